Source: an optimization exercise on an open RTL-to-GDS flow (aim: small area). Production flows keep margins and buffers that such runs may drop. In this exercise RTL edits were held to simulation tests only and were not proved equivalent to the original. Runs are listed by start time; runs that overlapped did not see each other's results, and the first one shown may already differ from the original design. Some runs may be left out. An edit can pass the tests and still lose a function that they never use. The clock port is modelled as an ideal driver; clocking choices that lean on that would not hold on a real chip.

<file path="design/flow/config.mk">
export PLATFORM = sky130hd
export DESIGN_NAME = sort_pipe
export DESIGN_NICKNAME = sort_pipe
export VERILOG_FILES = /design/flow/design.v
export SDC_FILE = /design/flow/constraint.sdc
export NUM_CORES = 4
export LEC_CHECK = 0
export CAP_MARGIN = 20
export CORE_MARGIN = 2
export CORE_UTILIZATION = 60
export CTS_BUF_LIST = sky130_fd_sc_hd__clkbuf_4 sky130_fd_sc_hd__clkbuf_8
export CTS_CLUSTER_SIZE = 20
export SLEW_MARGIN = 20
export SYNTH_HIERARCHICAL = 1
</file>
<file path="design/flow/constraint.sdc">
create_clock -name core_clock -period 6.0 [get_ports {clk}]
set_input_delay 1.2000 -clock core_clock [delete_from_list [all_inputs] [get_ports {clk}]]
set_output_delay 1.2000 -clock core_clock [all_outputs]
set_load 0.01 [all_outputs]
</file>
<file path="design/flow/design.v">
module sort_pipe(
     input clk,
     input  [7:0] x_0, x_1, x_2, x_3, x_4, x_5, x_6, x_7, x_8, x_9, x_10, x_11, x_12, x_13, x_14, x_15, x_16, x_17, x_18, x_19, x_20, x_21, x_22, x_23, x_24, x_25, x_26, x_27, x_28, x_29, x_30, x_31, x_32, x_33, x_34, x_35, x_36, x_37, x_38, x_39, x_40, x_41, x_42, x_43, x_44, x_45, x_46, x_47, x_48,
     output [7:0] median
);
wire [2:0] s0_e0;
wire [2:0] s0_e1;
wire [2:0] s0_e2;
wire [2:0] s0_e3;
wire [2:0] s0_e4;
wire [2:0] s0_e5;
wire [2:0] s0_e6;
wire [2:0] s0_e7;
wire [2:0] s0_e8;
wire [2:0] s0_e9;
wire [2:0] s0_e10;
wire [2:0] s0_e11;
wire [2:0] s0_e12;
wire [2:0] s0_e13;
wire [2:0] s0_e14;
wire [2:0] s0_e15;
wire [2:0] s0_e16;
wire [2:0] s0_e17;
wire [2:0] s0_e18;
wire [2:0] s0_e19;
wire [2:0] s0_e20;
wire [2:0] s0_e21;
wire [2:0] s0_e22;
wire [2:0] s0_e23;
wire [2:0] s0_e24;
wire [2:0] s0_e25;
wire [2:0] s0_e26;
wire [2:0] s0_e27;
wire [2:0] s0_e28;
wire [2:0] s0_e29;
wire [2:0] s0_e30;
wire [2:0] s0_e31;
wire [2:0] s0_e32;
wire [2:0] s0_e33;
wire [2:0] s0_e34;
wire [2:0] s0_e35;
wire [2:0] s0_e36;
wire [2:0] s0_e37;
wire [2:0] s0_e38;
wire [2:0] s0_e39;
wire [2:0] s0_e40;
wire [2:0] s0_e41;
wire [2:0] s0_e42;
wire [2:0] s0_e43;
wire [2:0] s0_e44;
wire [2:0] s0_e45;
wire [2:0] s0_e46;
wire [2:0] s0_e47;
wire [2:0] s0_e48;
wire [1:0] s0_f0;
wire [1:0] s0_f1;
wire [1:0] s0_f2;
wire [1:0] s0_f3;
wire [1:0] s0_f4;
wire [1:0] s0_f5;
wire [1:0] s0_f6;
wire [1:0] s0_f7;
wire [1:0] s0_f8;
wire [1:0] s0_f9;
wire [1:0] s0_f10;
wire [1:0] s0_f11;
wire [1:0] s0_f12;
wire [1:0] s0_f13;
wire [1:0] s0_f14;
wire [1:0] s0_f15;
wire [1:0] s0_f16;
wire [1:0] s0_f17;
wire [1:0] s0_f18;
wire [1:0] s0_f19;
wire [1:0] s0_f20;
wire [1:0] s0_f21;
wire [1:0] s0_f22;
wire [1:0] s0_f23;
wire [1:0] s0_f24;
wire [1:0] s0_f25;
wire [1:0] s0_f26;
wire [1:0] s0_f27;
wire [1:0] s0_f28;
wire [1:0] s0_f29;
wire [1:0] s0_f30;
wire [1:0] s0_f31;
wire [1:0] s0_f32;
wire [1:0] s0_f33;
wire [1:0] s0_f34;
wire [1:0] s0_f35;
wire [1:0] s0_f36;
wire [1:0] s0_f37;
wire [1:0] s0_f38;
wire [1:0] s0_f39;
wire [1:0] s0_f40;
wire [1:0] s0_f41;
wire [1:0] s0_f42;
wire [1:0] s0_f43;
wire [1:0] s0_f44;
wire [1:0] s0_f45;
wire [1:0] s0_f46;
wire [1:0] s0_f47;
wire [1:0] s0_f48;
wire [3:1] s0_t;
wire [1:0] s0_d;
wire [3:0] s0_h;
wire [0:0] s0_dl;
wire [5:0] s0_c0;
wire [5:0] s0_c1;
wire [5:0] s0_c2;
wire [5:0] s0_c3;
wire [5:0] s0_c4;
wire [5:0] s0_c5;
wire [5:0] s0_c6;
wire [5:0] s0_c7;
wire [5:0] s0_c8;
wire [5:0] s0_c9;
wire [5:0] s0_c10;
wire [5:0] s0_c11;
wire [5:0] s0_c12;
wire [5:0] s0_c13;
wire [5:0] s0_c14;
wire [5:0] s0_c15;
wire [5:0] s0_c16;
wire [5:0] s0_c17;
wire [5:0] s0_c18;
wire [5:0] s0_c19;
wire [5:0] s0_c20;
wire [5:0] s0_c21;
wire [5:0] s0_c22;
wire [5:0] s0_c23;
wire [5:0] s0_c24;
wire [5:0] s0_c25;
wire [5:0] s0_c26;
wire [5:0] s0_c27;
wire [5:0] s0_c28;
wire [5:0] s0_c29;
wire [5:0] s0_c30;
wire [5:0] s0_c31;
wire [5:0] s0_c32;
wire [5:0] s0_c33;
wire [5:0] s0_c34;
wire [5:0] s0_c35;
wire [5:0] s0_c36;
wire [5:0] s0_c37;
wire [5:0] s0_c38;
wire [5:0] s0_c39;
wire [5:0] s0_c40;
wire [5:0] s0_c41;
wire [5:0] s0_c42;
wire [5:0] s0_c43;
wire [5:0] s0_c44;
wire [5:0] s0_c45;
wire [5:0] s0_c46;
wire [5:0] s0_c47;
wire [5:0] s0_c48;
reg [5:0] s0_v0;
reg [5:0] s0_v1;
reg [5:0] s0_v2;
reg [5:0] s0_v3;
reg [5:0] s0_v4;
reg [5:0] s0_v5;
reg [5:0] s0_v6;
reg [5:0] s0_v7;
reg [5:0] s0_v8;
reg [5:0] s0_v9;
reg [5:0] s0_v10;
reg [5:0] s0_v11;
reg [5:0] s0_v12;
reg [5:0] s0_v13;
reg [5:0] s0_v14;
reg [5:0] s0_v15;
reg [5:0] s0_v16;
reg [5:0] s0_v17;
reg [5:0] s0_v18;
reg [5:0] s0_v19;
reg [5:0] s0_v20;
reg [5:0] s0_v21;
reg [5:0] s0_v22;
reg [5:0] s0_v23;
reg [5:0] s0_v24;
reg [5:0] s0_v25;
reg [5:0] s0_v26;
reg [5:0] s0_v27;
reg [5:0] s0_v28;
reg [5:0] s0_v29;
reg [5:0] s0_v30;
reg [5:0] s0_v31;
reg [5:0] s0_v32;
reg [5:0] s0_v33;
reg [5:0] s0_v34;
reg [5:0] s0_v35;
reg [5:0] s0_v36;
reg [5:0] s0_v37;
reg [5:0] s0_v38;
reg [5:0] s0_v39;
reg [5:0] s0_v40;
reg [5:0] s0_v41;
reg [5:0] s0_v42;
reg [5:0] s0_v43;
reg [5:0] s0_v44;
reg [5:0] s0_v45;
reg [5:0] s0_v46;
reg [5:0] s0_v47;
reg [5:0] s0_v48;
reg [1:0] s0_m;
wire [2:0] s1_e0;
wire [2:0] s1_e1;
wire [2:0] s1_e2;
wire [2:0] s1_e3;
wire [2:0] s1_e4;
wire [2:0] s1_e5;
wire [2:0] s1_e6;
wire [2:0] s1_e7;
wire [2:0] s1_e8;
wire [2:0] s1_e9;
wire [2:0] s1_e10;
wire [2:0] s1_e11;
wire [2:0] s1_e12;
wire [2:0] s1_e13;
wire [2:0] s1_e14;
wire [2:0] s1_e15;
wire [2:0] s1_e16;
wire [2:0] s1_e17;
wire [2:0] s1_e18;
wire [2:0] s1_e19;
wire [2:0] s1_e20;
wire [2:0] s1_e21;
wire [2:0] s1_e22;
wire [2:0] s1_e23;
wire [2:0] s1_e24;
wire [2:0] s1_e25;
wire [2:0] s1_e26;
wire [2:0] s1_e27;
wire [2:0] s1_e28;
wire [2:0] s1_e29;
wire [2:0] s1_e30;
wire [2:0] s1_e31;
wire [2:0] s1_e32;
wire [2:0] s1_e33;
wire [2:0] s1_e34;
wire [2:0] s1_e35;
wire [2:0] s1_e36;
wire [2:0] s1_e37;
wire [2:0] s1_e38;
wire [2:0] s1_e39;
wire [2:0] s1_e40;
wire [2:0] s1_e41;
wire [2:0] s1_e42;
wire [2:0] s1_e43;
wire [2:0] s1_e44;
wire [2:0] s1_e45;
wire [2:0] s1_e46;
wire [2:0] s1_e47;
wire [2:0] s1_e48;
wire [1:0] s1_f0;
wire [1:0] s1_f1;
wire [1:0] s1_f2;
wire [1:0] s1_f3;
wire [1:0] s1_f4;
wire [1:0] s1_f5;
wire [1:0] s1_f6;
wire [1:0] s1_f7;
wire [1:0] s1_f8;
wire [1:0] s1_f9;
wire [1:0] s1_f10;
wire [1:0] s1_f11;
wire [1:0] s1_f12;
wire [1:0] s1_f13;
wire [1:0] s1_f14;
wire [1:0] s1_f15;
wire [1:0] s1_f16;
wire [1:0] s1_f17;
wire [1:0] s1_f18;
wire [1:0] s1_f19;
wire [1:0] s1_f20;
wire [1:0] s1_f21;
wire [1:0] s1_f22;
wire [1:0] s1_f23;
wire [1:0] s1_f24;
wire [1:0] s1_f25;
wire [1:0] s1_f26;
wire [1:0] s1_f27;
wire [1:0] s1_f28;
wire [1:0] s1_f29;
wire [1:0] s1_f30;
wire [1:0] s1_f31;
wire [1:0] s1_f32;
wire [1:0] s1_f33;
wire [1:0] s1_f34;
wire [1:0] s1_f35;
wire [1:0] s1_f36;
wire [1:0] s1_f37;
wire [1:0] s1_f38;
wire [1:0] s1_f39;
wire [1:0] s1_f40;
wire [1:0] s1_f41;
wire [1:0] s1_f42;
wire [1:0] s1_f43;
wire [1:0] s1_f44;
wire [1:0] s1_f45;
wire [1:0] s1_f46;
wire [1:0] s1_f47;
wire [1:0] s1_f48;
wire [3:1] s1_t;
wire [1:0] s1_d;
wire [3:0] s1_h;
wire [0:0] s1_dl;
wire [3:0] s1_c0;
wire [3:0] s1_c1;
wire [3:0] s1_c2;
wire [3:0] s1_c3;
wire [3:0] s1_c4;
wire [3:0] s1_c5;
wire [3:0] s1_c6;
wire [3:0] s1_c7;
wire [3:0] s1_c8;
wire [3:0] s1_c9;
wire [3:0] s1_c10;
wire [3:0] s1_c11;
wire [3:0] s1_c12;
wire [3:0] s1_c13;
wire [3:0] s1_c14;
wire [3:0] s1_c15;
wire [3:0] s1_c16;
wire [3:0] s1_c17;
wire [3:0] s1_c18;
wire [3:0] s1_c19;
wire [3:0] s1_c20;
wire [3:0] s1_c21;
wire [3:0] s1_c22;
wire [3:0] s1_c23;
wire [3:0] s1_c24;
wire [3:0] s1_c25;
wire [3:0] s1_c26;
wire [3:0] s1_c27;
wire [3:0] s1_c28;
wire [3:0] s1_c29;
wire [3:0] s1_c30;
wire [3:0] s1_c31;
wire [3:0] s1_c32;
wire [3:0] s1_c33;
wire [3:0] s1_c34;
wire [3:0] s1_c35;
wire [3:0] s1_c36;
wire [3:0] s1_c37;
wire [3:0] s1_c38;
wire [3:0] s1_c39;
wire [3:0] s1_c40;
wire [3:0] s1_c41;
wire [3:0] s1_c42;
wire [3:0] s1_c43;
wire [3:0] s1_c44;
wire [3:0] s1_c45;
wire [3:0] s1_c46;
wire [3:0] s1_c47;
wire [3:0] s1_c48;
reg [3:0] s1_v0;
reg [3:0] s1_v1;
reg [3:0] s1_v2;
reg [3:0] s1_v3;
reg [3:0] s1_v4;
reg [3:0] s1_v5;
reg [3:0] s1_v6;
reg [3:0] s1_v7;
reg [3:0] s1_v8;
reg [3:0] s1_v9;
reg [3:0] s1_v10;
reg [3:0] s1_v11;
reg [3:0] s1_v12;
reg [3:0] s1_v13;
reg [3:0] s1_v14;
reg [3:0] s1_v15;
reg [3:0] s1_v16;
reg [3:0] s1_v17;
reg [3:0] s1_v18;
reg [3:0] s1_v19;
reg [3:0] s1_v20;
reg [3:0] s1_v21;
reg [3:0] s1_v22;
reg [3:0] s1_v23;
reg [3:0] s1_v24;
reg [3:0] s1_v25;
reg [3:0] s1_v26;
reg [3:0] s1_v27;
reg [3:0] s1_v28;
reg [3:0] s1_v29;
reg [3:0] s1_v30;
reg [3:0] s1_v31;
reg [3:0] s1_v32;
reg [3:0] s1_v33;
reg [3:0] s1_v34;
reg [3:0] s1_v35;
reg [3:0] s1_v36;
reg [3:0] s1_v37;
reg [3:0] s1_v38;
reg [3:0] s1_v39;
reg [3:0] s1_v40;
reg [3:0] s1_v41;
reg [3:0] s1_v42;
reg [3:0] s1_v43;
reg [3:0] s1_v44;
reg [3:0] s1_v45;
reg [3:0] s1_v46;
reg [3:0] s1_v47;
reg [3:0] s1_v48;
reg [3:0] s1_m;
wire [2:0] s2_e0;
wire [2:0] s2_e1;
wire [2:0] s2_e2;
wire [2:0] s2_e3;
wire [2:0] s2_e4;
wire [2:0] s2_e5;
wire [2:0] s2_e6;
wire [2:0] s2_e7;
wire [2:0] s2_e8;
wire [2:0] s2_e9;
wire [2:0] s2_e10;
wire [2:0] s2_e11;
wire [2:0] s2_e12;
wire [2:0] s2_e13;
wire [2:0] s2_e14;
wire [2:0] s2_e15;
wire [2:0] s2_e16;
wire [2:0] s2_e17;
wire [2:0] s2_e18;
wire [2:0] s2_e19;
wire [2:0] s2_e20;
wire [2:0] s2_e21;
wire [2:0] s2_e22;
wire [2:0] s2_e23;
wire [2:0] s2_e24;
wire [2:0] s2_e25;
wire [2:0] s2_e26;
wire [2:0] s2_e27;
wire [2:0] s2_e28;
wire [2:0] s2_e29;
wire [2:0] s2_e30;
wire [2:0] s2_e31;
wire [2:0] s2_e32;
wire [2:0] s2_e33;
wire [2:0] s2_e34;
wire [2:0] s2_e35;
wire [2:0] s2_e36;
wire [2:0] s2_e37;
wire [2:0] s2_e38;
wire [2:0] s2_e39;
wire [2:0] s2_e40;
wire [2:0] s2_e41;
wire [2:0] s2_e42;
wire [2:0] s2_e43;
wire [2:0] s2_e44;
wire [2:0] s2_e45;
wire [2:0] s2_e46;
wire [2:0] s2_e47;
wire [2:0] s2_e48;
wire [1:0] s2_f0;
wire [1:0] s2_f1;
wire [1:0] s2_f2;
wire [1:0] s2_f3;
wire [1:0] s2_f4;
wire [1:0] s2_f5;
wire [1:0] s2_f6;
wire [1:0] s2_f7;
wire [1:0] s2_f8;
wire [1:0] s2_f9;
wire [1:0] s2_f10;
wire [1:0] s2_f11;
wire [1:0] s2_f12;
wire [1:0] s2_f13;
wire [1:0] s2_f14;
wire [1:0] s2_f15;
wire [1:0] s2_f16;
wire [1:0] s2_f17;
wire [1:0] s2_f18;
wire [1:0] s2_f19;
wire [1:0] s2_f20;
wire [1:0] s2_f21;
wire [1:0] s2_f22;
wire [1:0] s2_f23;
wire [1:0] s2_f24;
wire [1:0] s2_f25;
wire [1:0] s2_f26;
wire [1:0] s2_f27;
wire [1:0] s2_f28;
wire [1:0] s2_f29;
wire [1:0] s2_f30;
wire [1:0] s2_f31;
wire [1:0] s2_f32;
wire [1:0] s2_f33;
wire [1:0] s2_f34;
wire [1:0] s2_f35;
wire [1:0] s2_f36;
wire [1:0] s2_f37;
wire [1:0] s2_f38;
wire [1:0] s2_f39;
wire [1:0] s2_f40;
wire [1:0] s2_f41;
wire [1:0] s2_f42;
wire [1:0] s2_f43;
wire [1:0] s2_f44;
wire [1:0] s2_f45;
wire [1:0] s2_f46;
wire [1:0] s2_f47;
wire [1:0] s2_f48;
wire [3:1] s2_t;
wire [1:0] s2_d;
wire [3:0] s2_h;
wire [0:0] s2_dl;
wire [1:0] s2_c0;
wire [1:0] s2_c1;
wire [1:0] s2_c2;
wire [1:0] s2_c3;
wire [1:0] s2_c4;
wire [1:0] s2_c5;
wire [1:0] s2_c6;
wire [1:0] s2_c7;
wire [1:0] s2_c8;
wire [1:0] s2_c9;
wire [1:0] s2_c10;
wire [1:0] s2_c11;
wire [1:0] s2_c12;
wire [1:0] s2_c13;
wire [1:0] s2_c14;
wire [1:0] s2_c15;
wire [1:0] s2_c16;
wire [1:0] s2_c17;
wire [1:0] s2_c18;
wire [1:0] s2_c19;
wire [1:0] s2_c20;
wire [1:0] s2_c21;
wire [1:0] s2_c22;
wire [1:0] s2_c23;
wire [1:0] s2_c24;
wire [1:0] s2_c25;
wire [1:0] s2_c26;
wire [1:0] s2_c27;
wire [1:0] s2_c28;
wire [1:0] s2_c29;
wire [1:0] s2_c30;
wire [1:0] s2_c31;
wire [1:0] s2_c32;
wire [1:0] s2_c33;
wire [1:0] s2_c34;
wire [1:0] s2_c35;
wire [1:0] s2_c36;
wire [1:0] s2_c37;
wire [1:0] s2_c38;
wire [1:0] s2_c39;
wire [1:0] s2_c40;
wire [1:0] s2_c41;
wire [1:0] s2_c42;
wire [1:0] s2_c43;
wire [1:0] s2_c44;
wire [1:0] s2_c45;
wire [1:0] s2_c46;
wire [1:0] s2_c47;
wire [1:0] s2_c48;
reg [1:0] s2_v0;
reg [1:0] s2_v1;
reg [1:0] s2_v2;
reg [1:0] s2_v3;
reg [1:0] s2_v4;
reg [1:0] s2_v5;
reg [1:0] s2_v6;
reg [1:0] s2_v7;
reg [1:0] s2_v8;
reg [1:0] s2_v9;
reg [1:0] s2_v10;
reg [1:0] s2_v11;
reg [1:0] s2_v12;
reg [1:0] s2_v13;
reg [1:0] s2_v14;
reg [1:0] s2_v15;
reg [1:0] s2_v16;
reg [1:0] s2_v17;
reg [1:0] s2_v18;
reg [1:0] s2_v19;
reg [1:0] s2_v20;
reg [1:0] s2_v21;
reg [1:0] s2_v22;
reg [1:0] s2_v23;
reg [1:0] s2_v24;
reg [1:0] s2_v25;
reg [1:0] s2_v26;
reg [1:0] s2_v27;
reg [1:0] s2_v28;
reg [1:0] s2_v29;
reg [1:0] s2_v30;
reg [1:0] s2_v31;
reg [1:0] s2_v32;
reg [1:0] s2_v33;
reg [1:0] s2_v34;
reg [1:0] s2_v35;
reg [1:0] s2_v36;
reg [1:0] s2_v37;
reg [1:0] s2_v38;
reg [1:0] s2_v39;
reg [1:0] s2_v40;
reg [1:0] s2_v41;
reg [1:0] s2_v42;
reg [1:0] s2_v43;
reg [1:0] s2_v44;
reg [1:0] s2_v45;
reg [1:0] s2_v46;
reg [1:0] s2_v47;
reg [1:0] s2_v48;
reg [5:0] s2_m;
wire [2:0] s3_e0;
wire [2:0] s3_e1;
wire [2:0] s3_e2;
wire [2:0] s3_e3;
wire [2:0] s3_e4;
wire [2:0] s3_e5;
wire [2:0] s3_e6;
wire [2:0] s3_e7;
wire [2:0] s3_e8;
wire [2:0] s3_e9;
wire [2:0] s3_e10;
wire [2:0] s3_e11;
wire [2:0] s3_e12;
wire [2:0] s3_e13;
wire [2:0] s3_e14;
wire [2:0] s3_e15;
wire [2:0] s3_e16;
wire [2:0] s3_e17;
wire [2:0] s3_e18;
wire [2:0] s3_e19;
wire [2:0] s3_e20;
wire [2:0] s3_e21;
wire [2:0] s3_e22;
wire [2:0] s3_e23;
wire [2:0] s3_e24;
wire [2:0] s3_e25;
wire [2:0] s3_e26;
wire [2:0] s3_e27;
wire [2:0] s3_e28;
wire [2:0] s3_e29;
wire [2:0] s3_e30;
wire [2:0] s3_e31;
wire [2:0] s3_e32;
wire [2:0] s3_e33;
wire [2:0] s3_e34;
wire [2:0] s3_e35;
wire [2:0] s3_e36;
wire [2:0] s3_e37;
wire [2:0] s3_e38;
wire [2:0] s3_e39;
wire [2:0] s3_e40;
wire [2:0] s3_e41;
wire [2:0] s3_e42;
wire [2:0] s3_e43;
wire [2:0] s3_e44;
wire [2:0] s3_e45;
wire [2:0] s3_e46;
wire [2:0] s3_e47;
wire [2:0] s3_e48;
wire [1:0] s3_f0;
wire [1:0] s3_f1;
wire [1:0] s3_f2;
wire [1:0] s3_f3;
wire [1:0] s3_f4;
wire [1:0] s3_f5;
wire [1:0] s3_f6;
wire [1:0] s3_f7;
wire [1:0] s3_f8;
wire [1:0] s3_f9;
wire [1:0] s3_f10;
wire [1:0] s3_f11;
wire [1:0] s3_f12;
wire [1:0] s3_f13;
wire [1:0] s3_f14;
wire [1:0] s3_f15;
wire [1:0] s3_f16;
wire [1:0] s3_f17;
wire [1:0] s3_f18;
wire [1:0] s3_f19;
wire [1:0] s3_f20;
wire [1:0] s3_f21;
wire [1:0] s3_f22;
wire [1:0] s3_f23;
wire [1:0] s3_f24;
wire [1:0] s3_f25;
wire [1:0] s3_f26;
wire [1:0] s3_f27;
wire [1:0] s3_f28;
wire [1:0] s3_f29;
wire [1:0] s3_f30;
wire [1:0] s3_f31;
wire [1:0] s3_f32;
wire [1:0] s3_f33;
wire [1:0] s3_f34;
wire [1:0] s3_f35;
wire [1:0] s3_f36;
wire [1:0] s3_f37;
wire [1:0] s3_f38;
wire [1:0] s3_f39;
wire [1:0] s3_f40;
wire [1:0] s3_f41;
wire [1:0] s3_f42;
wire [1:0] s3_f43;
wire [1:0] s3_f44;
wire [1:0] s3_f45;
wire [1:0] s3_f46;
wire [1:0] s3_f47;
wire [1:0] s3_f48;
wire [3:1] s3_t;
wire [1:0] s3_d;
wire [3:0] s3_h;
wire [0:0] s3_dl;
reg [7:0] s3_m;
reg [7:0] dly1;
reg [7:0] dly2;
reg [7:0] dly3;
reg [7:0] dly4;
reg [7:0] dly5;
reg [7:0] dly6;
reg [7:0] dly7;
reg [7:0] dly8;
reg [7:0] dly9;
reg [7:0] dly10;
reg [7:0] dly11;
reg [7:0] dly12;
reg [7:0] dly13;
reg [7:0] dly14;
reg [7:0] dly15;
reg [7:0] dly16;
reg [7:0] dly17;
reg [7:0] dly18;
reg [7:0] dly19;
reg [7:0] dly20;
reg [7:0] dly21;
reg [7:0] dly22;
reg [7:0] dly23;
reg [7:0] dly24;
reg [7:0] dly25;
reg [7:0] dly26;
reg [7:0] dly27;
reg [7:0] dly28;
reg [7:0] dly29;
reg [7:0] dly30;
reg [7:0] dly31;
reg [7:0] dly32;
reg [7:0] dly33;
reg [7:0] dly34;
reg [7:0] dly35;
reg [7:0] dly36;
reg [7:0] dly37;
hyp_2 s0_hy0 (.a(x_0[7:6]), .f(s0_f0));
assign s0_e0 = {s0_f0[1:1], x_0[7], s0_f0[0:0]};
hyp_2 s0_hy1 (.a(x_1[7:6]), .f(s0_f1));
assign s0_e1 = {s0_f1[1:1], x_1[7], s0_f1[0:0]};
hyp_2 s0_hy2 (.a(x_2[7:6]), .f(s0_f2));
assign s0_e2 = {s0_f2[1:1], x_2[7], s0_f2[0:0]};
hyp_2 s0_hy3 (.a(x_3[7:6]), .f(s0_f3));
assign s0_e3 = {s0_f3[1:1], x_3[7], s0_f3[0:0]};
hyp_2 s0_hy4 (.a(x_4[7:6]), .f(s0_f4));
assign s0_e4 = {s0_f4[1:1], x_4[7], s0_f4[0:0]};
hyp_2 s0_hy5 (.a(x_5[7:6]), .f(s0_f5));
assign s0_e5 = {s0_f5[1:1], x_5[7], s0_f5[0:0]};
hyp_2 s0_hy6 (.a(x_6[7:6]), .f(s0_f6));
assign s0_e6 = {s0_f6[1:1], x_6[7], s0_f6[0:0]};
hyp_2 s0_hy7 (.a(x_7[7:6]), .f(s0_f7));
assign s0_e7 = {s0_f7[1:1], x_7[7], s0_f7[0:0]};
hyp_2 s0_hy8 (.a(x_8[7:6]), .f(s0_f8));
assign s0_e8 = {s0_f8[1:1], x_8[7], s0_f8[0:0]};
hyp_2 s0_hy9 (.a(x_9[7:6]), .f(s0_f9));
assign s0_e9 = {s0_f9[1:1], x_9[7], s0_f9[0:0]};
hyp_2 s0_hy10 (.a(x_10[7:6]), .f(s0_f10));
assign s0_e10 = {s0_f10[1:1], x_10[7], s0_f10[0:0]};
hyp_2 s0_hy11 (.a(x_11[7:6]), .f(s0_f11));
assign s0_e11 = {s0_f11[1:1], x_11[7], s0_f11[0:0]};
hyp_2 s0_hy12 (.a(x_12[7:6]), .f(s0_f12));
assign s0_e12 = {s0_f12[1:1], x_12[7], s0_f12[0:0]};
hyp_2 s0_hy13 (.a(x_13[7:6]), .f(s0_f13));
assign s0_e13 = {s0_f13[1:1], x_13[7], s0_f13[0:0]};
hyp_2 s0_hy14 (.a(x_14[7:6]), .f(s0_f14));
assign s0_e14 = {s0_f14[1:1], x_14[7], s0_f14[0:0]};
hyp_2 s0_hy15 (.a(x_15[7:6]), .f(s0_f15));
assign s0_e15 = {s0_f15[1:1], x_15[7], s0_f15[0:0]};
hyp_2 s0_hy16 (.a(x_16[7:6]), .f(s0_f16));
assign s0_e16 = {s0_f16[1:1], x_16[7], s0_f16[0:0]};
hyp_2 s0_hy17 (.a(x_17[7:6]), .f(s0_f17));
assign s0_e17 = {s0_f17[1:1], x_17[7], s0_f17[0:0]};
hyp_2 s0_hy18 (.a(x_18[7:6]), .f(s0_f18));
assign s0_e18 = {s0_f18[1:1], x_18[7], s0_f18[0:0]};
hyp_2 s0_hy19 (.a(x_19[7:6]), .f(s0_f19));
assign s0_e19 = {s0_f19[1:1], x_19[7], s0_f19[0:0]};
hyp_2 s0_hy20 (.a(x_20[7:6]), .f(s0_f20));
assign s0_e20 = {s0_f20[1:1], x_20[7], s0_f20[0:0]};
hyp_2 s0_hy21 (.a(x_21[7:6]), .f(s0_f21));
assign s0_e21 = {s0_f21[1:1], x_21[7], s0_f21[0:0]};
hyp_2 s0_hy22 (.a(x_22[7:6]), .f(s0_f22));
assign s0_e22 = {s0_f22[1:1], x_22[7], s0_f22[0:0]};
hyp_2 s0_hy23 (.a(x_23[7:6]), .f(s0_f23));
assign s0_e23 = {s0_f23[1:1], x_23[7], s0_f23[0:0]};
hyp_2 s0_hy24 (.a(x_24[7:6]), .f(s0_f24));
assign s0_e24 = {s0_f24[1:1], x_24[7], s0_f24[0:0]};
hyp_2 s0_hy25 (.a(x_25[7:6]), .f(s0_f25));
assign s0_e25 = {s0_f25[1:1], x_25[7], s0_f25[0:0]};
hyp_2 s0_hy26 (.a(x_26[7:6]), .f(s0_f26));
assign s0_e26 = {s0_f26[1:1], x_26[7], s0_f26[0:0]};
hyp_2 s0_hy27 (.a(x_27[7:6]), .f(s0_f27));
assign s0_e27 = {s0_f27[1:1], x_27[7], s0_f27[0:0]};
hyp_2 s0_hy28 (.a(x_28[7:6]), .f(s0_f28));
assign s0_e28 = {s0_f28[1:1], x_28[7], s0_f28[0:0]};
hyp_2 s0_hy29 (.a(x_29[7:6]), .f(s0_f29));
assign s0_e29 = {s0_f29[1:1], x_29[7], s0_f29[0:0]};
hyp_2 s0_hy30 (.a(x_30[7:6]), .f(s0_f30));
assign s0_e30 = {s0_f30[1:1], x_30[7], s0_f30[0:0]};
hyp_2 s0_hy31 (.a(x_31[7:6]), .f(s0_f31));
assign s0_e31 = {s0_f31[1:1], x_31[7], s0_f31[0:0]};
hyp_2 s0_hy32 (.a(x_32[7:6]), .f(s0_f32));
assign s0_e32 = {s0_f32[1:1], x_32[7], s0_f32[0:0]};
hyp_2 s0_hy33 (.a(x_33[7:6]), .f(s0_f33));
assign s0_e33 = {s0_f33[1:1], x_33[7], s0_f33[0:0]};
hyp_2 s0_hy34 (.a(x_34[7:6]), .f(s0_f34));
assign s0_e34 = {s0_f34[1:1], x_34[7], s0_f34[0:0]};
hyp_2 s0_hy35 (.a(x_35[7:6]), .f(s0_f35));
assign s0_e35 = {s0_f35[1:1], x_35[7], s0_f35[0:0]};
hyp_2 s0_hy36 (.a(x_36[7:6]), .f(s0_f36));
assign s0_e36 = {s0_f36[1:1], x_36[7], s0_f36[0:0]};
hyp_2 s0_hy37 (.a(x_37[7:6]), .f(s0_f37));
assign s0_e37 = {s0_f37[1:1], x_37[7], s0_f37[0:0]};
hyp_2 s0_hy38 (.a(x_38[7:6]), .f(s0_f38));
assign s0_e38 = {s0_f38[1:1], x_38[7], s0_f38[0:0]};
hyp_2 s0_hy39 (.a(x_39[7:6]), .f(s0_f39));
assign s0_e39 = {s0_f39[1:1], x_39[7], s0_f39[0:0]};
hyp_2 s0_hy40 (.a(x_40[7:6]), .f(s0_f40));
assign s0_e40 = {s0_f40[1:1], x_40[7], s0_f40[0:0]};
hyp_2 s0_hy41 (.a(x_41[7:6]), .f(s0_f41));
assign s0_e41 = {s0_f41[1:1], x_41[7], s0_f41[0:0]};
hyp_2 s0_hy42 (.a(x_42[7:6]), .f(s0_f42));
assign s0_e42 = {s0_f42[1:1], x_42[7], s0_f42[0:0]};
hyp_2 s0_hy43 (.a(x_43[7:6]), .f(s0_f43));
assign s0_e43 = {s0_f43[1:1], x_43[7], s0_f43[0:0]};
hyp_2 s0_hy44 (.a(x_44[7:6]), .f(s0_f44));
assign s0_e44 = {s0_f44[1:1], x_44[7], s0_f44[0:0]};
hyp_2 s0_hy45 (.a(x_45[7:6]), .f(s0_f45));
assign s0_e45 = {s0_f45[1:1], x_45[7], s0_f45[0:0]};
hyp_2 s0_hy46 (.a(x_46[7:6]), .f(s0_f46));
assign s0_e46 = {s0_f46[1:1], x_46[7], s0_f46[0:0]};
hyp_2 s0_hy47 (.a(x_47[7:6]), .f(s0_f47));
assign s0_e47 = {s0_f47[1:1], x_47[7], s0_f47[0:0]};
hyp_2 s0_hy48 (.a(x_48[7:6]), .f(s0_f48));
assign s0_e48 = {s0_f48[1:1], x_48[7], s0_f48[0:0]};
maj49 s0_mj1 (.in({s0_e48[0], s0_e47[0], s0_e46[0], s0_e45[0], s0_e44[0], s0_e43[0], s0_e42[0], s0_e41[0], s0_e40[0], s0_e39[0], s0_e38[0], s0_e37[0], s0_e36[0], s0_e35[0], s0_e34[0], s0_e33[0], s0_e32[0], s0_e31[0], s0_e30[0], s0_e29[0], s0_e28[0], s0_e27[0], s0_e26[0], s0_e25[0], s0_e24[0], s0_e23[0], s0_e22[0], s0_e21[0], s0_e20[0], s0_e19[0], s0_e18[0], s0_e17[0], s0_e16[0], s0_e15[0], s0_e14[0], s0_e13[0], s0_e12[0], s0_e11[0], s0_e10[0], s0_e9[0], s0_e8[0], s0_e7[0], s0_e6[0], s0_e5[0], s0_e4[0], s0_e3[0], s0_e2[0], s0_e1[0], s0_e0[0]}), .out(s0_t[1]));
maj49 s0_mj2 (.in({s0_e48[1], s0_e47[1], s0_e46[1], s0_e45[1], s0_e44[1], s0_e43[1], s0_e42[1], s0_e41[1], s0_e40[1], s0_e39[1], s0_e38[1], s0_e37[1], s0_e36[1], s0_e35[1], s0_e34[1], s0_e33[1], s0_e32[1], s0_e31[1], s0_e30[1], s0_e29[1], s0_e28[1], s0_e27[1], s0_e26[1], s0_e25[1], s0_e24[1], s0_e23[1], s0_e22[1], s0_e21[1], s0_e20[1], s0_e19[1], s0_e18[1], s0_e17[1], s0_e16[1], s0_e15[1], s0_e14[1], s0_e13[1], s0_e12[1], s0_e11[1], s0_e10[1], s0_e9[1], s0_e8[1], s0_e7[1], s0_e6[1], s0_e5[1], s0_e4[1], s0_e3[1], s0_e2[1], s0_e1[1], s0_e0[1]}), .out(s0_t[2]));
maj49 s0_mj3 (.in({s0_e48[2], s0_e47[2], s0_e46[2], s0_e45[2], s0_e44[2], s0_e43[2], s0_e42[2], s0_e41[2], s0_e40[2], s0_e39[2], s0_e38[2], s0_e37[2], s0_e36[2], s0_e35[2], s0_e34[2], s0_e33[2], s0_e32[2], s0_e31[2], s0_e30[2], s0_e29[2], s0_e28[2], s0_e27[2], s0_e26[2], s0_e25[2], s0_e24[2], s0_e23[2], s0_e22[2], s0_e21[2], s0_e20[2], s0_e19[2], s0_e18[2], s0_e17[2], s0_e16[2], s0_e15[2], s0_e14[2], s0_e13[2], s0_e12[2], s0_e11[2], s0_e10[2], s0_e9[2], s0_e8[2], s0_e7[2], s0_e6[2], s0_e5[2], s0_e4[2], s0_e3[2], s0_e2[2], s0_e1[2], s0_e0[2]}), .out(s0_t[3]));
dec_2 s0_dc (.t(s0_t), .dl(s0_dl), .h(s0_h));
assign s0_d = {s0_t[2], s0_dl};
clamp_8_2 s0_cl0 (.v(x_0[5:0]), .e(s0_e0), .h(s0_h), .o(s0_c0));
clamp_8_2 s0_cl1 (.v(x_1[5:0]), .e(s0_e1), .h(s0_h), .o(s0_c1));
clamp_8_2 s0_cl2 (.v(x_2[5:0]), .e(s0_e2), .h(s0_h), .o(s0_c2));
clamp_8_2 s0_cl3 (.v(x_3[5:0]), .e(s0_e3), .h(s0_h), .o(s0_c3));
clamp_8_2 s0_cl4 (.v(x_4[5:0]), .e(s0_e4), .h(s0_h), .o(s0_c4));
clamp_8_2 s0_cl5 (.v(x_5[5:0]), .e(s0_e5), .h(s0_h), .o(s0_c5));
clamp_8_2 s0_cl6 (.v(x_6[5:0]), .e(s0_e6), .h(s0_h), .o(s0_c6));
clamp_8_2 s0_cl7 (.v(x_7[5:0]), .e(s0_e7), .h(s0_h), .o(s0_c7));
clamp_8_2 s0_cl8 (.v(x_8[5:0]), .e(s0_e8), .h(s0_h), .o(s0_c8));
clamp_8_2 s0_cl9 (.v(x_9[5:0]), .e(s0_e9), .h(s0_h), .o(s0_c9));
clamp_8_2 s0_cl10 (.v(x_10[5:0]), .e(s0_e10), .h(s0_h), .o(s0_c10));
clamp_8_2 s0_cl11 (.v(x_11[5:0]), .e(s0_e11), .h(s0_h), .o(s0_c11));
clamp_8_2 s0_cl12 (.v(x_12[5:0]), .e(s0_e12), .h(s0_h), .o(s0_c12));
clamp_8_2 s0_cl13 (.v(x_13[5:0]), .e(s0_e13), .h(s0_h), .o(s0_c13));
clamp_8_2 s0_cl14 (.v(x_14[5:0]), .e(s0_e14), .h(s0_h), .o(s0_c14));
clamp_8_2 s0_cl15 (.v(x_15[5:0]), .e(s0_e15), .h(s0_h), .o(s0_c15));
clamp_8_2 s0_cl16 (.v(x_16[5:0]), .e(s0_e16), .h(s0_h), .o(s0_c16));
clamp_8_2 s0_cl17 (.v(x_17[5:0]), .e(s0_e17), .h(s0_h), .o(s0_c17));
clamp_8_2 s0_cl18 (.v(x_18[5:0]), .e(s0_e18), .h(s0_h), .o(s0_c18));
clamp_8_2 s0_cl19 (.v(x_19[5:0]), .e(s0_e19), .h(s0_h), .o(s0_c19));
clamp_8_2 s0_cl20 (.v(x_20[5:0]), .e(s0_e20), .h(s0_h), .o(s0_c20));
clamp_8_2 s0_cl21 (.v(x_21[5:0]), .e(s0_e21), .h(s0_h), .o(s0_c21));
clamp_8_2 s0_cl22 (.v(x_22[5:0]), .e(s0_e22), .h(s0_h), .o(s0_c22));
clamp_8_2 s0_cl23 (.v(x_23[5:0]), .e(s0_e23), .h(s0_h), .o(s0_c23));
clamp_8_2 s0_cl24 (.v(x_24[5:0]), .e(s0_e24), .h(s0_h), .o(s0_c24));
clamp_8_2 s0_cl25 (.v(x_25[5:0]), .e(s0_e25), .h(s0_h), .o(s0_c25));
clamp_8_2 s0_cl26 (.v(x_26[5:0]), .e(s0_e26), .h(s0_h), .o(s0_c26));
clamp_8_2 s0_cl27 (.v(x_27[5:0]), .e(s0_e27), .h(s0_h), .o(s0_c27));
clamp_8_2 s0_cl28 (.v(x_28[5:0]), .e(s0_e28), .h(s0_h), .o(s0_c28));
clamp_8_2 s0_cl29 (.v(x_29[5:0]), .e(s0_e29), .h(s0_h), .o(s0_c29));
clamp_8_2 s0_cl30 (.v(x_30[5:0]), .e(s0_e30), .h(s0_h), .o(s0_c30));
clamp_8_2 s0_cl31 (.v(x_31[5:0]), .e(s0_e31), .h(s0_h), .o(s0_c31));
clamp_8_2 s0_cl32 (.v(x_32[5:0]), .e(s0_e32), .h(s0_h), .o(s0_c32));
clamp_8_2 s0_cl33 (.v(x_33[5:0]), .e(s0_e33), .h(s0_h), .o(s0_c33));
clamp_8_2 s0_cl34 (.v(x_34[5:0]), .e(s0_e34), .h(s0_h), .o(s0_c34));
clamp_8_2 s0_cl35 (.v(x_35[5:0]), .e(s0_e35), .h(s0_h), .o(s0_c35));
clamp_8_2 s0_cl36 (.v(x_36[5:0]), .e(s0_e36), .h(s0_h), .o(s0_c36));
clamp_8_2 s0_cl37 (.v(x_37[5:0]), .e(s0_e37), .h(s0_h), .o(s0_c37));
clamp_8_2 s0_cl38 (.v(x_38[5:0]), .e(s0_e38), .h(s0_h), .o(s0_c38));
clamp_8_2 s0_cl39 (.v(x_39[5:0]), .e(s0_e39), .h(s0_h), .o(s0_c39));
clamp_8_2 s0_cl40 (.v(x_40[5:0]), .e(s0_e40), .h(s0_h), .o(s0_c40));
clamp_8_2 s0_cl41 (.v(x_41[5:0]), .e(s0_e41), .h(s0_h), .o(s0_c41));
clamp_8_2 s0_cl42 (.v(x_42[5:0]), .e(s0_e42), .h(s0_h), .o(s0_c42));
clamp_8_2 s0_cl43 (.v(x_43[5:0]), .e(s0_e43), .h(s0_h), .o(s0_c43));
clamp_8_2 s0_cl44 (.v(x_44[5:0]), .e(s0_e44), .h(s0_h), .o(s0_c44));
clamp_8_2 s0_cl45 (.v(x_45[5:0]), .e(s0_e45), .h(s0_h), .o(s0_c45));
clamp_8_2 s0_cl46 (.v(x_46[5:0]), .e(s0_e46), .h(s0_h), .o(s0_c46));
clamp_8_2 s0_cl47 (.v(x_47[5:0]), .e(s0_e47), .h(s0_h), .o(s0_c47));
clamp_8_2 s0_cl48 (.v(x_48[5:0]), .e(s0_e48), .h(s0_h), .o(s0_c48));
always @(posedge clk) begin
  s0_v0 <= s0_c0;
  s0_v1 <= s0_c1;
  s0_v2 <= s0_c2;
  s0_v3 <= s0_c3;
  s0_v4 <= s0_c4;
  s0_v5 <= s0_c5;
  s0_v6 <= s0_c6;
  s0_v7 <= s0_c7;
  s0_v8 <= s0_c8;
  s0_v9 <= s0_c9;
  s0_v10 <= s0_c10;
  s0_v11 <= s0_c11;
  s0_v12 <= s0_c12;
  s0_v13 <= s0_c13;
  s0_v14 <= s0_c14;
  s0_v15 <= s0_c15;
  s0_v16 <= s0_c16;
  s0_v17 <= s0_c17;
  s0_v18 <= s0_c18;
  s0_v19 <= s0_c19;
  s0_v20 <= s0_c20;
  s0_v21 <= s0_c21;
  s0_v22 <= s0_c22;
  s0_v23 <= s0_c23;
  s0_v24 <= s0_c24;
  s0_v25 <= s0_c25;
  s0_v26 <= s0_c26;
  s0_v27 <= s0_c27;
  s0_v28 <= s0_c28;
  s0_v29 <= s0_c29;
  s0_v30 <= s0_c30;
  s0_v31 <= s0_c31;
  s0_v32 <= s0_c32;
  s0_v33 <= s0_c33;
  s0_v34 <= s0_c34;
  s0_v35 <= s0_c35;
  s0_v36 <= s0_c36;
  s0_v37 <= s0_c37;
  s0_v38 <= s0_c38;
  s0_v39 <= s0_c39;
  s0_v40 <= s0_c40;
  s0_v41 <= s0_c41;
  s0_v42 <= s0_c42;
  s0_v43 <= s0_c43;
  s0_v44 <= s0_c44;
  s0_v45 <= s0_c45;
  s0_v46 <= s0_c46;
  s0_v47 <= s0_c47;
  s0_v48 <= s0_c48;
  s0_m <= s0_d;
end
hyp_2 s1_hy0 (.a(s0_v0[5:4]), .f(s1_f0));
assign s1_e0 = {s1_f0[1:1], s0_v0[5], s1_f0[0:0]};
hyp_2 s1_hy1 (.a(s0_v1[5:4]), .f(s1_f1));
assign s1_e1 = {s1_f1[1:1], s0_v1[5], s1_f1[0:0]};
hyp_2 s1_hy2 (.a(s0_v2[5:4]), .f(s1_f2));
assign s1_e2 = {s1_f2[1:1], s0_v2[5], s1_f2[0:0]};
hyp_2 s1_hy3 (.a(s0_v3[5:4]), .f(s1_f3));
assign s1_e3 = {s1_f3[1:1], s0_v3[5], s1_f3[0:0]};
hyp_2 s1_hy4 (.a(s0_v4[5:4]), .f(s1_f4));
assign s1_e4 = {s1_f4[1:1], s0_v4[5], s1_f4[0:0]};
hyp_2 s1_hy5 (.a(s0_v5[5:4]), .f(s1_f5));
assign s1_e5 = {s1_f5[1:1], s0_v5[5], s1_f5[0:0]};
hyp_2 s1_hy6 (.a(s0_v6[5:4]), .f(s1_f6));
assign s1_e6 = {s1_f6[1:1], s0_v6[5], s1_f6[0:0]};
hyp_2 s1_hy7 (.a(s0_v7[5:4]), .f(s1_f7));
assign s1_e7 = {s1_f7[1:1], s0_v7[5], s1_f7[0:0]};
hyp_2 s1_hy8 (.a(s0_v8[5:4]), .f(s1_f8));
assign s1_e8 = {s1_f8[1:1], s0_v8[5], s1_f8[0:0]};
hyp_2 s1_hy9 (.a(s0_v9[5:4]), .f(s1_f9));
assign s1_e9 = {s1_f9[1:1], s0_v9[5], s1_f9[0:0]};
hyp_2 s1_hy10 (.a(s0_v10[5:4]), .f(s1_f10));
assign s1_e10 = {s1_f10[1:1], s0_v10[5], s1_f10[0:0]};
hyp_2 s1_hy11 (.a(s0_v11[5:4]), .f(s1_f11));
assign s1_e11 = {s1_f11[1:1], s0_v11[5], s1_f11[0:0]};
hyp_2 s1_hy12 (.a(s0_v12[5:4]), .f(s1_f12));
assign s1_e12 = {s1_f12[1:1], s0_v12[5], s1_f12[0:0]};
hyp_2 s1_hy13 (.a(s0_v13[5:4]), .f(s1_f13));
assign s1_e13 = {s1_f13[1:1], s0_v13[5], s1_f13[0:0]};
hyp_2 s1_hy14 (.a(s0_v14[5:4]), .f(s1_f14));
assign s1_e14 = {s1_f14[1:1], s0_v14[5], s1_f14[0:0]};
hyp_2 s1_hy15 (.a(s0_v15[5:4]), .f(s1_f15));
assign s1_e15 = {s1_f15[1:1], s0_v15[5], s1_f15[0:0]};
hyp_2 s1_hy16 (.a(s0_v16[5:4]), .f(s1_f16));
assign s1_e16 = {s1_f16[1:1], s0_v16[5], s1_f16[0:0]};
hyp_2 s1_hy17 (.a(s0_v17[5:4]), .f(s1_f17));
assign s1_e17 = {s1_f17[1:1], s0_v17[5], s1_f17[0:0]};
hyp_2 s1_hy18 (.a(s0_v18[5:4]), .f(s1_f18));
assign s1_e18 = {s1_f18[1:1], s0_v18[5], s1_f18[0:0]};
hyp_2 s1_hy19 (.a(s0_v19[5:4]), .f(s1_f19));
assign s1_e19 = {s1_f19[1:1], s0_v19[5], s1_f19[0:0]};
hyp_2 s1_hy20 (.a(s0_v20[5:4]), .f(s1_f20));
assign s1_e20 = {s1_f20[1:1], s0_v20[5], s1_f20[0:0]};
hyp_2 s1_hy21 (.a(s0_v21[5:4]), .f(s1_f21));
assign s1_e21 = {s1_f21[1:1], s0_v21[5], s1_f21[0:0]};
hyp_2 s1_hy22 (.a(s0_v22[5:4]), .f(s1_f22));
assign s1_e22 = {s1_f22[1:1], s0_v22[5], s1_f22[0:0]};
hyp_2 s1_hy23 (.a(s0_v23[5:4]), .f(s1_f23));
assign s1_e23 = {s1_f23[1:1], s0_v23[5], s1_f23[0:0]};
hyp_2 s1_hy24 (.a(s0_v24[5:4]), .f(s1_f24));
assign s1_e24 = {s1_f24[1:1], s0_v24[5], s1_f24[0:0]};
hyp_2 s1_hy25 (.a(s0_v25[5:4]), .f(s1_f25));
assign s1_e25 = {s1_f25[1:1], s0_v25[5], s1_f25[0:0]};
hyp_2 s1_hy26 (.a(s0_v26[5:4]), .f(s1_f26));
assign s1_e26 = {s1_f26[1:1], s0_v26[5], s1_f26[0:0]};
hyp_2 s1_hy27 (.a(s0_v27[5:4]), .f(s1_f27));
assign s1_e27 = {s1_f27[1:1], s0_v27[5], s1_f27[0:0]};
hyp_2 s1_hy28 (.a(s0_v28[5:4]), .f(s1_f28));
assign s1_e28 = {s1_f28[1:1], s0_v28[5], s1_f28[0:0]};
hyp_2 s1_hy29 (.a(s0_v29[5:4]), .f(s1_f29));
assign s1_e29 = {s1_f29[1:1], s0_v29[5], s1_f29[0:0]};
hyp_2 s1_hy30 (.a(s0_v30[5:4]), .f(s1_f30));
assign s1_e30 = {s1_f30[1:1], s0_v30[5], s1_f30[0:0]};
hyp_2 s1_hy31 (.a(s0_v31[5:4]), .f(s1_f31));
assign s1_e31 = {s1_f31[1:1], s0_v31[5], s1_f31[0:0]};
hyp_2 s1_hy32 (.a(s0_v32[5:4]), .f(s1_f32));
assign s1_e32 = {s1_f32[1:1], s0_v32[5], s1_f32[0:0]};
hyp_2 s1_hy33 (.a(s0_v33[5:4]), .f(s1_f33));
assign s1_e33 = {s1_f33[1:1], s0_v33[5], s1_f33[0:0]};
hyp_2 s1_hy34 (.a(s0_v34[5:4]), .f(s1_f34));
assign s1_e34 = {s1_f34[1:1], s0_v34[5], s1_f34[0:0]};
hyp_2 s1_hy35 (.a(s0_v35[5:4]), .f(s1_f35));
assign s1_e35 = {s1_f35[1:1], s0_v35[5], s1_f35[0:0]};
hyp_2 s1_hy36 (.a(s0_v36[5:4]), .f(s1_f36));
assign s1_e36 = {s1_f36[1:1], s0_v36[5], s1_f36[0:0]};
hyp_2 s1_hy37 (.a(s0_v37[5:4]), .f(s1_f37));
assign s1_e37 = {s1_f37[1:1], s0_v37[5], s1_f37[0:0]};
hyp_2 s1_hy38 (.a(s0_v38[5:4]), .f(s1_f38));
assign s1_e38 = {s1_f38[1:1], s0_v38[5], s1_f38[0:0]};
hyp_2 s1_hy39 (.a(s0_v39[5:4]), .f(s1_f39));
assign s1_e39 = {s1_f39[1:1], s0_v39[5], s1_f39[0:0]};
hyp_2 s1_hy40 (.a(s0_v40[5:4]), .f(s1_f40));
assign s1_e40 = {s1_f40[1:1], s0_v40[5], s1_f40[0:0]};
hyp_2 s1_hy41 (.a(s0_v41[5:4]), .f(s1_f41));
assign s1_e41 = {s1_f41[1:1], s0_v41[5], s1_f41[0:0]};
hyp_2 s1_hy42 (.a(s0_v42[5:4]), .f(s1_f42));
assign s1_e42 = {s1_f42[1:1], s0_v42[5], s1_f42[0:0]};
hyp_2 s1_hy43 (.a(s0_v43[5:4]), .f(s1_f43));
assign s1_e43 = {s1_f43[1:1], s0_v43[5], s1_f43[0:0]};
hyp_2 s1_hy44 (.a(s0_v44[5:4]), .f(s1_f44));
assign s1_e44 = {s1_f44[1:1], s0_v44[5], s1_f44[0:0]};
hyp_2 s1_hy45 (.a(s0_v45[5:4]), .f(s1_f45));
assign s1_e45 = {s1_f45[1:1], s0_v45[5], s1_f45[0:0]};
hyp_2 s1_hy46 (.a(s0_v46[5:4]), .f(s1_f46));
assign s1_e46 = {s1_f46[1:1], s0_v46[5], s1_f46[0:0]};
hyp_2 s1_hy47 (.a(s0_v47[5:4]), .f(s1_f47));
assign s1_e47 = {s1_f47[1:1], s0_v47[5], s1_f47[0:0]};
hyp_2 s1_hy48 (.a(s0_v48[5:4]), .f(s1_f48));
assign s1_e48 = {s1_f48[1:1], s0_v48[5], s1_f48[0:0]};
maj49 s1_mj1 (.in({s1_e48[0], s1_e47[0], s1_e46[0], s1_e45[0], s1_e44[0], s1_e43[0], s1_e42[0], s1_e41[0], s1_e40[0], s1_e39[0], s1_e38[0], s1_e37[0], s1_e36[0], s1_e35[0], s1_e34[0], s1_e33[0], s1_e32[0], s1_e31[0], s1_e30[0], s1_e29[0], s1_e28[0], s1_e27[0], s1_e26[0], s1_e25[0], s1_e24[0], s1_e23[0], s1_e22[0], s1_e21[0], s1_e20[0], s1_e19[0], s1_e18[0], s1_e17[0], s1_e16[0], s1_e15[0], s1_e14[0], s1_e13[0], s1_e12[0], s1_e11[0], s1_e10[0], s1_e9[0], s1_e8[0], s1_e7[0], s1_e6[0], s1_e5[0], s1_e4[0], s1_e3[0], s1_e2[0], s1_e1[0], s1_e0[0]}), .out(s1_t[1]));
maj49 s1_mj2 (.in({s1_e48[1], s1_e47[1], s1_e46[1], s1_e45[1], s1_e44[1], s1_e43[1], s1_e42[1], s1_e41[1], s1_e40[1], s1_e39[1], s1_e38[1], s1_e37[1], s1_e36[1], s1_e35[1], s1_e34[1], s1_e33[1], s1_e32[1], s1_e31[1], s1_e30[1], s1_e29[1], s1_e28[1], s1_e27[1], s1_e26[1], s1_e25[1], s1_e24[1], s1_e23[1], s1_e22[1], s1_e21[1], s1_e20[1], s1_e19[1], s1_e18[1], s1_e17[1], s1_e16[1], s1_e15[1], s1_e14[1], s1_e13[1], s1_e12[1], s1_e11[1], s1_e10[1], s1_e9[1], s1_e8[1], s1_e7[1], s1_e6[1], s1_e5[1], s1_e4[1], s1_e3[1], s1_e2[1], s1_e1[1], s1_e0[1]}), .out(s1_t[2]));
maj49 s1_mj3 (.in({s1_e48[2], s1_e47[2], s1_e46[2], s1_e45[2], s1_e44[2], s1_e43[2], s1_e42[2], s1_e41[2], s1_e40[2], s1_e39[2], s1_e38[2], s1_e37[2], s1_e36[2], s1_e35[2], s1_e34[2], s1_e33[2], s1_e32[2], s1_e31[2], s1_e30[2], s1_e29[2], s1_e28[2], s1_e27[2], s1_e26[2], s1_e25[2], s1_e24[2], s1_e23[2], s1_e22[2], s1_e21[2], s1_e20[2], s1_e19[2], s1_e18[2], s1_e17[2], s1_e16[2], s1_e15[2], s1_e14[2], s1_e13[2], s1_e12[2], s1_e11[2], s1_e10[2], s1_e9[2], s1_e8[2], s1_e7[2], s1_e6[2], s1_e5[2], s1_e4[2], s1_e3[2], s1_e2[2], s1_e1[2], s1_e0[2]}), .out(s1_t[3]));
dec_2 s1_dc (.t(s1_t), .dl(s1_dl), .h(s1_h));
assign s1_d = {s1_t[2], s1_dl};
clamp_6_2 s1_cl0 (.v(s0_v0[3:0]), .e(s1_e0), .h(s1_h), .o(s1_c0));
clamp_6_2 s1_cl1 (.v(s0_v1[3:0]), .e(s1_e1), .h(s1_h), .o(s1_c1));
clamp_6_2 s1_cl2 (.v(s0_v2[3:0]), .e(s1_e2), .h(s1_h), .o(s1_c2));
clamp_6_2 s1_cl3 (.v(s0_v3[3:0]), .e(s1_e3), .h(s1_h), .o(s1_c3));
clamp_6_2 s1_cl4 (.v(s0_v4[3:0]), .e(s1_e4), .h(s1_h), .o(s1_c4));
clamp_6_2 s1_cl5 (.v(s0_v5[3:0]), .e(s1_e5), .h(s1_h), .o(s1_c5));
clamp_6_2 s1_cl6 (.v(s0_v6[3:0]), .e(s1_e6), .h(s1_h), .o(s1_c6));
clamp_6_2 s1_cl7 (.v(s0_v7[3:0]), .e(s1_e7), .h(s1_h), .o(s1_c7));
clamp_6_2 s1_cl8 (.v(s0_v8[3:0]), .e(s1_e8), .h(s1_h), .o(s1_c8));
clamp_6_2 s1_cl9 (.v(s0_v9[3:0]), .e(s1_e9), .h(s1_h), .o(s1_c9));
clamp_6_2 s1_cl10 (.v(s0_v10[3:0]), .e(s1_e10), .h(s1_h), .o(s1_c10));
clamp_6_2 s1_cl11 (.v(s0_v11[3:0]), .e(s1_e11), .h(s1_h), .o(s1_c11));
clamp_6_2 s1_cl12 (.v(s0_v12[3:0]), .e(s1_e12), .h(s1_h), .o(s1_c12));
clamp_6_2 s1_cl13 (.v(s0_v13[3:0]), .e(s1_e13), .h(s1_h), .o(s1_c13));
clamp_6_2 s1_cl14 (.v(s0_v14[3:0]), .e(s1_e14), .h(s1_h), .o(s1_c14));
clamp_6_2 s1_cl15 (.v(s0_v15[3:0]), .e(s1_e15), .h(s1_h), .o(s1_c15));
clamp_6_2 s1_cl16 (.v(s0_v16[3:0]), .e(s1_e16), .h(s1_h), .o(s1_c16));
clamp_6_2 s1_cl17 (.v(s0_v17[3:0]), .e(s1_e17), .h(s1_h), .o(s1_c17));
clamp_6_2 s1_cl18 (.v(s0_v18[3:0]), .e(s1_e18), .h(s1_h), .o(s1_c18));
clamp_6_2 s1_cl19 (.v(s0_v19[3:0]), .e(s1_e19), .h(s1_h), .o(s1_c19));
clamp_6_2 s1_cl20 (.v(s0_v20[3:0]), .e(s1_e20), .h(s1_h), .o(s1_c20));
clamp_6_2 s1_cl21 (.v(s0_v21[3:0]), .e(s1_e21), .h(s1_h), .o(s1_c21));
clamp_6_2 s1_cl22 (.v(s0_v22[3:0]), .e(s1_e22), .h(s1_h), .o(s1_c22));
clamp_6_2 s1_cl23 (.v(s0_v23[3:0]), .e(s1_e23), .h(s1_h), .o(s1_c23));
clamp_6_2 s1_cl24 (.v(s0_v24[3:0]), .e(s1_e24), .h(s1_h), .o(s1_c24));
clamp_6_2 s1_cl25 (.v(s0_v25[3:0]), .e(s1_e25), .h(s1_h), .o(s1_c25));
clamp_6_2 s1_cl26 (.v(s0_v26[3:0]), .e(s1_e26), .h(s1_h), .o(s1_c26));
clamp_6_2 s1_cl27 (.v(s0_v27[3:0]), .e(s1_e27), .h(s1_h), .o(s1_c27));
clamp_6_2 s1_cl28 (.v(s0_v28[3:0]), .e(s1_e28), .h(s1_h), .o(s1_c28));
clamp_6_2 s1_cl29 (.v(s0_v29[3:0]), .e(s1_e29), .h(s1_h), .o(s1_c29));
clamp_6_2 s1_cl30 (.v(s0_v30[3:0]), .e(s1_e30), .h(s1_h), .o(s1_c30));
clamp_6_2 s1_cl31 (.v(s0_v31[3:0]), .e(s1_e31), .h(s1_h), .o(s1_c31));
clamp_6_2 s1_cl32 (.v(s0_v32[3:0]), .e(s1_e32), .h(s1_h), .o(s1_c32));
clamp_6_2 s1_cl33 (.v(s0_v33[3:0]), .e(s1_e33), .h(s1_h), .o(s1_c33));
clamp_6_2 s1_cl34 (.v(s0_v34[3:0]), .e(s1_e34), .h(s1_h), .o(s1_c34));
clamp_6_2 s1_cl35 (.v(s0_v35[3:0]), .e(s1_e35), .h(s1_h), .o(s1_c35));
clamp_6_2 s1_cl36 (.v(s0_v36[3:0]), .e(s1_e36), .h(s1_h), .o(s1_c36));
clamp_6_2 s1_cl37 (.v(s0_v37[3:0]), .e(s1_e37), .h(s1_h), .o(s1_c37));
clamp_6_2 s1_cl38 (.v(s0_v38[3:0]), .e(s1_e38), .h(s1_h), .o(s1_c38));
clamp_6_2 s1_cl39 (.v(s0_v39[3:0]), .e(s1_e39), .h(s1_h), .o(s1_c39));
clamp_6_2 s1_cl40 (.v(s0_v40[3:0]), .e(s1_e40), .h(s1_h), .o(s1_c40));
clamp_6_2 s1_cl41 (.v(s0_v41[3:0]), .e(s1_e41), .h(s1_h), .o(s1_c41));
clamp_6_2 s1_cl42 (.v(s0_v42[3:0]), .e(s1_e42), .h(s1_h), .o(s1_c42));
clamp_6_2 s1_cl43 (.v(s0_v43[3:0]), .e(s1_e43), .h(s1_h), .o(s1_c43));
clamp_6_2 s1_cl44 (.v(s0_v44[3:0]), .e(s1_e44), .h(s1_h), .o(s1_c44));
clamp_6_2 s1_cl45 (.v(s0_v45[3:0]), .e(s1_e45), .h(s1_h), .o(s1_c45));
clamp_6_2 s1_cl46 (.v(s0_v46[3:0]), .e(s1_e46), .h(s1_h), .o(s1_c46));
clamp_6_2 s1_cl47 (.v(s0_v47[3:0]), .e(s1_e47), .h(s1_h), .o(s1_c47));
clamp_6_2 s1_cl48 (.v(s0_v48[3:0]), .e(s1_e48), .h(s1_h), .o(s1_c48));
always @(posedge clk) begin
  s1_v0 <= s1_c0;
  s1_v1 <= s1_c1;
  s1_v2 <= s1_c2;
  s1_v3 <= s1_c3;
  s1_v4 <= s1_c4;
  s1_v5 <= s1_c5;
  s1_v6 <= s1_c6;
  s1_v7 <= s1_c7;
  s1_v8 <= s1_c8;
  s1_v9 <= s1_c9;
  s1_v10 <= s1_c10;
  s1_v11 <= s1_c11;
  s1_v12 <= s1_c12;
  s1_v13 <= s1_c13;
  s1_v14 <= s1_c14;
  s1_v15 <= s1_c15;
  s1_v16 <= s1_c16;
  s1_v17 <= s1_c17;
  s1_v18 <= s1_c18;
  s1_v19 <= s1_c19;
  s1_v20 <= s1_c20;
  s1_v21 <= s1_c21;
  s1_v22 <= s1_c22;
  s1_v23 <= s1_c23;
  s1_v24 <= s1_c24;
  s1_v25 <= s1_c25;
  s1_v26 <= s1_c26;
  s1_v27 <= s1_c27;
  s1_v28 <= s1_c28;
  s1_v29 <= s1_c29;
  s1_v30 <= s1_c30;
  s1_v31 <= s1_c31;
  s1_v32 <= s1_c32;
  s1_v33 <= s1_c33;
  s1_v34 <= s1_c34;
  s1_v35 <= s1_c35;
  s1_v36 <= s1_c36;
  s1_v37 <= s1_c37;
  s1_v38 <= s1_c38;
  s1_v39 <= s1_c39;
  s1_v40 <= s1_c40;
  s1_v41 <= s1_c41;
  s1_v42 <= s1_c42;
  s1_v43 <= s1_c43;
  s1_v44 <= s1_c44;
  s1_v45 <= s1_c45;
  s1_v46 <= s1_c46;
  s1_v47 <= s1_c47;
  s1_v48 <= s1_c48;
  s1_m <= {s0_m, s1_d};
end
hyp_2 s2_hy0 (.a(s1_v0[3:2]), .f(s2_f0));
assign s2_e0 = {s2_f0[1:1], s1_v0[3], s2_f0[0:0]};
hyp_2 s2_hy1 (.a(s1_v1[3:2]), .f(s2_f1));
assign s2_e1 = {s2_f1[1:1], s1_v1[3], s2_f1[0:0]};
hyp_2 s2_hy2 (.a(s1_v2[3:2]), .f(s2_f2));
assign s2_e2 = {s2_f2[1:1], s1_v2[3], s2_f2[0:0]};
hyp_2 s2_hy3 (.a(s1_v3[3:2]), .f(s2_f3));
assign s2_e3 = {s2_f3[1:1], s1_v3[3], s2_f3[0:0]};
hyp_2 s2_hy4 (.a(s1_v4[3:2]), .f(s2_f4));
assign s2_e4 = {s2_f4[1:1], s1_v4[3], s2_f4[0:0]};
hyp_2 s2_hy5 (.a(s1_v5[3:2]), .f(s2_f5));
assign s2_e5 = {s2_f5[1:1], s1_v5[3], s2_f5[0:0]};
hyp_2 s2_hy6 (.a(s1_v6[3:2]), .f(s2_f6));
assign s2_e6 = {s2_f6[1:1], s1_v6[3], s2_f6[0:0]};
hyp_2 s2_hy7 (.a(s1_v7[3:2]), .f(s2_f7));
assign s2_e7 = {s2_f7[1:1], s1_v7[3], s2_f7[0:0]};
hyp_2 s2_hy8 (.a(s1_v8[3:2]), .f(s2_f8));
assign s2_e8 = {s2_f8[1:1], s1_v8[3], s2_f8[0:0]};
hyp_2 s2_hy9 (.a(s1_v9[3:2]), .f(s2_f9));
assign s2_e9 = {s2_f9[1:1], s1_v9[3], s2_f9[0:0]};
hyp_2 s2_hy10 (.a(s1_v10[3:2]), .f(s2_f10));
assign s2_e10 = {s2_f10[1:1], s1_v10[3], s2_f10[0:0]};
hyp_2 s2_hy11 (.a(s1_v11[3:2]), .f(s2_f11));
assign s2_e11 = {s2_f11[1:1], s1_v11[3], s2_f11[0:0]};
hyp_2 s2_hy12 (.a(s1_v12[3:2]), .f(s2_f12));
assign s2_e12 = {s2_f12[1:1], s1_v12[3], s2_f12[0:0]};
hyp_2 s2_hy13 (.a(s1_v13[3:2]), .f(s2_f13));
assign s2_e13 = {s2_f13[1:1], s1_v13[3], s2_f13[0:0]};
hyp_2 s2_hy14 (.a(s1_v14[3:2]), .f(s2_f14));
assign s2_e14 = {s2_f14[1:1], s1_v14[3], s2_f14[0:0]};
hyp_2 s2_hy15 (.a(s1_v15[3:2]), .f(s2_f15));
assign s2_e15 = {s2_f15[1:1], s1_v15[3], s2_f15[0:0]};
hyp_2 s2_hy16 (.a(s1_v16[3:2]), .f(s2_f16));
assign s2_e16 = {s2_f16[1:1], s1_v16[3], s2_f16[0:0]};
hyp_2 s2_hy17 (.a(s1_v17[3:2]), .f(s2_f17));
assign s2_e17 = {s2_f17[1:1], s1_v17[3], s2_f17[0:0]};
hyp_2 s2_hy18 (.a(s1_v18[3:2]), .f(s2_f18));
assign s2_e18 = {s2_f18[1:1], s1_v18[3], s2_f18[0:0]};
hyp_2 s2_hy19 (.a(s1_v19[3:2]), .f(s2_f19));
assign s2_e19 = {s2_f19[1:1], s1_v19[3], s2_f19[0:0]};
hyp_2 s2_hy20 (.a(s1_v20[3:2]), .f(s2_f20));
assign s2_e20 = {s2_f20[1:1], s1_v20[3], s2_f20[0:0]};
hyp_2 s2_hy21 (.a(s1_v21[3:2]), .f(s2_f21));
assign s2_e21 = {s2_f21[1:1], s1_v21[3], s2_f21[0:0]};
hyp_2 s2_hy22 (.a(s1_v22[3:2]), .f(s2_f22));
assign s2_e22 = {s2_f22[1:1], s1_v22[3], s2_f22[0:0]};
hyp_2 s2_hy23 (.a(s1_v23[3:2]), .f(s2_f23));
assign s2_e23 = {s2_f23[1:1], s1_v23[3], s2_f23[0:0]};
hyp_2 s2_hy24 (.a(s1_v24[3:2]), .f(s2_f24));
assign s2_e24 = {s2_f24[1:1], s1_v24[3], s2_f24[0:0]};
hyp_2 s2_hy25 (.a(s1_v25[3:2]), .f(s2_f25));
assign s2_e25 = {s2_f25[1:1], s1_v25[3], s2_f25[0:0]};
hyp_2 s2_hy26 (.a(s1_v26[3:2]), .f(s2_f26));
assign s2_e26 = {s2_f26[1:1], s1_v26[3], s2_f26[0:0]};
hyp_2 s2_hy27 (.a(s1_v27[3:2]), .f(s2_f27));
assign s2_e27 = {s2_f27[1:1], s1_v27[3], s2_f27[0:0]};
hyp_2 s2_hy28 (.a(s1_v28[3:2]), .f(s2_f28));
assign s2_e28 = {s2_f28[1:1], s1_v28[3], s2_f28[0:0]};
hyp_2 s2_hy29 (.a(s1_v29[3:2]), .f(s2_f29));
assign s2_e29 = {s2_f29[1:1], s1_v29[3], s2_f29[0:0]};
hyp_2 s2_hy30 (.a(s1_v30[3:2]), .f(s2_f30));
assign s2_e30 = {s2_f30[1:1], s1_v30[3], s2_f30[0:0]};
hyp_2 s2_hy31 (.a(s1_v31[3:2]), .f(s2_f31));
assign s2_e31 = {s2_f31[1:1], s1_v31[3], s2_f31[0:0]};
hyp_2 s2_hy32 (.a(s1_v32[3:2]), .f(s2_f32));
assign s2_e32 = {s2_f32[1:1], s1_v32[3], s2_f32[0:0]};
hyp_2 s2_hy33 (.a(s1_v33[3:2]), .f(s2_f33));
assign s2_e33 = {s2_f33[1:1], s1_v33[3], s2_f33[0:0]};
hyp_2 s2_hy34 (.a(s1_v34[3:2]), .f(s2_f34));
assign s2_e34 = {s2_f34[1:1], s1_v34[3], s2_f34[0:0]};
hyp_2 s2_hy35 (.a(s1_v35[3:2]), .f(s2_f35));
assign s2_e35 = {s2_f35[1:1], s1_v35[3], s2_f35[0:0]};
hyp_2 s2_hy36 (.a(s1_v36[3:2]), .f(s2_f36));
assign s2_e36 = {s2_f36[1:1], s1_v36[3], s2_f36[0:0]};
hyp_2 s2_hy37 (.a(s1_v37[3:2]), .f(s2_f37));
assign s2_e37 = {s2_f37[1:1], s1_v37[3], s2_f37[0:0]};
hyp_2 s2_hy38 (.a(s1_v38[3:2]), .f(s2_f38));
assign s2_e38 = {s2_f38[1:1], s1_v38[3], s2_f38[0:0]};
hyp_2 s2_hy39 (.a(s1_v39[3:2]), .f(s2_f39));
assign s2_e39 = {s2_f39[1:1], s1_v39[3], s2_f39[0:0]};
hyp_2 s2_hy40 (.a(s1_v40[3:2]), .f(s2_f40));
assign s2_e40 = {s2_f40[1:1], s1_v40[3], s2_f40[0:0]};
hyp_2 s2_hy41 (.a(s1_v41[3:2]), .f(s2_f41));
assign s2_e41 = {s2_f41[1:1], s1_v41[3], s2_f41[0:0]};
hyp_2 s2_hy42 (.a(s1_v42[3:2]), .f(s2_f42));
assign s2_e42 = {s2_f42[1:1], s1_v42[3], s2_f42[0:0]};
hyp_2 s2_hy43 (.a(s1_v43[3:2]), .f(s2_f43));
assign s2_e43 = {s2_f43[1:1], s1_v43[3], s2_f43[0:0]};
hyp_2 s2_hy44 (.a(s1_v44[3:2]), .f(s2_f44));
assign s2_e44 = {s2_f44[1:1], s1_v44[3], s2_f44[0:0]};
hyp_2 s2_hy45 (.a(s1_v45[3:2]), .f(s2_f45));
assign s2_e45 = {s2_f45[1:1], s1_v45[3], s2_f45[0:0]};
hyp_2 s2_hy46 (.a(s1_v46[3:2]), .f(s2_f46));
assign s2_e46 = {s2_f46[1:1], s1_v46[3], s2_f46[0:0]};
hyp_2 s2_hy47 (.a(s1_v47[3:2]), .f(s2_f47));
assign s2_e47 = {s2_f47[1:1], s1_v47[3], s2_f47[0:0]};
hyp_2 s2_hy48 (.a(s1_v48[3:2]), .f(s2_f48));
assign s2_e48 = {s2_f48[1:1], s1_v48[3], s2_f48[0:0]};
maj49 s2_mj1 (.in({s2_e48[0], s2_e47[0], s2_e46[0], s2_e45[0], s2_e44[0], s2_e43[0], s2_e42[0], s2_e41[0], s2_e40[0], s2_e39[0], s2_e38[0], s2_e37[0], s2_e36[0], s2_e35[0], s2_e34[0], s2_e33[0], s2_e32[0], s2_e31[0], s2_e30[0], s2_e29[0], s2_e28[0], s2_e27[0], s2_e26[0], s2_e25[0], s2_e24[0], s2_e23[0], s2_e22[0], s2_e21[0], s2_e20[0], s2_e19[0], s2_e18[0], s2_e17[0], s2_e16[0], s2_e15[0], s2_e14[0], s2_e13[0], s2_e12[0], s2_e11[0], s2_e10[0], s2_e9[0], s2_e8[0], s2_e7[0], s2_e6[0], s2_e5[0], s2_e4[0], s2_e3[0], s2_e2[0], s2_e1[0], s2_e0[0]}), .out(s2_t[1]));
maj49 s2_mj2 (.in({s2_e48[1], s2_e47[1], s2_e46[1], s2_e45[1], s2_e44[1], s2_e43[1], s2_e42[1], s2_e41[1], s2_e40[1], s2_e39[1], s2_e38[1], s2_e37[1], s2_e36[1], s2_e35[1], s2_e34[1], s2_e33[1], s2_e32[1], s2_e31[1], s2_e30[1], s2_e29[1], s2_e28[1], s2_e27[1], s2_e26[1], s2_e25[1], s2_e24[1], s2_e23[1], s2_e22[1], s2_e21[1], s2_e20[1], s2_e19[1], s2_e18[1], s2_e17[1], s2_e16[1], s2_e15[1], s2_e14[1], s2_e13[1], s2_e12[1], s2_e11[1], s2_e10[1], s2_e9[1], s2_e8[1], s2_e7[1], s2_e6[1], s2_e5[1], s2_e4[1], s2_e3[1], s2_e2[1], s2_e1[1], s2_e0[1]}), .out(s2_t[2]));
maj49 s2_mj3 (.in({s2_e48[2], s2_e47[2], s2_e46[2], s2_e45[2], s2_e44[2], s2_e43[2], s2_e42[2], s2_e41[2], s2_e40[2], s2_e39[2], s2_e38[2], s2_e37[2], s2_e36[2], s2_e35[2], s2_e34[2], s2_e33[2], s2_e32[2], s2_e31[2], s2_e30[2], s2_e29[2], s2_e28[2], s2_e27[2], s2_e26[2], s2_e25[2], s2_e24[2], s2_e23[2], s2_e22[2], s2_e21[2], s2_e20[2], s2_e19[2], s2_e18[2], s2_e17[2], s2_e16[2], s2_e15[2], s2_e14[2], s2_e13[2], s2_e12[2], s2_e11[2], s2_e10[2], s2_e9[2], s2_e8[2], s2_e7[2], s2_e6[2], s2_e5[2], s2_e4[2], s2_e3[2], s2_e2[2], s2_e1[2], s2_e0[2]}), .out(s2_t[3]));
dec_2 s2_dc (.t(s2_t), .dl(s2_dl), .h(s2_h));
assign s2_d = {s2_t[2], s2_dl};
clamp_4_2 s2_cl0 (.v(s1_v0[1:0]), .e(s2_e0), .h(s2_h), .o(s2_c0));
clamp_4_2 s2_cl1 (.v(s1_v1[1:0]), .e(s2_e1), .h(s2_h), .o(s2_c1));
clamp_4_2 s2_cl2 (.v(s1_v2[1:0]), .e(s2_e2), .h(s2_h), .o(s2_c2));
clamp_4_2 s2_cl3 (.v(s1_v3[1:0]), .e(s2_e3), .h(s2_h), .o(s2_c3));
clamp_4_2 s2_cl4 (.v(s1_v4[1:0]), .e(s2_e4), .h(s2_h), .o(s2_c4));
clamp_4_2 s2_cl5 (.v(s1_v5[1:0]), .e(s2_e5), .h(s2_h), .o(s2_c5));
clamp_4_2 s2_cl6 (.v(s1_v6[1:0]), .e(s2_e6), .h(s2_h), .o(s2_c6));
clamp_4_2 s2_cl7 (.v(s1_v7[1:0]), .e(s2_e7), .h(s2_h), .o(s2_c7));
clamp_4_2 s2_cl8 (.v(s1_v8[1:0]), .e(s2_e8), .h(s2_h), .o(s2_c8));
clamp_4_2 s2_cl9 (.v(s1_v9[1:0]), .e(s2_e9), .h(s2_h), .o(s2_c9));
clamp_4_2 s2_cl10 (.v(s1_v10[1:0]), .e(s2_e10), .h(s2_h), .o(s2_c10));
clamp_4_2 s2_cl11 (.v(s1_v11[1:0]), .e(s2_e11), .h(s2_h), .o(s2_c11));
clamp_4_2 s2_cl12 (.v(s1_v12[1:0]), .e(s2_e12), .h(s2_h), .o(s2_c12));
clamp_4_2 s2_cl13 (.v(s1_v13[1:0]), .e(s2_e13), .h(s2_h), .o(s2_c13));
clamp_4_2 s2_cl14 (.v(s1_v14[1:0]), .e(s2_e14), .h(s2_h), .o(s2_c14));
clamp_4_2 s2_cl15 (.v(s1_v15[1:0]), .e(s2_e15), .h(s2_h), .o(s2_c15));
clamp_4_2 s2_cl16 (.v(s1_v16[1:0]), .e(s2_e16), .h(s2_h), .o(s2_c16));
clamp_4_2 s2_cl17 (.v(s1_v17[1:0]), .e(s2_e17), .h(s2_h), .o(s2_c17));
clamp_4_2 s2_cl18 (.v(s1_v18[1:0]), .e(s2_e18), .h(s2_h), .o(s2_c18));
clamp_4_2 s2_cl19 (.v(s1_v19[1:0]), .e(s2_e19), .h(s2_h), .o(s2_c19));
clamp_4_2 s2_cl20 (.v(s1_v20[1:0]), .e(s2_e20), .h(s2_h), .o(s2_c20));
clamp_4_2 s2_cl21 (.v(s1_v21[1:0]), .e(s2_e21), .h(s2_h), .o(s2_c21));
clamp_4_2 s2_cl22 (.v(s1_v22[1:0]), .e(s2_e22), .h(s2_h), .o(s2_c22));
clamp_4_2 s2_cl23 (.v(s1_v23[1:0]), .e(s2_e23), .h(s2_h), .o(s2_c23));
clamp_4_2 s2_cl24 (.v(s1_v24[1:0]), .e(s2_e24), .h(s2_h), .o(s2_c24));
clamp_4_2 s2_cl25 (.v(s1_v25[1:0]), .e(s2_e25), .h(s2_h), .o(s2_c25));
clamp_4_2 s2_cl26 (.v(s1_v26[1:0]), .e(s2_e26), .h(s2_h), .o(s2_c26));
clamp_4_2 s2_cl27 (.v(s1_v27[1:0]), .e(s2_e27), .h(s2_h), .o(s2_c27));
clamp_4_2 s2_cl28 (.v(s1_v28[1:0]), .e(s2_e28), .h(s2_h), .o(s2_c28));
clamp_4_2 s2_cl29 (.v(s1_v29[1:0]), .e(s2_e29), .h(s2_h), .o(s2_c29));
clamp_4_2 s2_cl30 (.v(s1_v30[1:0]), .e(s2_e30), .h(s2_h), .o(s2_c30));
clamp_4_2 s2_cl31 (.v(s1_v31[1:0]), .e(s2_e31), .h(s2_h), .o(s2_c31));
clamp_4_2 s2_cl32 (.v(s1_v32[1:0]), .e(s2_e32), .h(s2_h), .o(s2_c32));
clamp_4_2 s2_cl33 (.v(s1_v33[1:0]), .e(s2_e33), .h(s2_h), .o(s2_c33));
clamp_4_2 s2_cl34 (.v(s1_v34[1:0]), .e(s2_e34), .h(s2_h), .o(s2_c34));
clamp_4_2 s2_cl35 (.v(s1_v35[1:0]), .e(s2_e35), .h(s2_h), .o(s2_c35));
clamp_4_2 s2_cl36 (.v(s1_v36[1:0]), .e(s2_e36), .h(s2_h), .o(s2_c36));
clamp_4_2 s2_cl37 (.v(s1_v37[1:0]), .e(s2_e37), .h(s2_h), .o(s2_c37));
clamp_4_2 s2_cl38 (.v(s1_v38[1:0]), .e(s2_e38), .h(s2_h), .o(s2_c38));
clamp_4_2 s2_cl39 (.v(s1_v39[1:0]), .e(s2_e39), .h(s2_h), .o(s2_c39));
clamp_4_2 s2_cl40 (.v(s1_v40[1:0]), .e(s2_e40), .h(s2_h), .o(s2_c40));
clamp_4_2 s2_cl41 (.v(s1_v41[1:0]), .e(s2_e41), .h(s2_h), .o(s2_c41));
clamp_4_2 s2_cl42 (.v(s1_v42[1:0]), .e(s2_e42), .h(s2_h), .o(s2_c42));
clamp_4_2 s2_cl43 (.v(s1_v43[1:0]), .e(s2_e43), .h(s2_h), .o(s2_c43));
clamp_4_2 s2_cl44 (.v(s1_v44[1:0]), .e(s2_e44), .h(s2_h), .o(s2_c44));
clamp_4_2 s2_cl45 (.v(s1_v45[1:0]), .e(s2_e45), .h(s2_h), .o(s2_c45));
clamp_4_2 s2_cl46 (.v(s1_v46[1:0]), .e(s2_e46), .h(s2_h), .o(s2_c46));
clamp_4_2 s2_cl47 (.v(s1_v47[1:0]), .e(s2_e47), .h(s2_h), .o(s2_c47));
clamp_4_2 s2_cl48 (.v(s1_v48[1:0]), .e(s2_e48), .h(s2_h), .o(s2_c48));
always @(posedge clk) begin
  s2_v0 <= s2_c0;
  s2_v1 <= s2_c1;
  s2_v2 <= s2_c2;
  s2_v3 <= s2_c3;
  s2_v4 <= s2_c4;
  s2_v5 <= s2_c5;
  s2_v6 <= s2_c6;
  s2_v7 <= s2_c7;
  s2_v8 <= s2_c8;
  s2_v9 <= s2_c9;
  s2_v10 <= s2_c10;
  s2_v11 <= s2_c11;
  s2_v12 <= s2_c12;
  s2_v13 <= s2_c13;
  s2_v14 <= s2_c14;
  s2_v15 <= s2_c15;
  s2_v16 <= s2_c16;
  s2_v17 <= s2_c17;
  s2_v18 <= s2_c18;
  s2_v19 <= s2_c19;
  s2_v20 <= s2_c20;
  s2_v21 <= s2_c21;
  s2_v22 <= s2_c22;
  s2_v23 <= s2_c23;
  s2_v24 <= s2_c24;
  s2_v25 <= s2_c25;
  s2_v26 <= s2_c26;
  s2_v27 <= s2_c27;
  s2_v28 <= s2_c28;
  s2_v29 <= s2_c29;
  s2_v30 <= s2_c30;
  s2_v31 <= s2_c31;
  s2_v32 <= s2_c32;
  s2_v33 <= s2_c33;
  s2_v34 <= s2_c34;
  s2_v35 <= s2_c35;
  s2_v36 <= s2_c36;
  s2_v37 <= s2_c37;
  s2_v38 <= s2_c38;
  s2_v39 <= s2_c39;
  s2_v40 <= s2_c40;
  s2_v41 <= s2_c41;
  s2_v42 <= s2_c42;
  s2_v43 <= s2_c43;
  s2_v44 <= s2_c44;
  s2_v45 <= s2_c45;
  s2_v46 <= s2_c46;
  s2_v47 <= s2_c47;
  s2_v48 <= s2_c48;
  s2_m <= {s1_m, s2_d};
end
hyp_2 s3_hy0 (.a(s2_v0[1:0]), .f(s3_f0));
assign s3_e0 = {s3_f0[1:1], s2_v0[1], s3_f0[0:0]};
hyp_2 s3_hy1 (.a(s2_v1[1:0]), .f(s3_f1));
assign s3_e1 = {s3_f1[1:1], s2_v1[1], s3_f1[0:0]};
hyp_2 s3_hy2 (.a(s2_v2[1:0]), .f(s3_f2));
assign s3_e2 = {s3_f2[1:1], s2_v2[1], s3_f2[0:0]};
hyp_2 s3_hy3 (.a(s2_v3[1:0]), .f(s3_f3));
assign s3_e3 = {s3_f3[1:1], s2_v3[1], s3_f3[0:0]};
hyp_2 s3_hy4 (.a(s2_v4[1:0]), .f(s3_f4));
assign s3_e4 = {s3_f4[1:1], s2_v4[1], s3_f4[0:0]};
hyp_2 s3_hy5 (.a(s2_v5[1:0]), .f(s3_f5));
assign s3_e5 = {s3_f5[1:1], s2_v5[1], s3_f5[0:0]};
hyp_2 s3_hy6 (.a(s2_v6[1:0]), .f(s3_f6));
assign s3_e6 = {s3_f6[1:1], s2_v6[1], s3_f6[0:0]};
hyp_2 s3_hy7 (.a(s2_v7[1:0]), .f(s3_f7));
assign s3_e7 = {s3_f7[1:1], s2_v7[1], s3_f7[0:0]};
hyp_2 s3_hy8 (.a(s2_v8[1:0]), .f(s3_f8));
assign s3_e8 = {s3_f8[1:1], s2_v8[1], s3_f8[0:0]};
hyp_2 s3_hy9 (.a(s2_v9[1:0]), .f(s3_f9));
assign s3_e9 = {s3_f9[1:1], s2_v9[1], s3_f9[0:0]};
hyp_2 s3_hy10 (.a(s2_v10[1:0]), .f(s3_f10));
assign s3_e10 = {s3_f10[1:1], s2_v10[1], s3_f10[0:0]};
hyp_2 s3_hy11 (.a(s2_v11[1:0]), .f(s3_f11));
assign s3_e11 = {s3_f11[1:1], s2_v11[1], s3_f11[0:0]};
hyp_2 s3_hy12 (.a(s2_v12[1:0]), .f(s3_f12));
assign s3_e12 = {s3_f12[1:1], s2_v12[1], s3_f12[0:0]};
hyp_2 s3_hy13 (.a(s2_v13[1:0]), .f(s3_f13));
assign s3_e13 = {s3_f13[1:1], s2_v13[1], s3_f13[0:0]};
hyp_2 s3_hy14 (.a(s2_v14[1:0]), .f(s3_f14));
assign s3_e14 = {s3_f14[1:1], s2_v14[1], s3_f14[0:0]};
hyp_2 s3_hy15 (.a(s2_v15[1:0]), .f(s3_f15));
assign s3_e15 = {s3_f15[1:1], s2_v15[1], s3_f15[0:0]};
hyp_2 s3_hy16 (.a(s2_v16[1:0]), .f(s3_f16));
assign s3_e16 = {s3_f16[1:1], s2_v16[1], s3_f16[0:0]};
hyp_2 s3_hy17 (.a(s2_v17[1:0]), .f(s3_f17));
assign s3_e17 = {s3_f17[1:1], s2_v17[1], s3_f17[0:0]};
hyp_2 s3_hy18 (.a(s2_v18[1:0]), .f(s3_f18));
assign s3_e18 = {s3_f18[1:1], s2_v18[1], s3_f18[0:0]};
hyp_2 s3_hy19 (.a(s2_v19[1:0]), .f(s3_f19));
assign s3_e19 = {s3_f19[1:1], s2_v19[1], s3_f19[0:0]};
hyp_2 s3_hy20 (.a(s2_v20[1:0]), .f(s3_f20));
assign s3_e20 = {s3_f20[1:1], s2_v20[1], s3_f20[0:0]};
hyp_2 s3_hy21 (.a(s2_v21[1:0]), .f(s3_f21));
assign s3_e21 = {s3_f21[1:1], s2_v21[1], s3_f21[0:0]};
hyp_2 s3_hy22 (.a(s2_v22[1:0]), .f(s3_f22));
assign s3_e22 = {s3_f22[1:1], s2_v22[1], s3_f22[0:0]};
hyp_2 s3_hy23 (.a(s2_v23[1:0]), .f(s3_f23));
assign s3_e23 = {s3_f23[1:1], s2_v23[1], s3_f23[0:0]};
hyp_2 s3_hy24 (.a(s2_v24[1:0]), .f(s3_f24));
assign s3_e24 = {s3_f24[1:1], s2_v24[1], s3_f24[0:0]};
hyp_2 s3_hy25 (.a(s2_v25[1:0]), .f(s3_f25));
assign s3_e25 = {s3_f25[1:1], s2_v25[1], s3_f25[0:0]};
hyp_2 s3_hy26 (.a(s2_v26[1:0]), .f(s3_f26));
assign s3_e26 = {s3_f26[1:1], s2_v26[1], s3_f26[0:0]};
hyp_2 s3_hy27 (.a(s2_v27[1:0]), .f(s3_f27));
assign s3_e27 = {s3_f27[1:1], s2_v27[1], s3_f27[0:0]};
hyp_2 s3_hy28 (.a(s2_v28[1:0]), .f(s3_f28));
assign s3_e28 = {s3_f28[1:1], s2_v28[1], s3_f28[0:0]};
hyp_2 s3_hy29 (.a(s2_v29[1:0]), .f(s3_f29));
assign s3_e29 = {s3_f29[1:1], s2_v29[1], s3_f29[0:0]};
hyp_2 s3_hy30 (.a(s2_v30[1:0]), .f(s3_f30));
assign s3_e30 = {s3_f30[1:1], s2_v30[1], s3_f30[0:0]};
hyp_2 s3_hy31 (.a(s2_v31[1:0]), .f(s3_f31));
assign s3_e31 = {s3_f31[1:1], s2_v31[1], s3_f31[0:0]};
hyp_2 s3_hy32 (.a(s2_v32[1:0]), .f(s3_f32));
assign s3_e32 = {s3_f32[1:1], s2_v32[1], s3_f32[0:0]};
hyp_2 s3_hy33 (.a(s2_v33[1:0]), .f(s3_f33));
assign s3_e33 = {s3_f33[1:1], s2_v33[1], s3_f33[0:0]};
hyp_2 s3_hy34 (.a(s2_v34[1:0]), .f(s3_f34));
assign s3_e34 = {s3_f34[1:1], s2_v34[1], s3_f34[0:0]};
hyp_2 s3_hy35 (.a(s2_v35[1:0]), .f(s3_f35));
assign s3_e35 = {s3_f35[1:1], s2_v35[1], s3_f35[0:0]};
hyp_2 s3_hy36 (.a(s2_v36[1:0]), .f(s3_f36));
assign s3_e36 = {s3_f36[1:1], s2_v36[1], s3_f36[0:0]};
hyp_2 s3_hy37 (.a(s2_v37[1:0]), .f(s3_f37));
assign s3_e37 = {s3_f37[1:1], s2_v37[1], s3_f37[0:0]};
hyp_2 s3_hy38 (.a(s2_v38[1:0]), .f(s3_f38));
assign s3_e38 = {s3_f38[1:1], s2_v38[1], s3_f38[0:0]};
hyp_2 s3_hy39 (.a(s2_v39[1:0]), .f(s3_f39));
assign s3_e39 = {s3_f39[1:1], s2_v39[1], s3_f39[0:0]};
hyp_2 s3_hy40 (.a(s2_v40[1:0]), .f(s3_f40));
assign s3_e40 = {s3_f40[1:1], s2_v40[1], s3_f40[0:0]};
hyp_2 s3_hy41 (.a(s2_v41[1:0]), .f(s3_f41));
assign s3_e41 = {s3_f41[1:1], s2_v41[1], s3_f41[0:0]};
hyp_2 s3_hy42 (.a(s2_v42[1:0]), .f(s3_f42));
assign s3_e42 = {s3_f42[1:1], s2_v42[1], s3_f42[0:0]};
hyp_2 s3_hy43 (.a(s2_v43[1:0]), .f(s3_f43));
assign s3_e43 = {s3_f43[1:1], s2_v43[1], s3_f43[0:0]};
hyp_2 s3_hy44 (.a(s2_v44[1:0]), .f(s3_f44));
assign s3_e44 = {s3_f44[1:1], s2_v44[1], s3_f44[0:0]};
hyp_2 s3_hy45 (.a(s2_v45[1:0]), .f(s3_f45));
assign s3_e45 = {s3_f45[1:1], s2_v45[1], s3_f45[0:0]};
hyp_2 s3_hy46 (.a(s2_v46[1:0]), .f(s3_f46));
assign s3_e46 = {s3_f46[1:1], s2_v46[1], s3_f46[0:0]};
hyp_2 s3_hy47 (.a(s2_v47[1:0]), .f(s3_f47));
assign s3_e47 = {s3_f47[1:1], s2_v47[1], s3_f47[0:0]};
hyp_2 s3_hy48 (.a(s2_v48[1:0]), .f(s3_f48));
assign s3_e48 = {s3_f48[1:1], s2_v48[1], s3_f48[0:0]};
maj49 s3_mj1 (.in({s3_e48[0], s3_e47[0], s3_e46[0], s3_e45[0], s3_e44[0], s3_e43[0], s3_e42[0], s3_e41[0], s3_e40[0], s3_e39[0], s3_e38[0], s3_e37[0], s3_e36[0], s3_e35[0], s3_e34[0], s3_e33[0], s3_e32[0], s3_e31[0], s3_e30[0], s3_e29[0], s3_e28[0], s3_e27[0], s3_e26[0], s3_e25[0], s3_e24[0], s3_e23[0], s3_e22[0], s3_e21[0], s3_e20[0], s3_e19[0], s3_e18[0], s3_e17[0], s3_e16[0], s3_e15[0], s3_e14[0], s3_e13[0], s3_e12[0], s3_e11[0], s3_e10[0], s3_e9[0], s3_e8[0], s3_e7[0], s3_e6[0], s3_e5[0], s3_e4[0], s3_e3[0], s3_e2[0], s3_e1[0], s3_e0[0]}), .out(s3_t[1]));
maj49 s3_mj2 (.in({s3_e48[1], s3_e47[1], s3_e46[1], s3_e45[1], s3_e44[1], s3_e43[1], s3_e42[1], s3_e41[1], s3_e40[1], s3_e39[1], s3_e38[1], s3_e37[1], s3_e36[1], s3_e35[1], s3_e34[1], s3_e33[1], s3_e32[1], s3_e31[1], s3_e30[1], s3_e29[1], s3_e28[1], s3_e27[1], s3_e26[1], s3_e25[1], s3_e24[1], s3_e23[1], s3_e22[1], s3_e21[1], s3_e20[1], s3_e19[1], s3_e18[1], s3_e17[1], s3_e16[1], s3_e15[1], s3_e14[1], s3_e13[1], s3_e12[1], s3_e11[1], s3_e10[1], s3_e9[1], s3_e8[1], s3_e7[1], s3_e6[1], s3_e5[1], s3_e4[1], s3_e3[1], s3_e2[1], s3_e1[1], s3_e0[1]}), .out(s3_t[2]));
maj49 s3_mj3 (.in({s3_e48[2], s3_e47[2], s3_e46[2], s3_e45[2], s3_e44[2], s3_e43[2], s3_e42[2], s3_e41[2], s3_e40[2], s3_e39[2], s3_e38[2], s3_e37[2], s3_e36[2], s3_e35[2], s3_e34[2], s3_e33[2], s3_e32[2], s3_e31[2], s3_e30[2], s3_e29[2], s3_e28[2], s3_e27[2], s3_e26[2], s3_e25[2], s3_e24[2], s3_e23[2], s3_e22[2], s3_e21[2], s3_e20[2], s3_e19[2], s3_e18[2], s3_e17[2], s3_e16[2], s3_e15[2], s3_e14[2], s3_e13[2], s3_e12[2], s3_e11[2], s3_e10[2], s3_e9[2], s3_e8[2], s3_e7[2], s3_e6[2], s3_e5[2], s3_e4[2], s3_e3[2], s3_e2[2], s3_e1[2], s3_e0[2]}), .out(s3_t[3]));
dec_2 s3_dc (.t(s3_t), .dl(s3_dl), .h(s3_h));
assign s3_d = {s3_t[2], s3_dl};
always @(posedge clk) begin
  s3_m <= {s2_m, s3_d};
end
always @(posedge clk) begin
  dly1 <= s3_m;
  dly2 <= dly1;
  dly3 <= dly2;
  dly4 <= dly3;
  dly5 <= dly4;
  dly6 <= dly5;
  dly7 <= dly6;
  dly8 <= dly7;
  dly9 <= dly8;
  dly10 <= dly9;
  dly11 <= dly10;
  dly12 <= dly11;
  dly13 <= dly12;
  dly14 <= dly13;
  dly15 <= dly14;
  dly16 <= dly15;
  dly17 <= dly16;
  dly18 <= dly17;
  dly19 <= dly18;
  dly20 <= dly19;
  dly21 <= dly20;
  dly22 <= dly21;
  dly23 <= dly22;
  dly24 <= dly23;
  dly25 <= dly24;
  dly26 <= dly25;
  dly27 <= dly26;
  dly28 <= dly27;
  dly29 <= dly28;
  dly30 <= dly29;
  dly31 <= dly30;
  dly32 <= dly31;
  dly33 <= dly32;
  dly34 <= dly33;
  dly35 <= dly34;
  dly36 <= dly35;
  dly37 <= dly36;
end
assign median = dly37;
endmodule
module hyp_2(input [1:0] a, output [1:0] f);
  assign f[0] = (a[1] | a[0]);
  assign f[1] = (a[1] & a[0]);
endmodule
module dec_2(input [3:1] t, output [0:0] dl, output [3:0] h);
  wire [1:0] d;
  assign d[1] = t[2];
  assign d[0] = (d[1:1] == 1'd0) ? t[1] : t[3];
  assign dl = d[0:0];
  assign h[0] = (d == 2'd0);
  assign h[1] = (d == 2'd1);
  assign h[2] = (d == 2'd2);
  assign h[3] = (d == 2'd3);
endmodule
module clamp_8_2(input [5:0] v, input [2:0] e, input [3:0] h, output [5:0] o);
  wire ge = h[0] | (h[1] & e[0]) | (h[2] & e[1]) | (h[3] & e[2]);
  wire gt = (h[0] & e[0]) | (h[1] & e[1]) | (h[2] & e[2]);
  assign o = {6{gt}} | (v & {6{ge}});
endmodule
module clamp_6_2(input [3:0] v, input [2:0] e, input [3:0] h, output [3:0] o);
  wire ge = h[0] | (h[1] & e[0]) | (h[2] & e[1]) | (h[3] & e[2]);
  wire gt = (h[0] & e[0]) | (h[1] & e[1]) | (h[2] & e[2]);
  assign o = {4{gt}} | (v & {4{ge}});
endmodule
module clamp_4_2(input [1:0] v, input [2:0] e, input [3:0] h, output [1:0] o);
  wire ge = h[0] | (h[1] & e[0]) | (h[2] & e[1]) | (h[3] & e[2]);
  wire gt = (h[0] & e[0]) | (h[1] & e[1]) | (h[2] & e[2]);
  assign o = {2{gt}} | (v & {2{ge}});
endmodule
module maj49(input [48:0] in, output out);
  wire w1, w2;
  wire w3, w4;
  wire w5, w6;
  wire w7, w8;
  wire w9, w10;
  wire w11, w12;
  wire w13, w14;
  wire w15, w16;
  wire w17, w18;
  wire w19, w20;
  wire w21, w22;
  wire w23, w24;
  wire w25, w26;
  wire w27, w28;
  wire w29, w30;
  wire w31, w32;
  wire w33, w34;
  wire w35, w36;
  wire w37, w38;
  wire w39, w40;
  wire w41, w42;
  wire w43, w44;
  wire w45, w46;
  wire w47, w48;
  wire w49, w50;
  wire w51, w52;
  wire w53, w54;
  wire w55, w56;
  wire w57, w58;
  wire w59, w60;
  wire w61, w62;
  wire w63, w64;
  wire w65, w66;
  wire w67, w68;
  wire w69, w70;
  wire w71, w72;
  wire w73, w74;
  wire w75, w76;
  wire w77, w78;
  wire w79, w80;
  wire w81, w82;
  wire w83, w84;
  wire w85, w86;
  wire w87, w88;
  assign w1 = ~(in[0] ^ in[1]);
  assign w2 = in[0] | in[1];
  fa3 fw3 (.a(in[2]), .b(in[3]), .c(in[4]), .s(w3), .co(w4));
  fa3 fw5 (.a(in[5]), .b(in[6]), .c(in[7]), .s(w5), .co(w6));
  fa3 fw7 (.a(in[8]), .b(in[9]), .c(in[10]), .s(w7), .co(w8));
  fa3 fw9 (.a(in[11]), .b(in[12]), .c(in[13]), .s(w9), .co(w10));
  fa3 fw11 (.a(in[14]), .b(in[15]), .c(in[16]), .s(w11), .co(w12));
  fa3 fw13 (.a(in[17]), .b(in[18]), .c(in[19]), .s(w13), .co(w14));
  fa3 fw15 (.a(in[20]), .b(in[21]), .c(in[22]), .s(w15), .co(w16));
  fa3 fw17 (.a(in[23]), .b(in[24]), .c(in[25]), .s(w17), .co(w18));
  fa3 fw19 (.a(in[26]), .b(in[27]), .c(in[28]), .s(w19), .co(w20));
  fa3 fw21 (.a(in[29]), .b(in[30]), .c(in[31]), .s(w21), .co(w22));
  fa3 fw23 (.a(in[32]), .b(in[33]), .c(in[34]), .s(w23), .co(w24));
  fa3 fw25 (.a(in[35]), .b(in[36]), .c(in[37]), .s(w25), .co(w26));
  fa3 fw27 (.a(in[38]), .b(in[39]), .c(in[40]), .s(w27), .co(w28));
  fa3 fw29 (.a(in[41]), .b(in[42]), .c(in[43]), .s(w29), .co(w30));
  fa3 fw31 (.a(in[44]), .b(in[45]), .c(in[46]), .s(w31), .co(w32));
  fa3 fw33 (.a(in[47]), .b(in[48]), .c(w1), .s(w33), .co(w34));
  fa3 fw35 (.a(w3), .b(w5), .c(w7), .s(w35), .co(w36));
  fa3 fw37 (.a(w9), .b(w11), .c(w13), .s(w37), .co(w38));
  fa3 fw39 (.a(w15), .b(w17), .c(w19), .s(w39), .co(w40));
  fa3 fw41 (.a(w21), .b(w23), .c(w25), .s(w41), .co(w42));
  fa3 fw43 (.a(w27), .b(w29), .c(w31), .s(w43), .co(w44));
  fa3 fw45 (.a(w33), .b(w35), .c(w37), .s(w45), .co(w46));
  fa3 fw47 (.a(w39), .b(w41), .c(w43), .s(w47), .co(w48));
  assign w49 = ~(w2 ^ w4);
  assign w50 = w2 | w4;
  fa3 fw51 (.a(w6), .b(w8), .c(w10), .s(w51), .co(w52));
  fa3 fw53 (.a(w12), .b(w14), .c(w16), .s(w53), .co(w54));
  fa3 fw55 (.a(w18), .b(w20), .c(w22), .s(w55), .co(w56));
  fa3 fw57 (.a(w24), .b(w26), .c(w28), .s(w57), .co(w58));
  fa3 fw59 (.a(w30), .b(w32), .c(w34), .s(w59), .co(w60));
  fa3 fw61 (.a(w49), .b(w36), .c(w38), .s(w61), .co(w62));
  fa3 fw63 (.a(w40), .b(w42), .c(w44), .s(w63), .co(w64));
  fa3 fw65 (.a(w51), .b(w53), .c(w55), .s(w65), .co(w66));
  fa3 fw67 (.a(w57), .b(w59), .c(w46), .s(w67), .co(w68));
  fa3 fw69 (.a(w48), .b(w61), .c(w63), .s(w69), .co(w70));
  ha2 hw71 (.a(w65), .b(w67), .s(w71), .co(w72));
  assign w73 = ~(w50 ^ w52);
  assign w74 = w50 | w52;
  fa3 fw75 (.a(w54), .b(w56), .c(w58), .s(w75), .co(w76));
  fa3 fw77 (.a(w60), .b(w73), .c(w62), .s(w77), .co(w78));
  fa3 fw79 (.a(w64), .b(w66), .c(w75), .s(w79), .co(w80));
  fa3 fw81 (.a(w68), .b(w70), .c(w77), .s(w81), .co(w82));
  ha2 hw83 (.a(w79), .b(w72), .s(w83), .co(w84));
  fa3 fw85 (.a(w74), .b(w76), .c(w78), .s(w85), .co(w86));
  fa3 fw87 (.a(w80), .b(w82), .c(w85), .s(w87), .co(w88));
  assign out = ((w45 & w47) & (w69 | w71) & (w81 | w83) & (w84 | w87) & (w86 | w88)) | ((w69 & w71) & (w81 | w83) & (w84 | w87) & (w86 | w88)) | ((w81 & w83) & (w84 | w87) & (w86 | w88)) | ((w84 & w87) & (w86 | w88)) | ((w86 & w88));
endmodule
module fa3(input a, input b, input c, output s, output co);
  assign {co, s} = a + b + c;
endmodule
module ha2(input a, input b, output s, output co);
  assign {co, s} = a + b;
endmodule
</file>
<file path="design/flow/run.sh">
#!/bin/bash
# synth_recipe.tcl (not shown) runs the flow's synth.tcl, then flattens the netlist and writes it again
# the make line also repeats each setting of config.mk as NAME=value (left out here)
make -C /OpenROAD-flow-scripts/flow DESIGN_CONFIG=/design/flow/config.mk WORK_HOME=/design/flow/orfs CLKGATE_MAP_FILE= SYNTH_SCRIPT=/design/flow/synth_recipe.tcl finish
</file>
==> results of run 1 <==
-- worst max-delay path: cells and delay by family, from the launching register on --
kind / cells / cell delay, ns
adders and majority gates: 6 / 3.08
and+or+nand+nor: 3 / 1.02
AOI/OAI and AO/OA: 5 / 0.89
DFF: 1 / 0.41
buffers and inverters: 1 / 0.27
-- metrics by stage --
stage | util (%) | hold WS (ns)
after floorplan | - | 0.310
after global placement | 71.2 | 0.310
after detailed placement | 71.2 | 0.312
after CTS | 75.9 | 0.304
after global routing | 75.9 | 0.307
final | 75.9 | 0.316
-- worst paths after layout --
kind | startpoint | depth (start not counted) | endpoint | slack (ns)
max | s0_v23[5]$_DFF_P_ | 15 | s1_v28[1]$_DFF_P_ | 0.21
min | dly6[0]$_DFF_P_ | 0 | dly7[0]$_DFF_P_ | 0.32
max reg2reg | s0_v23[5]$_DFF_P_ | 15 | s1_v28[1]$_DFF_P_ | 0.21
min reg2reg | dly6[0]$_DFF_P_ | 0 | dly7[0]$_DFF_P_ | 0.32
-- cell type report --
cell class	count	area (µm²)	area share, %
clock buffer	211	2670	5.10
multi-input combinational	2514	23600	45.2
sequential	904	18100	34.6
tap	931	1160	2.23
timing repair buffer	604	5800	11.1
antenna	2	5.00	0.00958
inverter	96	360	0.690
clock inverter	41	548	1.05
-- layer usage --
metal	part of all wire (%)	GRT usage (%)	wire, µm
met4	5.7	20.1	8070
met1	40	52.0	56300
met3	10	11.8	14700
met2	44	59.0	61900
met5	0.059	0	83
==> results.toml, run 1 <==
[synth]
syn_nets = 4435
ys_warn_count = 7
syn_inst = 3514
syn_avg_cell_area_um2 = 11.9
netlist_area_mm2 = 0.0419

[setup_path]
cp_max_fo = 28
worstPathArrival_ns = 6.51
crit_path_end_kind = "flip-flop"
worstSetupPathType = "flip-flop to flip-flop"
cp_slowest_cell = "fa_1"
cp_data_required_time_ns = 6.72
critPathMaxStageDelay_ns = 0.63
crit_top_cell = "fa_1"
critPathLaunchType = "flip-flop"
crit_chain = "or2_1 > fa_1 > fa_1 > fa_1 > fa_1 > fa_1 > fa_1 > o22ai_1 > a21oi_1 > o22a_1 > and2b_4 > buf_12 > a22oi_2 > nand2_2 > a21o_1"

[clocking]
clkSinkCount = 904
cts_setup_buffers = 0
clk_pin_slew_ns = 0.06
numCtsBuffers = 142
hold_buffers = 0
cts_tree = "yes"
clock_latency_ns = 0.84
root_buffer = "clkbuf_8"
cts_buffer_depth = 3
htreeDepth = 4
ctsResizeCount = 0

[final_layout]
num-nets-final = 5183
syn2layout_area_growth_pct = 24.7
mostFrequentLayoutCells = "dfxtp_1 (904), a21o_1 (588), fa_1 (447)"
drive_gt1_share_pct = 21.6
fin_cells = 5303
fill_cells = 4285
layout_commonest_cell = "dfxtp_1"
design_area_mm2 = 0.0522

[floorplanning]
design.core.area_mm2 = 0.0688
placementRows = 96
dieArea_mm2 = 0.0720
fp.dieW_um = 268
dieHeight_um = 268
io_pins = 401
start_util_pct = 60.9

[outcome]
status = "finished clean"

[routing]
drt-vias-per-instance = 5.98
ant_nets = 0
drtPass1Iterations = 6
initialDrtViolationCount = 3745
wl_per_cell_um = 26.6
num_vias = 31732
drc = 0
routed_wl_mm = 141

[grt]
grt_pass1_vias = 32829
antenna_found_initial = 13
grt_pass1_wl_mm = 204
overflow = 0
grt_max_degree = 99
track_usage_pct = 39.4

[sta]
post-route-min-period_ns = 5.79
setup_viol = 0
clock.fmax_ghz = 0.173
clock_skew_ns = 0.0503
maxSlewViolCount = 0
fin_crit_sh_pct = 96.5
worstMarginPinSlew_ns = 0.584
hold_viol_final = 0
fin_ws_ns = 0.211
maxSlewHeadroom_pct = 61.0
rsz0062_at_grt = "false"
final.setup.tns_ns = 0

[flow_run]
maxCapViolations = 0

[placement]
port-buffer-count = 400
gp_congestion = 1.00
dp_cells = 5049
placed_area_mm2 = 0.0490
dp_hpwl_mm = 111
dp_slack_ns = -0.455

[worst_hold_path]
min-delay-path-class = "flip-flop to flip-flop"
Power of run 1 is not shown: default switching activity piles up to over one toggle a cycle in this logic, so the estimate is an artifact.
==> inputs of run 2 (changes only) <==
--- a/design/flow/config.mk
+++ b/design/flow/config.mk
@@ -8,7 +8,5 @@
 export CAP_MARGIN = 20
 export CORE_MARGIN = 2
 export CORE_UTILIZATION = 60
-export CTS_BUF_LIST = sky130_fd_sc_hd__clkbuf_4 sky130_fd_sc_hd__clkbuf_8
-export CTS_CLUSTER_SIZE = 20
 export SLEW_MARGIN = 20
 export SYNTH_HIERARCHICAL = 1
==> results.toml, run 2 <==
[synth]
syn_avg_cell_area_um2 = 11.9
netlist_area_mm2 = 0.0419
syn_inst = 3514
ys_warn_count = 7
syn_nets = 4435

[routing]
initialDrtViolationCount = 3597
drtPass1Iterations = 7
routed_wl_mm = 142
ant_nets = 0
num_vias = 31485
wl_per_cell_um = 27.3
drc = 0
drt-vias-per-instance = 6.04

[final_layout]
mostFrequentLayoutCells = "dfxtp_1 (904), a21o_1 (588), fa_1 (447)"
drive_gt1_share_pct = 19.7
fill_cells = 4233
num-nets-final = 5128
syn2layout_area_growth_pct = 24.6
layout_commonest_cell = "dfxtp_1"
design_area_mm2 = 0.0522

[worst_hold_path]
hold_path.startpoint = "dly4[2]$_DFF_P_"
min-delay-path-class = "flip-flop to flip-flop"

[sta]
clock.fmax_ghz = 0.170
maxSlewHeadroom_pct = 61.2
maxSlewViolCount = 0
clock_skew_ns = 0.0332
rsz0062_at_grt = "false"
setup_viol = 0
hold_viol_final = 0
worstMarginPinSlew_ns = 0.582
post-route-min-period_ns = 5.87
fin_crit_sh_pct = 97.8

[setup_path]
worstPathArrival_ns = 6.40
worstSetupPathType = "input port to flip-flop"
crit_path_end_kind = "flip-flop"
reg2reg_depth = 15
critPathLaunchType = "input port"
setup.worst_path.start = "x_12[7]"
cp-endpoint = "s0_v48[2]$_DFF_P_"
timing.rr.end = "s1_v28[1]$_DFF_P_"
r2r_slack_ns = 0.16
cp_max_fo = 24
cp_data_required_time_ns = 6.53
rr_startpoint = "s0_v23[5]$_DFF_P_"

[clocking]
cts_tree = "yes"
ctsResizeCount = 0
htreeDepth = 3
root_buffer = "clkbuf_16"
clk_pin_slew_ns = 0.08
numCtsBuffers = 87
hold_buffers = 0
cts_buffer_depth = 3
clkSinkCount = 904
cts_setup_buffers = 0
clock_latency_ns = 0.66

[floorplanning]
start_util_pct = 60.9
io_pins = 401
dieArea_mm2 = 0.0720
placementRows = 96
fp.dieW_um = 268
design.core.area_mm2 = 0.0688
dieHeight_um = 268

[flow_run]
maxCapViolations = 0

[placement]
placed_area_mm2 = 0.0490
port-buffer-count = 400
dp_hpwl_mm = 111
gp_congestion = 1.00

[grt]
track_usage_pct = 39.6
grt_max_degree = 99
antenna_found_initial = 11
overflow = 0
grt_pass1_vias = 32472
grt_pass1_wl_mm = 205

[outcome]
status = "finished clean"
[run 2: cell type report]
type | count | area [µm²] | area share, %
Clock inverter | 48 | 738 | 1.41
Timing Repair Buffer | 604 | 5800 | 11.1
Inverter | 96 | 360 | 0.690
Multi-Input combinational cell | 2514 | 23600 | 45.2
Antenna cell | 2 | 5.00 | 0.00959
Clock buffer | 111 | 2420 | 4.63
Tap cell | 931 | 1160 | 2.23
Sequential cell | 904 | 18100 | 34.7
[run 2: metal layers]
| layer | global-route usage [%] | vias to the layer above | routed length [µm] |
|---|---|---|---|
| met5 | 0 | - | 69 |
| met4 | 20.1 | 10 | 8010 |
| met3 | 10.6 | 427 | 14500 |
| met2 | 60.0 | 1994 | 63000 |
| met1 | 52.6 | 15564 | 56700 |
| li1 | - | 13490 | - |
[run 2: worst min-delay path by stage]
stage | depth (start not counted) | endpoint | slack [ns]
after floorplan | 0 | dly10[0]$_DFF_P_ | 0.31
after global placement | 0 | dly8[7]$_DFF_P_ | 0.31
after detailed placement | 0 | dly33[2]$_DFF_P_ | 0.31
after CTS | 0 | dly4[7]$_DFF_P_ | 0.31
after global routing | 0 | dly1[3]$_DFF_P_ | 0.32
final | 0 | dly5[2]$_DFF_P_ | 0.31
[run 2: stage by stage]
step                hold WS (ns)  cells  setup slack (ns)  utilization [%]  TNS (ns)
floorplan                  0.310   3514            -0.149                -    -41.82
global placement           0.310   5049            -0.370             71.2    -90.11
detailed placement         0.312   5049            -0.455             71.2   -109.86
CTS                        0.314   5208             0.167             75.8         0
global route               0.319   5208           0.00607             75.8         0
finish                     0.314   5210             0.135             75.8         0
[run 2: worst max-delay path, stage by stage]
cell and delay, ns:
clkdlybuf4s50_1 0.45, buf_4 0.19, and2_2 0.22, fa_1 0.61, fa_2 0.49, fa_2 0.39
fa_2 0.38, fa_2 0.39, fa_1 0.54, o22ai_1 0.10, a21oi_1 0.14, o22a_1 0.26
nor2b_4 0.08, buf_12 0.16, buf_12 0.16, a22oi_1 0.27, nand2_2 0.16, a21o_1 0.19
Power of run 2 is left out for the same reason.
==> run 3: too many edits to list; what changed since run 2 <==
design/flow/design.v: 1636 -> 1660 lines; modules unchanged: 3
  sort_pipe: edited, 1507 -> 1507 lines, shown in part
  hyp_2_0: new, 5 lines
  dec_2_0: new, 11 lines
  clamp_8_2_01: new, 7 lines
  hyp_2_1: new, 5 lines
  dec_2_1: new, 11 lines
  clamp_6_2_10: new, 7 lines
  clamp_4_2_01: new, 7 lines
  removed: hyp_2, dec_2, clamp_8_2, clamp_6_2, clamp_4_2
==> module sort_pipe, changes in run 3, first 41 of 936 lines <==
@@ -746,158 +746,158 @@
 reg [7:0] dly35;
 reg [7:0] dly36;
 reg [7:0] dly37;
-hyp_2 s0_hy0 (.a(x_0[7:6]), .f(s0_f0));
+hyp_2_0 s0_hy0 (.ai(x_0[7:6]), .f(s0_f0));
 assign s0_e0 = {s0_f0[1:1], x_0[7], s0_f0[0:0]};
-hyp_2 s0_hy1 (.a(x_1[7:6]), .f(s0_f1));
+hyp_2_0 s0_hy1 (.ai(x_1[7:6]), .f(s0_f1));
 assign s0_e1 = {s0_f1[1:1], x_1[7], s0_f1[0:0]};
-hyp_2 s0_hy2 (.a(x_2[7:6]), .f(s0_f2));
+hyp_2_0 s0_hy2 (.ai(x_2[7:6]), .f(s0_f2));
 assign s0_e2 = {s0_f2[1:1], x_2[7], s0_f2[0:0]};
-hyp_2 s0_hy3 (.a(x_3[7:6]), .f(s0_f3));
+hyp_2_0 s0_hy3 (.ai(x_3[7:6]), .f(s0_f3));
 assign s0_e3 = {s0_f3[1:1], x_3[7], s0_f3[0:0]};
-hyp_2 s0_hy4 (.a(x_4[7:6]), .f(s0_f4));
+hyp_2_0 s0_hy4 (.ai(x_4[7:6]), .f(s0_f4));
 assign s0_e4 = {s0_f4[1:1], x_4[7], s0_f4[0:0]};
-hyp_2 s0_hy5 (.a(x_5[7:6]), .f(s0_f5));
+hyp_2_0 s0_hy5 (.ai(x_5[7:6]), .f(s0_f5));
 assign s0_e5 = {s0_f5[1:1], x_5[7], s0_f5[0:0]};
-hyp_2 s0_hy6 (.a(x_6[7:6]), .f(s0_f6));
+hyp_2_0 s0_hy6 (.ai(x_6[7:6]), .f(s0_f6));
 assign s0_e6 = {s0_f6[1:1], x_6[7], s0_f6[0:0]};
-hyp_2 s0_hy7 (.a(x_7[7:6]), .f(s0_f7));
+hyp_2_0 s0_hy7 (.ai(x_7[7:6]), .f(s0_f7));
 assign s0_e7 = {s0_f7[1:1], x_7[7], s0_f7[0:0]};
-hyp_2 s0_hy8 (.a(x_8[7:6]), .f(s0_f8));
+hyp_2_0 s0_hy8 (.ai(x_8[7:6]), .f(s0_f8));
 assign s0_e8 = {s0_f8[1:1], x_8[7], s0_f8[0:0]};
-hyp_2 s0_hy9 (.a(x_9[7:6]), .f(s0_f9));
+hyp_2_0 s0_hy9 (.ai(x_9[7:6]), .f(s0_f9));
 assign s0_e9 = {s0_f9[1:1], x_9[7], s0_f9[0:0]};
-hyp_2 s0_hy10 (.a(x_10[7:6]), .f(s0_f10));
+hyp_2_0 s0_hy10 (.ai(x_10[7:6]), .f(s0_f10));
 assign s0_e10 = {s0_f10[1:1], x_10[7], s0_f10[0:0]};
-hyp_2 s0_hy11 (.a(x_11[7:6]), .f(s0_f11));
+hyp_2_0 s0_hy11 (.ai(x_11[7:6]), .f(s0_f11));
 assign s0_e11 = {s0_f11[1:1], x_11[7], s0_f11[0:0]};
-hyp_2 s0_hy12 (.a(x_12[7:6]), .f(s0_f12));
==> module hyp_2_0 as of run 3 <==
module hyp_2_0(input [1:0] ai, output [1:0] f);
  wire [1:0] a = ai;
  assign f[0] = ~(a[1] | a[0]);
  assign f[1] = ~(a[1] & a[0]);
endmodule
==> module dec_2_0 as of run 3 <==
module dec_2_0(input [3:1] ti, output [0:0] dl, output [3:0] h);
  wire [3:1] t = ti ^ 3'b101;
  wire [1:0] d;
  assign d[1] = t[2];
  assign d[0] = (d[1:1] == 1'd0) ? t[1] : t[3];
  assign dl = d[0:0];
  assign h[0] = (d == 2'd0);
  assign h[1] = (d == 2'd1);
  assign h[2] = (d == 2'd2);
  assign h[3] = (d == 2'd3);
endmodule
==> module clamp_8_2_01 as of run 3 <==
module clamp_8_2_01(input [5:0] vi, input [2:0] ei, input [3:0] h, output [5:0] o);
  wire [2:0] e = ei ^ 3'b101;
  wire [5:0] v = vi;
  wire ge = h[0] | (h[1] & e[0]) | (h[2] & e[1]) | (h[3] & e[2]);
  wire gt = (h[0] & e[0]) | (h[1] & e[1]) | (h[2] & e[2]);
  assign o = ~({6{gt}} | (v & {6{ge}}));
endmodule
==> module hyp_2_1 as of run 3 <==
module hyp_2_1(input [1:0] ai, output [1:0] f);
  wire [1:0] a = ~ai;
  assign f[0] = (a[1] | a[0]);
  assign f[1] = (a[1] & a[0]);
endmodule
==> module dec_2_1 as of run 3 <==
module dec_2_1(input [3:1] ti, output [0:0] dl, output [3:0] h);
  wire [3:1] t = ti ^ 3'b010;
  wire [1:0] d;
  assign d[1] = t[2];
  assign d[0] = (d[1:1] == 1'd0) ? t[1] : t[3];
  assign dl = d[0:0];
  assign h[0] = (d == 2'd0);
  assign h[1] = (d == 2'd1);
  assign h[2] = (d == 2'd2);
  assign h[3] = (d == 2'd3);
endmodule
==> module clamp_6_2_10 as of run 3 <==
module clamp_6_2_10(input [3:0] vi, input [2:0] ei, input [3:0] h, output [3:0] o);
  wire [2:0] e = ei ^ 3'b010;
  wire [3:0] v = ~vi;
  wire ge = h[0] | (h[1] & e[0]) | (h[2] & e[1]) | (h[3] & e[2]);
  wire gt = (h[0] & e[0]) | (h[1] & e[1]) | (h[2] & e[2]);
  assign o = ({4{gt}} | (v & {4{ge}}));
endmodule
==> module clamp_4_2_01 as of run 3 <==
module clamp_4_2_01(input [1:0] vi, input [2:0] ei, input [3:0] h, output [1:0] o);
  wire [2:0] e = ei ^ 3'b101;
  wire [1:0] v = vi;
  wire ge = h[0] | (h[1] & e[0]) | (h[2] & e[1]) | (h[3] & e[2]);
  wire gt = (h[0] & e[0]) | (h[1] & e[1]) | (h[2] & e[2]);
  assign o = ~({2{gt}} | (v & {2{ge}}));
endmodule
removed: design/flow/run.sh
==> design/flow/flow/run.sh (new file) <==
#!/bin/bash
# The standard layout (standard.sh), with the port buffers made of the
# smallest buffer cell and a clock tree without dummy loads.
set -euo pipefail
export BUFFER_PORTS_ARGS="-buffer_cell sky130_fd_sc_hd__buf_1"
export CTS_ARGS="-sink_clustering_enable -repair_clock_nets -dont_use_dummy_load"
bash standard.sh > standard_flow.log 2>&1
==> design/flow/standard.sh (new file) <==
#!/bin/bash
# synth_recipe.tcl (not shown) runs the flow's synth.tcl, then flattens the netlist and writes it again
# the make line also repeats each setting of config.mk as NAME=value (left out here)
make -C /OpenROAD-flow-scripts/flow DESIGN_CONFIG=/design/flow/config.mk WORK_HOME=/design/flow/orfs CLKGATE_MAP_FILE= SYNTH_SCRIPT=/design/flow/synth_recipe.tcl "${@:-finish}"
==> results.toml, run 3 <==
[sta]
maxSlewViolCount = 0
maxSlewHeadroom_pct = 44.3
worstMarginPinSlew_ns = 0.836
rsz0062_at_grt = "false"
clock_skew_ns = 0.106
post-route-min-period_ns = 5.86
setup_viol = 0
hold_viol_final = 0
clock.fmax_ghz = 0.171
hold_ws_ns = 0.305
fin_crit_sh_pct = 97.7

[floorplanning]
design.core.area_mm2 = 0.0670
dieArea_mm2 = 0.0698
dieHeight_um = 264
start_util_pct = 60.6
io_pins = 401
placementRows = 95
fp.dieW_um = 264

[final_layout]
syn2layout_area_growth_pct = 18.1
insertedDiodeCount = 0
drive_gt1_share_pct = 15.1
mostFrequentLayoutCells = "dfxtp_1 (904), fa_1 (457), a21oi_1 (404)"
seqCellArea_mm2 = 0.0181
num-nets-final = 5281
multi_input_area_mm2 = 0.0216
layout_commonest_cell = "dfxtp_1"
fill_cells = 4999

[setup_path]
cp_max_fo = 14
cp_data_required_time_ns = 6.45
rr_startpoint = "s0_v29[5]$_DFF_P_"
r2r_slack_ns = 0.19
crit_chain = "buf_1 > nand2_1 > fa_1 > fa_1 > fa_1 > fa_1 > fa_1 > fa_1 > a22oi_1 > o21ai_1 > o22a_1 > and2_4 > buf_4 > inv_1 > o221ai_2 > buf_4 > a21oi_1"
reg2reg_depth = 15
critPathLaunchType = "input port"
critPathMaxStageDelay_ns = 0.61
worstPathArrival_ns = 6.31
crit_path_end_kind = "flip-flop"
cp_slowest_cell = "fa_1"
cp-endpoint = "s0_v28[1]$_DFF_P_"
setup.worst_path.start = "x_8[7]"
worstSetupPathType = "input port to flip-flop"
timing.rr.end = "s1_v43[3]$_DFF_P_"
crit_top_cell = "fa_1"

[clocking]
cts_tree = "yes"
htreeDepth = 3
hold_buffers = 0
clk_pin_slew_ns = 0.06
root_buffer = "clkbuf_16"
numCtsBuffers = 89
clock_latency_ns = 0.66
clkSinkCount = 904
cts_buffer_depth = 3

[routing]
wl_per_cell_um = 23.4
routed_wl_mm = 122
initialDrtViolationCount = 3308
ant_nets = 0
num_vias = 29816
drtPass1Iterations = 8
drc = 0
drt-vias-per-instance = 5.70

[grt]
grt_pass1_vias = 29381
track_usage_pct = 35.1
overflow = 0
grt_max_degree = 66
antenna_found_initial = 1
grt_pass1_wl_mm = 179

[synth]
syn_avg_cell_area_um2 = 11.2
syn_inst = 3614
ys_warn_count = 7
syn_nets = 4535
netlist_area_mm2 = 0.0406

[worst_hold_path]
min-delay-path-class = "flip-flop to flip-flop"

[placement]
port-buffer-count = 400
dp_hpwl_mm = 99.3
gp_congestion = 1.01

[outcome]
status = "finished clean"

[flow_run]
maxCapViolations = 0
## run 3: critical path: cells and delay by family
kind | cells | cell delay [ns]
compound gates | 5 | 0.66
fa+ha+maj | 6 | 3.13
simple gates | 2 | 0.52
buf+inv | 4 | 0.76
## run 3: area by class of cell
type,count,share of cell area (%)
Sequential cell,904,37.7
Clock buffer,89,4.64
Timing Repair Buffer,654,7.68
Multi-Input combinational cell,2368,45.0
Tap cell,873,2.28
Inverter,343,2.68
## run 3: stage by stage
stage | util (%) | setup TNS, ns | instance area (µm²) | setup slack (ns) | std cells
5_1_grt | 71.5 | 0 | 48000 | 0.00466 | 5231
4_1_cts | 71.5 | 0 | 47900 | 0.111 | 5227
2_1_floorplan | - | -171.13 | 40900 | -0.610 | 3614
3_3_place_gp | 68.2 | -79.30 | 45700 | -0.327 | 5138
3_5_place_dp | 68.2 | -100.43 | 45700 | -0.438 | 5138
6_report | 71.5 | 0 | 48000 | 0.140 | 5231
## run 3: metal layers
| metal | share of wire [%] | vias up | GRT usage, % |
|---|---|---|---|
| met5 | 0 | - | 0 |
| met4 | 5.4 | 0 | 15.9 |
| met3 | 8.8 | 296 | 6.89 |
| met2 | 44 | 1473 | 53.6 |
| met1 | 42 | 14324 | 48.8 |
| li1 | - | 13723 | - |
## run 3: timing repair
item | in CTS | in global routing
endpoints found under the setup margin | 0 | 42
setup buffers | 0 | 3
resized for setup | 0 | 2
## run 3: how the worst min path moves through the flow
stage / start / endpoint / slack, ns / depth (start not counted)
2_1_floorplan: dly9[0]$_DFF_P_ / dly10[0]$_DFF_P_ / 0.31 / 0
3_3_place_gp: s3_m[0]$_DFF_P_ / dly1[0]$_DFF_P_ / 0.31 / 0
3_5_place_dp: dly5[3]$_DFF_P_ / dly6[3]$_DFF_P_ / 0.31 / 0
4_1_cts: dly4[4]$_DFF_P_ / dly5[4]$_DFF_P_ / 0.30 / 0
5_1_grt: s1_m[3]$_DFF_P_ / s2_m[5]$_DFF_P_ / 0.31 / 0
6_report: dly7[0]$_DFF_P_ / dly8[0]$_DFF_P_ / 0.30 / 0
Power of run 3 is left out for the same reason.
==> inputs of run 4 (changes only) <==
--- a/design/flow/design.v
+++ b/design/flow/design.v
@@ -1507,22 +1507,19 @@
 endmodule
 module hyp_2_0(input [1:0] ai, output [1:0] f);
   wire [1:0] a = ai;
-  assign f[0] = ~(a[1] | a[0]);
-  assign f[1] = ~(a[1] & a[0]);
+  assign f[0] = (a[1] | a[0]);
+  assign f[1] = (a[1] & a[0]);
 endmodule
 module dec_2_0(input [3:1] ti, output [0:0] dl, output [3:0] h);
-  wire [3:1] t = ti ^ 3'b101;
-  wire [1:0] d;
-  assign d[1] = t[2];
-  assign d[0] = (d[1:1] == 1'd0) ? t[1] : t[3];
-  assign dl = d[0:0];
-  assign h[0] = (d == 2'd0);
-  assign h[1] = (d == 2'd1);
-  assign h[2] = (d == 2'd2);
-  assign h[3] = (d == 2'd3);
+  wire [3:1] t = ti ^ 3'b000;
+  assign h[0] = ~t[1];
+  assign h[3] = t[3];
+  assign h[1] = t[1] & ~t[2];
+  assign h[2] = t[2] & ~t[3];
+  assign dl[0] = h[1] | h[3];
 endmodule
 module clamp_8_2_01(input [5:0] vi, input [2:0] ei, input [3:0] h, output [5:0] o);
-  wire [2:0] e = ei ^ 3'b101;
+  wire [2:0] e = ei ^ 3'b000;
   wire [5:0] v = vi;
   wire ge = h[0] | (h[1] & e[0]) | (h[2] & e[1]) | (h[3] & e[2]);
   wire gt = (h[0] & e[0]) | (h[1] & e[1]) | (h[2] & e[2]);
@@ -1535,14 +1532,11 @@
 endmodule
 module dec_2_1(input [3:1] ti, output [0:0] dl, output [3:0] h);
   wire [3:1] t = ti ^ 3'b010;
-  wire [1:0] d;
-  assign d[1] = t[2];
-  assign d[0] = (d[1:1] == 1'd0) ? t[1] : t[3];
-  assign dl = d[0:0];
-  assign h[0] = (d == 2'd0);
-  assign h[1] = (d == 2'd1);
-  assign h[2] = (d == 2'd2);
-  assign h[3] = (d == 2'd3);
+  assign h[0] = ~t[1];
+  assign h[3] = t[3];
+  assign h[1] = t[1] & ~t[2];
+  assign h[2] = t[2] & ~t[3];
+  assign dl[0] = h[1] | h[3];
 endmodule
 module clamp_6_2_10(input [3:0] vi, input [2:0] ei, input [3:0] h, output [3:0] o);
   wire [2:0] e = ei ^ 3'b010;
@@ -1552,7 +1546,7 @@
   assign o = ({4{gt}} | (v & {4{ge}}));
 endmodule
 module clamp_4_2_01(input [1:0] vi, input [2:0] ei, input [3:0] h, output [1:0] o);
-  wire [2:0] e = ei ^ 3'b101;
+  wire [2:0] e = ei ^ 3'b000;
   wire [1:0] v = vi;
   wire ge = h[0] | (h[1] & e[0]) | (h[2] & e[1]) | (h[3] & e[2]);
   wire gt = (h[0] & e[0]) | (h[1] & e[1]) | (h[2] & e[2]);
--- a/design/flow/config.mk
+++ b/design/flow/config.mk
@@ -8,5 +8,7 @@
 export CAP_MARGIN = 20
 export CORE_MARGIN = 2
 export CORE_UTILIZATION = 60
+export GPL_TIMING_DRIVEN = 0
+export SETUP_SLACK_MARGIN = 0.1
 export SLEW_MARGIN = 20
 export SYNTH_HIERARCHICAL = 1
==> results.toml, run 4 <==
[grt]
track_usage_pct = 36.3
grt_max_degree = 72
antenna_found_initial = 4
grt_pass1_vias = 29792
grt_pass1_wl_mm = 180
overflow = 0

[clocking]
clock_latency_ns = 0.63
numCtsBuffers = 82
cts_buffer_depth = 3
hold_buffers = 0
clkSinkCount = 904
htreeDepth = 3
root_buffer = "clkbuf_16"
clk_pin_slew_ns = 0.06
cts_tree = "yes"

[outcome]
status = "finished clean"

[synth]
syn_nets = 4339
syn_avg_cell_area_um2 = 11.6
ys_warn_count = 7
netlist_area_mm2 = 0.0396
syn_inst = 3418

[floorplanning]
start_util_pct = 60.5
placementRows = 94
io_pins = 401
dieHeight_um = 261
fp.dieW_um = 261
design.core.area_mm2 = 0.0655
dieArea_mm2 = 0.0681

[final_layout]
mostFrequentLayoutCells = "dfxtp_1 (902), a21oi_1 (496), fa_1 (458)"
drive_gt1_share_pct = 11.9
syn2layout_area_growth_pct = 13.7
multi_input_area_mm2 = 0.0211
fin_util_pct = 68.7
fill_cells = 4769
layout_commonest_cell = "dfxtp_1"
num-nets-final = 4863
seqCellArea_mm2 = 0.0181

[worst_hold_path]
hold_path.startpoint = "dly5[6]$_DFF_P_"
whs_path_depth = 0
min_to = "dly6[6]$_DFF_P_"
min-delay-path-class = "flip-flop to flip-flop"

[flow_run]
maxCapViolations = 0

[setup_path]
cp_max_fo = 27
rr_startpoint = "s0_v29[5]$_DFF_P_"
cp_data_required_time_ns = 6.45
crit_path_end_kind = "flip-flop"
critPathLaunchType = "flip-flop"
worstSetupPathType = "flip-flop to flip-flop"
worstPathArrival_ns = 6.28
timing.rr.end = "s1_v36[0]$_DFF_P_"
reg2reg_depth = 15
r2r_slack_ns = 0.17

[sta]
final.setup.tns_ns = 0
fin_ws_ns = 0.169
maxSlewHeadroom_pct = 46.4
worstMarginPinSlew_ns = 0.801
fin_crit_sh_pct = 97.2
maxSlewViolCount = 0
hold_ws_ns = 0.291
rsz0062_at_grt = "true"
clock.fmax_ghz = 0.172
hold_viol_final = 0
post-route-min-period_ns = 5.83
clock_skew_ns = 0.0527
setup_viol = 0

[routing]
initialDrtViolationCount = 3496
drt-vias-per-instance = 6.10
routed_wl_mm = 124
num_vias = 29337
wl_per_cell_um = 25.8
drc = 0
drtPass1Iterations = 8
ant_nets = 0

[placement]
port-buffer-count = 400
dp_slack_ns = -0.735
gp_congestion = 0.990
dp_hpwl_mm = 98.8
==> run 4: repair_timing <==
action | 4_1_cts | 5_1_grt
gates resized for setup | 1 | 15
pin swaps | 1 | 9
buffers inserted | 6 | 11
gates cloned | 2 | 1
setup endpoints to repair | 212 | 345
==> run 4: area by class of cell <==
| type | count | area share [%] |
|---|---|---|
| multi-input combinational | 2364 | 46.8 |
| sequential | 904 | 40.2 |
| timing repair buffer | 437 | 4.68 |
| clock buffer | 82 | 4.56 |
| tap | 864 | 2.40 |
| inverter | 150 | 1.27 |
| buffer | 3 | 0.0667 |
| antenna | 2 | 0.0111 |
==> run 4: critical path: stages, from the launching register on <==
cell and delay, ns:
dfxtp_1 0.39, nor2_1 0.32, fa_1 0.52, fa_1 0.58, fa_1 0.46, fa_1 0.46
fa_1 0.43, fa_1 0.57, o22ai_1 0.10, a21oi_1 0.14, o22a_1 0.28, nor2_4 0.15
buf_12 0.21, buf_12 0.18, a222oi_1 0.65, o21ai_1 0.24
==> run 4: per-stage QoR <==
step	std cells	cell area [µm²]
after floorplan	3418	39700
after global placement	4682	42300
after detailed placement	4702	42800
after CTS	4792	44900
after global routing	4805	45000
final	4806	45000
==> run 4: how the worst max path moves through the flow <==
stage,startpoint,to,slack [ns]
after floorplan,x_28[6],s0_v0[0]$_DFF_P_,-0.56
after global placement,x_32[7],s0_v9[5]$_DFF_P_,-1.92
after detailed placement,x_23[7],s0_v9[5]$_DFF_P_,-0.73
after CTS,s0_v29[5]$_DFF_P_,s1_v6[1]$_DFF_P_,0.13
after global routing,x_32[7],s0_v9[5]$_DFF_P_,0.004
final,s0_v29[5]$_DFF_P_,s1_v36[0]$_DFF_P_,0.17
==> run 4: metal layers <==
layer	track usage (%)	wire length, µm	vias to the layer above
met5	0	15	-
met4	18.3	7100	2
met3	6.70	10900	362
met2	57.3	56600	1799
met1	48.5	49400	14260
li1	-	-	12914
Power of run 4 is left out for the same reason.
==> inputs of run 5 (changes only) <==
==> design/flow/flow/run.sh (replaced) <==
#!/bin/bash
# The standard layout (standard.sh), with the port buffers made of the
# smallest buffer cell and a clock tree without dummy loads.
set -euo pipefail
export BUFFER_PORTS_ARGS="-buffer_cell sky130_fd_sc_hd__buf_1"
export CTS_ARGS="-sink_clustering_enable -repair_clock_nets -dont_use_dummy_load -sink_clustering_size 30 -sink_clustering_max_diameter 100"
bash standard.sh > standard_flow.log 2>&1
==> results.toml, run 5 <==
[sta]
hold_ws_ns = 0.322
worstMarginPinSlew_ns = 0.827
rsz0062_at_grt = "true"
post-route-min-period_ns = 5.84
setup_viol = 0
clock_skew_ns = 0.0481
final.setup.tns_ns = 0
hold_viol_final = 0
maxSlewViolCount = 0
clock.fmax_ghz = 0.171
maxSlewHeadroom_pct = 44.6
fin_crit_sh_pct = 97.3

[clocking]
clkSinkCount = 904
numCtsBuffers = 36
cts_buffer_depth = 3
clock_latency_ns = 0.60
clk_pin_slew_ns = 0.11
hold_buffers = 0
root_buffer = "clkbuf_16"
htreeDepth = 2
cts_tree = "yes"

[setup_path]
rr_startpoint = "s0_v26[5]$_DFF_P_"
reg2reg_depth = 14
critPathMaxStageDelay_ns = 0.57
cp_max_fo = 49
crit_chain = "buf_1 > and2_2 > fa_1 > fa_1 > fa_1 > fa_1 > fa_1 > fa_1 > a22oi_1 > o21ai_1 > o22a_2 > buf_6 > a22oi_2 > nand2_2 > a21oi_1"
crit_path_end_kind = "flip-flop"
cp_slowest_cell = "fa_1"
r2r_slack_ns = 0.17
crit_top_cell = "fa_1"
cp_data_required_time_ns = 6.47
timing.rr.end = "s1_v9[0]$_DFF_P_"
critPathLaunchType = "input port"
worstSetupPathType = "input port to flip-flop"
worstPathArrival_ns = 6.31

[synth]
syn_nets = 4339
syn_inst = 3418
ys_warn_count = 7
syn_avg_cell_area_um2 = 11.6
netlist_area_mm2 = 0.0396

[final_layout]
syn2layout_area_growth_pct = 10.9
layout_commonest_cell = "dfxtp_1"
mostFrequentLayoutCells = "dfxtp_1 (901), a21oi_1 (495), fa_1 (458)"
drive_gt1_share_pct = 11.0
num-nets-final = 4822

[floorplanning]
design.core.area_mm2 = 0.0655
dieHeight_um = 261
dieArea_mm2 = 0.0681
placementRows = 94
fp.dieW_um = 261
start_util_pct = 60.5
io_pins = 401

[routing]
ant_nets = 0
drc = 0
drt-vias-per-instance = 6.07
drtPass1Iterations = 9
wl_per_cell_um = 25.5
num_vias = 28911
routed_wl_mm = 122
initialDrtViolationCount = 3394

[grt]
grt_use_met2_pct = 55.7
top_usage_layer = "met2"
grt_max_degree = 72
use_met3_pct = 6.72
grtUsageMet1_pct = 48.0
grt_pass1_vias = 29144
overflow = 0
grt_pass1_wl_mm = 176
antenna_found_initial = 3
track_usage_pct = 35.5

[worst_hold_path]
min-delay-path-class = "flip-flop to flip-flop"
min_to = "s3_m[5]$_DFF_P_"
hold_path.startpoint = "s2_m[3]$_DFF_P_"
whs_path_depth = 0

[flow_run]
maxCapViolations = 0

[placement]
gp_congestion = 0.990
port-buffer-count = 400
dp_hpwl_mm = 98.8

[outcome]
status = "finished clean"
[run 5: cell type report]
type                    count  area (µm²)
inverters                 150         572
fillers                  4921       21600
clock buffers              36         901
flip-flops and latches    904       18100
diodes                      2        5.00
well taps                 864        1080
multi-input cells        2364       21100
plain buffers               3        30.0
repair buffers            442        2150
[run 5: routing by layer]
metal	routed length, µm	vias to the layer above
met5	13	-
met4	7120	2
met3	10400	348
met2	54900	1711
met1	49100	14018
li1	-	12832
[run 5: critical path: cells and delay by family]
kind | cells | cell delay, ns
simple gates | 2 | 0.54
fa+ha+maj | 6 | 2.96
compound gates | 5 | 0.75
buf+inv | 2 | 0.79
[run 5: repair_timing]
action / in CTS / in global routing
setup endpoints to repair: 216 / 417
resized for setup: 1 / 14
gates cloned: 2 / 1
setup buffers: 6 / 16
pin swaps: 1 / 13
[run 5: through the flow]
stage               cells  utilization, %  area (µm²)  setup slack (ns)
CTS                  4746            66.8       43700             0.120
global route         4763            67.0       43900            0.0892
floorplan            3418               -       39700            -0.561
global placement     4682            64.6       42300             -1.92
finish               4765            67.0       43900             0.162
detailed placement   4702            65.3       42800            -0.735
[run 5: worst max path at each step]
stage                                  from                 to  slack [ns]
after floorplan                     x_28[6]   s0_v0[0]$_DFF_P_       -0.56
after global placement              x_32[7]   s0_v9[5]$_DFF_P_       -1.92
after detailed placement            x_23[7]   s0_v9[5]$_DFF_P_       -0.73
after CTS                 s0_v29[5]$_DFF_P_  s1_v25[1]$_DFF_P_        0.12
after global routing      s0_v26[5]$_DFF_P_   s1_v1[3]$_DFF_P_        0.09
final                               x_21[7]  s0_v26[3]$_DFF_P_        0.16
Power of run 5 is left out for the same reason.
==> inputs of run 6 (changes only) <==
--- a/design/flow/design.v
+++ b/design/flow/design.v
@@ -1597,8 +1597,8 @@
   wire w83, w84;
   wire w85, w86;
   wire w87, w88;
-  assign w1 = ~(in[0] ^ in[1]);
-  assign w2 = in[0] | in[1];
+  xnor2m xw1 (.a(in[0]), .b(in[1]), .y(w1));
+  or2m ow1 (.a(in[0]), .b(in[1]), .y(w2));
   fa3 fw3 (.a(in[2]), .b(in[3]), .c(in[4]), .s(w3), .co(w4));
   fa3 fw5 (.a(in[5]), .b(in[6]), .c(in[7]), .s(w5), .co(w6));
   fa3 fw7 (.a(in[8]), .b(in[9]), .c(in[10]), .s(w7), .co(w8));
@@ -1622,8 +1622,8 @@
   fa3 fw43 (.a(w27), .b(w29), .c(w31), .s(w43), .co(w44));
   fa3 fw45 (.a(w33), .b(w35), .c(w37), .s(w45), .co(w46));
   fa3 fw47 (.a(w39), .b(w41), .c(w43), .s(w47), .co(w48));
-  assign w49 = ~(w2 ^ w4);
-  assign w50 = w2 | w4;
+  xnor2m xw49 (.a(w2), .b(w4), .y(w49));
+  or2m ow49 (.a(w2), .b(w4), .y(w50));
   fa3 fw51 (.a(w6), .b(w8), .c(w10), .s(w51), .co(w52));
   fa3 fw53 (.a(w12), .b(w14), .c(w16), .s(w53), .co(w54));
   fa3 fw55 (.a(w18), .b(w20), .c(w22), .s(w55), .co(w56));
@@ -1635,8 +1635,8 @@
   fa3 fw67 (.a(w57), .b(w59), .c(w46), .s(w67), .co(w68));
   fa3 fw69 (.a(w48), .b(w61), .c(w63), .s(w69), .co(w70));
   ha2 hw71 (.a(w65), .b(w67), .s(w71), .co(w72));
-  assign w73 = ~(w50 ^ w52);
-  assign w74 = w50 | w52;
+  xnor2m xw73 (.a(w50), .b(w52), .y(w73));
+  or2m ow73 (.a(w50), .b(w52), .y(w74));
   fa3 fw75 (.a(w54), .b(w56), .c(w58), .s(w75), .co(w76));
   fa3 fw77 (.a(w60), .b(w73), .c(w62), .s(w77), .co(w78));
   fa3 fw79 (.a(w64), .b(w66), .c(w75), .s(w79), .co(w80));
@@ -1649,6 +1649,12 @@
 module fa3(input a, input b, input c, output s, output co);
   assign {co, s} = a + b + c;
 endmodule
+module xnor2m(input a, input b, output y);
+  assign y = ~(a ^ b);
+endmodule
+module or2m(input a, input b, output y);
+  assign y = a | b;
+endmodule
 module ha2(input a, input b, output s, output co);
   assign {co, s} = a + b;
 endmodule
==> design/flow/flow/run.sh (replaced) <==
#!/bin/bash
# The standard layout (standard.sh), with the port buffers made of the
# smallest buffer cell and a clock tree without dummy loads.
set -euo pipefail
export BUFFER_PORTS_ARGS="-buffer_cell sky130_fd_sc_hd__buf_1"
export CTS_ARGS="-sink_clustering_enable -repair_clock_nets -dont_use_dummy_load -sink_clustering_size 30 -sink_clustering_max_diameter 60"
bash standard.sh > standard_flow.log 2>&1
==> results.toml, run 6 <==
[outcome]
status = "finished clean"

[final_layout]
fin_cells = 4713
syn2layout_area_growth_pct = 11.9
insertedDiodeCount = 0
drive_gt1_share_pct = 11.7
num-nets-final = 4745
fin_util_pct = 68.1
mostFrequentLayoutCells = "dfxtp_1 (898), a21oi_1 (494), fa_1 (456)"
design_area_mm2 = 0.0440
layout_commonest_cell = "dfxtp_1"

[sta]
hold_viol_final = 0
final.setup.tns_ns = 0
maxSlewHeadroom_pct = 41.3
clock_skew_ns = 0.0582
clock.fmax_ghz = 0.173
maxSlewViolCount = 0
post-route-min-period_ns = 5.78
fin_crit_sh_pct = 96.3
worstMarginPinSlew_ns = 0.881
rsz0062_at_grt = "true"
setup_viol = 0

[floorplanning]
start_util_pct = 60.8
fp.dieW_um = 260
dieArea_mm2 = 0.0676
dieHeight_um = 260
io_pins = 401
design.core.area_mm2 = 0.0647
placementRows = 93

[clocking]
clkSinkCount = 904
numCtsBuffers = 45
hold_buffers = 0
root_buffer = "clkbuf_16"
cts_buffer_depth = 3
clk_pin_slew_ns = 0.10
cts_tree = "yes"
clock_latency_ns = 0.61
htreeDepth = 2

[placement]
gp_congestion = 1.01
dp_cells = 4636
placed_area_mm2 = 0.0426
dp_hpwl_mm = 99.3
port-buffer-count = 400

[routing]
drc = 0
drt-vias-per-instance = 6.16
initialDrtViolationCount = 3632
routed_wl_mm = 123
num_vias = 29026
wl_per_cell_um = 26.1
ant_nets = 0
drtPass1Iterations = 9

[grt]
grt_pass1_wl_mm = 180
track_usage_pct = 36.3
grt_max_degree = 71
grt_pass1_vias = 29812
overflow = 0
antenna_found_initial = 1

[setup_path]
worstPathArrival_ns = 6.24
crit_path_end_kind = "flip-flop"
cp_data_required_time_ns = 6.47
critPathLaunchType = "input port"
worstSetupPathType = "input port to flip-flop"
cp_max_fo = 26

[synth]
syn_avg_cell_area_um2 = 11.7
syn_nets = 4243
netlist_area_mm2 = 0.0393
ys_warn_count = 7
syn_inst = 3358

[flow_run]
maxCapViolations = 0

[worst_hold_path]
min-delay-path-class = "flip-flop to flip-flop"
## run 6: changes by cell type in the layout (fill, tap and decap cells not counted), sizes merged
cell	delta
and2	+1
buf	+9
clkbuf	+10
diode	-2
ha	-36
inv	-96
nor2b	-1
or2	+36
xnor2	+36
## run 6: timing repair
| item | in CTS | in global routing |
|---|---|---|
| cloned | 2 | 1 |
| setup endpoints to repair | 254 | 306 |
| gates resized for setup | 4 | 23 |
| pin swaps | 7 | 24 |
| buffers inserted | 10 | 19 |
## run 6: through the flow
step,setup slack [ns],hold slack [ns]
floorplan,-0.561,0.310
global route,0.0635,0.282
finish,0.222,0.283
CTS,0.134,0.286
global placement,-1.96,0.311
detailed placement,-0.775,0.312
## run 6: final timing paths
check             cells after the start  slack (ns)             start           endpoint
setup / recovery                     17        0.22           x_11[7]   s0_v3[2]$_DFF_P_
hold / removal                        0        0.28   s2_m[3]$_DFF_P_    s3_m[5]$_DFF_P_
setup reg to reg                     15        0.25  s0_v5[5]$_DFF_P_  s1_v14[1]$_DFF_P_
hold reg to reg                       0        0.28   s2_m[3]$_DFF_P_    s3_m[5]$_DFF_P_
## run 6: layout make-up
| type | count | area, µm² |
|---|---|---|
| Multi-Input combinational cell | 2400 | 21200 |
| Fill cell | 4768 | 20700 |
| Sequential cell | 904 | 18100 |
| Timing Repair Buffer | 452 | 2270 |
| Clock buffer | 45 | 1130 |
| Tap cell | 855 | 1070 |
| Inverter | 54 | 211 |
| Buffer | 3 | 42.5 |
## run 6: routing by layer
layer	share of wire (%)	global-route usage, %	vias to the layer above	routed length (µm)
met5	0	0	-	0
met3	8.8	7.12	357	10800
met1	39	48.7	14217	48600
met4	5.7	17.7	0	7080
li1	-	-	12733	-
met2	46	56.9	1719	56700
## run 6: critical path: stages
cell,delay [ns]
buf_1,0.16
and2_2,0.28
fa_1,0.57
fa_1,0.48
fa_2,0.53
fa_1,0.44
fa_1,0.43
fa_1,0.57
o22ai_1,0.10
a21oi_1,0.14
o22a_2,0.26
nor2b_4,0.07
buf_8,0.16
buf_16,0.17
a22oi_1,0.26
nand2_2,0.13
a21oi_1,0.27
Power of run 6 is left out for the same reason.
==> inputs of run 7 (changes only) <==
==> design/flow/flow/run.sh (replaced) <==
#!/bin/bash
# The standard layout (standard.sh), with the port buffers made of the
# smallest buffer cell and a clock tree without dummy loads.
set -euo pipefail
export BUFFER_PORTS_ARGS="-buffer_cell sky130_fd_sc_hd__buf_1"
export CTS_ARGS="-sink_clustering_enable -repair_clock_nets -dont_use_dummy_load -sink_clustering_size 30 -sink_clustering_max_diameter 100"
bash standard.sh > standard_flow.log 2>&1
==> results.toml, run 7 <==
[outcome]
status = "finished clean"

[routing]
drt-vias-per-instance = 6.17
ant_nets = 0
drc = 0
wl_per_cell_um = 26.2
drtPass1Iterations = 8
num_vias = 29037
routed_wl_mm = 123
initialDrtViolationCount = 3798

[clocking]
hold_buffers = 0
root_buffer = "clkbuf_16"
numCtsBuffers = 36
cts_tree = "yes"
clk_pin_slew_ns = 0.12
clkSinkCount = 904
htreeDepth = 2
cts_buffer_depth = 3
clock_latency_ns = 0.60

[floorplanning]
design.core.area_mm2 = 0.0647
dieArea_mm2 = 0.0676
fp.dieW_um = 260
io_pins = 401
dieHeight_um = 260
placementRows = 93
start_util_pct = 60.8

[setup_path]
reg2reg_depth = 15
cp_data_required_time_ns = 6.40
r2r_slack_ns = 0.19
cp_slowest_cell = "fa_1"
timing.rr.end = "s1_v37[3]$_DFF_P_"
crit_top_cell = "fa_1"
critPathMaxStageDelay_ns = 0.63
worstSetupPathType = "flip-flop to flip-flop"
critPathLaunchType = "flip-flop"
worstPathArrival_ns = 6.20
crit_chain = "nand2_1 > fa_1 > fa_1 > fa_1 > fa_1 > fa_1 > fa_1 > o22ai_1 > a21oi_1 > o22a_2 > clkinvlp_4 > buf_16 > buf_16 > a222oi_1 > o21ai_1"
rr_startpoint = "s0_v27[5]$_DFF_P_"
crit_path_end_kind = "flip-flop"
cp_max_fo = 24

[sta]
fin_ws_ns = 0.194
hold_ws_ns = 0.289
fin_crit_sh_pct = 96.8
clock.fmax_ghz = 0.172
maxSlewViolCount = 0
post-route-min-period_ns = 5.81
maxSlewHeadroom_pct = 49.7
setup_viol = 0
worstMarginPinSlew_ns = 0.755
rsz0062_at_grt = "true"
clock_skew_ns = 0.0474
hold_viol_final = 0

[synth]
syn_inst = 3358
syn_avg_cell_area_um2 = 11.7
ys_warn_count = 7
netlist_area_mm2 = 0.0393
syn_nets = 4243

[worst_hold_path]
min_to = "s2_m[2]$_DFF_P_"
whs_path_depth = 0
hold_path.startpoint = "s1_m[0]$_DFF_P_"
min-delay-path-class = "flip-flop to flip-flop"

[placement]
dp_slack_ns = -0.775
port-buffer-count = 400
dp_cells = 4636
gp_congestion = 1.01
dp_hpwl_mm = 99.3

[final_layout]
drive_gt1_share_pct = 11.5
layout_commonest_cell = "dfxtp_1"
fin_util_pct = 67.7
mostFrequentLayoutCells = "dfxtp_1 (899), a21oi_1 (494), fa_1 (456)"
fin_cells = 4705
insertedDiodeCount = 0
num-nets-final = 4737
syn2layout_area_growth_pct = 11.4

[grt]
overflow = 0
antenna_found_initial = 0
track_usage_pct = 36.4
grt_pass1_vias = 29642
grt_pass1_wl_mm = 180
grt_max_degree = 71

[flow_run]
maxCapViolations = 0
==> run 7: changes by cell type in the layout (fill, tap and decap cells not counted) <==
cell and change:
buf_12 +2, buf_16 -1, clkbuf_16 -9, dfxtp_1 +1, dfxtp_2 -1
==> run 7: worst max path at each step <==
| stage | startpoint | end | slack (ns) |
|---|---|---|---|
| global route | s0_v24[5]$_DFF_P_ | s1_v34[1]$_DFF_P_ | -0.002 |
| floorplan | x_28[6] | s0_v0[0]$_DFF_P_ | -0.56 |
| global placement | x_7[7] | s0_v8[4]$_DFF_P_ | -1.96 |
| detailed placement | x_2[7] | s0_v8[4]$_DFF_P_ | -0.78 |
| finish | s0_v27[5]$_DFF_P_ | s1_v37[3]$_DFF_P_ | 0.19 |
| CTS | x_33[7] | s0_v17[5]$_DFF_P_ | 0.11 |
==> run 7: area by class of cell <==
class / count / area (µm²)
tap: 855 / 1070
clock buffer: 36 / 901
fill: 4813 / 20900
inverter: 54 / 211
multi-input combinational: 2400 / 21200
buffer: 3 / 35.0
timing repair buffer: 453 / 2290
sequential: 904 / 18100
==> run 7: worst max-delay path, delay by kind of cell, from the launching register on <==
kind,cells,cell delay (ns)
simple gates,1,0.14
compound gates,5,1.33
flops,1,0.43
fa+ha+maj,6,3.05
buf+inv,3,0.60
==> run 7: per-layer routing <==
metal,part of all wire [%],wire length [µm],vias up,track usage [%]
met5,0,0,-,0
met4,5.4,6640,0,16.7
met3,8.9,11000,310,7.32
met2,46,57000,1673,57.4
met1,40,48800,14341,48.7
li1,-,-,12713,-
==> run 7: repair_timing <==
action / CTS / global route
pin swaps: 7 / 22
resized for setup: 4 / 21
setup buffers: 10 / 20
setup endpoints to repair: 259 / 330
gates cloned: 2 / 1
==> run 7: per-stage QoR <==
stage	cell area, µm²	TNS [ns]
global route	43800	-0.00194
global placement	42000	-834.02
floorplan	39400	-162.12
detailed placement	42600	-160.24
CTS	43600	0
finish	43800	0
Power of run 7 is left out for the same reason.

## afterwards: timing with drivers on the ports
How much do the figures lean on ideal ports? The routed layouts below were timed once more, with nothing changed but the port constraints.
Step 1 sets driving cells, clkbuf_16 on the clock port and buf_2 on the other inputs (assumed; they add their load-dependent delay and slew).
Step 2 adds t to the input delays and takes it off the output delays; t is the mean of the earliest and latest rising clock arrival at the registers after step 1. Input paths then give back, and output paths get back, about the clock's delay inside the block.
a / b / c = ideal / step 1 / step 2; a / b = the first two.
run | shift t [ns] | setup WS [ns] | pins driven straight from the clock port
run 1 | 0.876 | 0.211 / 0.211 / -0.550 | 1
run 2 | 0.716 | 0.135 / 0.161 / -0.536 | 1
run 3 | 0.683 | 0.140 / 0.188 / -0.495 | 1
run 4 | 0.681 | 0.169 / 0.169 / -0.409 | 1
run 5 | 0.654 | 0.162 / 0.169 / -0.446 | 1
run 6 | 0.655 | 0.222 / 0.247 / -0.404 | 1
run 7 | 0.649 | 0.194 / 0.194 / -0.403 | 1
With both steps, setup timing fails in every run listed, where it was met with ideal ports. The setup slack of run 1, which loses most, moves by 0.000 ns with the drivers and by -0.761 ns with both steps.
